Source: an optimization exercise on an open RTL-to-GDS flow (aim: a short achievable clock period and few clock cycles). Production flows keep margins and buffers that such runs may drop. Only simulation tests tie the RTL to the original design; equivalence was not proved. Runs are listed by start time; runs that overlapped did not see each other's results, and the first one shown may already differ from the original design. Not every run is shown, and edits may drop behaviour that the tests do not exercise. No activity file was given, so power comes from the tool's default toggle rates.

--- run.sh ---
#!/bin/bash
# synth_recipe.tcl (not shown) runs the flow's synth.tcl, then flattens the netlist and writes it again
# the make line also repeats each setting of config.mk as NAME=value (left out here)
make -C /OpenROAD-flow-scripts/flow DESIGN_CONFIG=/design/flow/config.mk WORK_HOME=/design/flow/orfs CLKGATE_MAP_FILE= SYNTH_SCRIPT=/design/flow/synth_recipe.tcl finish
--- config.mk ---
export PLATFORM = sky130hd
export DESIGN_NAME = fmrt_core
export DESIGN_NICKNAME = fmrt_core
export VERILOG_FILES = /design/flow/design.v
export SDC_FILE = /design/flow/constraint.sdc
export NUM_CORES = 4
export LEC_CHECK = 0
export CAP_MARGIN = 20
export CORE_MARGIN = 2
export CORE_UTILIZATION = 40
export PLACE_DENSITY = 0.6
export SLEW_MARGIN = 20
--- constraint.sdc ---
create_clock -name core_clock -period 10.0 [get_ports {clk}]
set_input_delay 2.0000 -clock core_clock [delete_from_list [all_inputs] [get_ports {clk}]]
set_output_delay 2.0000 -clock core_clock [all_outputs]
set_load 0.01 [all_outputs]
--- design.v ---
`timescale 1ns/1ps
module fmrt_core (
    input             clk,
    input             rst,
    output     [31:0] imem_addr,
    input      [31:0] imem_rdata,
    output     [31:0] dmem_addr,
    input      [31:0] dmem_rdata,
    output            dmem_we,
    output     [31:0] dmem_wdata
);
    localparam [31:0] RESET_PC = 32'h0000E100;
    reg  [31:0] pc_f;
    reg         fd_valid;
    reg  [31:0] fd_insn;
    reg  [31:0] fd_pc;
    reg         de_valid;
    reg  [31:0] de_a, de_b, de_sd;    
    reg  [31:0] de_c;                 
    reg  [31:0] de_alt;               
    reg         de_a_em, de_a_mw, de_b_em, de_b_mw, de_s_em, de_s_mw;
    reg  [4:0]  de_rd;
    reg         de_wr;
    reg         de_r_add, de_r_log, de_r_sft, de_r_slt, de_r_c;
    reg         de_sub;
    reg         de_l_and, de_l_or;    
    reg         de_s_left, de_s_arith;
    reg         de_slt_u;
    reg         de_br, de_pred, de_jalr;
    reg  [2:0]  de_f3;
    reg         de_ld, de_st, de_sw;
    reg         em_valid;
    reg  [31:0] em_res;
    reg  [31:0] em_sd;
    reg  [4:0]  em_rd;
    reg         em_wr;
    reg         em_ld;
    reg         em_sub_st;            
    reg  [2:0]  em_f3;
    reg         em_phase;             
    reg         m_we;
    reg         mw_valid;
    reg  [31:0] mw_res;
    reg  [4:0]  mw_rd;
    reg         mw_wr;
    reg  [31:0] rf [1:31];
    assign imem_addr  = pc_f;
    assign dmem_addr  = em_res;
    assign dmem_wdata = em_sd;
    assign dmem_we    = m_we;
    wire [31:0] ins   = fd_insn;
    wire [6:0]  opc   = ins[6:0];
    wire [2:0]  f3    = ins[14:12];
    wire [6:0]  f7    = ins[31:25];
    wire [4:0]  rs1   = ins[19:15];
    wire [4:0]  rs2   = ins[24:20];
    wire [4:0]  rd    = ins[11:7];
    wire op_lui   = (opc == 7'b0110111);
    wire op_auipc = (opc == 7'b0010111);
    wire op_jal   = (opc == 7'b1101111);
    wire op_jalr  = (opc == 7'b1100111);
    wire op_br    = (opc == 7'b1100011);
    wire op_ld    = (opc == 7'b0000011);
    wire op_st    = (opc == 7'b0100011);
    wire op_imm   = (opc == 7'b0010011);
    wire op_reg   = (opc == 7'b0110011);
    wire [31:0] imm_i = {{20{ins[31]}}, ins[31:20]};
    wire [31:0] imm_s = {{20{ins[31]}}, ins[31:25], ins[11:7]};
    wire [31:0] imm_b = {{20{ins[31]}}, ins[7], ins[30:25], ins[11:8], 1'b0};
    wire [31:0] imm_u = {ins[31:12], 12'b0};
    wire [31:0] imm_j = {{12{ins[31]}}, ins[19:12], ins[20], ins[30:21], 1'b0};
    wire [31:0] imm_jr = {{20{ins[31]}}, ins[31:21], 1'b0};
    wire [31:0] imm_sh = {27'b0, ins[24:20]};
    wire f7_zero = (f7 == 7'b0000000);
    wire f7_alt  = (f7 == 7'b0100000);
    wire ld_ok = (f3 == 3'b000) | (f3 == 3'b001) | (f3 == 3'b010) |
                 (f3 == 3'b100) | (f3 == 3'b101);
    wire st_ok = (f3 == 3'b000) | (f3 == 3'b001) | (f3 == 3'b010);
    wire d_wr = op_lui | op_auipc | op_jal | op_jalr |
                (op_ld & ld_ok) |
                (op_imm & ((f3 != 3'b101) | f7_zero | f7_alt)) |
                (op_reg & (((f3 != 3'b000) & (f3 != 3'b101)) | f7_zero | f7_alt));
    wire use1 = op_jalr | op_br | op_ld | op_st | op_imm | op_reg;
    wire use2 = op_br | op_st | op_reg;
    wire d_r_c   = op_lui | op_auipc | op_jal | op_jalr;
    wire d_r_slt = (op_imm | op_reg) & (f3[2:1] == 2'b01);
    wire d_r_sft = (op_imm | op_reg) & (f3[1:0] == 2'b01);
    wire d_r_log = (op_imm | op_reg) & f3[2] & (f3[1:0] != 2'b01);
    wire d_r_add = op_ld | op_st | ((op_imm | op_reg) & (f3 == 3'b000));
    wire d_sub   = op_reg & (f3 == 3'b000) & f7_alt;
    wire        use_imm = op_imm | op_ld | op_st | op_jalr;
    wire [31:0] d_imm   = op_st   ? imm_s  :
                          op_jalr ? imm_jr :
                          (op_imm & (f3 == 3'b101)) ? imm_sh : imm_i;
    wire [31:0] pc4    = fd_pc + 32'd4;
    wire [31:0] tgt_b  = fd_pc + imm_b;
    wire [31:0] tgt_j  = fd_pc + imm_j;
    wire [31:0] auipc  = fd_pc + imm_u;
    wire        pred   = ins[31] | (f3 == 3'b001);    
    wire w_we = mw_valid & mw_wr & ~rst;
    wire [31:0] rf1 = (rs1 == 5'd0) ? 32'd0 : rf[rs1];
    wire [31:0] rf2 = (rs2 == 5'd0) ? 32'd0 : rf[rs2];
    wire [31:0] r1  = (w_we & (mw_rd == rs1) & (rs1 != 5'd0)) ? mw_res : rf1;
    wire [31:0] r2  = (w_we & (mw_rd == rs2) & (rs2 != 5'd0)) ? mw_res : rf2;
    wire a_em = de_valid & de_wr & (de_rd == rs1) & (rs1 != 5'd0);
    wire a_mw = em_valid & ~em_phase & em_wr & (em_rd == rs1) & (rs1 != 5'd0);
    wire b_em = de_valid & de_wr & (de_rd == rs2) & (rs2 != 5'd0);
    wire b_mw = em_valid & ~em_phase & em_wr & (em_rd == rs2) & (rs2 != 5'd0);
    wire stall_d = fd_valid & de_valid & de_ld & de_wr & (de_rd != 5'd0) &
                   ((use1 & (de_rd == rs1)) | (use2 & (de_rd == rs2)));
    wire [31:0] ea = de_a_em ? em_res : de_a_mw ? mw_res : de_a;
    wire [31:0] eb = de_b_em ? em_res : de_b_mw ? mw_res : de_b;
    wire [31:0] es = de_s_em ? em_res : de_s_mw ? mw_res : de_sd;
    wire [31:0] sum    = ea + (de_sub ? ~eb : eb) + {31'b0, de_sub};
    wire [31:0] logic_r = de_l_and ? (ea & eb) : de_l_or ? (ea | eb) : (ea ^ eb);
    wire        big    = |eb[31:5];
    wire [4:0]  sh     = eb[4:0];
    wire [31:0] sll_r  = ea << sh;
    wire signed [32:0] sr_in = {de_s_arith & ea[31], ea};
    wire signed [32:0] sr_w  = sr_in >>> sh;
    wire [31:0] sr_r   = sr_w[31:0];
    wire [31:0] sft_r  = de_s_left ? (big ? 32'd0 : sll_r)
                                   : (big ? {32{de_s_arith & ea[31]}} : sr_r);
    wire        eq     = (ea == eb);
    wire        ltu    = (ea < eb);
    wire        lt     = (ea[31] != eb[31]) ? ea[31] : ltu;
    wire        slt_r  = de_slt_u ? ltu : lt;
    wire [31:0] e_res = ({32{de_r_add}} & sum) |
                        ({32{de_r_log}} & logic_r) |
                        ({32{de_r_sft}} & sft_r) |
                        ({32{de_r_slt}} & {31'b0, slt_r}) |
                        ({32{de_r_c}}   & de_c);
    wire cond   = de_f3[2] ? (de_f3[1] ? ltu : lt) : eq;
    wire taken  = (cond ^ de_f3[0]) & (de_f3[2] | ~de_f3[1]);
    wire stall_m = em_valid & em_sub_st & ~em_phase;
    wire redirect_e = de_valid & ~stall_m & (de_jalr | (de_br & (taken ^ de_pred)));
    wire [31:0] e_target = de_jalr ? sum : de_alt;
    wire redirect_d = fd_valid & ~stall_m & ~redirect_e & ~stall_d &
                      (op_jal | (op_br & pred));
    wire [31:0] d_target = op_jal ? tgt_j : tgt_b;
    wire [1:0]  off   = em_res[1:0];
    wire [31:0] rw    = dmem_rdata;
    wire [7:0]  lbyte = off[1] ? (off[0] ? rw[31:24] : rw[23:16])
                               : (off[0] ? rw[15:8]  : rw[7:0]);
    wire [15:0] lhalf = off[1] ? rw[31:16] : rw[15:0];
    wire [31:0] ldata = (em_f3[1:0] == 2'b00) ? {{24{lbyte[7] & ~em_f3[2]}}, lbyte} :
                        (em_f3[1:0] == 2'b01) ? {{16{lhalf[15] & ~em_f3[2]}}, lhalf} :
                        rw;
    wire [31:0] merged = em_f3[0] ?
                         (off[1] ? {em_sd[15:0], rw[15:0]} : {rw[31:16], em_sd[15:0]}) :
                         (off == 2'd0 ? {rw[31:8], em_sd[7:0]} :
                          off == 2'd1 ? {rw[31:16], em_sd[7:0], rw[7:0]} :
                          off == 2'd2 ? {rw[31:24], em_sd[7:0], rw[15:0]} :
                                        {em_sd[7:0], rw[23:0]});
    always @(posedge clk) begin
        if (rst)
            pc_f <= RESET_PC;
        else if (stall_m)
            pc_f <= pc_f;
        else if (redirect_e)
            pc_f <= e_target;
        else if (stall_d)
            pc_f <= pc_f;
        else if (redirect_d)
            pc_f <= d_target;
        else
            pc_f <= pc_f + 32'd4;
    end
    always @(posedge clk) begin
        if (rst)
            fd_valid <= 1'b0;
        else if (!stall_m) begin
            if (redirect_e | redirect_d)
                fd_valid <= 1'b0;
            else if (!stall_d)
                fd_valid <= 1'b1;
        end
        if (!stall_m && !stall_d) begin
            fd_insn <= imem_rdata;
            fd_pc   <= pc_f;
        end
    end
    always @(posedge clk) begin
        if (rst)
            de_valid <= 1'b0;
        else if (!stall_m)
            de_valid <= fd_valid & ~redirect_e & ~stall_d;
        if (stall_m) begin
            de_a <= ea; de_b <= eb; de_sd <= es;
            de_a_em <= 1'b0; de_a_mw <= 1'b0;
            de_b_em <= 1'b0; de_b_mw <= 1'b0;
            de_s_em <= 1'b0; de_s_mw <= 1'b0;
        end else begin
            de_a    <= r1;
            de_b    <= use_imm ? d_imm : r2;
            de_sd   <= r2;
            de_a_em <= a_em;
            de_a_mw <= a_mw;
            de_b_em <= b_em & ~use_imm;
            de_b_mw <= b_mw & ~use_imm;
            de_s_em <= b_em;
            de_s_mw <= b_mw;
            de_c    <= op_lui ? imm_u : op_auipc ? auipc : pc4;
            de_alt  <= pred ? pc4 : tgt_b;
            de_rd   <= rd;
            de_wr   <= d_wr;
            de_r_add <= d_r_add;
            de_r_log <= d_r_log;
            de_r_sft <= d_r_sft;
            de_r_slt <= d_r_slt;
            de_r_c   <= d_r_c;
            de_sub   <= d_sub;
            de_l_and <= (f3[1:0] == 2'b11);
            de_l_or  <= (f3[1:0] == 2'b10);
            de_s_left  <= ~f3[2];
            de_s_arith <= ins[30];
            de_slt_u   <= f3[0];
            de_br    <= op_br;
            de_pred  <= pred;
            de_jalr  <= op_jalr;
            de_f3    <= f3;
            de_ld    <= op_ld & ld_ok;
            de_st    <= op_st & st_ok;
            de_sw    <= op_st & (f3 == 3'b010);
        end
    end
    always @(posedge clk) begin
        if (rst) begin
            em_valid <= 1'b0;
            em_phase <= 1'b0;
            m_we     <= 1'b0;
        end else begin
            em_phase <= stall_m;
            if (stall_m) begin
                m_we <= 1'b1;
            end else begin
                em_valid <= de_valid;
                m_we     <= de_valid & de_sw;
            end
        end
        if (stall_m) begin
            em_sd <= merged;
        end else begin
            em_res    <= e_res;
            em_sd     <= es;
            em_rd     <= de_rd;
            em_wr     <= de_wr;
            em_ld     <= de_ld;
            em_sub_st <= de_st & ~de_sw;
            em_f3     <= de_f3;
        end
    end
    always @(posedge clk) begin
        if (rst)
            mw_valid <= 1'b0;
        else
            mw_valid <= em_valid & ~stall_m & ~em_phase;
        mw_res <= em_ld ? ldata : em_res;
        mw_rd  <= em_rd;
        mw_wr  <= em_wr;
    end
    always @(posedge clk) begin
        if (w_we && mw_rd != 5'd0)
            rf[mw_rd] <= mw_res;
    end
endmodule
==> results of run 1 <==
==> worst paths after layout <==
kind	startpoint	endpoint	depth (start not counted)	slack, ps
worst max-delay path	de_b_mw$_SDFF_PP0_	pc_f[9]$_SDFFE_PP0P_	15	3850
worst min-delay path	em_wr$_DFFE_PN_	mw_wr$_DFF_P_	0	360
worst max register to register	de_b_mw$_SDFF_PP0_	pc_f[9]$_SDFFE_PP0P_	15	3850
worst min register to register	em_wr$_DFFE_PN_	mw_wr$_DFF_P_	0	360
==> stage by stage <==
stage               setup WS [ps]  hold WS, ps  cells  instance area [µm²]
floorplan                    4520          340   5867                77400
global route                 3730          369   8568                87100
finish                       3850          362   8570                87100
global placement             4060          353   8288                82000
detailed placement           3910          356   8288                82000
CTS                          4070          363   8568                87100
==> per-layer routing <==
layer / vias to the layer above / track usage (%) / share of wire (%)
met4: 20 / 11.9 / 4.6
met1: 28297 / 41.1 / 42
met5: - / 0 / 0.050
met2: 3218 / 41.0 / 43
met3: 516 / 6.62 / 10
li1: 23159 / - / -
==> final cells by class <==
class | instances | area [µm²]
Antenna cell | 2 | 5.00
Clock buffer | 205 | 4210
Clock inverter | 75 | 872
Fill cell | 17066 | 105000
Inverter | 137 | 526
Multi-Input combinational cell | 3880 | 35100
Sequential cell | 1408 | 40300
Tap cell | 2526 | 3160
Timing Repair Buffer | 337 | 2990
==> power groups by stage <==
| stage | Combinational, mW | Sequential [mW] | Clock [mW] |
|---|---|---|---|
| after floorplan | 1.53 | 6.65 | 0 |
| after global placement | 2.46 | 6.70 | 0 |
| after detailed placement | 2.46 | 6.71 | 0 |
| after CTS | 2.47 | 6.58 | 5.85 |
| after global routing | 2.68 | 6.59 | 6.10 |
| final | 2.56 | 6.59 | 5.78 |
==> Yosys cell counts, drive strengths merged, types with 24 or more instances <==
master	number
xnor2	125
a21oi	400
and3	36
a221oi	50
o211ai	48
nor2b	30
o21bai	24
nand2b	29
mux4	560
nand4	31
a31oi	35
nand3	87
o22ai	37
a211oi	130
nand2	453
mux2i	360
o21a	43
xor2	55
nor2	415
edfxtp	1204
nor3	44
ha	183
a21o	51
o21ai	293
buf	146
clkbuf	296
dfxtp	204
inv	134
mux2	87
==> cells by family (layout without fill, tap and decap cells) <==
group	count (synthesis)	in the layout	share of synthesized area (%)
flops	1408	1408	52.0
fa+ha+maj	187	187	3.06
compound gates	1289	1289	10.7
simple gates	1217	1217	6.99
mux	1007	1007	22.2
xor+xnor	180	180	2.04
buf+inv	579	754	3.01
other cells	0	2	0
==> critical path: stages (launching register included) <==
cell and delay [ps]:
sky130_fd_sc_hd__dfxtp_2 1000, sky130_fd_sc_hd__mux2_2 410, sky130_fd_sc_hd__mux2i_1 480, sky130_fd_sc_hd__ha_1 370, sky130_fd_sc_hd__nor4_1 470, sky130_fd_sc_hd__nand4_1 300
sky130_fd_sc_hd__nor4b_2 620, sky130_fd_sc_hd__o41ai_1 230, sky130_fd_sc_hd__o2111ai_2 220, sky130_fd_sc_hd__o2111ai_1 220, sky130_fd_sc_hd__nor3b_2 240, sky130_fd_sc_hd__a211oi_4 160
sky130_fd_sc_hd__buf_4 460, sky130_fd_sc_hd__nand2_1 340, sky130_fd_sc_hd__o31ai_1 310, sky130_fd_sc_hd__o22ai_1 120
==> qor_table.md, run 1 <==
| Group | Result | This run |
|:---|:---|:---|
| final layout | Commonest non-fill, non-tap cell in the layout | sky130_fd_sc_hd__edfxtp_1 |
| cts | Sinks on the clock net | 1408 |
| sta | Fmax | 0.163 GHz |
| die | Site Rows | 161 |
| routing | Number of routed nets with antenna violations | 0 |
| place | DPL Wire Length | 193000 µm |
| worst setup path | Setup CP Type | flip-flop to flip-flop |
| synthesis | Library cells used by synthesis | 102 |
| routing | Mean number of vias per cell | 6.44 |
| power | Leakage power | 30.2 nW |
| cts | Count of H-tree levels built during CTS | 4 |
| global route | Global-route wire length before repair | 402000 µm |
| synthesis | Area share of the leading cell type in the synthesized netlist | 46.7% |
| sta | Relative slew slack | 12.7% |
| die | Effective utilization at floorplan | 40.2% |
| die | Die W | 444 µm |
| routing | Routed WL per cell | 33.2 µm |
| power | Reg power frac | 44.1% |
| worst setup path | Req. time, crit path | 10680 ps |
| synthesis | Number of flops mapped to enable cells by yosys | 1204 |
| power | P_sw | 4.28 mW |
| worst setup path | Data arrival, critical path | 6830 ps |
| sta | Unrepaired setup endpoints after global routing | false |
| synthesis | Post-synth net total | 6120 |
| routing | Number of DRC markers after the initial detailed-route iteration | 7955 |
| final layout | Most used cells in the layout excluding fill and tap cells | sky130_fd_sc_hd__edfxtp_1, sky130_fd_sc_hd__mux4_2, sky130_fd_sc_hd__nand2_1 |
| status | Status | no timing/DRC/antenna violations |
| cts | Clock buffers created by TritonCTS | 155 |
| cts | Clock tree root buffer cell | sky130_fd_sc_hd__clkbuf_16 |
| cts | Number of buffers on the longest clock path | 3 |
| synthesis | Most area-consuming cells after synthesis | sky130_fd_sc_hd__edfxtp_1, sky130_fd_sc_hd__mux4_2, sky130_fd_sc_hd__dfxtp_1 |
| sta | Setup TNS | 0 ps |
| power | Overall power of the completed layout | 14.9 mW |
| synthesis | Number of warning messages in the yosys log | 1 |
| sta | Actual slew at the worst max-slew pin | 1300 ps |
| die | Placeable core region | 192000 µm² |
| synthesis | Post-synthesis sequential area ratio | 52.0% |
| global route | Maximum number of pins on one net before global-route repair | 120 |
| power | Fraction of power consumed by the clock network | 38.7% |
| synthesis | Average instance area after synthesis | 13.2 µm² |
| worst setup path | Startpoint Class | flip-flop |
| sta | Post-route fraction of the period consumed by the critical path | 61.5% |
| global route | Antenna violations before repair | 22 |
| synthesis | Cell taking the most area after synthesis | sky130_fd_sc_hd__edfxtp_1 |
| place | Number of buffers inserted by port buffering | 162 |
| synthesis | Share of flip-flops with an asynchronous set or reset | 0% |
| cts | Insertion delay of the later-clocked pin in the worst-skew pair | 840 ps |
| sta | Final hold viol count | 0 |
| cts | Number of buffers inserted by post-CTS setup repair | 0 |
| die | DIE AREA | 197000 µm² |
| routing | DRC Markers | 0 |
| power | Worst vdd ir | 0.159 mV |
| place | Routability-driven placement congestion ratio | 1.03 |
| routing | Drt pass-1 iters | 7 |
| final layout | Most flops, register | rf |
| final layout | Count of nets after finishing | 6172 |
| flow run | Count of max-cap constraint violations | 0 |
| cts | Clock-pin slew of the registers on the worst-case setup and hold paths | 60 ps |
| final layout | Number of flip-flops under the largest register name | 992 |
| power | Switching share of power | 28.7% |
| routing | Detailed Route WL | 284000 µm |
| cts | CTS tree | built |
| die | Vertical extent of the die | 444 µm |
| final layout | Ratio of cells with drive above 1 in the final layout | 19.0% |
| synthesis | Synth Instances | 5867 |
| final layout | Area growth, synth to finish | 12.6% |
| routing | Vias after detailed routing | 55210 |
| global route | GRT Resource Usage Total | 28.4% |
| worst setup path | Endpoint class of the critical path | flip-flop |
| synthesis | Number of flip-flops and latches in the synthesized netlist | 1408 |
| power | Relative contribution of combinational cells to total power | 17.1% |
| final layout | Final cell utilization of the core | 45.3% |
| synthesis | Netlist area before placement | 77400 µm² |
| die | I/O pin count | 163 |
| global route | Number of global-route vias before repair | 52921 |
| min path | Type of the worst min-delay path | flip-flop to flip-flop |
| sta | Final Max Tran Viols | 0 |
| cts | CTS-repair resized insts | 0 |
| power | Power density cells | 171 nW/µm² |
| sta | Final Setup Violations | 0 |
| worst setup path | Highest fanout seen on the critical path | 40 |
| sta | Minimum clock period | 6150 ps |
| synthesis | Primary FF master, synth | sky130_fd_sc_hd__edfxtp_1 |
| sta | Max Clock Skew | 57.7 ps |
| global route | GRT Residual Overflow | 0 |
| cts | Quantity of hold-fixing buffers added after cts | 0 |
| power | Internal power | 10.6 mW |
Testbench counts, summed over its fixed seeds: cycles 49,947.
==> run 2: changes to the inputs <==
--- a/config.mk
+++ b/config.mk
@@ -5,8 +5,10 @@
 export SDC_FILE = /design/flow/constraint.sdc
 export NUM_CORES = 4
 export LEC_CHECK = 0
+export ABC_CLOCK_PERIOD_IN_PS = 3000
 export CAP_MARGIN = 20
 export CORE_MARGIN = 2
 export CORE_UTILIZATION = 40
 export PLACE_DENSITY = 0.6
+export SETUP_SLACK_MARGIN = 5
 export SLEW_MARGIN = 20
==> qor_table.md, run 2 <==
| Group | Result | This run |
|:---|:---|:---|
| status | Status | no timing/DRC/antenna violations |
| final layout | Area growth, synth to finish | 13.3% |
| synthesis | Number of warning messages in the yosys log | 1 |
| cts | Clock buffers created by TritonCTS | 154 |
| cts | Insertion delay of the later-clocked pin in the worst-skew pair | 830 ps |
| global route | Number of global-route vias before repair | 52818 |
| routing | Drt pass-1 iters | 7 |
| synthesis | Area share of the leading cell type in the synthesized netlist | 46.7% |
| synthesis | Post-synth net total | 6120 |
| worst setup path | Highest fanout seen on the critical path | 25 |
| flow run | Count of max-cap constraint violations | 0 |
| min path | HP Start | em_wr$_DFFE_PN_ |
| synthesis | Share of flip-flops with an asynchronous set or reset | 0% |
| synthesis | Netlist area before placement | 77400 µm² |
| final layout | Most flops, register | rf |
| final layout | Commonest non-fill, non-tap cell in the layout | sky130_fd_sc_hd__edfxtp_1 |
| power | Power density cells | 170 nW/µm² |
| final layout | Number of flip-flops under the largest register name | 992 |
| worst setup path | Startpoint Class | input pin |
| place | Worst-case setup slack after placement | 3540 ps |
| die | Placeable core region | 192000 µm² |
| global route | Antenna violations before repair | 21 |
| routing | Number of DRC markers after the initial detailed-route iteration | 7654 |
| final layout | Ratio of cells with drive above 1 in the final layout | 20.1% |
| min path | Type of the worst min-delay path | flip-flop to flip-flop |
| sta | Unrepaired setup endpoints after global routing | true |
| global route | GRT Resource Usage Total | 28.2% |
| sta | Final Max Tran Viols | 0 |
| sta | Relative slew slack | 19.3% |
| synthesis | Post-synthesis sequential area ratio | 52.0% |
| die | Effective utilization at floorplan | 40.2% |
| power | Leakage power | 30.4 nW |
| die | I/O pin count | 163 |
| synthesis | Primary FF master, synth | sky130_fd_sc_hd__edfxtp_1 |
| sta | Min setup slack post-route | 5040 ps |
| synthesis | Leading cell type by number of instances after synthesis | sky130_fd_sc_hd__edfxtp_1 |
| cts | Number of buffers on the longest clock path | 3 |
| synthesis | Cell taking the most area after synthesis | sky130_fd_sc_hd__edfxtp_1 |
| die | DIE AREA | 197000 µm² |
| place | DPL Wire Length | 193000 µm |
| synthesis | Average instance area after synthesis | 13.2 µm² |
| final layout | Count of nets after finishing | 6206 |
| cts | Clock tree root buffer cell | sky130_fd_sc_hd__clkbuf_16 |
| routing | Number of routed nets with antenna violations | 0 |
| worst setup path | Endpoint class of the critical path | flip-flop |
| sta | Minimum clock period | 4960 ps |
| worst setup path | Internal reg-to-reg setup slack | 5100 ps |
| synthesis | Library cells used by synthesis | 102 |
| place | Number of buffers inserted by port buffering | 162 |
| die | Site Rows | 161 |
| worst setup path | R2R cell count | 15 |
| die | Die W | 444 µm |
| synthesis | Synth Instances | 5867 |
| sta | Post-route fraction of the period consumed by the critical path | 49.6% |
| cts | Sinks on the clock net | 1408 |
| sta | Fmax | 0.202 GHz |
| min path | Hold Crit Endpoint | mw_wr$_DFF_P_ |
| cts | Clock-pin slew of the registers on the worst-case setup and hold paths | 60 ps |
| global route | GRT Residual Overflow | 0 |
| worst setup path | Setup CP Type | input pin to flip-flop |
| place | Routability-driven placement congestion ratio | 1.01 |
| global route | Maximum number of pins on one net before global-route repair | 137 |
| cts | CTS tree | built |
| worst setup path | Data arrival, critical path | 5410 ps |
| synthesis | Number of flops mapped to enable cells by yosys | 1204 |
| synthesis | Cell types with the highest counts after synthesis | sky130_fd_sc_hd__edfxtp_1, sky130_fd_sc_hd__mux4_2, sky130_fd_sc_hd__nand2_1, sky130_fd_sc_hd__nor2_1, sky130_fd_sc_hd__a21oi_1 |
| routing | Vias after detailed routing | 55659 |
| global route | Global-route wire length before repair | 399000 µm |
| cts | Count of H-tree levels built during CTS | 4 |
| worst setup path | Reg-to-reg endpoint | em_res[27]$_DFFE_PN_ |
| sta | Setup TNS | 0 ps |
| die | Vertical extent of the die | 444 µm |
| sta | Max Clock Skew | 58.4 ps |
| routing | Mean number of vias per cell | 6.46 |
| sta | Final hold viol count | 0 |
| power | Worst vdd ir | 0.234 mV |
| min path | Number of cells on the worst hold path | 0 |
| worst setup path | Critical R2R Launch | de_b_mw$_SDFF_PP0_ |
| synthesis | Most area-consuming cells after synthesis | sky130_fd_sc_hd__edfxtp_1, sky130_fd_sc_hd__mux4_2, sky130_fd_sc_hd__dfxtp_1 |
| worst setup path | Req. time, crit path | 10450 ps |
| routing | Detailed Route WL | 284000 µm |
| routing | Routed WL per cell | 33.0 µm |
| power | Overall power of the completed layout | 14.9 mW |
| final layout | Most used cells in the layout excluding fill and tap cells | sky130_fd_sc_hd__edfxtp_1, sky130_fd_sc_hd__mux4_2, sky130_fd_sc_hd__nand2_1 |
| routing | DRC Markers | 0 |
| sta | Actual slew at the worst max-slew pin | 1200 ps |
| sta | Final Setup Violations | 0 |
| synthesis | Number of flip-flops and latches in the synthesized netlist | 1408 |
[run 2: cell counts after synthesis]
Identical to the previous run, type by type.
[run 2: cell type report]
class	instances	area, µm²
antenna	6	15.0
multi-input combinational	3882	35300
timing repair buffer	370	3320
clock buffer	197	4170
inverter	137	528
fill	16953	105000
tap	2526	3160
sequential	1408	40300
clock inverter	89	883
[run 2: worst max-delay path by stage]
stage	from	end	slack [ps]	depth (start not counted)
finish	rst	rf[12][13]$_DFFE_PP_	5040	7
detailed placement	rst	rf[14][14]$_DFFE_PP_	3540	7
global placement	rst	rf[14][14]$_DFFE_PP_	3640	7
global route	de_a_mw$_SDFF_PP0_	pc_f[31]$_SDFFE_PP0P_	4960	17
floorplan	rst	rf[6][0]$_DFFE_PP_	4520	5
CTS	de_a_em$_SDFF_PP0_	pc_f[31]$_SDFFE_PP0P_	4970	16
[run 2: worst max-delay path, stage by stage]
cell,delay [ps]
sky130_fd_sc_hd__clkdlybuf4s50_1,410
sky130_fd_sc_hd__buf_4,240
sky130_fd_sc_hd__inv_1,420
sky130_fd_sc_hd__and3_2,460
sky130_fd_sc_hd__nand3_1,490
sky130_fd_sc_hd__nor2_4,720
sky130_fd_sc_hd__buf_4,590
[run 2: power breakdown]
group | switching (mW) | leakage (nW) | internal (mW) | total (mW)
sequential | 0.138 | 13.3 | 6.45 | 6.59
clock | 2.53 | 2.46 | 3.22 | 5.74
combinational | 1.67 | 14.7 | 0.932 | 2.60
total | 4.34 | 30.4 | 10.6 | 14.9
[run 2: kinds of logic (layout without fill, tap and decap cells)]
kind of cell,count (synthesis),after routing,share of synthesized area (%)
flops,1408,1408,52.0
compound gates,1289,1289,10.7
simple gates,1217,1219,6.99
mux,1007,1007,22.2
buf+inv,579,793,3.01
fa+ha+maj,187,187,3.06
xor+xnor,180,180,2.04
other cells,0,6,0
[run 2: layer usage]
layer	vias to the layer above	global-route usage (%)	routed length (µm)
li1	23246	-	-
met1	28507	40.4	117000
met2	3392	41.6	124000
met3	494	6.34	31100
met4	20	11.4	12200
met5	-	0	143
[run 2: what timing repair did]
item                                   in CTS  in global routing
buffers inserted                            9                 20
gates cloned                                1                  1
hold buffers                                0                  0
pin swaps                                   4                  3
endpoints found under the hold margin       0                  0
gates resized for setup                    37                 36
setup endpoints to repair                 579                 75
[run 2: through the flow]
stage | area (µm²) | hold slack, ps | util, % | instances
floorplan | 77400 | 340 | - | 5867
global placement | 82100 | 371 | 42.7 | 8291
detailed placement | 82100 | 377 | 42.7 | 8292
CTS | 87300 | 390 | 45.4 | 8588
global route | 87700 | 399 | 45.6 | 8609
finish | 87700 | 394 | 45.6 | 8615
==> run 3: changes to the inputs <==
--- a/design.v
+++ b/design.v
@@ -26,7 +26,9 @@
     reg         de_l_and, de_l_or;    
     reg         de_s_left, de_s_arith;
     reg         de_slt_u;
-    reg         de_br, de_pred, de_jalr;
+    reg         de_br, de_pred;
+    reg  [31:0] jb;                   
+    reg         jb_ok;
     reg  [2:0]  de_f3;
     reg         de_ld, de_st, de_sw;
     reg         em_valid;
@@ -37,16 +39,18 @@
     reg         em_ld;
     reg         em_sub_st;            
     reg  [2:0]  em_f3;
-    reg         em_phase;             
-    reg         m_we;
+    reg         em_mem;               
+    reg         m_we;                 
+    reg  [31:0] ma_q, wd_q;
+    reg         wpend;                
     reg         mw_valid;
     reg  [31:0] mw_res;
     reg  [4:0]  mw_rd;
     reg         mw_wr;
     reg  [31:0] rf [1:31];
     assign imem_addr  = pc_f;
-    assign dmem_addr  = em_res;
-    assign dmem_wdata = em_sd;
+    assign dmem_addr  = ma_q;
+    assign dmem_wdata = wd_q;
     assign dmem_we    = m_we;
     wire [31:0] ins   = fd_insn;
     wire [6:0]  opc   = ins[6:0];
@@ -103,11 +107,19 @@
     wire [31:0] r1  = (w_we & (mw_rd == rs1) & (rs1 != 5'd0)) ? mw_res : rf1;
     wire [31:0] r2  = (w_we & (mw_rd == rs2) & (rs2 != 5'd0)) ? mw_res : rf2;
     wire a_em = de_valid & de_wr & (de_rd == rs1) & (rs1 != 5'd0);
-    wire a_mw = em_valid & ~em_phase & em_wr & (em_rd == rs1) & (rs1 != 5'd0);
+    wire a_mw = em_valid & em_wr & (em_rd == rs1) & (rs1 != 5'd0);
     wire b_em = de_valid & de_wr & (de_rd == rs2) & (rs2 != 5'd0);
-    wire b_mw = em_valid & ~em_phase & em_wr & (em_rd == rs2) & (rs2 != 5'd0);
-    wire stall_d = fd_valid & de_valid & de_ld & de_wr & (de_rd != 5'd0) &
-                   ((use1 & (de_rd == rs1)) | (use2 & (de_rd == rs2)));
+    wire b_mw = em_valid & em_wr & (em_rd == rs2) & (rs2 != 5'd0);
+    wire ld_use = fd_valid & de_valid & de_ld & de_wr & (de_rd != 5'd0) &
+                  ((use1 & (de_rd == rs1)) | (use2 & (de_rd == rs2)));
+    wire j_e_c = de_valid & de_wr & de_r_c & (de_rd == rs1) & (rs1 != 5'd0);
+    wire j_pend = (de_valid & de_wr & (de_rd == rs1) & (rs1 != 5'd0)) |
+                  (em_valid & em_wr & (em_rd == rs1) & (rs1 != 5'd0)) |
+                  (mw_valid & mw_wr & (mw_rd == rs1) & (rs1 != 5'd0));
+    wire j_ready = j_e_c | (jb_ok & ~j_pend);
+    wire [31:0] j_base = j_e_c ? de_c : jb;
+    wire [31:0] tgt_jr = j_base + imm_jr;
+    wire stall_d = ld_use | (fd_valid & op_jalr & ~j_ready);
     wire [31:0] ea = de_a_em ? em_res : de_a_mw ? mw_res : de_a;
     wire [31:0] eb = de_b_em ? em_res : de_b_mw ? mw_res : de_b;
     wire [31:0] es = de_s_em ? em_res : de_s_mw ? mw_res : de_sd;
@@ -132,12 +144,14 @@
                         ({32{de_r_c}}   & de_c);
     wire cond   = de_f3[2] ? (de_f3[1] ? ltu : lt) : eq;
     wire taken  = (cond ^ de_f3[0]) & (de_f3[2] | ~de_f3[1]);
-    wire stall_m = em_valid & em_sub_st & ~em_phase;
-    wire redirect_e = de_valid & ~stall_m & (de_jalr | (de_br & (taken ^ de_pred)));
-    wire [31:0] e_target = de_jalr ? sum : de_alt;
+    wire stall_m = wpend & em_valid & em_mem;
+    wire sub_rd  = em_valid & em_sub_st & ~wpend;
+    wire em_st_w = em_valid & em_mem & ~em_ld & ~em_sub_st;    
+    wire redirect_e = de_valid & ~stall_m & de_br & (taken ^ de_pred);
+    wire [31:0] e_target = de_alt;
     wire redirect_d = fd_valid & ~stall_m & ~redirect_e & ~stall_d &
-                      (op_jal | (op_br & pred));
-    wire [31:0] d_target = op_jal ? tgt_j : tgt_b;
+                      (op_jal | op_jalr | (op_br & pred));
+    wire [31:0] d_target = op_jal ? tgt_j : op_jalr ? tgt_jr : tgt_b;
     wire [1:0]  off   = em_res[1:0];
     wire [31:0] rw    = dmem_rdata;
     wire [7:0]  lbyte = off[1] ? (off[0] ? rw[31:24] : rw[23:16])
@@ -217,7 +231,6 @@
             de_slt_u   <= f3[0];
             de_br    <= op_br;
             de_pred  <= pred;
-            de_jalr  <= op_jalr;
             de_f3    <= f3;
             de_ld    <= op_ld & ld_ok;
             de_st    <= op_st & st_ok;
@@ -225,36 +238,52 @@
         end
     end
     always @(posedge clk) begin
-        if (rst) begin
+        if (rst)
+            jb_ok <= 1'b0;
+        else
+            jb_ok <= fd_valid & op_jalr & ~j_pend & ~redirect_e & (stall_m | stall_d);
+        jb <= rf1;
+    end
+    always @(posedge clk) begin
+        if (rst)
             em_valid <= 1'b0;
-            em_phase <= 1'b0;
-            m_we     <= 1'b0;
-        end else begin
-            em_phase <= stall_m;
-            if (stall_m) begin
-                m_we <= 1'b1;
-            end else begin
-                em_valid <= de_valid;
-                m_we     <= de_valid & de_sw;
-            end
-        end
-        if (stall_m) begin
-            em_sd <= merged;
-        end else begin
+        else if (!stall_m)
+            em_valid <= de_valid;
+        if (!stall_m) begin
             em_res    <= e_res;
             em_sd     <= es;
             em_rd     <= de_rd;
             em_wr     <= de_wr;
             em_ld     <= de_ld;
+            em_mem    <= de_ld | de_st;
             em_sub_st <= de_st & ~de_sw;
             em_f3     <= de_f3;
         end
     end
     always @(posedge clk) begin
+        if (rst) begin
+            m_we  <= 1'b0;
+            wpend <= 1'b0;
+        end else begin
+            wpend <= sub_rd;
+            m_we  <= sub_rd | (stall_m ? em_st_w : (de_valid & de_sw));
+        end
+        if (sub_rd) begin
+            ma_q <= ma_q;
+            wd_q <= merged;
+        end else if (stall_m) begin
+            ma_q <= em_res;
+            wd_q <= em_sd;
+        end else begin
+            ma_q <= e_res;
+            wd_q <= es;
+        end
+    end
+    always @(posedge clk) begin
         if (rst)
             mw_valid <= 1'b0;
         else
-            mw_valid <= em_valid & ~stall_m & ~em_phase;
+            mw_valid <= em_valid & ~stall_m;
         mw_res <= em_ld ? ldata : em_res;
         mw_rd  <= em_rd;
         mw_wr  <= em_wr;
==> flow/run.sh (new file) <==
#!/bin/bash
set -euo pipefail
MARGIN=${MARGIN:-7}
sed -e "s/SETUP_SLACK_MARGIN=[0-9.]*/SETUP_SLACK_MARGIN=${MARGIN}/" standard.sh > standard_margin.sh
grep -q "SETUP_SLACK_MARGIN=${MARGIN}" standard_margin.sh
bash standard_margin.sh > flow_make.log 2>&1
==> standard.sh (new file) <==
#!/bin/bash
# synth_recipe.tcl (not shown) runs the flow's synth.tcl, then flattens the netlist and writes it again
# the make line also repeats each setting of config.mk as NAME=value (left out here)
make -C /OpenROAD-flow-scripts/flow DESIGN_CONFIG=/design/flow/config.mk WORK_HOME=/design/flow/orfs CLKGATE_MAP_FILE= SYNTH_SCRIPT=/design/flow/synth_recipe.tcl "${@:-finish}"
removed: run.sh
==> qor_table.md, run 3 <==
| Group | Result | This run |
|:---|:---|:---|
| synthesis | Primary FF master, synth | sky130_fd_sc_hd__edfxtp_1 |
| synthesis | Number of flops mapped to enable cells by yosys | 1188 |
| cts | Count of H-tree levels built during CTS | 4 |
| synthesis | Post-synth net total | 6725 |
| power | Leakage power | 37.9 nW |
| synthesis | Leading cell type by number of instances after synthesis | sky130_fd_sc_hd__edfxtp_1 |
| die | Vertical extent of the die | 456 µm |
| final layout | Final cell utilization of the core | 51.7% |
| routing | Detailed Route WL | 340000 µm |
| global route | GRT Resource Usage Total | 30.9% |
| synthesis | Number of flip-flops and latches in the synthesized netlist | 1505 |
| place | Routability-driven placement congestion ratio | 0.966 |
| sta | Unrepaired setup endpoints after global routing | true |
| global route | Global-route wire length before repair | 460000 µm |
| sta | Final hold viol count | 0 |
| worst setup path | Req. time, crit path | 10780 ps |
| final layout | Number of flip-flops under the largest register name | 992 |
| power | Worst vdd ir | 0.183 mV |
| synthesis | Xor/xnor share of the synthesized area | 2.20% |
| worst setup path | Highest fanout seen on the critical path | 8 |
| synthesis | Library cells used by synthesis | 90 |
| sta | Max Clock Skew | 55.5 ps |
| routing | Drt pass-1 iters | 8 |
| synthesis | Compound-cell area share of the yosys netlist | 10.6% |
| cts | Clock tree root buffer cell | sky130_fd_sc_hd__clkbuf_16 |
| routing | Number of routed nets with antenna violations | 0 |
| cts | Insertion delay of the later-clocked pin in the worst-skew pair | 850 ps |
| final layout | Count of nets after finishing | 7354 |
| synthesis | Synth Instances | 6441 |
| min path | Type of the worst min-delay path | flip-flop to flip-flop |
| die | Effective utilization at floorplan | 40.3% |
| worst setup path | Startpoint Class | flip-flop |
| final layout | Commonest non-fill, non-tap cell in the layout | sky130_fd_sc_hd__edfxtp_1 |
| sta | Actual slew at the worst max-slew pin | 1030 ps |
| worst setup path | Data arrival, critical path | 5430 ps |
| sta | Final Setup Violations | 0 |
| place | Worst-case setup slack after placement | 4150 ps |
| sta | Setup TNS | 0 ps |
| synthesis | Netlist area before placement | 81600 µm² |
| sta | Post-route fraction of the period consumed by the critical path | 46.5% |
| synthesis | Most area-consuming cells after synthesis | sky130_fd_sc_hd__edfxtp_1, sky130_fd_sc_hd__mux4_2, sky130_fd_sc_hd__dfxtp_1 |
| routing | Mean number of vias per cell | 6.50 |
| synthesis | Multiplexer area fraction after synthesis | 21.5% |
| final layout | Most flops, register | rf |
| die | Die W | 456 µm |
| status | Status | no timing/DRC/antenna violations |
| global route | Number of global-route vias before repair | 60653 |
| synthesis | Cell types with the highest counts after synthesis | sky130_fd_sc_hd__edfxtp_1, sky130_fd_sc_hd__mux4_2, sky130_fd_sc_hd__nand2_1, sky130_fd_sc_hd__nor2_1, sky130_fd_sc_hd__a21oi_1 |
| cts | CTS tree | built |
| die | DIE AREA | 208000 µm² |
| global route | GRT Residual Overflow | 0 |
| synthesis | Simple logic cell fraction of the synthesized area | 7.96% |
| synthesis | Cell taking the most area after synthesis | sky130_fd_sc_hd__edfxtp_1 |
| cts | Clock buffers created by TritonCTS | 165 |
| synthesis | Post-synthesis sequential area ratio | 51.5% |
| worst setup path | Endpoint class of the critical path | flip-flop |
| routing | DRC Markers | 0 |
| worst setup path | Setup CP Type | flip-flop to flip-flop |
| global route | Antenna violations before repair | 16 |
| sta | Fin Hold WS | 401 ps |
| die | Placeable core region | 203000 µm² |
| routing | Number of DRC markers after the initial detailed-route iteration | 9629 |
| final layout | Area growth, synth to finish | 28.4% |
| routing | Vias after detailed routing | 64252 |
| die | I/O pin count | 163 |
| power | Power density cells | 159 nW/µm² |
| synthesis | Share of flip-flops with an asynchronous set or reset | 0% |
| sta | Min setup slack post-route | 5350 ps |
| final layout | Ratio of cells with drive above 1 in the final layout | 34.6% |
| final layout | Most used cells in the layout excluding fill and tap cells | sky130_fd_sc_hd__edfxtp_1, sky130_fd_sc_hd__mux4_2, sky130_fd_sc_hd__nand2_1 |
| cts | Sinks on the clock net | 1505 |
| synthesis | Area share of the leading cell type in the synthesized netlist | 43.7% |
| sta | Minimum clock period | 4650 ps |
| synthesis | Main combinational cell family by area after synthesis | multiplexers |
| sta | Final Max Tran Viols | 0 |
| place | DPL Wire Length | 202000 µm |
| routing | Routed WL per cell | 34.4 µm |
| cts | Clock-pin slew of the registers on the worst-case setup and hold paths | 60 ps |
| global route | Maximum number of pins on one net before global-route repair | 157 |
| synthesis | Number of warning messages in the yosys log | 1 |
| cts | Number of buffers on the longest clock path | 3 |
| synthesis | Adder-cell area share of the yosys netlist | 3.39% |
| sta | Fmax | 0.215 GHz |
| sta | Relative slew slack | 31.5% |
| place | Number of buffers inserted by port buffering | 162 |
| synthesis | Average instance area after synthesis | 12.7 µm² |
| flow run | Count of max-cap constraint violations | 0 |
| die | Site Rows | 165 |
## run 3: worst max-delay path, cell delays in order, from the launching register on
cell and delay (ps):
sky130_fd_sc_hd__dfxtp_4 400, sky130_fd_sc_hd__buf_12 120, sky130_fd_sc_hd__buf_16 150, sky130_fd_sc_hd__mux2_4 320, sky130_fd_sc_hd__mux2i_4 190, sky130_fd_sc_hd__ha_4 240
sky130_fd_sc_hd__nor4_4 400, sky130_fd_sc_hd__nand3_2 140, sky130_fd_sc_hd__or4b_4 540, sky130_fd_sc_hd__a211o_1 340, sky130_fd_sc_hd__a31oi_4 200, sky130_fd_sc_hd__buf_12 150
sky130_fd_sc_hd__mux2_4 350, sky130_fd_sc_hd__buf_12 150, sky130_fd_sc_hd__o211ai_4 280, sky130_fd_sc_hd__buf_4 180, sky130_fd_sc_hd__mux2i_1 200, sky130_fd_sc_hd__o22ai_1 100
sky130_fd_sc_hd__o21ai_1 110
## run 3: worst paths after layout
kind | from | end | slack, ps | cells past startpoint
setup reg to reg | de_b_mw$_SDFF_PP0_ | pc_f[13]$_SDFFE_PP1P_ | 5350 | 18
hold reg to reg | em_wr$_DFFE_PN_ | mw_wr$_DFF_P_ | 400 | 0
hold / removal | em_wr$_DFFE_PN_ | mw_wr$_DFF_P_ | 400 | 0
setup / recovery | de_b_mw$_SDFF_PP0_ | pc_f[13]$_SDFFE_PP1P_ | 5350 | 18
## run 3: layout make-up
class	instances	area, µm²
inverters	140	593
well taps	2672	3340
flip-flops and latches	1505	42300
repair inverters	1	16.3
clock buffers	208	4450
multi-input cells	4346	42100
clock inverters	93	957
repair buffers	911	11000
fillers	16710	97800
diodes	10	25.0
## run 3: what timing repair did
| action | 4_1_cts | 5_1_grt |
|---|---|---|
| gates cloned | 59 | 36 |
| hold endpoints to repair | 0 | 0 |
| pin swaps | 205 | 153 |
| gates resized for setup | 1204 | 362 |
| setup endpoints to repair | 1439 | 913 |
| buffers inserted | 369 | 149 |
| hold buffers | 0 | 0 |
## run 3: where the power goes
part	total, mW	internal, mW	leakage, nW	switching, mW
Clock	6.17	3.44	2.62	2.73
Sequential	7.02	6.85	14.4	0.161
Combinational	3.48	1.47	20.9	2.01
## run 3: cells by family (layout without fill, tap and decap cells)
| family | count (synthesis) | after routing |
|---|---|---|
| DFF | 1505 | 1505 |
| buffers and inverters | 599 | 1353 |
| and+or+nand+nor | 1475 | 1480 |
| adders and majority gates | 218 | 218 |
| muxes | 1027 | 1027 |
| xor gates and xnor gates | 205 | 205 |
| AOI/OAI and AO/OA | 1412 | 1416 |
| other | 0 | 10 |
## run 3: stage by stage
stage	power, mW	area, µm²	instances
after floorplan	8.88	83700	6441
after global placement	9.84	87700	8961
after detailed placement	9.84	87700	8962
after CTS	16.4	101000	9691
after global routing	17.1	105000	9879
final	16.7	105000	9886
## run 3: layer usage
layer | GRT usage (%) | vias up | routed length [µm]
li1 | - | 26306 | -
met1 | 40.7 | 32677 | 127000
met2 | 47.5 | 4278 | 152000
met3 | 6.52 | 979 | 36000
met4 | 17.5 | 12 | 24800
met5 | 0 | - | 177
Testbench counts for the RTL of run 3, summed over its fixed seeds: cycles 47,562.
==> run 4: changes to the inputs <==
--- a/design.v
+++ b/design.v
@@ -14,6 +14,7 @@
     reg         fd_valid;
     reg  [31:0] fd_insn;
     reg  [31:0] fd_pc;
+    reg         fd_bt;                
     reg         de_valid;
     reg  [31:0] de_a, de_b, de_sd;    
     reg  [31:0] de_c;                 
@@ -27,6 +28,7 @@
     reg         de_s_left, de_s_arith;
     reg         de_slt_u;
     reg         de_br, de_pred;
+    reg  [31:0] de_pc;
     reg  [31:0] jb;                   
     reg         jb_ok;
     reg  [2:0]  de_f3;
@@ -100,7 +102,8 @@
     wire [31:0] tgt_b  = fd_pc + imm_b;
     wire [31:0] tgt_j  = fd_pc + imm_j;
     wire [31:0] auipc  = fd_pc + imm_u;
-    wire        pred   = ins[31] | (f3 == 3'b001);    
+    wire        spred  = ins[31] | (f3 == 3'b001);    
+    wire        pred   = fd_bt | spred;
     wire w_we = mw_valid & mw_wr & ~rst;
     wire [31:0] rf1 = (rs1 == 5'd0) ? 32'd0 : rf[rs1];
     wire [31:0] rf2 = (rs2 == 5'd0) ? 32'd0 : rf[rs2];
@@ -150,8 +153,56 @@
     wire redirect_e = de_valid & ~stall_m & de_br & (taken ^ de_pred);
     wire [31:0] e_target = de_alt;
     wire redirect_d = fd_valid & ~stall_m & ~redirect_e & ~stall_d &
-                      (op_jal | op_jalr | (op_br & pred));
-    wire [31:0] d_target = op_jal ? tgt_j : op_jalr ? tgt_jr : tgt_b;
+                      (fd_bt ? ~(op_jal | op_br) : (op_jal | op_jalr | (op_br & spred)));
+    wire [31:0] d_target = fd_bt ? pc4 : op_jal ? tgt_j : op_jalr ? tgt_jr : tgt_b;
+    localparam NB = 8;
+    reg  [NB-1:0] bv;
+    reg  [31:0]   btag [0:NB-1];
+    reg  [31:0]   btgt [0:NB-1];
+    reg  [2:0]    bptr;
+    reg           upd_v, upd_inv;
+    reg  [31:0]   upd_pc, upd_tgt;
+    reg  [NB-1:0] bhv;
+    reg  [31:0]   btgt_sel;
+    integer       bk;
+    always @(*) begin
+        btgt_sel = 32'd0;
+        for (bk = 0; bk < NB; bk = bk + 1) begin
+            bhv[bk]  = bv[bk] & (btag[bk] == pc_f);
+            btgt_sel = btgt_sel | ({32{bhv[bk]}} & btgt[bk]);
+        end
+    end
+    wire bhit = |bhv;
+    wire e_alloc = redirect_e & taken;       
+    wire e_inval = redirect_e & ~taken;      
+    wire d_alloc = redirect_d & ~fd_bt & (op_jal | op_br);
+    always @(posedge clk) begin
+        if (rst)
+            upd_v <= 1'b0;
+        else
+            upd_v <= e_alloc | e_inval | d_alloc;
+        upd_inv <= e_inval;
+        upd_pc  <= redirect_e ? de_pc : fd_pc;
+        upd_tgt <= redirect_e ? de_alt : d_target;
+    end
+    always @(posedge clk) begin
+        if (rst) begin
+            bv   <= {NB{1'b0}};
+            bptr <= 3'd0;
+        end else if (upd_v) begin
+            if (upd_inv) begin
+                for (bk = 0; bk < NB; bk = bk + 1)
+                    if (btag[bk] == upd_pc) bv[bk] <= 1'b0;
+            end else begin
+                bv[bptr]   <= 1'b1;
+                bptr       <= bptr + 3'd1;
+            end
+        end
+        if (upd_v && !upd_inv) begin
+            btag[bptr] <= upd_pc;
+            btgt[bptr] <= upd_tgt;
+        end
+    end
     wire [1:0]  off   = em_res[1:0];
     wire [31:0] rw    = dmem_rdata;
     wire [7:0]  lbyte = off[1] ? (off[0] ? rw[31:24] : rw[23:16])
@@ -178,7 +229,7 @@
         else if (redirect_d)
             pc_f <= d_target;
         else
-            pc_f <= pc_f + 32'd4;
+            pc_f <= bhit ? btgt_sel : pc_f + 32'd4;
     end
     always @(posedge clk) begin
         if (rst)
@@ -192,6 +243,7 @@
         if (!stall_m && !stall_d) begin
             fd_insn <= imem_rdata;
             fd_pc   <= pc_f;
+            fd_bt   <= bhit;
         end
     end
     always @(posedge clk) begin
@@ -231,6 +283,7 @@
             de_slt_u   <= f3[0];
             de_br    <= op_br;
             de_pred  <= pred;
+            de_pc    <= fd_pc;
             de_f3    <= f3;
             de_ld    <= op_ld & ld_ok;
             de_st    <= op_st & st_ok;
==> run.sh (new file) <==
#!/bin/bash
# synth_recipe.tcl (not shown) runs the flow's synth.tcl, then flattens the netlist and writes it again
# the make line also repeats each setting of config.mk as NAME=value (left out here)
make -C /OpenROAD-flow-scripts/flow DESIGN_CONFIG=/design/flow/config.mk WORK_HOME=/design/flow/orfs CLKGATE_MAP_FILE= SYNTH_SCRIPT=/design/flow/synth_recipe.tcl finish
removed: flow/run.sh
removed: standard.sh
==> qor_table.md, run 4 <==
| Group | Result | This run |
|:---|:---|:---|
| status | Status | no timing/DRC/antenna violations |
| worst setup path | Data arrival, critical path | 5730 ps |
| routing | Mean number of vias per cell | 6.28 |
| worst setup path | Endpoint class of the critical path | flip-flop |
| worst setup path | Start point of the critical path | de_a_mw$_SDFF_PP0_ |
| synthesis | Library cells used by synthesis | 86 |
| final layout | Area growth, synth to finish | 13.9% |
| cts | Count of H-tree levels built during CTS | 4 |
| power | Reg power frac | 46.5% |
| worst setup path | Startpoint Class | flip-flop |
| synthesis | Number of flops mapped to enable cells by yosys | 1732 |
| power | Worst vdd ir | 0.132 mV |
| die | Placeable core region | 270000 µm² |
| final layout | Top Registers | rf: 992 flops, btag: 256 flops, btgt: 256 flops |
| cts | Sinks on the clock net | 2126 |
| die | I/O pin count | 163 |
| routing | Detailed Route WL | 402000 µm |
| sta | Post-route fraction of the period consumed by the critical path | 49.8% |
| sta | Final Max Tran Viols | 0 |
| power | Leakage power | 43.8 nW |
| global route | Number of global-route vias before repair | 73654 |
| min path | Type of the worst min-delay path | flip-flop to flip-flop |
| die | DIE AREA | 275000 µm² |
| worst setup path | Setup CP Type | flip-flop to flip-flop |
| routing | DRC Markers | 0 |
| final layout | Final cell utilization of the core | 45.7% |
| synthesis | Area share of the leading cell type in the synthesized netlist | 48.0% |
| place | Routability-driven placement congestion ratio | 0.974 |
| synthesis | Most area-consuming cells after synthesis | sky130_fd_sc_hd__edfxtp_1, sky130_fd_sc_hd__mux4_2, sky130_fd_sc_hd__dfxtp_1 |
| synthesis | Average instance area after synthesis | 13.1 µm² |
| sta | Final Setup Violations | 0 |
| power | Power density cells | 174 nW/µm² |
| sta | Relative slew slack | 19.0% |
| synthesis | Number of flip-flops and latches in the synthesized netlist | 2126 |
| final layout | Most flops, register | rf |
| worst setup path | Req. time, crit path | 10740 ps |
| cts | Number of buffers on the longest clock path | 4 |
| power | Switching share of power | 26.6% |
| global route | Maximum number of pins on one net before global-route repair | 133 |
| power | P_sw | 5.70 mW |
| power | Overall power of the completed layout | 21.4 mW |
| routing | Routed WL per cell | 32.9 µm |
| die | Effective utilization at floorplan | 40.1% |
| min path | HP Start | em_wr$_DFFE_PN_ |
| final layout | Count of nets after finishing | 8721 |
| cts | Clock tree root buffer cell | sky130_fd_sc_hd__clkbuf_16 |
| synthesis | Share of flip-flops with an asynchronous set or reset | 0% |
| sta | Unrepaired setup endpoints after global routing | true |
| sta | Min setup slack post-route | 5020 ps |
| final layout | Most used cells in the layout excluding fill and tap cells | sky130_fd_sc_hd__edfxtp_1, sky130_fd_sc_hd__nand2_1, sky130_fd_sc_hd__mux4_2 |
| synthesis | Cell taking the most area after synthesis | sky130_fd_sc_hd__edfxtp_1 |
| power | Relative contribution of combinational cells to total power | 13.3% |
| synthesis | Post-synth net total | 8582 |
| final layout | Number of flip-flops under the largest register name | 992 |
| synthesis | Post-synthesis sequential area ratio | 55.3% |
| global route | Global-route wire length before repair | 560000 µm |
| die | Site Rows | 191 |
| cts | Quantity of hold-fixing buffers added after cts | 0 |
| place | Number of buffers inserted by port buffering | 162 |
| sta | Actual slew at the worst max-slew pin | 1180 ps |
| cts | Insertion delay of the later-clocked pin in the worst-skew pair | 950 ps |
| worst setup path | Highest fanout seen on the critical path | 32 |
| synthesis | Synth Instances | 8295 |
| sta | Final hold viol count | 0 |
| routing | Number of routed nets with antenna violations | 0 |
| routing | Vias after detailed routing | 76668 |
| sta | Max Clock Skew | 144 ps |
| sta | Fmax | 0.201 GHz |
| synthesis | Number of warning messages in the yosys log | 1 |
| routing | Number of DRC markers after the initial detailed-route iteration | 9957 |
| global route | Antenna violations before repair | 19 |
| global route | GRT Residual Overflow | 0 |
| sta | Setup TNS | 0 ps |
| synthesis | Leading cell type by number of instances after synthesis | sky130_fd_sc_hd__edfxtp_1 |
| synthesis | Primary FF master, synth | sky130_fd_sc_hd__edfxtp_1 |
| power | Fraction of power consumed by the clock network | 40.2% |
| cts | CTS tree | built |
| sta | Minimum clock period | 4980 ps |
| die | Die W | 524 µm |
| final layout | Ratio of cells with drive above 1 in the final layout | 17.9% |
| global route | GRT Resource Usage Total | 28.4% |
| synthesis | Netlist area before placement | 108000 µm² |
| worst setup path | Critical R2R Launch | de_a_mw$_SDFF_PP0_ |
| cts | Clock-pin slew of the registers on the worst-case setup and hold paths | 60 ps |
| power | Internal power | 15.7 mW |
| final layout | Commonest non-fill, non-tap cell in the layout | sky130_fd_sc_hd__edfxtp_1 |
| routing | Drt pass-1 iters | 8 |
| die | Vertical extent of the die | 524 µm |
| flow run | Count of max-cap constraint violations | 0 |
| place | Worst-case setup slack after placement | 3160 ps |
| place | DPL Wire Length | 260000 µm |
| sta | Fin Hold WS | 353 ps |
| cts | Clock buffers created by TritonCTS | 231 |
| synthesis | Cell types with the highest counts after synthesis | sky130_fd_sc_hd__edfxtp_1, sky130_fd_sc_hd__nand2_1, sky130_fd_sc_hd__mux4_2, sky130_fd_sc_hd__nor2_1, sky130_fd_sc_hd__xor2_1 |
[run 4: cell count changes after synthesis, moves of 32 or more]
cell,before,now
sky130_fd_sc_hd__edfxtp_1,1188,1732
sky130_fd_sc_hd__xor2_1,68,471
sky130_fd_sc_hd__xnor2_1,137,255
sky130_fd_sc_hd__nor4_1,20,133
sky130_fd_sc_hd__nand2_1,544,648
sky130_fd_sc_hd__clkbuf_1,312,411
sky130_fd_sc_hd__dfxtp_1,317,394
sky130_fd_sc_hd__a22oi_1,17,75
sky130_fd_sc_hd__nand4_1,27,81
sky130_fd_sc_hd__nand3_1,91,135
sky130_fd_sc_hd__a221oi_1,32,72
sky130_fd_sc_hd__a22o_1,0,32
[run 4: kinds of logic (layout without fill, tap and decap cells)]
kind of cell	count (synthesis)	count (layout)	share of synthesized area, %
compound gates	1566	1566	9.23
simple gates	1872	1876	7.88
flops	2126	2126	55.3
fa+ha+maj	221	221	2.59
mux	1063	1063	16.6
other cells	0	9	0
buf+inv	721	1042	2.56
xor+xnor	726	726	5.87
[run 4: routing by layer]
metal | up-vias | global-route usage [%] | share of wire (%)
met5 | - | 0 | 0.026
met4 | 12 | 13.7 | 5.6
met3 | 858 | 4.66 | 8.9
met2 | 4403 | 44.5 | 46
met1 | 39216 | 38.6 | 40
li1 | 32179 | - | -
[run 4: stage by stage]
stage,std cells,instance area [µm²]
after floorplan,8295,108000
after global placement,11710,115000
after detailed placement,11711,115000
after CTS,12161,123000
after global routing,12193,123000
final,12199,123000
[run 4: final cells by class]
class | count | area, µm²
fill | 23954 | 147000
tap | 3570 | 4470
sequential | 2126 | 60000
timing repair buffer | 474 | 4290
clock inverter | 133 | 1310
antenna | 9 | 22.5
multi-input combinational | 5452 | 46600
clock buffer | 286 | 6130
inverter | 149 | 571
[run 4: final timing paths]
path | end | slack [ps] | depth (start not counted)
hold / removal | mw_wr$_DFF_P_ | 350 | 0
setup / recovery | pc_f[25]$_SDFFE_PP0P_ | 5020 | 17
setup reg to reg | pc_f[25]$_SDFFE_PP0P_ | 5020 | 17
hold reg to reg | mw_wr$_DFF_P_ | 350 | 0
[run 4: repair_timing]
item / in CTS / in global routing
pin swaps: 8 / 42
cloned: 5 / 4
setup endpoints to repair: 187 / 68
resized for setup: 84 / 91
endpoints found under the hold margin: 0 / 0
buffers inserted: 26 / 25
[run 4: power groups by stage]
stage / clock [mW] / sequential (mW) / combinational, mW
floorplan: 0 / 10.0 / 1.73
global placement: 0 / 10.1 / 2.69
detailed placement: 0 / 10.1 / 2.68
CTS: 8.67 / 9.95 / 2.73
global route: 8.99 / 9.96 / 3.01
finish: 8.60 / 9.95 / 2.85
[run 4: worst max-delay path: stages, from the launching register on]
cell and delay (ps):
sky130_fd_sc_hd__dfxtp_2 340, sky130_fd_sc_hd__buf_12 270, sky130_fd_sc_hd__mux2i_1 240, sky130_fd_sc_hd__o21a_2 320, sky130_fd_sc_hd__ha_1 310, sky130_fd_sc_hd__or4_1 590, sky130_fd_sc_hd__or4_4 480, sky130_fd_sc_hd__nor2_2 160
sky130_fd_sc_hd__o21a_1 180, sky130_fd_sc_hd__o41a_1 250, sky130_fd_sc_hd__o31ai_2 140, sky130_fd_sc_hd__a311oi_4 340, sky130_fd_sc_hd__buf_6 210, sky130_fd_sc_hd__nor2_4 60, sky130_fd_sc_hd__buf_12 170, sky130_fd_sc_hd__and2_2 280
sky130_fd_sc_hd__a2111o_1 380, sky130_fd_sc_hd__a21oi_1 120
Testbench counts for the RTL of run 4, summed over its fixed seeds: cycles 44,528.
==> run 5: changes to the inputs <==
--- a/design.v
+++ b/design.v
@@ -10,11 +10,30 @@
     output     [31:0] dmem_wdata
 );
     localparam [31:0] RESET_PC = 32'h0000E100;
+    function [31:0] ks_add(input [31:0] x, input [31:0] y, input cin);
+        reg [31:0] g, p, gn, pn;
+        integer i, d;
+        begin
+            g = x & y;
+            p = x ^ y;
+            g[0] = g[0] | (p[0] & cin);
+            for (d = 1; d < 32; d = d * 2) begin
+                gn = g; pn = p;
+                for (i = d; i < 32; i = i + 1) begin
+                    gn[i] = g[i] | (p[i] & g[i-d]);
+                    pn[i] = p[i] & p[i-d];
+                end
+                g = gn; p = pn;
+            end
+            ks_add = (x ^ y) ^ {g[30:0], cin};
+        end
+    endfunction
     reg  [31:0] pc_f;
     reg         fd_valid;
     reg  [31:0] fd_insn;
     reg  [31:0] fd_pc;
     reg         fd_bt;                
+    reg         fd_jec;               
     reg         de_valid;
     reg  [31:0] de_a, de_b, de_sd;    
     reg  [31:0] de_c;                 
@@ -28,6 +47,7 @@
     reg         de_s_left, de_s_arith;
     reg         de_slt_u;
     reg         de_br, de_pred;
+    reg         de_c_eq, de_c_lt, de_c_ltu, de_x, de_bok;
     reg  [31:0] de_pc;
     reg  [31:0] jb;                   
     reg         jb_ok;
@@ -104,7 +124,7 @@
     wire [31:0] auipc  = fd_pc + imm_u;
     wire        spred  = ins[31] | (f3 == 3'b001);    
     wire        pred   = fd_bt | spred;
-    wire w_we = mw_valid & mw_wr & ~rst;
+    wire w_we = mw_valid & mw_wr;
     wire [31:0] rf1 = (rs1 == 5'd0) ? 32'd0 : rf[rs1];
     wire [31:0] rf2 = (rs2 == 5'd0) ? 32'd0 : rf[rs2];
     wire [31:0] r1  = (w_we & (mw_rd == rs1) & (rs1 != 5'd0)) ? mw_res : rf1;
@@ -115,18 +135,19 @@
     wire b_mw = em_valid & em_wr & (em_rd == rs2) & (rs2 != 5'd0);
     wire ld_use = fd_valid & de_valid & de_ld & de_wr & (de_rd != 5'd0) &
                   ((use1 & (de_rd == rs1)) | (use2 & (de_rd == rs2)));
-    wire j_e_c = de_valid & de_wr & de_r_c & (de_rd == rs1) & (rs1 != 5'd0);
+    wire j_e_c = fd_jec;
     wire j_pend = (de_valid & de_wr & (de_rd == rs1) & (rs1 != 5'd0)) |
                   (em_valid & em_wr & (em_rd == rs1) & (rs1 != 5'd0)) |
                   (mw_valid & mw_wr & (mw_rd == rs1) & (rs1 != 5'd0));
     wire j_ready = j_e_c | (jb_ok & ~j_pend);
-    wire [31:0] j_base = j_e_c ? de_c : jb;
-    wire [31:0] tgt_jr = j_base + imm_jr;
+    wire [31:0] tgt_jr_c = de_c + imm_jr;
+    wire [31:0] tgt_jr_b = jb + imm_jr;
+    wire [31:0] tgt_jr = j_e_c ? tgt_jr_c : tgt_jr_b;
     wire stall_d = ld_use | (fd_valid & op_jalr & ~j_ready);
     wire [31:0] ea = de_a_em ? em_res : de_a_mw ? mw_res : de_a;
     wire [31:0] eb = de_b_em ? em_res : de_b_mw ? mw_res : de_b;
     wire [31:0] es = de_s_em ? em_res : de_s_mw ? mw_res : de_sd;
-    wire [31:0] sum    = ea + (de_sub ? ~eb : eb) + {31'b0, de_sub};
+    wire [31:0] sum    = ks_add(ea, de_sub ? ~eb : eb, de_sub);
     wire [31:0] logic_r = de_l_and ? (ea & eb) : de_l_or ? (ea | eb) : (ea ^ eb);
     wire        big    = |eb[31:5];
     wire [4:0]  sh     = eb[4:0];
@@ -138,30 +159,34 @@
                                    : (big ? {32{de_s_arith & ea[31]}} : sr_r);
     wire        eq     = (ea == eb);
     wire        ltu    = (ea < eb);
-    wire        lt     = (ea[31] != eb[31]) ? ea[31] : ltu;
+    wire        lt     = ({~ea[31], ea[30:0]} < {~eb[31], eb[30:0]});
     wire        slt_r  = de_slt_u ? ltu : lt;
     wire [31:0] e_res = ({32{de_r_add}} & sum) |
                         ({32{de_r_log}} & logic_r) |
                         ({32{de_r_sft}} & sft_r) |
                         ({32{de_r_slt}} & {31'b0, slt_r}) |
                         ({32{de_r_c}}   & de_c);
-    wire cond   = de_f3[2] ? (de_f3[1] ? ltu : lt) : eq;
-    wire taken  = (cond ^ de_f3[0]) & (de_f3[2] | ~de_f3[1]);
+    wire cond   = (de_c_eq & eq) | (de_c_lt & lt) | (de_c_ltu & ltu);
+    wire mis    = de_bok ? (cond ^ de_x) : de_pred;    
+    wire taken  = mis ^ de_pred;
     wire stall_m = wpend & em_valid & em_mem;
     wire sub_rd  = em_valid & em_sub_st & ~wpend;
     wire em_st_w = em_valid & em_mem & ~em_ld & ~em_sub_st;    
-    wire redirect_e = de_valid & ~stall_m & de_br & (taken ^ de_pred);
+    wire redirect_e = de_valid & de_br & ~stall_m & mis;
     wire [31:0] e_target = de_alt;
-    wire redirect_d = fd_valid & ~stall_m & ~redirect_e & ~stall_d &
-                      (fd_bt ? ~(op_jal | op_br) : (op_jal | op_jalr | (op_br & spred)));
+    wire redirect_dr = fd_valid & ~stall_m & ~stall_d &
+                       (fd_bt ? ~(op_jal | op_br) : (op_jal | op_jalr | (op_br & spred)));
+    wire redirect_d = redirect_dr & ~redirect_e;
     wire [31:0] d_target = fd_bt ? pc4 : op_jal ? tgt_j : op_jalr ? tgt_jr : tgt_b;
     localparam NB = 8;
     reg  [NB-1:0] bv;
     reg  [31:0]   btag [0:NB-1];
     reg  [31:0]   btgt [0:NB-1];
     reg  [2:0]    bptr;
-    reg           upd_v, upd_inv;
-    reg  [31:0]   upd_pc, upd_tgt;
+    reg           upd_v, upd_inv, upd_e;
+    reg  [31:0]   upd_dpc, upd_epc, upd_dtgt, upd_etgt;
+    wire [31:0]   upd_pc  = upd_e ? upd_epc : upd_dpc;
+    wire [31:0]   upd_tgt = upd_e ? upd_etgt : upd_dtgt;
     reg  [NB-1:0] bhv;
     reg  [31:0]   btgt_sel;
     integer       bk;
@@ -173,8 +198,8 @@
         end
     end
     wire bhit = |bhv;
-    wire e_alloc = redirect_e & taken;       
-    wire e_inval = redirect_e & ~taken;      
+    wire e_alloc = redirect_e & ~de_pred;    
+    wire e_inval = redirect_e & de_pred;     
     wire d_alloc = redirect_d & ~fd_bt & (op_jal | op_br);
     always @(posedge clk) begin
         if (rst)
@@ -182,8 +207,11 @@
         else
             upd_v <= e_alloc | e_inval | d_alloc;
         upd_inv <= e_inval;
-        upd_pc  <= redirect_e ? de_pc : fd_pc;
-        upd_tgt <= redirect_e ? de_alt : d_target;
+        upd_e    <= redirect_e;
+        upd_epc  <= de_pc;
+        upd_dpc  <= fd_pc;
+        upd_etgt <= de_alt;
+        upd_dtgt <= d_target;
     end
     always @(posedge clk) begin
         if (rst) begin
@@ -217,29 +245,29 @@
                           off == 2'd1 ? {rw[31:16], em_sd[7:0], rw[7:0]} :
                           off == 2'd2 ? {rw[31:24], em_sd[7:0], rw[15:0]} :
                                         {em_sd[7:0], rw[23:0]});
+    wire [31:0] pc_seq = bhit ? btgt_sel : pc_f + 32'd4;
+    wire [31:0] pc_nr  = (stall_m | stall_d) ? pc_f :
+                         redirect_dr ? d_target : pc_seq;
+    wire fd_valid_nr   = stall_m ? fd_valid :
+                         redirect_dr ? 1'b0 :
+                         stall_d ? fd_valid : 1'b1;
     always @(posedge clk) begin
         if (rst)
             pc_f <= RESET_PC;
-        else if (stall_m)
-            pc_f <= pc_f;
-        else if (redirect_e)
-            pc_f <= e_target;
-        else if (stall_d)
-            pc_f <= pc_f;
-        else if (redirect_d)
-            pc_f <= d_target;
         else
-            pc_f <= bhit ? btgt_sel : pc_f + 32'd4;
+            pc_f <= redirect_e ? e_target : pc_nr;
     end
     always @(posedge clk) begin
         if (rst)
             fd_valid <= 1'b0;
-        else if (!stall_m) begin
-            if (redirect_e | redirect_d)
-                fd_valid <= 1'b0;
-            else if (!stall_d)
-                fd_valid <= 1'b1;
-        end
+        else
+            fd_valid <= ~redirect_e & fd_valid_nr;
+        if (rst)
+            fd_jec <= 1'b0;
+        else if (!stall_m && !stall_d)
+            fd_jec <= fd_valid & d_r_c & (imem_rdata[19:15] == rd) & (imem_rdata[19:15] != 5'd0);
+        else if (!stall_m)
+            fd_jec <= 1'b0;
         if (!stall_m && !stall_d) begin
             fd_insn <= imem_rdata;
             fd_pc   <= pc_f;
@@ -283,6 +311,11 @@
             de_slt_u   <= f3[0];
             de_br    <= op_br;
             de_pred  <= pred;
+            de_c_eq  <= (f3[2:1] == 2'b00);
+            de_c_lt  <= (f3[2:1] == 2'b10);
+            de_c_ltu <= (f3[2:1] == 2'b11);
+            de_x     <= f3[0] ^ pred;
+            de_bok   <= f3[2] | ~f3[1];
             de_pc    <= fd_pc;
             de_f3    <= f3;
             de_ld    <= op_ld & ld_ok;
==> flow/run.sh (new file) <==
#!/bin/bash
set -euo pipefail
MARGIN=${MARGIN:-7}
sed -e "s/SETUP_SLACK_MARGIN=[0-9.]*/SETUP_SLACK_MARGIN=${MARGIN}/" standard.sh > standard_margin.sh
grep -q "SETUP_SLACK_MARGIN=${MARGIN}" standard_margin.sh
bash standard_margin.sh > flow_make.log 2>&1
==> standard.sh (new file) <==
#!/bin/bash
# synth_recipe.tcl (not shown) runs the flow's synth.tcl, then flattens the netlist and writes it again
# the make line also repeats each setting of config.mk as NAME=value (left out here)
make -C /OpenROAD-flow-scripts/flow DESIGN_CONFIG=/design/flow/config.mk WORK_HOME=/design/flow/orfs CLKGATE_MAP_FILE= SYNTH_SCRIPT=/design/flow/synth_recipe.tcl "${@:-finish}"
removed: run.sh
==> qor_table.md, run 5 <==
| Group | Result | This run |
|:---|:---|:---|
| routing | Mean number of vias per cell | 6.47 |
| sta | Fin Hold WS | 340 ps |
| synthesis | Cell types with the highest counts after synthesis | sky130_fd_sc_hd__edfxtp_1, sky130_fd_sc_hd__mux4_2, sky130_fd_sc_hd__nor2_1, sky130_fd_sc_hd__nand2_1, sky130_fd_sc_hd__xnor2_1 |
| die | Vertical extent of the die | 529 µm |
| flow run | Count of max-cap constraint violations | 0 |
| cts | Clock-pin slew of the registers on the worst-case setup and hold paths | 70 ps |
| worst setup path | Ordered cell list for the critical path | buf_12 -> buf_16 -> buf_4 -> buf_4 -> mux2_2 -> mux2i_4 -> ha_4 -> or4_4 -> or4_4 -> a22oi_2 -> xnor2_2 -> a2111o_2 -> buf_12 -> buf_16 -> buf_4 -> o2111ai_1 -> o311ai_1 |
| synthesis | Average instance area after synthesis | 13.3 µm² |
| worst setup path | Startpoint Class | flip-flop |
| worst setup path | Reg-to-reg endpoint | pc_f[12]$_SDFFE_PP0P_ |
| power | Overall power of the completed layout | 23.1 mW |
| power | Power density cells | 166 nW/µm² |
| sta | Final Max Tran Viols | 0 |
| die | DIE AREA | 280000 µm² |
| cts | Insertion delay of the later-clocked pin in the worst-skew pair | 950 ps |
| worst setup path | Highest fanout seen on the critical path | 7 |
| sta | Post-route fraction of the period consumed by the critical path | 47.0% |
| synthesis | Area share of the leading cell type in the synthesized netlist | 47.3% |
| power | Reg power frac | 44.0% |
| worst setup path | Worst path top cell family by delay | compound AO/OA/AOI/OAI gates |
| final layout | Area growth, synth to finish | 26.3% |
| synthesis | Post-synthesis sequential area ratio | 55.7% |
| final layout | Most flops, register | rf |
| final layout | Count of nets after finishing | 9404 |
| synthesis | Most area-consuming cells after synthesis | sky130_fd_sc_hd__edfxtp_1, sky130_fd_sc_hd__mux4_2, sky130_fd_sc_hd__dfxtp_1 |
| global route | GRT Residual Overflow | 0 |
| die | Placeable core region | 274000 µm² |
| routing | Number of routed nets with antenna violations | 0 |
| cts | Sinks on the clock net | 2196 |
| sta | Minimum clock period | 4700 ps |
| power | Internal power | 16.8 mW |
| power | P_sw | 6.33 mW |
| routing | Detailed Route WL | 468000 µm |
| worst setup path | Data arrival, critical path | 5400 ps |
| cts | Number of buffers on the longest clock path | 4 |
| routing | DRC Markers | 0 |
| status | Status | no timing/DRC/antenna violations |
| global route | Antenna violations before repair | 29 |
| routing | Number of DRC markers after the initial detailed-route iteration | 13750 |
| final layout | Most used cells in the layout excluding fill and tap cells | sky130_fd_sc_hd__edfxtp_1, sky130_fd_sc_hd__buf_4, sky130_fd_sc_hd__mux4_2 |
| die | Die W | 529 µm |
| place | Cell area after placement | 117000 µm² |
| routing | Vias after detailed routing | 83623 |
| synthesis | Number of flops mapped to enable cells by yosys | 1737 |
| synthesis | Number of flip-flops and latches in the synthesized netlist | 2196 |
| final layout | Top Registers | rf: 992 flops, btag: 256 flops, btgt: 256 flops |
| min path | Number of cells on the worst hold path | 0 |
| final layout | Commonest non-fill, non-tap cell in the layout | sky130_fd_sc_hd__edfxtp_1 |
| die | Effective utilization at floorplan | 40.2% |
| place | Worst-case setup slack after placement | 3600 ps |
| synthesis | Leading cell type by number of instances after synthesis | sky130_fd_sc_hd__edfxtp_1 |
| worst setup path | Most frequent CP cell | sky130_fd_sc_hd__buf_4 |
| synthesis | Netlist area before placement | 110000 µm² |
| sta | Final Setup Violations | 0 |
| sta | Max Clock Skew | 124 ps |
| global route | Number of global-route vias before repair | 78152 |
| place | Placed Cells | 11744 |
| synthesis | Synth Instances | 8284 |
| final layout | Layout fillers | 23108 |
| cts | Clock tree root buffer cell | sky130_fd_sc_hd__clkbuf_16 |
| sta | Fmax | 0.213 GHz |
| sta | Actual slew at the worst max-slew pin | 1330 ps |
| place | Number of buffers inserted by port buffering | 162 |
| final layout | Final cell utilization of the core | 50.8% |
| routing | Drt pass-1 iters | 8 |
| worst setup path | Endpoint class of the critical path | flip-flop |
| synthesis | Cell taking the most area after synthesis | sky130_fd_sc_hd__edfxtp_1 |
| power | Fraction of power consumed by the clock network | 38.5% |
| sta | Min setup slack post-route | 5300 ps |
| final layout | Sequential cell area | 61500 µm² |
| final layout | Number of flip-flops under the largest register name | 992 |
| cts | CTS tree | built |
| place | Routability-driven placement congestion ratio | 1.00 |
| min path | Hold Crit Endpoint | upd_epc[26]$_DFF_P_ |
| power | Worst vdd ir | 0.184 mV |
| routing | Routed WL per cell | 36.3 µm |
| synthesis | Number of warning messages in the yosys log | 1 |
| final layout | Post-layout instance area | 139000 µm² |
| sta | Setup TNS | 0 ps |
| global route | Global-route wire length before repair | 631000 µm |
| cts | Clock buffers created by TritonCTS | 238 |
| power | Switching share of power | 27.4% |
| power | Relative contribution of combinational cells to total power | 17.4% |
| worst setup path | Buf+Inv Stages, Crit Path | 7 |
| cts | Quantity of hold-fixing buffers added after cts | 0 |
| sta | Unrepaired setup endpoints after global routing | true |
| worst setup path | Slowest stage cell on the critical path | sky130_fd_sc_hd__a2111o_2 |
| synthesis | Post-synth net total | 8572 |
| min path | Type of the worst min-delay path | flip-flop to flip-flop |
| global route | GRT Resource Usage Total | 32.2% |
| cts | Count of H-tree levels built during CTS | 4 |
| die | Site Rows | 192 |
| worst setup path | Internal reg-to-reg setup slack | 5300 ps |
| synthesis | Share of flip-flops with an asynchronous set or reset | 0% |
| worst setup path | Setup CP Type | flip-flop to flip-flop |
| sta | Final hold viol count | 0 |
| synthesis | Library cells used by synthesis | 101 |
| final layout | Area occupied by multi-input gates | 52000 µm² |
| final layout | Final cell count without fillers | 12918 |
| synthesis | Primary FF master, synth | sky130_fd_sc_hd__edfxtp_1 |
| power | Leakage power | 48.5 nW |
| sta | Relative slew slack | 11.3% |
| die | I/O pin count | 163 |
| worst setup path | Req. time, crit path | 10700 ps |
| worst setup path | Critical R2R Launch | de_b_mw$_SDFF_PP0_ |
| final layout | Ratio of cells with drive above 1 in the final layout | 32.3% |
| worst setup path | Delay of the slowest cell on the worst path | 590 ps |
| place | DPL Wire Length | 284000 µm |
| min path | HP Start | de_pc[26]$_DFFE_PN_ |
| worst setup path | R2R cell count | 17 |
| global route | Maximum number of pins on one net before global-route repair | 116 |
## run 5: cell types whose count changed after synthesis, sizes merged, moves of 41 or more
cell and delta:
xnor2 +232, xor2 -210, nand2 -110, clkbuf -81, dfxtp +65, mux2i +64
buf +54, nor3 -48, o21ai -41
## run 5: routing by layer
| layer | global-route usage (%) | vias up | wire length [µm] |
|---|---|---|---|
| li1 | - | 33621 | - |
| met1 | 45.3 | 42943 | 183000 |
| met2 | 47.2 | 5954 | 202000 |
| met3 | 7.59 | 1091 | 58500 |
| met4 | 14.2 | 14 | 25000 |
| met5 | 0 | - | 92 |
## run 5: cell type report
class | count | share of cell area (%)
flip-flops and latches | 2196 | 44.2
repair buffers | 1126 | 9.12
clock buffers | 302 | 4.63
inverters | 186 | 0.532
multi-input cells | 5366 | 37.3
well taps | 3589 | 3.23
clock inverters | 137 | 0.914
repair inverters | 2 | 0.0126
diodes | 14 | 0.0252
## run 5: worst register-to-register path, cell delays in order, from the launching register on
cell                        delay (ps)
sky130_fd_sc_hd__dfxtp_4           420
sky130_fd_sc_hd__buf_12            130
sky130_fd_sc_hd__buf_16            140
sky130_fd_sc_hd__buf_4             130
sky130_fd_sc_hd__buf_4             100
sky130_fd_sc_hd__mux2_2            340
sky130_fd_sc_hd__mux2i_4           220
sky130_fd_sc_hd__ha_4              250
sky130_fd_sc_hd__or4_4             440
sky130_fd_sc_hd__or4_4             530
sky130_fd_sc_hd__a22oi_2           350
sky130_fd_sc_hd__xnor2_2           160
sky130_fd_sc_hd__a2111o_2          590
sky130_fd_sc_hd__buf_12            200
sky130_fd_sc_hd__buf_16            140
sky130_fd_sc_hd__buf_4             160
sky130_fd_sc_hd__o2111ai_1          80
sky130_fd_sc_hd__o311ai_1          120
## run 5: timing repair
action | in CTS | in global routing
endpoints found under the setup margin | 1122 | 550
pin swaps | 230 | 224
gates cloned | 55 | 25
gates resized for setup | 1608 | 410
setup buffers | 472 | 169
## run 5: logic make-up after synthesis
family,after synthesis,synth area share (%)
xor+xnor,748,5.94
buf+inv,731,2.67
compound gates,1514,8.91
fa+ha+maj,222,2.55
simple gates,1724,7.24
flops,2196,55.7
mux,1149,17.0
## run 5: power by group through the flow
stage	clock, mW	sequential [mW]	combinational, mW
after floorplan	0	10.3	1.80
after global placement	0	10.4	2.84
after detailed placement	0	10.4	2.84
after CTS	8.94	10.2	3.62
after global routing	9.29	10.2	4.15
final	8.90	10.2	4.02
## run 5: worst max path at each step
stage | slack (ps) | cells past startpoint | end | from
final | 5300 | 17 | pc_f[12]$_SDFFE_PP0P_ | de_b_mw$_SDFF_PP0_
after global routing | 5290 | 17 | pc_f[22]$_SDFFE_PP0P_ | de_b_mw$_SDFF_PP0_
after CTS | 5370 | 16 | pc_f[26]$_SDFFE_PP0P_ | de_b_mw$_SDFF_PP0_
after detailed placement | 3600 | 15 | pc_f[26]$_SDFFE_PP0P_ | de_b_mw$_SDFF_PP0_
after global placement | 3670 | 15 | pc_f[26]$_SDFFE_PP0P_ | de_b_mw$_SDFF_PP0_
after floorplan | 5660 | 23 | ma_q[28]$_DFFE_PN_ | de_b_mw$_SDFF_PP0_
Testbench counts for the RTL of run 5, summed over its fixed seeds: cycles 44,528.
==> run 6: changes to the inputs <==
--- a/design.v
+++ b/design.v
@@ -10,6 +10,13 @@
     output     [31:0] dmem_wdata
 );
     localparam [31:0] RESET_PC = 32'h0000E100;
+    function [2:0] cmp3(input [31:0] x, input [31:0] y);
+        begin
+            cmp3[2] = (x == y);
+            cmp3[1] = ({~x[31], x[30:0]} < {~y[31], y[30:0]});
+            cmp3[0] = (x < y);
+        end
+    endfunction
     function [31:0] ks_add(input [31:0] x, input [31:0] y, input cin);
         reg [31:0] g, p, gn, pn;
         integer i, d;
@@ -38,7 +45,7 @@
     reg  [31:0] de_a, de_b, de_sd;    
     reg  [31:0] de_c;                 
     reg  [31:0] de_alt;               
-    reg         de_a_em, de_a_mw, de_b_em, de_b_mw, de_s_em, de_s_mw;
+    reg         de_a_em, de_b_em, de_s_em;    
     reg  [4:0]  de_rd;
     reg         de_wr;
     reg         de_r_add, de_r_log, de_r_sft, de_r_slt, de_r_c;
@@ -47,7 +54,7 @@
     reg         de_s_left, de_s_arith;
     reg         de_slt_u;
     reg         de_br, de_pred;
-    reg         de_c_eq, de_c_lt, de_c_ltu, de_x, de_bok;
+    reg         de_eq1, de_eq0, de_lt1, de_lt0, de_ltu1, de_ltu0, de_rall;
     reg  [31:0] de_pc;
     reg  [31:0] jb;                   
     reg         jb_ok;
@@ -129,10 +136,13 @@
     wire [31:0] rf2 = (rs2 == 5'd0) ? 32'd0 : rf[rs2];
     wire [31:0] r1  = (w_we & (mw_rd == rs1) & (rs1 != 5'd0)) ? mw_res : rf1;
     wire [31:0] r2  = (w_we & (mw_rd == rs2) & (rs2 != 5'd0)) ? mw_res : rf2;
+    wire [31:0] mw_next;              
     wire a_em = de_valid & de_wr & (de_rd == rs1) & (rs1 != 5'd0);
     wire a_mw = em_valid & em_wr & (em_rd == rs1) & (rs1 != 5'd0);
     wire b_em = de_valid & de_wr & (de_rd == rs2) & (rs2 != 5'd0);
     wire b_mw = em_valid & em_wr & (em_rd == rs2) & (rs2 != 5'd0);
+    wire [31:0] r1f = a_mw ? mw_next : r1;
+    wire [31:0] r2f = b_mw ? mw_next : r2;
     wire ld_use = fd_valid & de_valid & de_ld & de_wr & (de_rd != 5'd0) &
                   ((use1 & (de_rd == rs1)) | (use2 & (de_rd == rs2)));
     wire j_e_c = fd_jec;
@@ -144,9 +154,9 @@
     wire [31:0] tgt_jr_b = jb + imm_jr;
     wire [31:0] tgt_jr = j_e_c ? tgt_jr_c : tgt_jr_b;
     wire stall_d = ld_use | (fd_valid & op_jalr & ~j_ready);
-    wire [31:0] ea = de_a_em ? em_res : de_a_mw ? mw_res : de_a;
-    wire [31:0] eb = de_b_em ? em_res : de_b_mw ? mw_res : de_b;
-    wire [31:0] es = de_s_em ? em_res : de_s_mw ? mw_res : de_sd;
+    wire [31:0] ea = de_a_em ? em_res : de_a;
+    wire [31:0] eb = de_b_em ? em_res : de_b;
+    wire [31:0] es = de_s_em ? em_res : de_sd;
     wire [31:0] sum    = ks_add(ea, de_sub ? ~eb : eb, de_sub);
     wire [31:0] logic_r = de_l_and ? (ea & eb) : de_l_or ? (ea | eb) : (ea ^ eb);
     wire        big    = |eb[31:5];
@@ -157,18 +167,21 @@
     wire [31:0] sr_r   = sr_w[31:0];
     wire [31:0] sft_r  = de_s_left ? (big ? 32'd0 : sll_r)
                                    : (big ? {32{de_s_arith & ea[31]}} : sr_r);
-    wire        eq     = (ea == eb);
-    wire        ltu    = (ea < eb);
-    wire        lt     = ({~ea[31], ea[30:0]} < {~eb[31], eb[30:0]});
+    wire [2:0]  c00 = cmp3(de_a, de_b);
+    wire [2:0]  c10 = cmp3(em_res, de_b);
+    wire [2:0]  c01 = cmp3(de_a, em_res);
+    wire [2:0]  csel = de_a_em ? (de_b_em ? 3'b100 : c10) : (de_b_em ? c01 : c00);
+    wire        eq     = csel[2];
+    wire        lt     = csel[1];
+    wire        ltu    = csel[0];
     wire        slt_r  = de_slt_u ? ltu : lt;
     wire [31:0] e_res = ({32{de_r_add}} & sum) |
                         ({32{de_r_log}} & logic_r) |
                         ({32{de_r_sft}} & sft_r) |
                         ({32{de_r_slt}} & {31'b0, slt_r}) |
                         ({32{de_r_c}}   & de_c);
-    wire cond   = (de_c_eq & eq) | (de_c_lt & lt) | (de_c_ltu & ltu);
-    wire mis    = de_bok ? (cond ^ de_x) : de_pred;    
-    wire taken  = mis ^ de_pred;
+    wire mis    = (eq & de_eq1) | (~eq & de_eq0) | (lt & de_lt1) | (~lt & de_lt0) |
+                  (ltu & de_ltu1) | (~ltu & de_ltu0) | de_rall;    
     wire stall_m = wpend & em_valid & em_mem;
     wire sub_rd  = em_valid & em_sub_st & ~wpend;
     wire em_st_w = em_valid & em_mem & ~em_ld & ~em_sub_st;    
@@ -239,6 +252,7 @@
     wire [31:0] ldata = (em_f3[1:0] == 2'b00) ? {{24{lbyte[7] & ~em_f3[2]}}, lbyte} :
                         (em_f3[1:0] == 2'b01) ? {{16{lhalf[15] & ~em_f3[2]}}, lhalf} :
                         rw;
+    assign mw_next = em_ld ? ldata : em_res;
     wire [31:0] merged = em_f3[0] ?
                          (off[1] ? {em_sd[15:0], rw[15:0]} : {rw[31:16], em_sd[15:0]}) :
                          (off == 2'd0 ? {rw[31:8], em_sd[7:0]} :
@@ -281,19 +295,14 @@
             de_valid <= fd_valid & ~redirect_e & ~stall_d;
         if (stall_m) begin
             de_a <= ea; de_b <= eb; de_sd <= es;
-            de_a_em <= 1'b0; de_a_mw <= 1'b0;
-            de_b_em <= 1'b0; de_b_mw <= 1'b0;
-            de_s_em <= 1'b0; de_s_mw <= 1'b0;
+            de_a_em <= 1'b0; de_b_em <= 1'b0; de_s_em <= 1'b0;
         end else begin
-            de_a    <= r1;
-            de_b    <= use_imm ? d_imm : r2;
-            de_sd   <= r2;
+            de_a    <= r1f;
+            de_b    <= use_imm ? d_imm : r2f;
+            de_sd   <= r2f;
             de_a_em <= a_em;
-            de_a_mw <= a_mw;
             de_b_em <= b_em & ~use_imm;
-            de_b_mw <= b_mw & ~use_imm;
             de_s_em <= b_em;
-            de_s_mw <= b_mw;
             de_c    <= op_lui ? imm_u : op_auipc ? auipc : pc4;
             de_alt  <= pred ? pc4 : tgt_b;
             de_rd   <= rd;
@@ -311,11 +320,13 @@
             de_slt_u   <= f3[0];
             de_br    <= op_br;
             de_pred  <= pred;
-            de_c_eq  <= (f3[2:1] == 2'b00);
-            de_c_lt  <= (f3[2:1] == 2'b10);
-            de_c_ltu <= (f3[2:1] == 2'b11);
-            de_x     <= f3[0] ^ pred;
-            de_bok   <= f3[2] | ~f3[1];
+            de_eq1   <= op_br & (f3[2:1] == 2'b00) & ~(f3[0] ^ pred);
+            de_eq0   <= op_br & (f3[2:1] == 2'b00) &  (f3[0] ^ pred);
+            de_lt1   <= op_br & (f3[2:1] == 2'b10) & ~(f3[0] ^ pred);
+            de_lt0   <= op_br & (f3[2:1] == 2'b10) &  (f3[0] ^ pred);
+            de_ltu1  <= op_br & (f3[2:1] == 2'b11) & ~(f3[0] ^ pred);
+            de_ltu0  <= op_br & (f3[2:1] == 2'b11) &  (f3[0] ^ pred);
+            de_rall  <= op_br & (f3[2:1] == 2'b01) & pred;
             de_pc    <= fd_pc;
             de_f3    <= f3;
             de_ld    <= op_ld & ld_ok;
@@ -370,7 +381,7 @@
             mw_valid <= 1'b0;
         else
             mw_valid <= em_valid & ~stall_m;
-        mw_res <= em_ld ? ldata : em_res;
+        mw_res <= mw_next;
         mw_rd  <= em_rd;
         mw_wr  <= em_wr;
     end
==> qor_table.md, run 6 <==
| Group | Result | This run |
|:---|:---|:---|
| status | Status | no timing/DRC/antenna violations |
| min path | Number of cells on the worst hold path | 0 |
| global route | GRT Resource Usage Total | 32.1% |
| min path | Type of the worst min-delay path | flip-flop to flip-flop |
| worst setup path | Most frequent CP cell | sky130_fd_sc_hd__buf_6 |
| cts | Insertion delay of the later-clocked pin in the worst-skew pair | 990 ps |
| routing | Drt pass-1 iters | 6 |
| synthesis | Cell taking the most area after synthesis | sky130_fd_sc_hd__edfxtp_1 |
| place | DPL Wire Length | 287000 µm |
| global route | GRT Residual Overflow | 0 |
| synthesis | Share of flip-flops with an asynchronous set or reset | 0% |
| worst setup path | Ordered cell list for the critical path | buf_12 -> buf_16 -> mux2i_4 -> buf_6 -> fa_2 -> nor2b_4 -> o31a_1 -> o21ai_2 -> a211oi_4 -> o2111ai_4 -> buf_4 -> buf_6 -> nand2_2 -> or3_1 -> a31oi_1 -> a22oi_1 |
| die | Site Rows | 194 |
| sta | Relative slew slack | 23.9% |
| final layout | Count of nets after finishing | 10037 |
| cts | Number of buffers on the longest clock path | 4 |
| synthesis | Leading cell type by number of instances after synthesis | sky130_fd_sc_hd__edfxtp_1 |
| power | Worst vdd ir | 0.220 mV |
| global route | Antenna violations before repair | 35 |
| worst setup path | Highest fanout seen on the critical path | 6 |
| synthesis | Average instance area after synthesis | 13.0 µm² |
| min path | Hold Crit Endpoint | upd_epc[10]$_DFF_P_ |
| place | Number of buffers inserted by port buffering | 162 |
| routing | Routed WL per cell | 35.3 µm |
| final layout | Layout fillers | 23010 |
| synthesis | Primary FF master, synth | sky130_fd_sc_hd__edfxtp_1 |
| final layout | Number of flip-flops under the largest register name | 992 |
| cts | Clock tree root buffer cell | sky130_fd_sc_hd__clkbuf_16 |
| synthesis | Area share of the leading cell type in the synthesized netlist | 46.4% |
| sta | Actual slew at the worst max-slew pin | 1130 ps |
| global route | Global-route wire length before repair | 650000 µm |
| sta | Post-route fraction of the period consumed by the critical path | 38.1% |
| worst setup path | Req. time, crit path | 10640 ps |
| worst setup path | Reg-to-reg endpoint | ma_q[24]$_DFFE_PN_ |
| cts | Sinks on the clock net | 2195 |
| sta | Final Setup Violations | 0 |
| synthesis | Library cells used by synthesis | 107 |
| worst setup path | Data arrival, critical path | 4440 ps |
| sta | Fin Hold WS | 283 ps |
| synthesis | Most area-consuming cells after synthesis | sky130_fd_sc_hd__edfxtp_1, sky130_fd_sc_hd__mux4_2, sky130_fd_sc_hd__dfxtp_1 |
| final layout | Final cell utilization of the core | 52.3% |
| worst setup path | Slowest stage cell on the critical path | sky130_fd_sc_hd__mux2i_4 |
| synthesis | Post-synth net total | 8990 |
| cts | Clock buffers created by TritonCTS | 233 |
| place | Routability-driven placement congestion ratio | 1.02 |
| routing | Vias after detailed routing | 87803 |
| synthesis | Number of flops mapped to enable cells by yosys | 1739 |
| die | Die W | 535 µm |
| flow run | Count of max-cap constraint violations | 0 |
| routing | Mean number of vias per cell | 6.45 |
| synthesis | Number of warning messages in the yosys log | 1 |
| global route | Maximum number of pins on one net before global-route repair | 118 |
| die | Placeable core region | 280000 µm² |
| power | Leakage power | 51.8 nW |
| sta | Final Max Tran Viols | 0 |
| routing | DRC Markers | 0 |
| worst setup path | R2R cell count | 16 |
| sta | Minimum clock period | 3810 ps |
| sta | Max Clock Skew | 143 ps |
| synthesis | Netlist area before placement | 113000 µm² |
| power | Power density cells | 161 nW/µm² |
| die | DIE AREA | 286000 µm² |
| synthesis | Synth Instances | 8636 |
| cts | Clock-pin slew of the registers on the worst-case setup and hold paths | 60 ps |
| cts | Count of H-tree levels built during CTS | 4 |
| sta | Fmax | 0.263 GHz |
| worst setup path | Delay of the slowest cell on the worst path | 460 ps |
| routing | Number of DRC markers after the initial detailed-route iteration | 13693 |
| worst setup path | Internal reg-to-reg setup slack | 6190 ps |
| place | Worst-case setup slack after placement | 4760 ps |
| cts | CTS tree | built |
| die | I/O pin count | 163 |
| sta | Unrepaired setup endpoints after global routing | true |
| final layout | Ratio of cells with drive above 1 in the final layout | 35.0% |
| synthesis | Cell types with the highest counts after synthesis | sky130_fd_sc_hd__edfxtp_1, sky130_fd_sc_hd__mux4_2, sky130_fd_sc_hd__nand2_1, sky130_fd_sc_hd__nor2_1, sky130_fd_sc_hd__xnor2_1 |
| min path | HP Start | de_pc[10]$_DFFE_PN_ |
| sta | Min setup slack post-route | 6190 ps |
| worst setup path | Setup CP Type | flip-flop to flip-flop |
| final layout | Sequential cell area | 61700 µm² |
| final layout | Commonest non-fill, non-tap cell in the layout | sky130_fd_sc_hd__edfxtp_1 |
| final layout | Most flops, register | rf |
| sta | Setup TNS | 0 ps |
| die | Vertical extent of the die | 535 µm |
| final layout | Area growth, synth to finish | 29.8% |
| final layout | Area occupied by multi-input gates | 54900 µm² |
| final layout | Top Registers | rf: 992 flops, btag: 256 flops, btgt: 256 flops |
| synthesis | Number of flip-flops and latches in the synthesized netlist | 2195 |
| cts | Quantity of hold-fixing buffers added after cts | 0 |
| routing | Number of routed nets with antenna violations | 0 |
| die | Effective utilization at floorplan | 40.3% |
| synthesis | Post-synthesis sequential area ratio | 54.5% |
| worst setup path | Startpoint Class | flip-flop |
| final layout | Most used cells in the layout excluding fill and tap cells | sky130_fd_sc_hd__edfxtp_1, sky130_fd_sc_hd__buf_4, sky130_fd_sc_hd__mux4_2 |
| sta | Final hold viol count | 0 |
| worst setup path | Endpoint class of the critical path | flip-flop |
| global route | Number of global-route vias before repair | 83114 |
| routing | Detailed Route WL | 480000 µm |
| worst setup path | Critical R2R Launch | de_a_em$_SDFF_PP0_ |
-- run 6: cell types whose count changed in the layout (fill, tap and decap cells not counted), sizes merged, moves of 45 or more --
cell,previous run,this run
nor2,577,524
inv,190,235
xor2,261,210
nor3,70,147
a21oi,379,451
ha,217,283
mux2i,457,380
buf,1027,1267
-- run 6: worst max-delay path: cells and delay by family, from the launching register on --
family | cells | cell delay [ps]
buffers and inverters | 5 | 710
adder cells (fa/ha/maj) | 1 | 230
AO/OA/AOI/OAI | 6 | 1270
multiplexers | 1 | 460
flip-flops | 1 | 450
AND/OR/NAND/NOR | 3 | 410
-- run 6: worst max-delay path by stage --
stage | startpoint | end | slack [ps] | cells past startpoint
2_1_floorplan | de_b_em$_SDFF_PP0_ | ma_q[28]$_DFFE_PN_ | 6340 | 19
4_1_cts | de_a_em$_SDFF_PP0_ | ma_q[28]$_DFFE_PN_ | 6290 | 15
6_report | de_a_em$_SDFF_PP0_ | ma_q[24]$_DFFE_PN_ | 6190 | 16
3_5_place_dp | fd_insn[15]$_DFFE_PP_ | pc_f[31]$_SDFFE_PP0P_ | 4760 | 12
5_1_grt | de_b_em$_SDFF_PP0_ | ma_q[28]$_DFFE_PN_ | 6170 | 15
3_3_place_gp | fd_insn[15]$_DFFE_PP_ | pc_f[25]$_SDFFE_PP0P_ | 4770 | 12
-- run 6: through the flow --
stage | area, µm² | instances | power [mW]
detailed placement | 120000 | 12203 | 13.4
CTS | 141000 | 13351 | 23.1
finish | 146000 | 13619 | 23.5
global placement | 120000 | 12202 | 13.4
global route | 146000 | 13611 | 24.1
floorplan | 114000 | 8636 | 12.3
-- run 6: area by class of cell --
class	count	share of cell area, %
Multi-Input combinational cell	5648	37.6
Clock buffer	307	4.46
Sequential cell	2195	42.2
Inverter	234	0.686
Tap cell	3724	3.19
Timing Repair Buffer	1366	11.0
Antenna cell	13	0.0223
Timing Repair inverter	5	0.0573
Clock inverter	127	0.883
-- run 6: where the power goes --
group / switching (mW) / total (mW) / internal, mW / leakage, nW
registers: 0.237 / 10.2 / 10.0 / 20.1
clock network: 3.83 / 8.95 / 5.13 / 3.84
logic: 2.43 / 4.31 / 1.88 / 27.9
-- run 6: logic make-up (layout without fill, tap and decap cells) --
family | Yosys count | after routing | share of synthesized area (%)
AO/OA/AOI/OAI | 1738 | 1740 | 10.1
XOR/XNOR | 730 | 730 | 5.68
adder cells (fa/ha/maj) | 288 | 288 | 3.23
buffers and inverters | 797 | 2039 | 2.94
flip-flops | 2195 | 2195 | 54.5
multiplexers | 1048 | 1048 | 15.8
other | 0 | 13 | 0
AND/OR/NAND/NOR | 1840 | 1842 | 7.73
-- run 6: layer usage --
layer	part of all wire [%]	up-vias	global-route usage [%]
met1	38	44731	44.4
met3	13	1271	7.65
met5	0.035	-	0
met4	6.0	22	15.2
met2	43	6160	47.6
li1	-	35619	-
-- run 6: timing repair --
action | CTS | global route
pin swaps | 270 | 245
setup endpoints to repair | 656 | 401
cloned | 85 | 22
resized for setup | 1893 | 490
buffers inserted | 629 | 230
Testbench counts for the RTL of run 6, summed over its fixed seeds: cycles 44,528.
==> run 7: changes to the inputs <==
--- a/design.v
+++ b/design.v
@@ -40,6 +40,7 @@
     reg  [31:0] fd_insn;
     reg  [31:0] fd_pc;
     reg         fd_bt;                
+    reg  [31:0] fd_ptgt;              
     reg         fd_jec;               
     reg         de_valid;
     reg  [31:0] de_a, de_b, de_sd;    
@@ -56,6 +57,8 @@
     reg         de_br, de_pred;
     reg         de_eq1, de_eq0, de_lt1, de_lt0, de_ltu1, de_ltu0, de_rall;
     reg  [31:0] de_pc;
+    reg         de_jchk;              
+    reg  [31:0] de_jp;                
     reg  [31:0] jb;                   
     reg         jb_ok;
     reg  [2:0]  de_f3;
@@ -185,10 +188,11 @@
     wire stall_m = wpend & em_valid & em_mem;
     wire sub_rd  = em_valid & em_sub_st & ~wpend;
     wire em_st_w = em_valid & em_mem & ~em_ld & ~em_sub_st;    
-    wire redirect_e = de_valid & de_br & ~stall_m & mis;
+    wire jmis = (de_alt != de_jp);
+    wire redirect_e = de_valid & ~stall_m & ((de_br & mis) | (de_jchk & jmis));
     wire [31:0] e_target = de_alt;
     wire redirect_dr = fd_valid & ~stall_m & ~stall_d &
-                       (fd_bt ? ~(op_jal | op_br) : (op_jal | op_jalr | (op_br & spred)));
+                       (fd_bt ? ~(op_jal | op_br | op_jalr) : (op_jal | op_jalr | (op_br & spred)));
     wire redirect_d = redirect_dr & ~redirect_e;
     wire [31:0] d_target = fd_bt ? pc4 : op_jal ? tgt_j : op_jalr ? tgt_jr : tgt_b;
     localparam NB = 8;
@@ -213,7 +217,7 @@
     wire bhit = |bhv;
     wire e_alloc = redirect_e & ~de_pred;    
     wire e_inval = redirect_e & de_pred;     
-    wire d_alloc = redirect_d & ~fd_bt & (op_jal | op_br);
+    wire d_alloc = redirect_d & ~fd_bt & (op_jal | op_br | op_jalr);
     always @(posedge clk) begin
         if (rst)
             upd_v <= 1'b0;
@@ -286,6 +290,7 @@
             fd_insn <= imem_rdata;
             fd_pc   <= pc_f;
             fd_bt   <= bhit;
+            fd_ptgt <= btgt_sel;
         end
     end
     always @(posedge clk) begin
@@ -304,7 +309,9 @@
             de_b_em <= b_em & ~use_imm;
             de_s_em <= b_em;
             de_c    <= op_lui ? imm_u : op_auipc ? auipc : pc4;
-            de_alt  <= pred ? pc4 : tgt_b;
+            de_alt  <= op_jalr ? tgt_jr : pred ? pc4 : tgt_b;
+            de_jchk <= op_jalr & fd_bt;
+            de_jp   <= fd_ptgt;
             de_rd   <= rd;
             de_wr   <= d_wr;
             de_r_add <= d_r_add;
@@ -365,16 +372,16 @@
             wpend <= sub_rd;
             m_we  <= sub_rd | (stall_m ? em_st_w : (de_valid & de_sw));
         end
-        if (sub_rd) begin
-            ma_q <= ma_q;
-            wd_q <= merged;
-        end else if (stall_m) begin
+        if (sub_rd | stall_m)
             ma_q <= em_res;
+        else
+            ma_q <= sum;              
+        if (sub_rd)
+            wd_q <= merged;
+        else if (stall_m)
             wd_q <= em_sd;
-        end else begin
-            ma_q <= e_res;
+        else
             wd_q <= es;
-        end
     end
     always @(posedge clk) begin
         if (rst)
==> qor_table.md, run 7 <==
| Group | Result | This run |
|:---|:---|:---|
| routing | DRC Markers | 0 |
| final layout | Most used cells in the layout excluding fill and tap cells | sky130_fd_sc_hd__edfxtp_1, sky130_fd_sc_hd__buf_4, sky130_fd_sc_hd__mux4_2 |
| final layout | Commonest non-fill, non-tap cell in the layout | sky130_fd_sc_hd__edfxtp_1 |
| power | Leakage power | 53.8 nW |
| synthesis | Leading cell type by number of instances after synthesis | sky130_fd_sc_hd__edfxtp_1 |
| sta | Unrepaired setup endpoints after global routing | true |
| cts | Clock tree root buffer cell | sky130_fd_sc_hd__clkbuf_16 |
| worst setup path | Worst path top cell family by delay | compound AO/OA/AOI/OAI gates |
| die | Placeable core region | 285000 µm² |
| die | DIE AREA | 290000 µm² |
| worst setup path | Most frequent CP cell | sky130_fd_sc_hd__buf_4 |
| final layout | Sequential cell area | 63600 µm² |
| sta | Fmax | 0.248 GHz |
| worst setup path | Critical R2R Launch | em_res[3]$_DFFE_PN_ |
| worst setup path | Endpoint class of the critical path | flip-flop |
| worst setup path | Setup CP Type | flip-flop to flip-flop |
| global route | Maximum number of pins on one net before global-route repair | 207 |
| cts | Clock buffers created by TritonCTS | 241 |
| min path | Type of the worst min-delay path | flip-flop to flip-flop |
| place | Number of buffers inserted by port buffering | 162 |
| cts | Number of buffers on the longest clock path | 4 |
| final layout | Ratio of cells with drive above 1 in the final layout | 34.9% |
| global route | Number of global-route vias before repair | 83800 |
| sta | Setup TNS | 0 ps |
| power | Worst vdd ir | 0.199 mV |
| worst setup path | Startpoint Class | flip-flop |
| worst setup path | Req. time, crit path | 10690 ps |
| sta | Fin Hold WS | 339 ps |
| final layout | Area occupied by multi-input gates | 55700 µm² |
| sta | Max Clock Skew | 116 ps |
| global route | GRT Residual Overflow | 0 |
| worst setup path | Buf+Inv Stages, Crit Path | 5 |
| worst setup path | Delay of the slowest cell on the worst path | 490 ps |
| synthesis | Cell taking the most area after synthesis | sky130_fd_sc_hd__edfxtp_1 |
| synthesis | Number of flops mapped to enable cells by yosys | 1805 |
| worst setup path | Internal reg-to-reg setup slack | 5970 ps |
| cts | Insertion delay of the later-clocked pin in the worst-skew pair | 980 ps |
| routing | Drt pass-1 iters | 8 |
| final layout | Top Registers | rf: 992 flops, btag: 256 flops, btgt: 256 flops |
| die | Die W | 539 µm |
| synthesis | Most area-consuming cells after synthesis | sky130_fd_sc_hd__edfxtp_1, sky130_fd_sc_hd__mux4_2, sky130_fd_sc_hd__dfxtp_1 |
| power | Power density cells | 166 nW/µm² |
| worst setup path | R2R cell count | 17 |
| sta | Final hold viol count | 0 |
| final layout | Count of nets after finishing | 10120 |
| synthesis | Share of flip-flops with an asynchronous set or reset | 0% |
| worst setup path | CP Depth | 17 |
| cts | Clock-pin slew of the registers on the worst-case setup and hold paths | 60 ps |
| sta | Final Setup Violations | 0 |
| worst setup path | End of the critical path | em_res[26]$_DFFE_PN_ |
| cts | CTS tree | built |
| synthesis | Area share of the leading cell type in the synthesized netlist | 47.4% |
| sta | Minimum clock period | 4030 ps |
| routing | Vias after detailed routing | 88743 |
| synthesis | Post-synth net total | 9113 |
| place | DPL Wire Length | 283000 µm |
| global route | Antenna violations before repair | 29 |
| final layout | Layout fillers | 23502 |
| synthesis | Post-synthesis sequential area ratio | 55.4% |
| synthesis | Synth Instances | 8759 |
| routing | Number of DRC markers after the initial detailed-route iteration | 13203 |
| routing | Detailed Route WL | 488000 µm |
| final layout | Area growth, synth to finish | 29.8% |
| worst setup path | Slowest stage cell on the critical path | sky130_fd_sc_hd__edfxtp_1 |
| flow run | Count of max-cap constraint violations | 0 |
| cts | Quantity of hold-fixing buffers added after cts | 0 |
| worst setup path | Start point of the critical path | em_res[3]$_DFFE_PN_ |
| cts | Count of H-tree levels built during CTS | 4 |
| synthesis | Library cells used by synthesis | 94 |
| routing | Mean number of vias per cell | 6.45 |
| worst setup path | Ordered cell list for the critical path | buf_4 -> mux2i_1 -> buf_4 -> inv_1 -> ha_2 -> o21a_1 -> o21ai_4 -> a211oi_4 -> o2111ai_4 -> a211oi_4 -> o221ai_4 -> buf_6 -> a21oi_2 -> buf_4 -> xor2_2 -> nand2_1 -> o211ai_1 |
| synthesis | Primary FF master, synth | sky130_fd_sc_hd__edfxtp_1 |
| sta | Actual slew at the worst max-slew pin | 1220 ps |
| die | I/O pin count | 163 |
| final layout | Most flops, register | rf |
| worst setup path | Data arrival, critical path | 4720 ps |
| die | Site Rows | 196 |
| status | Status | no timing/DRC/antenna violations |
| global route | Global-route wire length before repair | 662000 µm |
| place | Routability-driven placement congestion ratio | 0.994 |
| die | Vertical extent of the die | 539 µm |
| routing | Routed WL per cell | 35.5 µm |
| worst setup path | Highest fanout seen on the critical path | 6 |
| synthesis | Cell types with the highest counts after synthesis | sky130_fd_sc_hd__edfxtp_1, sky130_fd_sc_hd__mux4_2, sky130_fd_sc_hd__nand2_1, sky130_fd_sc_hd__nor2_1, sky130_fd_sc_hd__xnor2_1 |
| power | Overall power of the completed layout | 24.6 mW |
| global route | GRT Resource Usage Total | 32.2% |
| final layout | Post-layout instance area | 149000 µm² |
| cts | Sinks on the clock net | 2262 |
| place | Cell area after placement | 122000 µm² |
| die | Effective utilization at floorplan | 40.2% |
| sta | Post-route fraction of the period consumed by the critical path | 40.3% |
| synthesis | Number of warning messages in the yosys log | 1 |
| worst setup path | Reg-to-reg endpoint | em_res[26]$_DFFE_PN_ |
| final layout | Final cell utilization of the core | 52.1% |
| sta | Final Max Tran Viols | 0 |
| routing | Number of routed nets with antenna violations | 0 |
| synthesis | Netlist area before placement | 114000 µm² |
| synthesis | Number of flip-flops and latches in the synthesized netlist | 2262 |
| sta | Relative slew slack | 18.8% |
| final layout | Number of flip-flops under the largest register name | 992 |
| synthesis | Average instance area after synthesis | 13.1 µm² |
-- run 7: kinds of logic after synthesis --
| kind of cell | after synthesis | share of synthesized area [%] |
|---|---|---|
| DFF | 2262 | 55.4 |
| and+or+nand+nor | 1797 | 7.33 |
| AOI/OAI and AO/OA | 1776 | 9.91 |
| muxes | 1056 | 15.5 |
| buffers and inverters | 808 | 2.80 |
| xor gates and xnor gates | 772 | 5.91 |
| adders and majority gates | 288 | 3.18 |
-- run 7: metrics by stage --
stage | worst slack [ps] | instances
CTS | 6030 | 13512
global placement | 4570 | 12365
finish | 5970 | 13752
global route | 5860 | 13745
detailed placement | 4460 | 12365
floorplan | 5860 | 8759
-- run 7: repair_timing --
action / 4_1_cts / 5_1_grt
endpoints found under the setup margin: 997 / 483
pin swaps: 266 / 285
setup buffers: 604 / 212
gates resized for setup: 2053 / 600
gates cloned: 89 / 15
-- run 7: per-layer routing --
layer	vias to the layer above	global-route usage, %	part of all wire [%]
met4	18	18.0	7.0
li1	35868	-	-
met2	6117	48.3	44
met5	-	0	0.022
met3	1367	6.91	11
met1	45373	43.4	38
-- run 7: worst reg2reg max path: cells and delay by family (launching register included) --
family	cells	cell delay [ps]
xor gates and xnor gates	1	180
AOI/OAI and AO/OA	8	1710
muxes	1	150
and+or+nand+nor	1	80
DFF	1	490
buffers and inverters	5	840
adders and majority gates	1	390
-- run 7: worst min-delay path by stage --
stage / start / end / slack [ps] / cells past startpoint
2_1_floorplan: de_pc[0]$_DFFE_PN_ / upd_epc[0]$_DFF_P_ / 320 / 0
3_3_place_gp: de_pc[21]$_DFFE_PN_ / upd_epc[21]$_DFF_P_ / 320 / 0
3_5_place_dp: de_pc[27]$_DFFE_PN_ / upd_epc[27]$_DFF_P_ / 330 / 0
4_1_cts: de_pc[1]$_DFFE_PN_ / upd_epc[1]$_DFF_P_ / 340 / 0
5_1_grt: de_pc[27]$_DFFE_PN_ / upd_epc[27]$_DFF_P_ / 340 / 0
6_report: de_pc[1]$_DFFE_PN_ / upd_epc[1]$_DFF_P_ / 340 / 0
-- run 7: power breakdown --
group / total (mW) / internal [mW] / switching [mW]
logic: 4.71 / 2.05 / 2.67
clock network: 9.27 / 5.20 / 4.07
registers: 10.6 / 10.4 / 0.246
total: 24.6 / 17.6 / 6.98
-- run 7: layout make-up --
cell class | instances | share of cell area, %
Timing Repair inverter | 5 | 0.0489
Clock inverter | 149 | 0.952
Timing Repair Buffer | 1308 | 10.3
Clock buffer | 305 | 4.49
Sequential cell | 2262 | 42.8
Tap cell | 3762 | 3.17
Inverter | 252 | 0.705
Antenna cell | 13 | 0.0219
Multi-Input combinational cell | 5696 | 37.5
Testbench counts for the RTL of run 7, summed over its fixed seeds: cycles 44,139.
==> run 8: changes to the inputs <==
--- a/config.mk
+++ b/config.mk
@@ -8,7 +8,7 @@
 export ABC_CLOCK_PERIOD_IN_PS = 3000
 export CAP_MARGIN = 20
 export CORE_MARGIN = 2
-export CORE_UTILIZATION = 40
-export PLACE_DENSITY = 0.6
+export CORE_UTILIZATION = 55
+export PLACE_DENSITY = 0.7
 export SETUP_SLACK_MARGIN = 5
 export SLEW_MARGIN = 20
==> qor_table.md, run 8 <==
| Group | Result | This run |
|:---|:---|:---|
| power | Leakage power | 54.3 nW |
| synthesis | Number of flip-flops and latches in the synthesized netlist | 2262 |
| sta | Minimum clock period | 3990 ps |
| final layout | Ratio of cells with drive above 1 in the final layout | 34.6% |
| final layout | Most used cells in the layout excluding fill and tap cells | sky130_fd_sc_hd__edfxtp_1, sky130_fd_sc_hd__buf_4, sky130_fd_sc_hd__mux4_2 |
| routing | Routed WL per cell | 39.7 µm |
| sta | Unrepaired setup endpoints after global routing | true |
| cts | Clock buffers created by TritonCTS | 230 |
| synthesis | Library cells used by synthesis | 94 |
| sta | Final hold viol count | 0 |
| die | Die W | 460 µm |
| min path | Type of the worst min-delay path | flip-flop to flip-flop |
| sta | Final Setup Violations | 0 |
| global route | GRT Resource Usage Total | 45.6% |
| final layout | Layout fillers | 13181 |
| synthesis | Area share of the leading cell type in the synthesized netlist | 47.4% |
| routing | Number of routed nets with antenna violations | 0 |
| sta | Fmax | 0.250 GHz |
| sta | Post-route fraction of the period consumed by the critical path | 39.9% |
| final layout | Area occupied by multi-input gates | 55400 µm² |
| place | Routability-driven placement congestion ratio | 1.03 |
| power | P_sw | 6.90 mW |
| global route | Antenna violations before repair | 34 |
| die | Placeable core region | 207000 µm² |
| cts | Count of H-tree levels built during CTS | 4 |
| global route | Maximum number of pins on one net before global-route repair | 103 |
| routing | Number of DRC markers after the initial detailed-route iteration | 16279 |
| routing | Detailed Route WL | 507000 µm |
| cts | Number of buffers on the longest clock path | 3 |
| sta | Setup TNS | 0 ps |
| global route | Global-route wire length before repair | 672000 µm |
| global route | GRT Residual Overflow | 0 |
| synthesis | Primary FF master, synth | sky130_fd_sc_hd__edfxtp_1 |
| routing | Vias after detailed routing | 93093 |
| routing | Drt pass-1 iters | 10 |
| cts | Quantity of hold-fixing buffers added after cts | 0 |
| final layout | Count of nets after finishing | 10189 |
| synthesis | Synth Instances | 8759 |
| sta | Final Max Tran Viols | 0 |
| final layout | Top Registers | rf: 992 flops, btag: 256 flops, btgt: 256 flops |
| power | Power density cells | 163 nW/µm² |
| cts | CTS tree | built |
| final layout | Sequential cell area | 63600 µm² |
| cts | Clock-pin slew of the registers on the worst-case setup and hold paths | 70 ps |
| place | Number of buffers inserted by port buffering | 162 |
| synthesis | Number of flops mapped to enable cells by yosys | 1805 |
| sta | Relative slew slack | 18.3% |
| synthesis | Netlist area before placement | 114000 µm² |
| sta | Actual slew at the worst max-slew pin | 1220 ps |
| place | DPL Wire Length | 275000 µm |
| worst setup path | Req. time, crit path | 10650 ps |
| sta | Min setup slack post-route | 6010 ps |
| cts | Insertion delay of the later-clocked pin in the worst-skew pair | 990 ps |
| worst setup path | Data arrival, critical path | 4640 ps |
| synthesis | Cell types with the highest counts after synthesis | sky130_fd_sc_hd__edfxtp_1, sky130_fd_sc_hd__mux4_2, sky130_fd_sc_hd__nand2_1, sky130_fd_sc_hd__nor2_1, sky130_fd_sc_hd__xnor2_1 |
| synthesis | Post-synth net total | 9113 |
| die | I/O pin count | 163 |
| synthesis | Cell taking the most area after synthesis | sky130_fd_sc_hd__edfxtp_1 |
| power | Reg power frac | 43.9% |
| power | Relative contribution of combinational cells to total power | 19.2% |
| final layout | Commonest non-fill, non-tap cell in the layout | sky130_fd_sc_hd__edfxtp_1 |
| cts | Clock tree root buffer cell | sky130_fd_sc_hd__clkbuf_16 |
| power | Fraction of power consumed by the clock network | 36.8% |
| routing | Mean number of vias per cell | 7.29 |
| worst setup path | Setup CP Type | flip-flop to flip-flop |
| synthesis | Average instance area after synthesis | 13.1 µm² |
| die | Site Rows | 167 |
| worst setup path | Startpoint Class | flip-flop |
| sta | Max Clock Skew | 118 ps |
| synthesis | Number of warning messages in the yosys log | 1 |
| routing | DRC Markers | 0 |
| power | Internal power | 17.3 mW |
| final layout | Most flops, register | rf |
| synthesis | Leading cell type by number of instances after synthesis | sky130_fd_sc_hd__edfxtp_1 |
| cts | Sinks on the clock net | 2262 |
| worst setup path | Highest fanout seen on the critical path | 6 |
| die | Vertical extent of the die | 460 µm |
| power | Switching share of power | 28.6% |
| global route | Number of global-route vias before repair | 87075 |
| final layout | Area growth, synth to finish | 29.2% |
| die | Effective utilization at floorplan | 55.3% |
| synthesis | Post-synthesis sequential area ratio | 55.4% |
| power | Worst vdd ir | 0.225 mV |
| worst setup path | Endpoint class of the critical path | flip-flop |
| place | Worst-case setup slack after placement | 4020 ps |
| synthesis | Share of flip-flops with an asynchronous set or reset | 0% |
| flow run | Count of max-cap constraint violations | 0 |
| die | DIE AREA | 212000 µm² |
| status | Status | no timing/DRC/antenna violations |
| final layout | Number of flip-flops under the largest register name | 992 |
| synthesis | Most area-consuming cells after synthesis | sky130_fd_sc_hd__edfxtp_1, sky130_fd_sc_hd__mux4_2, sky130_fd_sc_hd__dfxtp_1 |
-- run 8: cell counts after synthesis --
Identical to the previous run, type by type.
-- run 8: what timing repair did --
| action | in CTS | in global routing |
|---|---|---|
| cloned | 109 | 18 |
| pin swaps | 290 | 294 |
| endpoints found under the setup margin | 810 | 608 |
| setup buffers | 627 | 243 |
| resized for setup | 1949 | 669 |
-- run 8: per-layer routing --
layer	global-route usage (%)	routed length [µm]
met5	0.253	250
met4	31.8	47100
met3	15.1	78000
met2	67.0	218000
met1	57.2	164000
-- run 8: layout make-up --
type	instances	share of cell area (%)
flip-flops and latches	2262	43.0
repair buffers	1386	11.2
repair inverters	9	0.104
multi-input cells	5694	37.5
well taps	2704	2.29
diodes	27	0.0457
clock inverters	140	0.980
inverters	252	0.719
clock buffers	293	4.19
-- run 8: path summary, 6_finish.rpt --
| path | depth (start not counted) | slack [ps] | to | from |
|---|---|---|---|---|
| hold reg to reg | 0 | 340 | upd_epc[27]$_DFF_P_ | de_pc[27]$_DFFE_PN_ |
| setup reg to reg | 17 | 6010 | em_res[28]$_DFFE_PN_ | de_a_em$_SDFF_PP0_ |
| hold / removal | 0 | 340 | upd_epc[27]$_DFF_P_ | de_pc[27]$_DFFE_PN_ |
| setup / recovery | 17 | 6010 | em_res[28]$_DFFE_PN_ | de_a_em$_SDFF_PP0_ |
-- run 8: metrics by stage --
stage	cells	total power [mW]	cell area, µm²	utilization, %	hold slack, ps
after global routing	12750	24.6	148000	71.4	341
final	12767	24.2	148000	71.5	338
after CTS	12479	23.5	142000	68.8	327
after detailed placement	11310	14.0	120000	58.2	327
after floorplan	8759	12.8	116000	-	323
after global placement	11309	14.0	120000	58.2	324
-- run 8: cells by family after synthesis --
family	after synthesis	share of synthesized area, %
and+or+nand+nor	1797	7.33
xor gates and xnor gates	772	5.91
adders and majority gates	288	3.18
muxes	1056	15.5
buffers and inverters	808	2.80
DFF	2262	55.4
AOI/OAI and AO/OA	1776	9.91
-- run 8: power by group through the flow --
stage	logic [mW]	clock network (mW)	registers, mW
finish	4.64	8.90	10.6
global route	4.79	9.18	10.6
CTS	4.07	8.80	10.6
detailed placement	3.22	0	10.8
global placement	3.19	0	10.8
floorplan	2.02	0	10.7
-- run 8: critical path, stage by stage, from the launching register on --
cell,delay (ps)
sky130_fd_sc_hd__dfxtp_4,390
sky130_fd_sc_hd__buf_16,150
sky130_fd_sc_hd__nand3b_1,200
sky130_fd_sc_hd__a21oi_2,250
sky130_fd_sc_hd__nor3_4,70
sky130_fd_sc_hd__fa_2,390
sky130_fd_sc_hd__nor2b_1,130
sky130_fd_sc_hd__o21a_1,170
sky130_fd_sc_hd__o21ai_2,80
sky130_fd_sc_hd__a211oi_2,300
sky130_fd_sc_hd__o2111ai_2,200
sky130_fd_sc_hd__a211oi_2,260
sky130_fd_sc_hd__buf_4,170
sky130_fd_sc_hd__o221ai_4,130
sky130_fd_sc_hd__a211oi_4,280
sky130_fd_sc_hd__nor2_2,100
sky130_fd_sc_hd__xnor2_2,150
sky130_fd_sc_hd__a221o_1,330
==> run 9: changes to the inputs <==
--- a/design.v
+++ b/design.v
@@ -44,6 +44,7 @@
     reg         fd_jec;               
     reg         de_valid;
     reg  [31:0] de_a, de_b, de_sd;    
+    reg  [31:0] de_bx;                
     reg  [31:0] de_c;                 
     reg  [31:0] de_alt;               
     reg         de_a_em, de_b_em, de_s_em;    
@@ -65,6 +66,7 @@
     reg         de_ld, de_st, de_sw;
     reg         em_valid;
     reg  [31:0] em_res;
+    reg  [31:0] em_addr;              
     reg  [31:0] em_sd;
     reg  [4:0]  em_rd;
     reg         em_wr;
@@ -75,6 +77,8 @@
     reg         m_we;                 
     reg  [31:0] ma_q, wd_q;
     reg         wpend;                
+    reg         wbus;                 
+    reg  [31:0] wb_addr, wb_data;
     reg         mw_valid;
     reg  [31:0] mw_res;
     reg  [4:0]  mw_rd;
@@ -160,7 +164,8 @@
     wire [31:0] ea = de_a_em ? em_res : de_a;
     wire [31:0] eb = de_b_em ? em_res : de_b;
     wire [31:0] es = de_s_em ? em_res : de_sd;
-    wire [31:0] sum    = ks_add(ea, de_sub ? ~eb : eb, de_sub);
+    wire [31:0] eb_add = de_b_em ? (em_res ^ {32{de_sub}}) : de_bx;
+    wire [31:0] sum    = ks_add(ea, eb_add, de_sub);
     wire [31:0] logic_r = de_l_and ? (ea & eb) : de_l_or ? (ea | eb) : (ea ^ eb);
     wire        big    = |eb[31:5];
     wire [4:0]  sh     = eb[4:0];
@@ -178,16 +183,23 @@
     wire        lt     = csel[1];
     wire        ltu    = csel[0];
     wire        slt_r  = de_slt_u ? ltu : lt;
-    wire [31:0] e_res = ({32{de_r_add}} & sum) |
-                        ({32{de_r_log}} & logic_r) |
+    wire [31:0] e_oth = ({32{de_r_log}} & logic_r) |
                         ({32{de_r_sft}} & sft_r) |
                         ({32{de_r_slt}} & {31'b0, slt_r}) |
                         ({32{de_r_c}}   & de_c);
+    wire [31:0] e_res = de_r_add ? sum : e_oth;    
     wire mis    = (eq & de_eq1) | (~eq & de_eq0) | (lt & de_lt1) | (~lt & de_lt0) |
                   (ltu & de_ltu1) | (~ltu & de_ltu0) | de_rall;    
-    wire stall_m = wpend & em_valid & em_mem;
+    wire wb_same = (em_res[31:2] == wb_addr[31:2]);
+    wire stall_m = wpend & em_valid & em_mem & (wbus | ~em_ld | wb_same);
     wire sub_rd  = em_valid & em_sub_st & ~wpend;
     wire em_st_w = em_valid & em_mem & ~em_ld & ~em_sub_st;    
+    wire pend_next = sub_rd | (wpend & ~wbus);
+    wire nx_ld     = stall_m ? (em_valid & em_ld) : (de_valid & de_ld);
+    wire wbus_next = pend_next & (~nx_ld | stall_m);
+    wire [31:0] wb_addr_next = sub_rd ? em_res : wb_addr;
+    wire        ma_sum = ~wbus_next & ~stall_m;
+    wire [31:0] ma_oth = wbus_next ? wb_addr_next : em_res;
     wire jmis = (de_alt != de_jp);
     wire redirect_e = de_valid & ~stall_m & ((de_br & mis) | (de_jchk & jmis));
     wire [31:0] e_target = de_alt;
@@ -263,6 +275,7 @@
                           off == 2'd1 ? {rw[31:16], em_sd[7:0], rw[7:0]} :
                           off == 2'd2 ? {rw[31:24], em_sd[7:0], rw[15:0]} :
                                         {em_sd[7:0], rw[23:0]});
+    wire [31:0] wb_data_next = sub_rd ? merged : wb_data;
     wire [31:0] pc_seq = bhit ? btgt_sel : pc_f + 32'd4;
     wire [31:0] pc_nr  = (stall_m | stall_d) ? pc_f :
                          redirect_dr ? d_target : pc_seq;
@@ -300,10 +313,12 @@
             de_valid <= fd_valid & ~redirect_e & ~stall_d;
         if (stall_m) begin
             de_a <= ea; de_b <= eb; de_sd <= es;
+            de_bx <= eb ^ {32{de_sub}};
             de_a_em <= 1'b0; de_b_em <= 1'b0; de_s_em <= 1'b0;
         end else begin
             de_a    <= r1f;
             de_b    <= use_imm ? d_imm : r2f;
+            de_bx   <= d_sub ? ~r2f : (use_imm ? d_imm : r2f);
             de_sd   <= r2f;
             de_a_em <= a_em;
             de_b_em <= b_em & ~use_imm;
@@ -353,8 +368,9 @@
             em_valid <= 1'b0;
         else if (!stall_m)
             em_valid <= de_valid;
+        em_res  <= (de_r_add & ~stall_m) ? sum : (stall_m ? em_addr : e_oth);    
+        em_addr <= stall_m ? em_res : sum;
         if (!stall_m) begin
-            em_res    <= e_res;
             em_sd     <= es;
             em_rd     <= de_rd;
             em_wr     <= de_wr;
@@ -368,16 +384,19 @@
         if (rst) begin
             m_we  <= 1'b0;
             wpend <= 1'b0;
+            wbus  <= 1'b0;
         end else begin
-            wpend <= sub_rd;
-            m_we  <= sub_rd | (stall_m ? em_st_w : (de_valid & de_sw));
+            wpend <= pend_next;
+            wbus  <= wbus_next;
+            m_we  <= wbus_next | (~pend_next & (stall_m ? em_st_w : (de_valid & de_sw)));
         end
-        if (sub_rd | stall_m)
-            ma_q <= em_res;
-        else
-            ma_q <= sum;              
-        if (sub_rd)
-            wd_q <= merged;
+        if (sub_rd) begin
+            wb_addr <= em_res;
+            wb_data <= merged;
+        end
+        ma_q <= ma_sum ? sum : ma_oth;    
+        if (wbus_next)
+            wd_q <= wb_data_next;
         else if (stall_m)
             wd_q <= em_sd;
         else
--- a/config.mk
+++ b/config.mk
@@ -8,7 +8,7 @@
 export ABC_CLOCK_PERIOD_IN_PS = 3000
 export CAP_MARGIN = 20
 export CORE_MARGIN = 2
-export CORE_UTILIZATION = 55
-export PLACE_DENSITY = 0.7
+export CORE_UTILIZATION = 40
+export PLACE_DENSITY = 0.6
 export SETUP_SLACK_MARGIN = 5
 export SLEW_MARGIN = 20
==> qor_table.md, run 9 <==
| Group | Result | This run |
|:---|:---|:---|
| status | Status | no timing/DRC/antenna violations |
| die | Effective utilization at floorplan | 40.2% |
| global route | Antenna violations before repair | 46 |
| min path | Type of the worst min-delay path | flip-flop to flip-flop |
| die | Die W | 553 µm |
| synthesis | Share of flip-flops with an asynchronous set or reset | 0% |
| cts | Number of buffers on the longest clock path | 4 |
| sta | Min setup slack post-route | 6130 ps |
| routing | Number of DRC markers after the initial detailed-route iteration | 15350 |
| global route | GRT Resource Usage Total | 34.3% |
| final layout | Most flops, register | rf |
| sta | Final hold viol count | 0 |
| flow run | Count of max-cap constraint violations | 0 |
| final layout | Post-layout instance area | 163000 µm² |
| cts | Clock-pin slew of the registers on the worst-case setup and hold paths | 60 ps |
| worst setup path | Req. time, crit path | 10870 ps |
| final layout | Final cell count without fillers | 14996 |
| sta | Final Max Tran Viols | 0 |
| worst setup path | Highest fanout seen on the critical path | 11 |
| cts | Quantity of hold-fixing buffers added after cts | 0 |
| power | Worst vdd ir | 0.123 mV |
| synthesis | Leading cell type by number of instances after synthesis | sky130_fd_sc_hd__edfxtp_1 |
| place | Number of buffers inserted by port buffering | 162 |
| die | Site Rows | 201 |
| synthesis | Library cells used by synthesis | 97 |
| place | Placed Cells | 13232 |
| cts | Insertion delay of the later-clocked pin in the worst-skew pair | 930 ps |
| cts | CTS tree | built |
| synthesis | Cell taking the most area after synthesis | sky130_fd_sc_hd__edfxtp_1 |
| cts | Sinks on the clock net | 2391 |
| global route | Maximum number of pins on one net before global-route repair | 109 |
| synthesis | Number of flops mapped to enable cells by yosys | 1773 |
| synthesis | Netlist area before placement | 120000 µm² |
| synthesis | Number of warning messages in the yosys log | 1 |
| sta | Minimum clock period | 3870 ps |
| die | Vertical extent of the die | 553 µm |
| synthesis | Area share of the leading cell type in the synthesized netlist | 44.2% |
| synthesis | Cell types with the highest counts after synthesis | sky130_fd_sc_hd__edfxtp_1, sky130_fd_sc_hd__nand2_1, sky130_fd_sc_hd__dfxtp_1, sky130_fd_sc_hd__xnor2_1, sky130_fd_sc_hd__mux4_2 |
| cts | Clock buffers created by TritonCTS | 267 |
| synthesis | Average instance area after synthesis | 12.7 µm² |
| final layout | Ratio of cells with drive above 1 in the final layout | 39.2% |
| die | DIE AREA | 306000 µm² |
| synthesis | Post-synth net total | 9844 |
| place | Worst-case setup slack after placement | 4250 ps |
| sta | Setup TNS | 0 ps |
| cts | Count of H-tree levels built during CTS | 5 |
| cts | Clock tree root buffer cell | sky130_fd_sc_hd__clkbuf_16 |
| place | Routability-driven placement congestion ratio | 1.02 |
| sta | Post-route fraction of the period consumed by the critical path | 38.7% |
| sta | Final Setup Violations | 0 |
| final layout | Number of flip-flops under the largest register name | 992 |
| sta | Actual slew at the worst max-slew pin | 1300 ps |
| die | I/O pin count | 163 |
| sta | Fin Hold WS | 287 ps |
| worst setup path | Data arrival, critical path | 4740 ps |
| final layout | Commonest non-fill, non-tap cell in the layout | sky130_fd_sc_hd__edfxtp_1 |
| power | Leakage power | 59.6 nW |
| global route | GRT Residual Overflow | 0 |
| power | Power density cells | 167 nW/µm² |
| power | Fraction of power consumed by the clock network | 37.8% |
| routing | Mean number of vias per cell | 6.55 |
| power | Switching share of power | 28.6% |
| power | P_sw | 7.75 mW |
| place | Cell area after placement | 128000 µm² |
| final layout | Most used cells in the layout excluding fill and tap cells | sky130_fd_sc_hd__edfxtp_1, sky130_fd_sc_hd__buf_4, sky130_fd_sc_hd__nand2_1 |
| global route | Number of global-route vias before repair | 92367 |
| synthesis | Most area-consuming cells after synthesis | sky130_fd_sc_hd__edfxtp_1, sky130_fd_sc_hd__mux4_2, sky130_fd_sc_hd__dfxtp_1 |
| die | Placeable core region | 300000 µm² |
| routing | DRC Markers | 0 |
| place | DPL Wire Length | 317000 µm |
| power | Reg power frac | 41.7% |
| final layout | Area growth, synth to finish | 35.3% |
| synthesis | Synth Instances | 9489 |
| sta | Fmax | 0.259 GHz |
| final layout | Final cell utilization of the core | 54.4% |
| final layout | Top Registers | rf: 992 flops, btag: 256 flops, btgt: 256 flops |
| sta | Unrepaired setup endpoints after global routing | true |
| final layout | Layout fillers | 24015 |
| routing | Routed WL per cell | 36.8 µm |
| power | Overall power of the completed layout | 27.1 mW |
| worst setup path | Startpoint Class | flip-flop |
| worst setup path | Endpoint class of the critical path | flip-flop |
| sta | Relative slew slack | 11.0% |
| routing | Number of routed nets with antenna violations | 0 |
| final layout | Count of nets after finishing | 11151 |
| worst setup path | Internal reg-to-reg setup slack | 6130 ps |
| synthesis | Primary FF master, synth | sky130_fd_sc_hd__edfxtp_1 |
| synthesis | Number of flip-flops and latches in the synthesized netlist | 2391 |
| global route | Global-route wire length before repair | 738000 µm |
| routing | Detailed Route WL | 552000 µm |
| synthesis | Post-synthesis sequential area ratio | 54.5% |
| sta | Max Clock Skew | 103 ps |
| worst setup path | Setup CP Type | flip-flop to flip-flop |
| routing | Drt pass-1 iters | 10 |
| power | Relative contribution of combinational cells to total power | 20.6% |
| power | Internal power | 19.4 mW |
| routing | Vias after detailed routing | 98263 |
-- run 9: layout make-up --
class,count,area [µm²],share of cell area [%]
timing repair buffer,1654,20400,12.5
inverter,241,1090,0.668
multi-input combinational,6224,61300,37.6
sequential,2391,66000,40.5
antenna,25,62.6,0.0384
tap,3958,4950,3.04
timing repair inverter,17,275,0.169
clock buffer,353,7430,4.56
clock inverter,133,1490,0.914
-- run 9: critical path, cell delays in order, from the launching register on --
cell	delay, ps
sky130_fd_sc_hd__dfxtp_4	380
sky130_fd_sc_hd__buf_4	200
sky130_fd_sc_hd__nor4_1	1100
sky130_fd_sc_hd__nand3_1	160
sky130_fd_sc_hd__o21ai_1	320
sky130_fd_sc_hd__and2_4	280
sky130_fd_sc_hd__buf_4	160
sky130_fd_sc_hd__nand2_4	140
sky130_fd_sc_hd__o2111ai_2	230
sky130_fd_sc_hd__nand4_1	370
sky130_fd_sc_hd__a221oi_2	380
sky130_fd_sc_hd__a21o_1	110
-- run 9: kinds of logic (layout without fill, tap and decap cells) --
kind of cell,count (synthesis),count (layout),synth area share (%)
AOI/OAI and AO/OA,1854,1856,9.72
xor gates and xnor gates,824,824,5.99
adders and majority gates,289,289,3.04
buffers and inverters,880,2398,2.96
DFF,2391,2391,54.5
muxes,1179,1179,15.9
other,0,25,0
and+or+nand+nor,2072,2076,7.94
-- run 9: final timing paths --
kind	from	endpoint	depth (start not counted)
worst max-delay path	em_res[11]$_DFF_P_	em_res[17]$_DFF_P_	11
worst min-delay path	de_pc[5]$_DFFE_PN_	upd_epc[5]$_DFF_P_	0
worst max register to register	em_res[11]$_DFF_P_	em_res[17]$_DFF_P_	11
worst min register to register	de_pc[5]$_DFFE_PN_	upd_epc[5]$_DFF_P_	0
-- run 9: timing repair --
action                                   CTS  global route
gates resized for setup                 2606           889
endpoints found under the setup margin  1364           852
pin swaps                                402           461
setup buffers                            732           345
gates cloned                             137            39
-- run 9: layer usage --
metal,part of all wire (%),wire [µm],track usage [%]
met5,0.041,228,0
met4,7.4,41100,20.3
met3,13,74500,9.78
met2,43,235000,50.0
met1,37,202000,45.2
-- run 9: power by group through the flow --
| stage | Combinational [mW] | Clock, mW | Sequential [mW] |
|---|---|---|---|
| after floorplan | 2.21 | 0 | 11.3 |
| after global placement | 3.58 | 0 | 11.5 |
| after detailed placement | 3.59 | 0 | 11.5 |
| after CTS | 4.85 | 10.3 | 11.3 |
| after global routing | 5.73 | 10.7 | 11.3 |
| final | 5.58 | 10.2 | 11.3 |
Testbench counts for the RTL of run 9, summed over its fixed seeds: cycles 43,911.
==> run 10: changes to the inputs <==
--- a/design.v
+++ b/design.v
@@ -51,7 +51,7 @@
     reg  [4:0]  de_rd;
     reg         de_wr;
     reg         de_r_add, de_r_log, de_r_sft, de_r_slt, de_r_c;
-    reg         de_sub;
+    reg         de_sub, de_sub_h;     
     reg         de_l_and, de_l_or;    
     reg         de_s_left, de_s_arith;
     reg         de_slt_u;
@@ -77,8 +77,6 @@
     reg         m_we;                 
     reg  [31:0] ma_q, wd_q;
     reg         wpend;                
-    reg         wbus;                 
-    reg  [31:0] wb_addr, wb_data;
     reg         mw_valid;
     reg  [31:0] mw_res;
     reg  [4:0]  mw_rd;
@@ -157,15 +155,28 @@
                   (em_valid & em_wr & (em_rd == rs1) & (rs1 != 5'd0)) |
                   (mw_valid & mw_wr & (mw_rd == rs1) & (rs1 != 5'd0));
     wire j_ready = j_e_c | (jb_ok & ~j_pend);
-    wire [31:0] tgt_jr_c = de_c + imm_jr;
-    wire [31:0] tgt_jr_b = jb + imm_jr;
+    wire [31:0] tgt_jr_c = ks_add(de_c, imm_jr, 1'b0);
+    wire [31:0] tgt_jr_b = ks_add(jb, imm_jr, 1'b0);
     wire [31:0] tgt_jr = j_e_c ? tgt_jr_c : tgt_jr_b;
     wire stall_d = ld_use | (fd_valid & op_jalr & ~j_ready);
     wire [31:0] ea = de_a_em ? em_res : de_a;
     wire [31:0] eb = de_b_em ? em_res : de_b;
     wire [31:0] es = de_s_em ? em_res : de_sd;
-    wire [31:0] eb_add = de_b_em ? (em_res ^ {32{de_sub}}) : de_bx;
-    wire [31:0] sum    = ks_add(ea, eb_add, de_sub);
+    wire [31:0] em_x   = em_res ^ {32{de_sub}};
+    wire [31:0] sum00  = ks_add(de_a, de_bx, de_sub);
+    wire [31:0] sum10  = ks_add(em_res, de_bx, de_sub);
+    wire [31:0] sum01  = ks_add(de_a, em_x, de_sub);
+    wire [31:0] sum11  = de_sub ? 32'd0 : {em_res[30:0], 1'b0};
+    wire        s00    = ~de_a_em & ~de_b_em;
+    wire        s10    =  de_a_em & ~de_b_em;
+    wire        s01    = ~de_a_em &  de_b_em;
+    wire        s11    =  de_a_em &  de_b_em;
+    wire [31:0] sum    = ({32{s00}} & sum00) | ({32{s10}} & sum10) |
+                         ({32{s01}} & sum01) | ({32{s11}} & sum11);
+    function [31:0] sum_if(input k);
+        sum_if = ({32{k & s00}} & sum00) | ({32{k & s10}} & sum10) |
+                 ({32{k & s01}} & sum01) | ({32{k & s11}} & sum11);
+    endfunction
     wire [31:0] logic_r = de_l_and ? (ea & eb) : de_l_or ? (ea | eb) : (ea ^ eb);
     wire        big    = |eb[31:5];
     wire [4:0]  sh     = eb[4:0];
@@ -190,16 +201,9 @@
     wire [31:0] e_res = de_r_add ? sum : e_oth;    
     wire mis    = (eq & de_eq1) | (~eq & de_eq0) | (lt & de_lt1) | (~lt & de_lt0) |
                   (ltu & de_ltu1) | (~ltu & de_ltu0) | de_rall;    
-    wire wb_same = (em_res[31:2] == wb_addr[31:2]);
-    wire stall_m = wpend & em_valid & em_mem & (wbus | ~em_ld | wb_same);
+    wire stall_m = wpend & em_valid & em_mem;
     wire sub_rd  = em_valid & em_sub_st & ~wpend;
     wire em_st_w = em_valid & em_mem & ~em_ld & ~em_sub_st;    
-    wire pend_next = sub_rd | (wpend & ~wbus);
-    wire nx_ld     = stall_m ? (em_valid & em_ld) : (de_valid & de_ld);
-    wire wbus_next = pend_next & (~nx_ld | stall_m);
-    wire [31:0] wb_addr_next = sub_rd ? em_res : wb_addr;
-    wire        ma_sum = ~wbus_next & ~stall_m;
-    wire [31:0] ma_oth = wbus_next ? wb_addr_next : em_res;
     wire jmis = (de_alt != de_jp);
     wire redirect_e = de_valid & ~stall_m & ((de_br & mis) | (de_jchk & jmis));
     wire [31:0] e_target = de_alt;
@@ -275,7 +279,6 @@
                           off == 2'd1 ? {rw[31:16], em_sd[7:0], rw[7:0]} :
                           off == 2'd2 ? {rw[31:24], em_sd[7:0], rw[15:0]} :
                                         {em_sd[7:0], rw[23:0]});
-    wire [31:0] wb_data_next = sub_rd ? merged : wb_data;
     wire [31:0] pc_seq = bhit ? btgt_sel : pc_f + 32'd4;
     wire [31:0] pc_nr  = (stall_m | stall_d) ? pc_f :
                          redirect_dr ? d_target : pc_seq;
@@ -311,6 +314,8 @@
             de_valid <= 1'b0;
         else if (!stall_m)
             de_valid <= fd_valid & ~redirect_e & ~stall_d;
+        de_sub   <= stall_m ? de_sub_h : d_sub;
+        de_sub_h <= stall_m ? de_sub : d_sub;
         if (stall_m) begin
             de_a <= ea; de_b <= eb; de_sd <= es;
             de_bx <= eb ^ {32{de_sub}};
@@ -334,7 +339,6 @@
             de_r_sft <= d_r_sft;
             de_r_slt <= d_r_slt;
             de_r_c   <= d_r_c;
-            de_sub   <= d_sub;
             de_l_and <= (f3[1:0] == 2'b11);
             de_l_or  <= (f3[1:0] == 2'b10);
             de_s_left  <= ~f3[2];
@@ -368,8 +372,9 @@
             em_valid <= 1'b0;
         else if (!stall_m)
             em_valid <= de_valid;
-        em_res  <= (de_r_add & ~stall_m) ? sum : (stall_m ? em_addr : e_oth);    
-        em_addr <= stall_m ? em_res : sum;
+        em_res  <= sum_if(de_r_add & ~stall_m) | ({32{stall_m}} & em_addr) |
+                   ({32{~stall_m & ~de_r_add}} & e_oth);
+        em_addr <= sum_if(~stall_m) | ({32{stall_m}} & em_res);
         if (!stall_m) begin
             em_sd     <= es;
             em_rd     <= de_rd;
@@ -384,19 +389,13 @@
         if (rst) begin
             m_we  <= 1'b0;
             wpend <= 1'b0;
-            wbus  <= 1'b0;
         end else begin
-            wpend <= pend_next;
-            wbus  <= wbus_next;
-            m_we  <= wbus_next | (~pend_next & (stall_m ? em_st_w : (de_valid & de_sw)));
+            wpend <= sub_rd;
+            m_we  <= sub_rd | (stall_m ? em_st_w : (de_valid & de_sw));
         end
-        if (sub_rd) begin
-            wb_addr <= em_res;
-            wb_data <= merged;
-        end
-        ma_q <= ma_sum ? sum : ma_oth;    
-        if (wbus_next)
-            wd_q <= wb_data_next;
+        ma_q <= sum_if(~(sub_rd | stall_m)) | ({32{sub_rd | stall_m}} & em_res);
+        if (sub_rd)
+            wd_q <= merged;
         else if (stall_m)
             wd_q <= em_sd;
         else
==> qor_table.md, run 10 <==
| Group | Result | This run |
|:---|:---|:---|
| status | Status | no timing/DRC/antenna violations |
| synthesis | Leading cell type by number of instances after synthesis | sky130_fd_sc_hd__edfxtp_1 |
| synthesis | Number of flops mapped to enable cells by yosys | 1772 |
| final layout | Area occupied by multi-input gates | 63700 µm² |
| final layout | Layout fillers | 25031 |
| final layout | Top Registers | rf: 992 flops, btag: 256 flops, btgt: 256 flops |
| synthesis | Share of flip-flops with an asynchronous set or reset | 0% |
| die | Effective utilization at floorplan | 40.1% |
| final layout | Most used cells in the layout excluding fill and tap cells | sky130_fd_sc_hd__edfxtp_1, sky130_fd_sc_hd__buf_4, sky130_fd_sc_hd__nand2_1 |
| synthesis | Cell types with the highest counts after synthesis | sky130_fd_sc_hd__edfxtp_1, sky130_fd_sc_hd__nand2_1, sky130_fd_sc_hd__xnor2_1, sky130_fd_sc_hd__mux4_2, sky130_fd_sc_hd__dfxtp_1 |
| routing | Vias after detailed routing | 101422 |
| place | DPL Wire Length | 334000 µm |
| die | I/O pin count | 163 |
| worst setup path | Critical R2R Launch | de_b_em$_SDFF_PP0_ |
| min path | Type of the worst min-delay path | flip-flop to flip-flop |
| sta | Final Max Tran Viols | 0 |
| worst setup path | Highest fanout seen on the critical path | 6 |
| sta | Max Clock Skew | 124 ps |
| final layout | Ratio of cells with drive above 1 in the final layout | 35.9% |
| synthesis | Library cells used by synthesis | 96 |
| sta | Unrepaired setup endpoints after global routing | true |
| synthesis | Number of warning messages in the yosys log | 1 |
| sta | Fin Hold WS | 335 ps |
| routing | Mean number of vias per cell | 6.56 |
| synthesis | Average instance area after synthesis | 12.4 µm² |
| synthesis | Area share of the leading cell type in the synthesized netlist | 43.5% |
| global route | Antenna violations before repair | 45 |
| power | Relative contribution of combinational cells to total power | 20.9% |
| final layout | Commonest non-fill, non-tap cell in the layout | sky130_fd_sc_hd__edfxtp_1 |
| flow run | Count of max-cap constraint violations | 0 |
| final layout | Sequential cell area | 64600 µm² |
| routing | DRC Markers | 0 |
| sta | Final hold viol count | 0 |
| power | Internal power | 18.8 mW |
| synthesis | Post-synth net total | 10330 |
| final layout | Count of nets after finishing | 11592 |
| sta | Minimum clock period | 3890 ps |
| worst setup path | Data arrival, critical path | 4690 ps |
| final layout | Final cell utilization of the core | 53.3% |
| cts | Clock-pin slew of the registers on the worst-case setup and hold paths | 60 ps |
| place | Routability-driven placement congestion ratio | 1.01 |
| min path | Hold Crit Endpoint | upd_epc[14]$_DFF_P_ |
| sta | Actual slew at the worst max-slew pin | 1280 ps |
| cts | Number of buffers on the longest clock path | 4 |
| synthesis | Primary FF master, synth | sky130_fd_sc_hd__edfxtp_1 |
| cts | Quantity of hold-fixing buffers added after cts | 0 |
| worst setup path | R2R cell count | 14 |
| global route | Number of global-route vias before repair | 95554 |
| global route | GRT Residual Overflow | 0 |
| power | Worst vdd ir | 0.131 mV |
| sta | Fmax | 0.257 GHz |
| sta | Relative slew slack | 14.8% |
| routing | Drt pass-1 iters | 13 |
| worst setup path | Startpoint Class | flip-flop |
| place | Placed Cells | 13791 |
| synthesis | Netlist area before placement | 122000 µm² |
| power | Power density cells | 163 nW/µm² |
| synthesis | Most area-consuming cells after synthesis | sky130_fd_sc_hd__edfxtp_1, sky130_fd_sc_hd__mux4_2, sky130_fd_sc_hd__dfxtp_1 |
| synthesis | Number of flip-flops and latches in the synthesized netlist | 2327 |
| die | Placeable core region | 305000 µm² |
| global route | GRT Resource Usage Total | 34.7% |
| die | Site Rows | 203 |
| routing | Number of routed nets with antenna violations | 0 |
| synthesis | Synth Instances | 9850 |
| global route | Global-route wire length before repair | 757000 µm |
| global route | Maximum number of pins on one net before global-route repair | 90 |
| power | Leakage power | 59.3 nW |
| routing | Routed WL per cell | 36.5 µm |
| die | Die W | 557 µm |
| worst setup path | Endpoint class of the critical path | flip-flop |
| synthesis | Cell taking the most area after synthesis | sky130_fd_sc_hd__edfxtp_1 |
| power | Reg power frac | 41.8% |
| final layout | Number of flip-flops under the largest register name | 992 |
| die | Vertical extent of the die | 557 µm |
| final layout | Post-layout instance area | 163000 µm² |
| cts | Sinks on the clock net | 2327 |
| worst setup path | Setup CP Type | flip-flop to flip-flop |
| power | P_sw | 7.71 mW |
| final layout | Area growth, synth to finish | 33.0% |
| cts | CTS tree | built |
| place | Cell area after placement | 131000 µm² |
| cts | Insertion delay of the later-clocked pin in the worst-skew pair | 950 ps |
| place | Number of buffers inserted by port buffering | 162 |
| sta | Final Setup Violations | 0 |
| worst setup path | Reg-to-reg endpoint | em_res[27]$_DFF_P_ |
| min path | HP Start | de_pc[14]$_DFFE_PN_ |
| cts | Count of H-tree levels built during CTS | 5 |
| min path | Number of cells on the worst hold path | 0 |
| sta | Setup TNS | 0 ps |
| cts | Clock buffers created by TritonCTS | 262 |
| final layout | Most flops, register | rf |
| die | DIE AREA | 311000 µm² |
| worst setup path | Internal reg-to-reg setup slack | 6110 ps |
| power | Switching share of power | 29.1% |
| routing | Number of DRC markers after the initial detailed-route iteration | 16125 |
| routing | Detailed Route WL | 564000 µm |
| synthesis | Post-synthesis sequential area ratio | 52.5% |
| final layout | Final cell count without fillers | 15459 |
| sta | Post-route fraction of the period consumed by the critical path | 38.9% |
| power | Fraction of power consumed by the clock network | 37.4% |
| cts | Clock tree root buffer cell | sky130_fd_sc_hd__clkbuf_16 |
| worst setup path | Req. time, crit path | 10800 ps |
run 10: cell count changes after synthesis, sizes merged, moves of 51 or more:
cell    delta
xor2      +51
mux2      -77
ha       +121
a211oi    +63
inv       +78
o211ai    +86
nand2     -80
a21o      +79
dfxtp     -63
mux2i     -84
run 10: final cells by class:
type                            instances  area share [%]
Sequential cell                      2327            39.7
Multi-Input combinational cell       6577            39.1
Timing Repair Buffer                 1615            11.7
Clock buffer                          357            4.48
Tap cell                             4100            3.15
Inverter                              322           0.860
Clock inverter                        117           0.824
Timing Repair inverter                  7          0.0922
Antenna cell                           37          0.0569
run 10: repair_timing:
item	in CTS	in global routing
setup buffers	750	271
endpoints found under the setup margin	1096	753
gates resized for setup	2398	713
pin swaps	440	420
hold endpoints to repair	0	0
gates cloned	114	22
run 10: cell families (layout without fill, tap and decap cells):
logic type	count (synthesis)	after routing	synth area share, %
multiplexers	1015	1015	14.2
buffers and inverters	950	2418	3.06
adder cells (fa/ha/maj)	414	414	4.29
other	0	37	0
AND/OR/NAND/NOR	2014	2018	7.71
AO/OA/AOI/OAI	2287	2287	12.2
flip-flops	2327	2327	52.5
XOR/XNOR	843	843	6.03
run 10: critical path, stage by stage (launching register included):
cell	delay, ps
sky130_fd_sc_hd__dfxtp_4	400
sky130_fd_sc_hd__buf_16	170
sky130_fd_sc_hd__buf_6	150
sky130_fd_sc_hd__nor3_2	190
sky130_fd_sc_hd__a31oi_1	100
sky130_fd_sc_hd__or4_4	580
sky130_fd_sc_hd__a211oi_4	230
sky130_fd_sc_hd__buf_6	190
sky130_fd_sc_hd__buf_6	110
sky130_fd_sc_hd__a31oi_1	70
sky130_fd_sc_hd__nor2_1	130
sky130_fd_sc_hd__a21oi_1	100
sky130_fd_sc_hd__a222oi_1	1080
sky130_fd_sc_hd__o21a_1	180
sky130_fd_sc_hd__o21ai_1	60
run 10: power groups by stage:
stage	sequential [mW]	combinational, mW	clock [mW]
2_1_floorplan	11.1	2.31	0
3_3_place_gp	11.2	3.83	0
3_5_place_dp	11.2	3.83	0
4_1_cts	11.0	4.89	9.94
5_1_grt	11.1	5.70	10.3
6_report	11.1	5.53	9.91
run 10: worst max path at each step:
stage	startpoint	slack, ps	end	cells after the start
finish	de_b_em$_SDFF_PP0_	6110	em_res[27]$_DFF_P_	14
global route	de_sub$_DFF_P_	6080	em_res[30]$_DFF_P_	17
CTS	de_sub$_DFF_P_	6230	em_res[29]$_DFF_P_	17
detailed placement	fd_insn[17]$_DFFE_PP_	4550	pc_f[2]$_SDFFE_PP0P_	14
global placement	fd_insn[15]$_DFFE_PP_	4490	pc_f[2]$_SDFFE_PP0P_	14
floorplan	upd_v$_SDFF_PP0_	5970	btag[5][0]$_DFFE_PP_	4
run 10: metrics by stage:
step | power, mW | setup WS (ps)
after floorplan | 13.4 | 5970
final | 26.5 | 6110
after CTS | 25.9 | 6230
after global routing | 27.1 | 6080
after global placement | 15.1 | 4490
after detailed placement | 15.1 | 4550
run 10: metal layers:
metal | up-vias | wire, µm | part of all wire, % | GRT usage, %
met5 | - | 150 | 0.027 | 0
met2 | 7803 | 240000 | 43 | 50.7
met1 | 51086 | 205000 | 36 | 45.2
met3 | 1884 | 73200 | 13 | 9.59
met4 | 12 | 45200 | 8.0 | 22.3
li1 | 40637 | - | - | -
Testbench counts for the RTL of run 10, summed over its fixed seeds: cycles 44,139.
==> run 11: changes to the inputs <==
--- a/design.v
+++ b/design.v
@@ -45,6 +45,7 @@
     reg         de_valid;
     reg  [31:0] de_a, de_b, de_sd;    
     reg  [31:0] de_bx;                
+    reg         de_big;               
     reg  [31:0] de_c;                 
     reg  [31:0] de_alt;               
     reg         de_a_em, de_b_em, de_s_em;    
@@ -77,6 +78,8 @@
     reg         m_we;                 
     reg  [31:0] ma_q, wd_q;
     reg         wpend;                
+    reg         wbus;                 
+    reg  [31:0] wb_addr, wb_data;
     reg         mw_valid;
     reg  [31:0] mw_res;
     reg  [4:0]  mw_rd;
@@ -178,7 +181,7 @@
                  ({32{k & s01}} & sum01) | ({32{k & s11}} & sum11);
     endfunction
     wire [31:0] logic_r = de_l_and ? (ea & eb) : de_l_or ? (ea | eb) : (ea ^ eb);
-    wire        big    = |eb[31:5];
+    wire        big    = de_b_em ? (|em_res[31:5]) : de_big;
     wire [4:0]  sh     = eb[4:0];
     wire [31:0] sll_r  = ea << sh;
     wire signed [32:0] sr_in = {de_s_arith & ea[31], ea};
@@ -201,9 +204,14 @@
     wire [31:0] e_res = de_r_add ? sum : e_oth;    
     wire mis    = (eq & de_eq1) | (~eq & de_eq0) | (lt & de_lt1) | (~lt & de_lt0) |
                   (ltu & de_ltu1) | (~ltu & de_ltu0) | de_rall;    
-    wire stall_m = wpend & em_valid & em_mem;
+    wire stall_m = wpend & em_valid & em_mem & (wbus | ~em_ld);
     wire sub_rd  = em_valid & em_sub_st & ~wpend;
     wire em_st_w = em_valid & em_mem & ~em_ld & ~em_sub_st;    
+    wire pend_next = sub_rd | (wpend & ~wbus);
+    wire nx_ld     = stall_m ? (em_valid & em_ld) : (de_valid & de_ld);
+    wire wbus_next = pend_next & ~nx_ld;
+    wire [31:0] wb_addr_next = sub_rd ? em_res : wb_addr;
+    wire wb_hit    = wpend & ~wbus & (em_res[31:2] == wb_addr[31:2]);
     wire jmis = (de_alt != de_jp);
     wire redirect_e = de_valid & ~stall_m & ((de_br & mis) | (de_jchk & jmis));
     wire [31:0] e_target = de_alt;
@@ -266,12 +274,13 @@
     end
     wire [1:0]  off   = em_res[1:0];
     wire [31:0] rw    = dmem_rdata;
-    wire [7:0]  lbyte = off[1] ? (off[0] ? rw[31:24] : rw[23:16])
-                               : (off[0] ? rw[15:8]  : rw[7:0]);
-    wire [15:0] lhalf = off[1] ? rw[31:16] : rw[15:0];
+    wire [31:0] lw    = wb_hit ? wb_data : dmem_rdata;
+    wire [7:0]  lbyte = off[1] ? (off[0] ? lw[31:24] : lw[23:16])
+                               : (off[0] ? lw[15:8]  : lw[7:0]);
+    wire [15:0] lhalf = off[1] ? lw[31:16] : lw[15:0];
     wire [31:0] ldata = (em_f3[1:0] == 2'b00) ? {{24{lbyte[7] & ~em_f3[2]}}, lbyte} :
                         (em_f3[1:0] == 2'b01) ? {{16{lhalf[15] & ~em_f3[2]}}, lhalf} :
-                        rw;
+                        lw;
     assign mw_next = em_ld ? ldata : em_res;
     wire [31:0] merged = em_f3[0] ?
                          (off[1] ? {em_sd[15:0], rw[15:0]} : {rw[31:16], em_sd[15:0]}) :
@@ -319,11 +328,13 @@
         if (stall_m) begin
             de_a <= ea; de_b <= eb; de_sd <= es;
             de_bx <= eb ^ {32{de_sub}};
+            de_big <= |eb[31:5];
             de_a_em <= 1'b0; de_b_em <= 1'b0; de_s_em <= 1'b0;
         end else begin
             de_a    <= r1f;
             de_b    <= use_imm ? d_imm : r2f;
             de_bx   <= d_sub ? ~r2f : (use_imm ? d_imm : r2f);
+            de_big  <= use_imm ? (|d_imm[31:5]) : (|r2f[31:5]);
             de_sd   <= r2f;
             de_a_em <= a_em;
             de_b_em <= b_em & ~use_imm;
@@ -389,13 +400,20 @@
         if (rst) begin
             m_we  <= 1'b0;
             wpend <= 1'b0;
+            wbus  <= 1'b0;
         end else begin
-            wpend <= sub_rd;
-            m_we  <= sub_rd | (stall_m ? em_st_w : (de_valid & de_sw));
+            wpend <= pend_next;
+            wbus  <= wbus_next;
+            m_we  <= wbus_next | (~pend_next & (stall_m ? em_st_w : (de_valid & de_sw)));
         end
-        ma_q <= sum_if(~(sub_rd | stall_m)) | ({32{sub_rd | stall_m}} & em_res);
-        if (sub_rd)
-            wd_q <= merged;
+        if (sub_rd) begin
+            wb_addr <= em_res;
+            wb_data <= merged;
+        end
+        ma_q <= sum_if(~wbus_next & ~stall_m) | ({32{wbus_next}} & wb_addr_next) |
+                ({32{~wbus_next & stall_m}} & em_res);
+        if (wbus_next)
+            wd_q <= sub_rd ? merged : wb_data;
         else if (stall_m)
             wd_q <= em_sd;
         else
==> qor_table.md, run 11 <==
| Group | Result | This run |
|:---|:---|:---|
| synthesis | Synth Instances | 10229 |
| place | Routability-driven placement congestion ratio | 1.01 |
| routing | Number of routed nets with antenna violations | 0 |
| die | Vertical extent of the die | 565 µm |
| power | Power density cells | 168 nW/µm² |
| sta | Final Max Tran Viols | 0 |
| synthesis | Post-synth net total | 10708 |
| cts | Number of buffers on the longest clock path | 4 |
| flow run | Count of max-cap constraint violations | 0 |
| final layout | Commonest non-fill, non-tap cell in the layout | sky130_fd_sc_hd__edfxtp_1 |
| final layout | Area occupied by multi-input gates | 64400 µm² |
| final layout | Ratio of cells with drive above 1 in the final layout | 32.3% |
| routing | DRC Markers | 0 |
| final layout | Top Registers | rf: 992 flops, btag: 256 flops, btgt: 256 flops |
| sta | Unrepaired setup endpoints after global routing | true |
| sta | Fmax | 0.245 GHz |
| sta | Setup TNS | 0 ps |
| sta | Actual slew at the worst max-slew pin | 1350 ps |
| die | Die W | 565 µm |
| worst setup path | Critical R2R Launch | em_res[5]$_DFF_P_ |
| sta | Minimum clock period | 4090 ps |
| cts | Sinks on the clock net | 2393 |
| cts | Clock buffers created by TritonCTS | 271 |
| sta | Post-route fraction of the period consumed by the critical path | 40.9% |
| synthesis | Area share of the leading cell type in the synthesized netlist | 42.3% |
| die | Placeable core region | 312000 µm² |
| routing | Detailed Route WL | 561000 µm |
| final layout | Count of nets after finishing | 11669 |
| synthesis | Leading cell type by number of instances after synthesis | sky130_fd_sc_hd__edfxtp_1 |
| worst setup path | Internal reg-to-reg setup slack | 5910 ps |
| worst setup path | Start point of the critical path | em_res[5]$_DFF_P_ |
| synthesis | Average instance area after synthesis | 12.3 µm² |
| synthesis | Cell taking the most area after synthesis | sky130_fd_sc_hd__edfxtp_1 |
| cts | Clock-pin slew of the registers on the worst-case setup and hold paths | 70 ps |
| sta | Final hold viol count | 0 |
| place | Number of buffers inserted by port buffering | 162 |
| min path | Type of the worst min-delay path | flip-flop to flip-flop |
| global route | GRT Residual Overflow | 0 |
| status | Status | no timing/DRC/antenna violations |
| die | DIE AREA | 319000 µm² |
| synthesis | Post-synthesis sequential area ratio | 52.2% |
| die | Site Rows | 205 |
| place | DPL Wire Length | 353000 µm |
| routing | Number of DRC markers after the initial detailed-route iteration | 14586 |
| power | Leakage power | 58.7 nW |
| final layout | Sequential cell area | 65900 µm² |
| sta | Relative slew slack | 9.97% |
| routing | Vias after detailed routing | 100528 |
| routing | Routed WL per cell | 36.0 µm |
| routing | Drt pass-1 iters | 7 |
| synthesis | Primary FF master, synth | sky130_fd_sc_hd__edfxtp_1 |
| cts | Count of H-tree levels built during CTS | 5 |
| worst setup path | Data arrival, critical path | 4890 ps |
| global route | Maximum number of pins on one net before global-route repair | 82 |
| worst setup path | R2R cell count | 15 |
| die | Effective utilization at floorplan | 40.2% |
| final layout | Layout fillers | 26416 |
| synthesis | Library cells used by synthesis | 100 |
| worst setup path | Highest fanout seen on the critical path | 9 |
| cts | CTS tree | built |
| global route | Number of global-route vias before repair | 95617 |
| synthesis | Most area-consuming cells after synthesis | sky130_fd_sc_hd__edfxtp_1, sky130_fd_sc_hd__mux4_2, sky130_fd_sc_hd__dfxtp_1 |
| final layout | Most flops, register | rf |
| cts | Clock tree root buffer cell | sky130_fd_sc_hd__clkbuf_16 |
| final layout | Most used cells in the layout excluding fill and tap cells | sky130_fd_sc_hd__edfxtp_1, sky130_fd_sc_hd__buf_4, sky130_fd_sc_hd__nand2_1 |
| sta | Max Clock Skew | 111 ps |
| synthesis | Number of flops mapped to enable cells by yosys | 1772 |
| worst setup path | Endpoint class of the critical path | flip-flop |
| synthesis | Cell types with the highest counts after synthesis | sky130_fd_sc_hd__edfxtp_1, sky130_fd_sc_hd__nor2_1, sky130_fd_sc_hd__nand2_1, sky130_fd_sc_hd__a21oi_1, sky130_fd_sc_hd__dfxtp_1 |
| worst setup path | End of the critical path | pc_f[25]$_SDFFE_PP0P_ |
| synthesis | Number of warning messages in the yosys log | 1 |
| synthesis | Number of flip-flops and latches in the synthesized netlist | 2393 |
| synthesis | Netlist area before placement | 126000 µm² |
| global route | GRT Resource Usage Total | 34.2% |
| global route | Global-route wire length before repair | 764000 µm |
| power | Worst vdd ir | 0.134 mV |
| global route | Antenna violations before repair | 48 |
| final layout | Number of flip-flops under the largest register name | 992 |
| routing | Mean number of vias per cell | 6.46 |
| final layout | Area growth, synth to finish | 27.8% |
| sta | Fin Hold WS | 338 ps |
| die | I/O pin count | 163 |
| cts | Insertion delay of the later-clocked pin in the worst-skew pair | 950 ps |
| worst setup path | Startpoint Class | flip-flop |
| worst setup path | Reg-to-reg endpoint | pc_f[25]$_SDFFE_PP0P_ |
| sta | Final Setup Violations | 0 |
| synthesis | Share of flip-flops with an asynchronous set or reset | 0% |
| worst setup path | Req. time, crit path | 10800 ps |
| worst setup path | Setup CP Type | flip-flop to flip-flop |
==> run 11: changes by cell type in the layout (fill, tap and decap cells not counted), moves of 53 or more <==
cell	previous run	this run
sky130_fd_sc_hd__a21oi_1	373	479
sky130_fd_sc_hd__buf_12	205	149
sky130_fd_sc_hd__buf_16	108	45
sky130_fd_sc_hd__buf_4	837	678
sky130_fd_sc_hd__dfxtp_1	394	466
sky130_fd_sc_hd__nor2_1	404	589
sky130_fd_sc_hd__o211ai_1	146	93
sky130_fd_sc_hd__o21ai_0	258	355
sky130_fd_sc_hd__xor2_1	242	323
==> run 11: metrics by stage <==
| step | utilization (%) | worst slack (ps) | power (mW) | instances | area [µm²] |
|---|---|---|---|---|---|
| 2_1_floorplan | - | 5860 | 13.8 | 10229 | 127000 |
| 3_3_place_gp | 42.8 | 4530 | 15.6 | 14185 | 134000 |
| 3_5_place_dp | 42.8 | 4540 | 15.6 | 14186 | 134000 |
| 4_1_cts | 50.3 | 5960 | 26.6 | 15374 | 157000 |
| 5_1_grt | 51.4 | 5910 | 27.6 | 15549 | 161000 |
| 6_report | 51.4 | 5910 | 27.0 | 15562 | 161000 |
==> run 11: final cells by class <==
cell class | count | share of cell area [%]
repair inverters | 6 | 0.0374
inverters | 295 | 0.776
flip-flops and latches | 2393 | 41.0
repair buffers | 1314 | 9.33
well taps | 4140 | 3.22
multi-input cells | 6909 | 40.1
diodes | 24 | 0.0374
clock buffers | 347 | 4.61
clock inverters | 134 | 0.864
==> run 11: worst min path at each step <==
stage / start / end / slack, ps / cells after the start
after floorplan: de_pc[0]$_DFFE_PN_ / upd_epc[0]$_DFF_P_ / 320 / 0
after global placement: de_pc[0]$_DFFE_PN_ / upd_epc[0]$_DFF_P_ / 320 / 0
after detailed placement: de_pc[24]$_DFFE_PN_ / upd_epc[24]$_DFF_P_ / 330 / 0
after CTS: de_pc[11]$_DFFE_PN_ / upd_epc[11]$_DFF_P_ / 340 / 0
after global routing: de_pc[19]$_DFFE_PN_ / upd_epc[19]$_DFF_P_ / 340 / 0
final: de_pc[11]$_DFFE_PN_ / upd_epc[11]$_DFF_P_ / 340 / 0
==> run 11: what timing repair did <==
item	in CTS	in global routing
cloned	68	4
hold buffers	0	0
resized for setup	2156	458
setup endpoints to repair	1116	630
pin swaps	409	300
setup buffers	639	159
==> run 11: per-layer routing <==
layer / share of wire [%] / GRT usage [%]
met3: 11 / 7.43
met1: 38 / 45.7
met5: 0.025 / 0
met2: 43 / 51.1
met4: 7.4 / 20.3
==> run 11: worst max-delay path, cell delays in order (launching register included) <==
cell                         delay, ps
sky130_fd_sc_hd__dfxtp_1           360
sky130_fd_sc_hd__buf_8             230
sky130_fd_sc_hd__clkinvlp_4        220
sky130_fd_sc_hd__ha_1              330
sky130_fd_sc_hd__nand3_1           230
sky130_fd_sc_hd__nor2_1            210
sky130_fd_sc_hd__o31ai_2           140
sky130_fd_sc_hd__a211oi_4          270
sky130_fd_sc_hd__nor3_4            110
sky130_fd_sc_hd__a221oi_4          320
sky130_fd_sc_hd__mux2i_2           320
sky130_fd_sc_hd__a41oi_4           150
sky130_fd_sc_hd__buf_12            180
sky130_fd_sc_hd__or2_4             290
sky130_fd_sc_hd__or4_1             400
sky130_fd_sc_hd__o22ai_1           160
==> run 11: kinds of logic after synthesis <==
family                   share of synthesized area, %
multiplexers                                     14.7
AO/OA/AOI/OAI                                    11.7
buffers and inverters                            3.05
flip-flops                                       52.2
adder cells (fa/ha/maj)                          4.17
XOR/XNOR                                         6.03
AND/OR/NAND/NOR                                  8.13
==> run 11: where the power goes <==
| part | total, mW | switching [mW] | leakage (nW) | internal (mW) |
|---|---|---|---|---|
| clock | 10.1 | 4.26 | 4.29 | 5.85 |
| sequential | 11.4 | 0.378 | 22.0 | 11.0 |
| combinational | 5.52 | 3.20 | 32.3 | 2.32 |
| total | 27.0 | 7.83 | 58.7 | 19.2 |
Testbench counts for the RTL of run 11, summed over its fixed seeds: cycles 43,911.
==> run 12: changes to the inputs <==
--- a/design.v
+++ b/design.v
@@ -10,11 +10,28 @@
     output     [31:0] dmem_wdata
 );
     localparam [31:0] RESET_PC = 32'h0000E100;
+    function lt_tree(input [31:0] x, input [31:0] y);
+        reg [31:0] l, e, ln, en;
+        integer i, d;
+        begin
+            l = ~x & y;           
+            e = ~(x ^ y);         
+            for (d = 1; d < 32; d = d * 2) begin
+                ln = l; en = e;
+                for (i = d; i < 32; i = i + 1) begin
+                    ln[i] = l[i] | (e[i] & l[i-d]);
+                    en[i] = e[i] & e[i-d];
+                end
+                l = ln; e = en;
+            end
+            lt_tree = l[31];
+        end
+    endfunction
     function [2:0] cmp3(input [31:0] x, input [31:0] y);
         begin
-            cmp3[2] = (x == y);
-            cmp3[1] = ({~x[31], x[30:0]} < {~y[31], y[30:0]});
-            cmp3[0] = (x < y);
+            cmp3[2] = ~|(x ^ y);
+            cmp3[1] = lt_tree({~x[31], x[30:0]}, {~y[31], y[30:0]});
+            cmp3[0] = lt_tree(x, y);
         end
     endfunction
     function [31:0] ks_add(input [31:0] x, input [31:0] y, input cin);
@@ -78,8 +95,6 @@
     reg         m_we;                 
     reg  [31:0] ma_q, wd_q;
     reg         wpend;                
-    reg         wbus;                 
-    reg  [31:0] wb_addr, wb_data;
     reg         mw_valid;
     reg  [31:0] mw_res;
     reg  [4:0]  mw_rd;
@@ -204,14 +219,9 @@
     wire [31:0] e_res = de_r_add ? sum : e_oth;    
     wire mis    = (eq & de_eq1) | (~eq & de_eq0) | (lt & de_lt1) | (~lt & de_lt0) |
                   (ltu & de_ltu1) | (~ltu & de_ltu0) | de_rall;    
-    wire stall_m = wpend & em_valid & em_mem & (wbus | ~em_ld);
+    wire stall_m = wpend & em_valid & em_mem;
     wire sub_rd  = em_valid & em_sub_st & ~wpend;
     wire em_st_w = em_valid & em_mem & ~em_ld & ~em_sub_st;    
-    wire pend_next = sub_rd | (wpend & ~wbus);
-    wire nx_ld     = stall_m ? (em_valid & em_ld) : (de_valid & de_ld);
-    wire wbus_next = pend_next & ~nx_ld;
-    wire [31:0] wb_addr_next = sub_rd ? em_res : wb_addr;
-    wire wb_hit    = wpend & ~wbus & (em_res[31:2] == wb_addr[31:2]);
     wire jmis = (de_alt != de_jp);
     wire redirect_e = de_valid & ~stall_m & ((de_br & mis) | (de_jchk & jmis));
     wire [31:0] e_target = de_alt;
@@ -274,13 +284,12 @@
     end
     wire [1:0]  off   = em_res[1:0];
     wire [31:0] rw    = dmem_rdata;
-    wire [31:0] lw    = wb_hit ? wb_data : dmem_rdata;
-    wire [7:0]  lbyte = off[1] ? (off[0] ? lw[31:24] : lw[23:16])
-                               : (off[0] ? lw[15:8]  : lw[7:0]);
-    wire [15:0] lhalf = off[1] ? lw[31:16] : lw[15:0];
+    wire [7:0]  lbyte = off[1] ? (off[0] ? rw[31:24] : rw[23:16])
+                               : (off[0] ? rw[15:8]  : rw[7:0]);
+    wire [15:0] lhalf = off[1] ? rw[31:16] : rw[15:0];
     wire [31:0] ldata = (em_f3[1:0] == 2'b00) ? {{24{lbyte[7] & ~em_f3[2]}}, lbyte} :
                         (em_f3[1:0] == 2'b01) ? {{16{lhalf[15] & ~em_f3[2]}}, lhalf} :
-                        lw;
+                        rw;
     assign mw_next = em_ld ? ldata : em_res;
     wire [31:0] merged = em_f3[0] ?
                          (off[1] ? {em_sd[15:0], rw[15:0]} : {rw[31:16], em_sd[15:0]}) :
@@ -400,20 +409,13 @@
         if (rst) begin
             m_we  <= 1'b0;
             wpend <= 1'b0;
-            wbus  <= 1'b0;
         end else begin
-            wpend <= pend_next;
-            wbus  <= wbus_next;
-            m_we  <= wbus_next | (~pend_next & (stall_m ? em_st_w : (de_valid & de_sw)));
-        end
-        if (sub_rd) begin
-            wb_addr <= em_res;
-            wb_data <= merged;
+            wpend <= sub_rd;
+            m_we  <= sub_rd | (stall_m ? em_st_w : (de_valid & de_sw));
         end
-        ma_q <= sum_if(~wbus_next & ~stall_m) | ({32{wbus_next}} & wb_addr_next) |
-                ({32{~wbus_next & stall_m}} & em_res);
-        if (wbus_next)
-            wd_q <= sub_rd ? merged : wb_data;
+        ma_q <= sum_if(~(sub_rd | stall_m)) | ({32{sub_rd | stall_m}} & em_res);
+        if (sub_rd)
+            wd_q <= merged;
         else if (stall_m)
             wd_q <= em_sd;
         else
==> qor_table.md, run 12 <==
| Group | Result | This run |
|:---|:---|:---|
| status | Status | no timing/DRC/antenna violations |
| synthesis | Post-synthesis sequential area ratio | 52.5% |
| synthesis | Average instance area after synthesis | 12.4 µm² |
| global route | GRT Residual Overflow | 0 |
| place | Placed Cells | 13796 |
| routing | Detailed Route WL | 563000 µm |
| synthesis | Synth Instances | 9858 |
| synthesis | Cell taking the most area after synthesis | sky130_fd_sc_hd__edfxtp_1 |
| place | Number of buffers inserted by port buffering | 162 |
| die | I/O pin count | 163 |
| worst setup path | R2R cell count | 16 |
| sta | Unrepaired setup endpoints after global routing | true |
| power | P_sw | 7.73 mW |
| worst setup path | Internal reg-to-reg setup slack | 6030 ps |
| sta | Relative slew slack | 9.82% |
| power | Switching share of power | 28.8% |
| power | Worst vdd ir | 0.147 mV |
| final layout | Layout fillers | 25384 |
| final layout | Top Registers | rf: 992 flops, btag: 256 flops, btgt: 256 flops |
| die | Vertical extent of the die | 557 µm |
| global route | Antenna violations before repair | 45 |
| synthesis | Post-synth net total | 10337 |
| worst setup path | Start point of the critical path | em_res[5]$_DFF_P_ |
| min path | HP Start | de_pc[16]$_DFFE_PN_ |
| cts | Clock tree root buffer cell | sky130_fd_sc_hd__clkbuf_16 |
| routing | Number of DRC markers after the initial detailed-route iteration | 15300 |
| power | Fraction of power consumed by the clock network | 37.5% |
| routing | Routed WL per cell | 36.5 µm |
| global route | Number of global-route vias before repair | 94750 |
| worst setup path | Data arrival, critical path | 4720 ps |
| cts | Insertion delay of the later-clocked pin in the worst-skew pair | 930 ps |
| sta | Fmax | 0.252 GHz |
| worst setup path | Reg-to-reg endpoint | pc_f[23]$_SDFFE_PP0P_ |
| sta | Minimum clock period | 3970 ps |
| global route | Maximum number of pins on one net before global-route repair | 127 |
| flow run | Count of max-cap constraint violations | 0 |
| die | Site Rows | 203 |
| worst setup path | End of the critical path | pc_f[23]$_SDFFE_PP0P_ |
| synthesis | Cell types with the highest counts after synthesis | sky130_fd_sc_hd__edfxtp_1, sky130_fd_sc_hd__nor2_1, sky130_fd_sc_hd__nand2_1, sky130_fd_sc_hd__a21oi_1, sky130_fd_sc_hd__mux4_2 |
| final layout | Final cell count without fillers | 15445 |
| place | Routability-driven placement congestion ratio | 1.00 |
| cts | Clock-pin slew of the registers on the worst-case setup and hold paths | 60 ps |
| worst setup path | Startpoint Class | flip-flop |
| final layout | Area growth, synth to finish | 33.2% |
| final layout | Number of flip-flops under the largest register name | 992 |
| synthesis | Number of flops mapped to enable cells by yosys | 1772 |
| routing | Mean number of vias per cell | 6.50 |
| worst setup path | Setup CP Type | flip-flop to flip-flop |
| global route | Global-route wire length before repair | 756000 µm |
| sta | Post-route fraction of the period consumed by the critical path | 39.7% |
| power | Overall power of the completed layout | 26.8 mW |
| sta | Final Setup Violations | 0 |
| final layout | Commonest non-fill, non-tap cell in the layout | sky130_fd_sc_hd__edfxtp_1 |
| routing | Vias after detailed routing | 100397 |
| die | Die W | 557 µm |
| power | Power density cells | 164 nW/µm² |
| synthesis | Most area-consuming cells after synthesis | sky130_fd_sc_hd__edfxtp_1, sky130_fd_sc_hd__mux4_2, sky130_fd_sc_hd__dfxtp_1 |
| die | DIE AREA | 311000 µm² |
| cts | Count of H-tree levels built during CTS | 5 |
| die | Effective utilization at floorplan | 40.1% |
| cts | Clock buffers created by TritonCTS | 268 |
| synthesis | Number of warning messages in the yosys log | 1 |
| cts | CTS tree | built |
| worst setup path | Highest fanout seen on the critical path | 7 |
| sta | Final Max Tran Viols | 0 |
| final layout | Most flops, register | rf |
| synthesis | Number of flip-flops and latches in the synthesized netlist | 2328 |
| min path | Type of the worst min-delay path | flip-flop to flip-flop |
| synthesis | Share of flip-flops with an asynchronous set or reset | 0% |
| synthesis | Leading cell type by number of instances after synthesis | sky130_fd_sc_hd__edfxtp_1 |
| sta | Actual slew at the worst max-slew pin | 1350 ps |
| routing | Number of routed nets with antenna violations | 0 |
| final layout | Count of nets after finishing | 11595 |
| routing | DRC Markers | 0 |
| final layout | Ratio of cells with drive above 1 in the final layout | 37.0% |
| cts | Sinks on the clock net | 2328 |
| synthesis | Netlist area before placement | 122000 µm² |
| place | DPL Wire Length | 339000 µm |
| worst setup path | Endpoint class of the critical path | flip-flop |
| die | Placeable core region | 305000 µm² |
| final layout | Most used cells in the layout excluding fill and tap cells | sky130_fd_sc_hd__edfxtp_1, sky130_fd_sc_hd__buf_4, sky130_fd_sc_hd__nand2_1 |
| cts | Quantity of hold-fixing buffers added after cts | 0 |
| global route | GRT Resource Usage Total | 34.7% |
| routing | Drt pass-1 iters | 9 |
| power | Relative contribution of combinational cells to total power | 21.2% |
| cts | Number of buffers on the longest clock path | 4 |
| sta | Final hold viol count | 0 |
| synthesis | Area share of the leading cell type in the synthesized netlist | 43.4% |
| worst setup path | Req. time, crit path | 10760 ps |
| worst setup path | Critical R2R Launch | em_res[5]$_DFF_P_ |
| power | Reg power frac | 41.3% |
| sta | Max Clock Skew | 88.9 ps |
| synthesis | Primary FF master, synth | sky130_fd_sc_hd__edfxtp_1 |
| power | Leakage power | 58.8 nW |
| synthesis | Library cells used by synthesis | 94 |
| sta | Setup TNS | 0 ps |
| power | Internal power | 19.1 mW |
-- run 12: critical path, cell delays in order, from the launching register on --
cell and delay [ps]:
sky130_fd_sc_hd__dfxtp_4 380, sky130_fd_sc_hd__ha_1 300, sky130_fd_sc_hd__nand4_1 210, sky130_fd_sc_hd__nor2_1 70
sky130_fd_sc_hd__o31ai_1 630, sky130_fd_sc_hd__a21oi_4 180, sky130_fd_sc_hd__nor4_4 330, sky130_fd_sc_hd__nor4_4 100
sky130_fd_sc_hd__mux2i_1 150, sky130_fd_sc_hd__a41o_4 360, sky130_fd_sc_hd__buf_12 160, sky130_fd_sc_hd__clkinvlp_4 80
sky130_fd_sc_hd__buf_8 130, sky130_fd_sc_hd__buf_8 150, sky130_fd_sc_hd__nor2_4 60, sky130_fd_sc_hd__buf_4 170
sky130_fd_sc_hd__a2111oi_2 320
-- run 12: cell families (layout without fill, tap and decap cells) --
group / Yosys count / in the layout / share of synthesized area [%]
multiplexers: 1048 / 1048 / 14.5
buffers and inverters: 934 / 2393 / 3.10
adder cells (fa/ha/maj): 413 / 413 / 4.28
flip-flops: 2328 / 2328 / 52.5
other: 0 / 21 / 0
AND/OR/NAND/NOR: 2079 / 2086 / 7.86
XOR/XNOR: 835 / 835 / 5.97
AO/OA/AOI/OAI: 2221 / 2221 / 11.8
-- run 12: repair_timing --
action,4_1_cts,5_1_grt
setup endpoints to repair,894,681
pin swaps,394,400
setup buffers,657,369
gates resized for setup,2566,800
gates cloned,95,26
-- run 12: stage by stage --
stage               setup slack, ps  hold WS (ps)  util, %  instance area (µm²)
floorplan                      5860           323        -               124000
global placement               4170           324     42.7               130000
detailed placement             4260           327     42.7               130000
CTS                            6160           328     51.0               156000
global route                   6000           340     53.4               163000
finish                         6030           323     53.4               163000
-- run 12: worst min-delay path by stage --
stage                                     end  slack (ps)  depth (start not counted)
after floorplan            upd_epc[0]$_DFF_P_         320                          0
after global placement     upd_epc[2]$_DFF_P_         320                          0
after detailed placement  upd_epc[10]$_DFF_P_         330                          0
after CTS                 upd_epc[16]$_DFF_P_         330                          0
after global routing      upd_epc[21]$_DFF_P_         340                          0
final                     upd_epc[16]$_DFF_P_         320                          0
-- run 12: power groups by stage --
stage          logic [mW]  registers, mW  clock network, mW
2_1_floorplan        2.31           11.1                  0
3_3_place_gp         3.81           11.2                  0
3_5_place_dp         3.81           11.3                  0
4_1_cts              4.95           11.0               10.1
5_1_grt              5.88           11.1               10.5
6_report             5.68           11.1               10.1
-- run 12: layout make-up --
class | instances | area [µm²] | share of cell area, %
clock inverters | 131 | 1500 | 0.916
diodes | 21 | 52.6 | 0.0322
clock buffers | 347 | 7260 | 4.45
well taps | 4100 | 5130 | 3.14
inverters | 322 | 1440 | 0.882
multi-input cells | 6603 | 64800 | 39.7
repair buffers | 1589 | 18200 | 11.1
flip-flops and latches | 2328 | 64800 | 39.7
repair inverters | 4 | 36.3 | 0.0222
-- run 12: routing by layer --
layer / track usage (%) / up-vias / part of all wire, %
li1: - / 40638 / -
met1: 45.6 / 50931 / 37
met4: 21.2 / 10 / 7.6
met3: 7.30 / 1763 / 11
met2: 52.6 / 7055 / 44
met5: 0 / - / 0.013
Testbench counts for the RTL of run 12, summed over its fixed seeds: cycles 44,139.
==> run 13: changes to the inputs <==
--- a/design.v
+++ b/design.v
@@ -95,6 +95,8 @@
     reg         m_we;                 
     reg  [31:0] ma_q, wd_q;
     reg         wpend;                
+    reg         wbus;                 
+    reg  [31:0] wb_addr, wb_data;
     reg         mw_valid;
     reg  [31:0] mw_res;
     reg  [4:0]  mw_rd;
@@ -219,9 +221,14 @@
     wire [31:0] e_res = de_r_add ? sum : e_oth;    
     wire mis    = (eq & de_eq1) | (~eq & de_eq0) | (lt & de_lt1) | (~lt & de_lt0) |
                   (ltu & de_ltu1) | (~ltu & de_ltu0) | de_rall;    
-    wire stall_m = wpend & em_valid & em_mem;
+    wire stall_m = wpend & em_valid & em_mem & (wbus | ~em_ld);
     wire sub_rd  = em_valid & em_sub_st & ~wpend;
     wire em_st_w = em_valid & em_mem & ~em_ld & ~em_sub_st;    
+    wire pend_next = sub_rd | (wpend & ~wbus);
+    wire nx_ld     = stall_m ? (em_valid & em_ld) : (de_valid & de_ld);
+    wire wbus_next = pend_next & ~nx_ld;
+    wire [31:0] wb_addr_next = sub_rd ? em_res : wb_addr;
+    wire wb_hit    = wpend & ~wbus & (em_res[31:2] == wb_addr[31:2]);
     wire jmis = (de_alt != de_jp);
     wire redirect_e = de_valid & ~stall_m & ((de_br & mis) | (de_jchk & jmis));
     wire [31:0] e_target = de_alt;
@@ -284,12 +291,13 @@
     end
     wire [1:0]  off   = em_res[1:0];
     wire [31:0] rw    = dmem_rdata;
-    wire [7:0]  lbyte = off[1] ? (off[0] ? rw[31:24] : rw[23:16])
-                               : (off[0] ? rw[15:8]  : rw[7:0]);
-    wire [15:0] lhalf = off[1] ? rw[31:16] : rw[15:0];
+    wire [31:0] lw    = wb_hit ? wb_data : dmem_rdata;
+    wire [7:0]  lbyte = off[1] ? (off[0] ? lw[31:24] : lw[23:16])
+                               : (off[0] ? lw[15:8]  : lw[7:0]);
+    wire [15:0] lhalf = off[1] ? lw[31:16] : lw[15:0];
     wire [31:0] ldata = (em_f3[1:0] == 2'b00) ? {{24{lbyte[7] & ~em_f3[2]}}, lbyte} :
                         (em_f3[1:0] == 2'b01) ? {{16{lhalf[15] & ~em_f3[2]}}, lhalf} :
-                        rw;
+                        lw;
     assign mw_next = em_ld ? ldata : em_res;
     wire [31:0] merged = em_f3[0] ?
                          (off[1] ? {em_sd[15:0], rw[15:0]} : {rw[31:16], em_sd[15:0]}) :
@@ -409,13 +417,20 @@
         if (rst) begin
             m_we  <= 1'b0;
             wpend <= 1'b0;
+            wbus  <= 1'b0;
         end else begin
-            wpend <= sub_rd;
-            m_we  <= sub_rd | (stall_m ? em_st_w : (de_valid & de_sw));
+            wpend <= pend_next;
+            wbus  <= wbus_next;
+            m_we  <= wbus_next | (~pend_next & (stall_m ? em_st_w : (de_valid & de_sw)));
         end
-        ma_q <= sum_if(~(sub_rd | stall_m)) | ({32{sub_rd | stall_m}} & em_res);
-        if (sub_rd)
-            wd_q <= merged;
+        if (sub_rd) begin
+            wb_addr <= em_res;
+            wb_data <= merged;
+        end
+        ma_q <= sum_if(~wbus_next & ~stall_m) | ({32{wbus_next}} & wb_addr_next) |
+                ({32{~wbus_next & stall_m}} & em_res);
+        if (wbus_next)
+            wd_q <= sub_rd ? merged : wb_data;
         else if (stall_m)
             wd_q <= em_sd;
         else
==> qor_table.md, run 13 <==
| Group | Result | This run |
|:---|:---|:---|
| worst setup path | R2R cell count | 18 |
| die | Effective utilization at floorplan | 40.2% |
| final layout | Area growth, synth to finish | 29.6% |
| synthesis | Leading cell type by number of instances after synthesis | sky130_fd_sc_hd__edfxtp_1 |
| synthesis | Average instance area after synthesis | 12.4 µm² |
| flow run | Count of max-cap constraint violations | 0 |
| die | Site Rows | 205 |
| global route | Antenna violations before repair | 33 |
| min path | Type of the worst min-delay path | flip-flop to flip-flop |
| die | DIE AREA | 318000 µm² |
| cts | Number of buffers on the longest clock path | 4 |
| routing | Routed WL per cell | 36.3 µm |
| power | Relative contribution of combinational cells to total power | 20.3% |
| sta | Fmax | 0.241 GHz |
| die | I/O pin count | 163 |
| die | Vertical extent of the die | 564 µm |
| global route | Maximum number of pins on one net before global-route repair | 83 |
| synthesis | Cell types with the highest counts after synthesis | sky130_fd_sc_hd__edfxtp_1, sky130_fd_sc_hd__nand2_1, sky130_fd_sc_hd__dfxtp_1, sky130_fd_sc_hd__a21oi_1, sky130_fd_sc_hd__nor2_1 |
| worst setup path | Data arrival, critical path | 4940 ps |
| cts | Clock tree root buffer cell | sky130_fd_sc_hd__clkbuf_16 |
| final layout | Most used cells in the layout excluding fill and tap cells | sky130_fd_sc_hd__edfxtp_1, sky130_fd_sc_hd__buf_4, sky130_fd_sc_hd__mux4_2 |
| die | Placeable core region | 312000 µm² |
| power | Reg power frac | 41.8% |
| synthesis | Most area-consuming cells after synthesis | sky130_fd_sc_hd__edfxtp_1, sky130_fd_sc_hd__mux4_2, sky130_fd_sc_hd__dfxtp_1 |
| worst setup path | Worst path top cell family by delay | compound AO/OA/AOI/OAI gates |
| worst setup path | Highest fanout seen on the critical path | 6 |
| worst setup path | Slowest stage cell on the critical path | sky130_fd_sc_hd__a222oi_1 |
| worst setup path | Ordered cell list for the critical path | buf_12 -> buf_6 -> buf_8 -> buf_6 -> mux2i_4 -> buf_12 -> clkinv_16 -> buf_12 -> mux2i_4 -> mux2i_4 -> mux2i_1 -> mux2i_1 -> o21ai_1 -> a22oi_1 -> o21ai_1 -> a222oi_1 -> mux2_4 -> o21ai_2 |
| final layout | Most flops, register | rf |
| place | Number of buffers inserted by port buffering | 162 |
| die | Die W | 564 µm |
| final layout | Ratio of cells with drive above 1 in the final layout | 33.8% |
| synthesis | Number of warning messages in the yosys log | 1 |
| sta | Minimum clock period | 4160 ps |
| routing | DRC Markers | 0 |
| cts | Quantity of hold-fixing buffers added after cts | 0 |
| final layout | Commonest non-fill, non-tap cell in the layout | sky130_fd_sc_hd__edfxtp_1 |
| cts | Sinks on the clock net | 2393 |
| global route | Number of global-route vias before repair | 95716 |
| final layout | Area occupied by multi-input gates | 64400 µm² |
| routing | Drt pass-1 iters | 12 |
| routing | Number of DRC markers after the initial detailed-route iteration | 16575 |
| power | Leakage power | 59.8 nW |
| final layout | Top Registers | rf: 992 flops, btag: 256 flops, btgt: 256 flops |
| sta | Final Max Tran Viols | 0 |
| status | Status | no timing/DRC/antenna violations |
| cts | Clock buffers created by TritonCTS | 275 |
| final layout | Count of nets after finishing | 11676 |
| place | Routability-driven placement congestion ratio | 1.03 |
| power | Switching share of power | 29.0% |
| power | Worst vdd ir | 0.138 mV |
| sta | Final hold viol count | 0 |
| synthesis | Post-synthesis sequential area ratio | 52.4% |
| sta | Final Setup Violations | 0 |
| final layout | Layout fillers | 26086 |
| sta | Max Clock Skew | 117 ps |
| min path | Number of cells on the worst hold path | 0 |
| cts | Count of H-tree levels built during CTS | 5 |
| power | P_sw | 7.88 mW |
| synthesis | Synth Instances | 10088 |
| final layout | Sequential cell area | 66000 µm² |
| sta | Unrepaired setup endpoints after global routing | true |
| cts | Insertion delay of the later-clocked pin in the worst-skew pair | 950 ps |
| worst setup path | Setup CP Type | flip-flop to flip-flop |
| worst setup path | CP Depth | 18 |
| place | Cell area after placement | 134000 µm² |
| synthesis | Area share of the leading cell type in the synthesized netlist | 42.5% |
| sta | Setup TNS | 0 ps |
| cts | CTS tree | built |
| cts | Clock-pin slew of the registers on the worst-case setup and hold paths | 60 ps |
| routing | Detailed Route WL | 566000 µm |
| worst setup path | Delay of the slowest cell on the worst path | 1030 ps |
| synthesis | Post-synth net total | 10567 |
| worst setup path | Endpoint class of the critical path | flip-flop |
| synthesis | Netlist area before placement | 125000 µm² |
| global route | Global-route wire length before repair | 767000 µm |
| worst setup path | Startpoint Class | flip-flop |
| synthesis | Primary FF master, synth | sky130_fd_sc_hd__edfxtp_1 |
| sta | Relative slew slack | 13.8% |
| place | DPL Wire Length | 343000 µm |
| routing | Mean number of vias per cell | 6.51 |
| final layout | Post-layout instance area | 162000 µm² |
| final layout | Number of flip-flops under the largest register name | 992 |
| power | Internal power | 19.3 mW |
| synthesis | Cell taking the most area after synthesis | sky130_fd_sc_hd__edfxtp_1 |
| sta | Post-route fraction of the period consumed by the critical path | 41.6% |
| routing | Number of routed nets with antenna violations | 0 |
| synthesis | Library cells used by synthesis | 100 |
| global route | GRT Residual Overflow | 0 |
| synthesis | Number of flip-flops and latches in the synthesized netlist | 2393 |
| synthesis | Number of flops mapped to enable cells by yosys | 1772 |
| global route | GRT Resource Usage Total | 34.4% |
| power | Power density cells | 167 nW/µm² |
| power | Fraction of power consumed by the clock network | 37.9% |
| worst setup path | Buf+Inv Stages, Crit Path | 7 |
| sta | Actual slew at the worst max-slew pin | 1260 ps |
| worst setup path | Req. time, crit path | 10780 ps |
| synthesis | Share of flip-flops with an asynchronous set or reset | 0% |
| routing | Vias after detailed routing | 101451 |
run 13: cell count changes after synthesis, moves of 45 or more:
cell,previous run,this run
sky130_fd_sc_hd__xor2_1,325,409
sky130_fd_sc_hd__o21ai_0,436,538
sky130_fd_sc_hd__dfxtp_1,556,621
sky130_fd_sc_hd__nand4_1,134,89
sky130_fd_sc_hd__a211oi_1,177,115
sky130_fd_sc_hd__mux2i_1,397,473
run 13: stage by stage:
stage          total power [mW]  hold slack [ps]  util, %  worst slack [ps]  instances
2_1_floorplan              13.7              323        -              5900      10088
3_3_place_gp               15.5              324     42.8              4450      14078
3_5_place_dp               15.5              327     42.8              4440      14079
4_1_cts                    26.6              335     50.5              5820      15318
5_1_grt                    27.8              345     52.1              5820      15566
6_report                   27.2              327     52.1              5840      15578
run 13: path summary, 6_finish.rpt:
path | start | endpoint | slack, ps
setup reg to reg | em_res[0]$_DFF_P_ | em_res[19]$_DFF_P_ | 5840
hold / removal | de_pc[15]$_DFFE_PN_ | upd_epc[15]$_DFF_P_ | 330
hold reg to reg | de_pc[15]$_DFFE_PN_ | upd_epc[15]$_DFF_P_ | 330
setup / recovery | em_res[0]$_DFF_P_ | em_res[19]$_DFF_P_ | 5840
run 13: final cells by class:
class                      count  area share (%)
clock buffer                 366            4.72
inverter                     297           0.810
tap                         4140            3.19
sequential                  2393            40.7
timing repair inverter        10          0.0817
clock inverter               131           0.854
antenna                       21          0.0324
timing repair buffer        1449            10.0
multi-input combinational   6771            39.6
run 13: timing repair:
item / CTS / global route
gates resized for setup: 2241 / 647
pin swaps: 436 / 370
gates cloned: 78 / 7
setup buffers: 664 / 231
setup endpoints to repair: 1412 / 766
run 13: power groups by stage:
stage	logic [mW]	registers, mW	clock network, mW
finish	5.51	11.4	10.3
global route	5.69	11.4	10.8
CTS	4.91	11.3	10.3
detailed placement	3.96	11.5	0
global placement	3.95	11.5	0
floorplan	2.35	11.4	0
run 13: per-layer routing:
metal	vias to the layer above	GRT usage, %	routed length, µm
met1	51283	46.2	214000
li1	40983	-	-
met3	1735	10.7	76200
met4	14	21.3	42500
met2	7436	48.4	233000
met5	-	0	104
run 13: cells by family (layout without fill, tap and decap cells):
family | Yosys count | count (layout) | synth area share, %
other | 0 | 21 | 0
adder cells (fa/ha/maj) | 413 | 413 | 4.18
flip-flops | 2393 | 2393 | 52.4
XOR/XNOR | 880 | 880 | 6.15
multiplexers | 1173 | 1173 | 15.3
buffers and inverters | 929 | 2253 | 2.94
AND/OR/NAND/NOR | 2082 | 2087 | 7.72
AO/OA/AOI/OAI | 2218 | 2218 | 11.4
Testbench counts for the RTL of run 13, summed over its fixed seeds: cycles 43,911.
==> run 14: changes to the inputs <==
==> design.v: back to that of run 9 <==
--- a/config.mk
+++ b/config.mk
@@ -8,7 +8,7 @@
 export ABC_CLOCK_PERIOD_IN_PS = 3000
 export CAP_MARGIN = 20
 export CORE_MARGIN = 2
-export CORE_UTILIZATION = 40
-export PLACE_DENSITY = 0.6
+export CORE_UTILIZATION = 35
+export PLACE_DENSITY = 0.5
 export SETUP_SLACK_MARGIN = 5
 export SLEW_MARGIN = 20
==> qor_table.md, run 14 <==
| Group | Result | This run |
|:---|:---|:---|
| die | DIE AREA | 349000 µm² |
| sta | Post-route fraction of the period consumed by the critical path | 37.2% |
| final layout | Post-layout instance area | 164000 µm² |
| min path | Type of the worst min-delay path | flip-flop to flip-flop |
| worst setup path | Worst path top cell family by delay | compound AO/OA/AOI/OAI gates |
| cts | Clock-pin slew of the registers on the worst-case setup and hold paths | 60 ps |
| sta | Minimum clock period | 3720 ps |
| synthesis | Cell taking the most area after synthesis | sky130_fd_sc_hd__edfxtp_1 |
| global route | Number of global-route vias before repair | 91359 |
| sta | Actual slew at the worst max-slew pin | 1160 ps |
| synthesis | Netlist area before placement | 120000 µm² |
| die | Effective utilization at floorplan | 35.2% |
| synthesis | Post-synthesis sequential area ratio | 54.5% |
| routing | Mean number of vias per cell | 6.15 |
| synthesis | Most area-consuming cells after synthesis | sky130_fd_sc_hd__edfxtp_1, sky130_fd_sc_hd__mux4_2, sky130_fd_sc_hd__dfxtp_1 |
| final layout | Number of flip-flops under the largest register name | 992 |
| cts | Clock tree root buffer cell | sky130_fd_sc_hd__clkbuf_16 |
| place | Number of buffers inserted by port buffering | 162 |
| power | Switching share of power | 28.8% |
| worst setup path | Ordered cell list for the critical path | buf_12 -> buf_16 -> mux2i_2 -> ha_1 -> o21ai_0 -> o21ai_0 -> a221o_1 -> a31oi_2 -> a311oi_2 |
| synthesis | Number of flip-flops and latches in the synthesized netlist | 2391 |
| worst setup path | Buf+Inv Stages, Crit Path | 2 |
| cts | CTS tree | built |
| global route | GRT Resource Usage Total | 31.6% |
| synthesis | Post-synth net total | 9844 |
| place | Cell area after placement | 129000 µm² |
| place | Routability-driven placement congestion ratio | 0.980 |
| die | Die W | 591 µm |
| power | P_sw | 7.91 mW |
| final layout | Ratio of cells with drive above 1 in the final layout | 39.9% |
| global route | Antenna violations before repair | 57 |
| power | Reg power frac | 41.2% |
| power | Fraction of power consumed by the clock network | 38.3% |
| worst setup path | Highest fanout seen on the critical path | 21 |
| synthesis | Area share of the leading cell type in the synthesized netlist | 44.2% |
| cts | Number of buffers on the longest clock path | 4 |
| power | Relative contribution of combinational cells to total power | 20.6% |
| synthesis | Library cells used by synthesis | 97 |
| final layout | Count of nets after finishing | 11163 |
| cts | Count of H-tree levels built during CTS | 5 |
| global route | Maximum number of pins on one net before global-route repair | 92 |
| final layout | Commonest non-fill, non-tap cell in the layout | sky130_fd_sc_hd__edfxtp_1 |
| power | Leakage power | 59.7 nW |
| worst setup path | Setup CP Type | flip-flop to flip-flop |
| status | Status | no timing/DRC/antenna violations |
| synthesis | Primary FF master, synth | sky130_fd_sc_hd__edfxtp_1 |
| worst setup path | Endpoint class of the critical path | flip-flop |
| worst setup path | Delay of the slowest cell on the worst path | 750 ps |
| sta | Final hold viol count | 0 |
| routing | DRC Markers | 0 |
| worst setup path | Req. time, crit path | 10820 ps |
| sta | Unrepaired setup endpoints after global routing | true |
| sta | Final Max Tran Viols | 0 |
| worst setup path | Startpoint Class | flip-flop |
| worst setup path | Most frequent CP cell | sky130_fd_sc_hd__o21ai_0 |
| flow run | Count of max-cap constraint violations | 0 |
| place | DPL Wire Length | 338000 µm |
| routing | Number of routed nets with antenna violations | 0 |
| final layout | Most flops, register | rf |
| synthesis | Cell types with the highest counts after synthesis | sky130_fd_sc_hd__edfxtp_1, sky130_fd_sc_hd__nand2_1, sky130_fd_sc_hd__dfxtp_1, sky130_fd_sc_hd__xnor2_1, sky130_fd_sc_hd__mux4_2 |
| cts | Quantity of hold-fixing buffers added after cts | 0 |
| sta | Fmax | 0.269 GHz |
| cts | Clock buffers created by TritonCTS | 281 |
| power | Power density cells | 167 nW/µm² |
| cts | Insertion delay of the later-clocked pin in the worst-skew pair | 980 ps |
| power | Internal power | 19.5 mW |
| die | Site Rows | 215 |
| sta | Setup TNS | 0 ps |
| routing | Vias after detailed routing | 96025 |
| routing | Number of DRC markers after the initial detailed-route iteration | 13576 |
| routing | Routed WL per cell | 36.8 µm |
| sta | Max Clock Skew | 143 ps |
| final layout | Top Registers | rf: 992 flops, btag: 256 flops, btgt: 256 flops |
| synthesis | Number of flops mapped to enable cells by yosys | 1773 |
| synthesis | Share of flip-flops with an asynchronous set or reset | 0% |
| final layout | Final cell count without fillers | 15612 |
| worst setup path | Data arrival, critical path | 4540 ps |
| final layout | Area growth, synth to finish | 36.4% |
| final layout | Most used cells in the layout excluding fill and tap cells | sky130_fd_sc_hd__edfxtp_1, sky130_fd_sc_hd__buf_4, sky130_fd_sc_hd__nand2_1 |
| synthesis | Average instance area after synthesis | 12.7 µm² |
| worst setup path | Slowest stage cell on the critical path | sky130_fd_sc_hd__mux2i_2 |
| sta | Final Setup Violations | 0 |
| routing | Drt pass-1 iters | 8 |
| synthesis | Synth Instances | 9489 |
| die | Vertical extent of the die | 591 µm |
| global route | Global-route wire length before repair | 767000 µm |
| place | Placed Cells | 13860 |
| die | I/O pin count | 163 |
| die | Placeable core region | 343000 µm² |
| global route | GRT Residual Overflow | 0 |
| routing | Detailed Route WL | 575000 µm |
| synthesis | Number of warning messages in the yosys log | 1 |
| power | Worst vdd ir | 0.135 mV |
| sta | Relative slew slack | 20.3% |
| synthesis | Leading cell type by number of instances after synthesis | sky130_fd_sc_hd__edfxtp_1 |
| cts | Sinks on the clock net | 2391 |
==> run 14: worst paths after layout <==
kind	start	end	slack, ps	cells after the start
hold / removal	de_pc[7]$_DFFE_PN_	upd_epc[7]$_DFF_P_	290	0
setup reg to reg	de_b_em$_SDFF_PP0_	em_res[23]$_DFF_P_	6280	9
setup / recovery	de_b_em$_SDFF_PP0_	em_res[23]$_DFF_P_	6280	9
hold reg to reg	de_pc[7]$_DFFE_PN_	upd_epc[7]$_DFF_P_	290	0
==> run 14: cell families after synthesis <==
kind of cell    after synthesis  share of synthesized area (%)
compound gates             1854                           9.72
flops                      2391                           54.5
mux                        1179                           15.9
xor+xnor                    824                           5.99
fa+ha+maj                   289                           3.04
simple gates               2072                           7.94
buf+inv                     880                           2.96
==> run 14: worst reg2reg max path: stages (launching register included) <==
cell,delay [ps]
sky130_fd_sc_hd__dfxtp_4,540
sky130_fd_sc_hd__buf_12,170
sky130_fd_sc_hd__buf_16,200
sky130_fd_sc_hd__mux2i_2,750
sky130_fd_sc_hd__ha_1,250
sky130_fd_sc_hd__o21ai_0,70
sky130_fd_sc_hd__o21ai_0,740
sky130_fd_sc_hd__a221o_1,300
sky130_fd_sc_hd__a31oi_2,90
sky130_fd_sc_hd__a311oi_2,500
==> run 14: power groups by stage <==
| stage | Combinational, mW | Sequential (mW) | Clock (mW) |
|---|---|---|---|
| after floorplan | 2.21 | 11.3 | 0 |
| after global placement | 3.70 | 11.5 | 0 |
| after detailed placement | 3.70 | 11.5 | 0 |
| after CTS | 5.02 | 11.3 | 10.5 |
| after global routing | 5.83 | 11.3 | 10.9 |
| final | 5.64 | 11.3 | 10.5 |
==> run 14: routing by layer <==
| layer | track usage [%] | up-vias | routed length [µm] |
|---|---|---|---|
| li1 | - | 38984 | - |
| met1 | 43.2 | 49565 | 229000 |
| met2 | 47.2 | 6074 | 249000 |
| met3 | 6.61 | 1386 | 60500 |
| met4 | 16.6 | 16 | 36800 |
| met5 | 0 | - | 301 |
==> run 14: layout make-up <==
type                    instances  area, µm²
repair inverters               11        176
inverters                     241       1080
clock inverters               134       1360
fillers                     29791     178000
diodes                         23       57.6
repair buffers               1654      20300
clock buffers                 373       7820
flip-flops and latches       2391      66000
well taps                    4557       5700
multi-input cells            6228      61800
==> run 14: through the flow <==
stage / util (%) / setup slack (ps) / total power, mW / hold WS, ps
CTS: 45.9 / 6400 / 26.8 / 304
finish: 47.9 / 6280 / 27.4 / 292
global route: 47.9 / 6210 / 28.1 / 323
floorplan: - / 6010 / 13.5 / 323
global placement: 37.6 / 4340 / 15.2 / 323
detailed placement: 37.6 / 4310 / 15.2 / 327
==> run 14: repair_timing <==
action | 4_1_cts | 5_1_grt
gates cloned | 146 | 26
resized for setup | 2686 | 853
pin swaps | 443 | 446
buffers inserted | 754 | 295
setup endpoints to repair | 983 | 782
Testbench counts for the RTL of run 14, summed over its fixed seeds: cycles 43,911.
==> run 15: changes to the inputs <==
--- a/config.mk
+++ b/config.mk
@@ -8,7 +8,7 @@
 export ABC_CLOCK_PERIOD_IN_PS = 3000
 export CAP_MARGIN = 20
 export CORE_MARGIN = 2
-export CORE_UTILIZATION = 35
-export PLACE_DENSITY = 0.5
+export CORE_UTILIZATION = 30
+export PLACE_DENSITY = 0.45
 export SETUP_SLACK_MARGIN = 5
 export SLEW_MARGIN = 20
==> qor_table.md, run 15 <==
| Group | Result | This run |
|:---|:---|:---|
| die | Die W | 638 µm |
| worst setup path | Startpoint Class | flip-flop |
| sta | Final hold viol count | 0 |
| global route | GRT Resource Usage Total | 27.2% |
| cts | Clock-pin slew of the registers on the worst-case setup and hold paths | 60 ps |
| sta | Minimum clock period | 4030 ps |
| sta | Min setup slack post-route | 5970 ps |
| worst setup path | Data arrival, critical path | 4870 ps |
| global route | Maximum number of pins on one net before global-route repair | 81 |
| routing | Number of routed nets with antenna violations | 0 |
| worst setup path | Slowest stage cell on the critical path | sky130_fd_sc_hd__a2111oi_4 |
| synthesis | Number of warning messages in the yosys log | 1 |
| cts | Sinks on the clock net | 2391 |
| synthesis | Primary FF master, synth | sky130_fd_sc_hd__edfxtp_1 |
| synthesis | Post-synthesis sequential area ratio | 54.5% |
| synthesis | Cell taking the most area after synthesis | sky130_fd_sc_hd__edfxtp_1 |
| cts | Clock tree root buffer cell | sky130_fd_sc_hd__clkbuf_16 |
| routing | Drt pass-1 iters | 5 |
| power | Fraction of power consumed by the clock network | 38.6% |
| place | Number of buffers inserted by port buffering | 162 |
| status | Status | no timing/DRC/antenna violations |
| final layout | Ratio of cells with drive above 1 in the final layout | 38.8% |
| synthesis | Leading cell type by number of instances after synthesis | sky130_fd_sc_hd__edfxtp_1 |
| final layout | Count of nets after finishing | 11165 |
| power | Leakage power | 60.0 nW |
| power | Worst vdd ir | 0.126 mV |
| worst setup path | Worst path top cell family by delay | compound AO/OA/AOI/OAI gates |
| cts | Insertion delay of the later-clocked pin in the worst-skew pair | 970 ps |
| power | Relative contribution of combinational cells to total power | 20.2% |
| routing | Number of DRC markers after the initial detailed-route iteration | 12773 |
| worst setup path | Highest fanout seen on the critical path | 6 |
| routing | Met2 layer wire length in the routed design | 260000 µm |
| synthesis | Share of flip-flops with an asynchronous set or reset | 0% |
| place | Placed Cells | 14575 |
| global route | Global-route wire length before repair | 771000 µm |
| cts | Count of H-tree levels built during CTS | 5 |
| flow run | Count of max-cap constraint violations | 0 |
| worst setup path | Start point of the critical path | de_a_em$_SDFF_PP0_ |
| final layout | Most flops, register | rf |
| sta | Actual slew at the worst max-slew pin | 1210 ps |
| synthesis | Netlist area before placement | 120000 µm² |
| die | I/O pin count | 163 |
| sta | Fmax | 0.248 GHz |
| cts | Number of buffers on the longest clock path | 4 |
| die | Placeable core region | 399000 µm² |
| cts | Quantity of hold-fixing buffers added after cts | 0 |
| synthesis | Cell types with the highest counts after synthesis | sky130_fd_sc_hd__edfxtp_1, sky130_fd_sc_hd__nand2_1, sky130_fd_sc_hd__dfxtp_1, sky130_fd_sc_hd__xnor2_1, sky130_fd_sc_hd__mux4_2 |
| routing | Top routing layer in use | met5 |
| synthesis | Number of flip-flops and latches in the synthesized netlist | 2391 |
| routing | Mean number of vias per cell | 5.82 |
| worst setup path | Setup CP Type | flip-flop to flip-flop |
| worst setup path | Delay of the slowest cell on the worst path | 510 ps |
| power | P_sw | 7.93 mW |
| place | Worst-case setup slack after placement | 4270 ps |
| power | Reg power frac | 41.2% |
| routing | DRC Markers | 0 |
| worst setup path | Req. time, crit path | 10840 ps |
| worst setup path | Ordered cell list for the critical path | buf_12 -> buf_6 -> buf_16 -> mux2i_4 -> inv_2 -> ha_4 -> o21a_1 -> o31ai_4 -> o2bb2ai_4 -> a2111oi_4 -> o2111ai_2 -> a41oi_2 -> a21oi_2 -> mux2i_1 -> or3_4 -> a31oi_4 |
| worst setup path | Buf+Inv Stages, Crit Path | 4 |
| cts | Clock buffers created by TritonCTS | 285 |
| final layout | Commonest non-fill, non-tap cell in the layout | sky130_fd_sc_hd__edfxtp_1 |
| worst setup path | Endpoint class of the critical path | flip-flop |
| sta | Max Clock Skew | 148 ps |
| die | Site Rows | 232 |
| global route | Antenna violations before repair | 45 |
| final layout | Final cell count without fillers | 16326 |
| place | Cell area after placement | 130000 µm² |
| min path | Type of the worst min-delay path | flip-flop to flip-flop |
| routing | Detailed Route WL | 584000 µm |
| routing | Met3 WL | 52800 µm |
| die | Effective utilization at floorplan | 30.2% |
| synthesis | Library cells used by synthesis | 97 |
| sta | Setup TNS | 0 ps |
| power | Power density cells | 166 nW/µm² |
| synthesis | Average instance area after synthesis | 12.7 µm² |
| final layout | Most used cells in the layout excluding fill and tap cells | sky130_fd_sc_hd__edfxtp_1, sky130_fd_sc_hd__buf_4, sky130_fd_sc_hd__nand2_1 |
| sta | Unrepaired setup endpoints after global routing | true |
| final layout | Post-layout instance area | 165000 µm² |
| synthesis | Synth Instances | 9489 |
| worst setup path | Critical R2R Launch | de_a_em$_SDFF_PP0_ |
| power | Switching share of power | 28.9% |
| die | Vertical extent of the die | 638 µm |
| die | DIE AREA | 407000 µm² |
| routing | M1 WL | 239000 µm |
| cts | CTS tree | built |
| final layout | Area growth, synth to finish | 37.1% |
| routing | Vias after detailed routing | 95070 |
| sta | Final Setup Violations | 0 |
| routing | Routed WL per cell | 35.8 µm |
| final layout | Top Registers | rf: 992 flops, btag: 256 flops, btgt: 256 flops |
| synthesis | Number of flops mapped to enable cells by yosys | 1773 |
| final layout | Number of flip-flops under the largest register name | 992 |
| sta | Final Max Tran Viols | 0 |
| min path | HP Start | de_pc[11]$_DFFE_PN_ |
| place | Routability-driven placement congestion ratio | 0.946 |
| sta | Relative slew slack | 16.7% |
| synthesis | Area share of the leading cell type in the synthesized netlist | 44.2% |
| global route | GRT Residual Overflow | 0 |
| synthesis | Most area-consuming cells after synthesis | sky130_fd_sc_hd__edfxtp_1, sky130_fd_sc_hd__mux4_2, sky130_fd_sc_hd__dfxtp_1 |
| synthesis | Post-synth net total | 9844 |
| power | Internal power | 19.5 mW |
| sta | Post-route fraction of the period consumed by the critical path | 40.3% |
| place | DPL Wire Length | 346000 µm |
| global route | Number of global-route vias before repair | 90470 |
run 15: cell types whose count changed in the layout (fill, tap and decap cells not counted), moves of 19 or more:
| cell | previous run | this run |
|---|---|---|
| sky130_fd_sc_hd__nand2_1 | 597 | 637 |
| sky130_fd_sc_hd__ha_1 | 175 | 202 |
| sky130_fd_sc_hd__clkbuf_16 | 315 | 339 |
| sky130_fd_sc_hd__nand2_2 | 116 | 94 |
| sky130_fd_sc_hd__ha_4 | 90 | 69 |
| sky130_fd_sc_hd__xnor2_1 | 572 | 552 |
| sky130_fd_sc_hd__nand2_4 | 35 | 16 |
run 15: what timing repair did:
item                       in CTS  in global routing
hold endpoints to repair        0                  0
pin swaps                     432                330
cloned                        126                 64
setup buffers                 745                277
setup endpoints to repair    1421                866
resized for setup            2702                708
run 15: kinds of logic (layout without fill, tap and decap cells):
group	after synthesis	count (layout)	synth area share (%)
DFF	2391	2391	54.5
and+or+nand+nor	2072	2078	7.94
AOI/OAI and AO/OA	1854	1857	9.72
muxes	1179	1179	15.9
buffers and inverters	880	2427	2.96
xor gates and xnor gates	824	824	5.99
adders and majority gates	289	289	3.04
other	0	16	0
run 15: worst paths after layout:
| path | slack, ps | end | depth (start not counted) |
|---|---|---|---|
| setup / recovery | 5970 | ma_q[30]$_DFF_P_ | 16 |
| hold / removal | 300 | upd_epc[11]$_DFF_P_ | 0 |
| setup reg to reg | 5970 | ma_q[30]$_DFF_P_ | 16 |
| hold reg to reg | 300 | upd_epc[11]$_DFF_P_ | 0 |
run 15: power by group through the flow:
| stage | logic [mW] | clock network (mW) | registers, mW |
|---|---|---|---|
| after detailed placement | 3.69 | 0 | 11.5 |
| final | 5.55 | 10.6 | 11.3 |
| after global routing | 5.75 | 11.1 | 11.3 |
| after CTS | 5.02 | 10.7 | 11.3 |
| after floorplan | 2.21 | 0 | 11.3 |
| after global placement | 3.68 | 0 | 11.5 |
run 15: layer usage:
metal | GRT usage, % | vias to the layer above
li1 | - | 39016
met1 | 37.5 | 49599
met2 | 42.2 | 5353
met3 | 4.46 | 1094
met4 | 11.6 | 8
met5 | 0 | -
run 15: stage by stage:
| stage | utilization [%] | power [mW] | hold WS, ps |
|---|---|---|---|
| 6_report | 41.3 | 27.5 | 297 |
| 5_1_grt | 41.3 | 28.2 | 331 |
| 4_1_cts | 39.6 | 27.0 | 310 |
| 3_5_place_dp | 32.4 | 15.2 | 327 |
| 3_3_place_gp | 32.4 | 15.2 | 323 |
| 2_1_floorplan | - | 13.5 | 323 |
run 15: final cells by class:
cell class	instances	area [µm²]
Timing Repair inverter	11	185
Multi-Input combinational cell	6227	61300
Inverter	241	1090
Sequential cell	2391	66000
Timing Repair Buffer	1653	20600
Tap cell	5265	6590
Antenna cell	16	40.0
Clock buffer	376	7830
Clock inverter	146	1510
Fill cell	36828	234000

-- afterwards: timing with drivers on the ports --
The flow's constraints put no driver on any port. The routed layouts listed below were extracted and timed again, unchanged, in two steps. Step 1, drivers: a clkbuf_16 drives clk and a buf_2 each remaining input, both assumed. Step 2 moves the port delays by t, midway between the first and last clock arrival at a register: inputs arrive t later, outputs are due t later. That takes back most of the time a late clock gives input paths. Slacks: ideal ports / drivers / drivers and shift; pairs: ideal ports / drivers.
run | t, ns | slack for setup (ns) | worst setup path after step 2 | latest minus earliest clock arrival (ns) | worst slew at a driven data input, ns
run 1 | 0.907 | 3.848 / 3.848 / 3.848 | register to register | 0.061 / 0.061 | 0.08
run 2 | 0.901 | 5.041 / 5.096 / 4.218 | input to register | 0.059 / 0.059 | 0.07
run 3 | 0.907 | 5.348 / 5.348 / 5.348 | register to register | 0.057 / 0.058 | 0.10
run 4 | 0.980 | 5.016 / 5.016 / 4.243 | input to register | 0.154 / 0.154 | 0.06
run 5 | 0.986 | 5.298 / 5.298 / 5.298 | register to register | 0.136 / 0.136 | 0.22
run 6 | 1.000 | 6.194 / 6.194 / 5.700 | input to register | 0.183 / 0.183 | 0.20
run 7 | 1.020 | 5.971 / 5.971 / 5.756 | input to register | 0.116 / 0.116 | 0.24
run 8 | 1.029 | 6.008 / 6.008 / 5.799 | input to register | 0.121 / 0.120 | 0.25
run 9 | 0.999 | 6.132 / 6.132 / 5.757 | input to register | 0.122 / 0.122 | 0.29
run 10 | 0.980 | 6.113 / 6.113 / 5.573 | input to register | 0.125 / 0.125 | 0.26
run 11 | 0.997 | 5.913 / 5.913 / 5.275 | input to register | 0.116 / 0.116 | 0.33
run 12 | 0.990 | 6.033 / 6.033 / 5.448 | input to register | 0.099 / 0.099 | 0.24
run 13 | 0.997 | 5.842 / 5.842 / 5.137 | input to register | 0.118 / 0.118 | 0.33
run 14 | 1.008 | 6.280 / 6.280 / 5.692 | input to register | 0.155 / 0.155 | 0.31
run 15 | 1.006 | 5.974 / 5.974 / 5.676 | input to register | 0.151 / 0.151 | 0.30
After both steps setup and hold are still met in every run listed. The setup slack of run 2, which loses most, moves by +0.055 ns with the drivers and by -0.823 ns with both steps.
